This design comes from an exercise in tuning for small area on the open sky130 flow, not from production work.
At most, simulation tests tie the RTL to the original design; equivalence was not proved.
The runs stand in the order in which they began. Some may have run side by side, so a run need not build on the results above it, and the first need not be the original design.
Some runs may be left out. An edit can pass the tests and still lose a function that they never use.
Function not checked in runs 2 to 4, 9, 14, 16 and 17: the RTL went through the layout flow alone.
No activity file was given, so power comes from the tool's default toggle rates.

==> design/flow/design.v <==
`timescale 1ns / 1ps
module DEC_v1(i_inst,o_aluOp,o_in1,o_in2, o_rw , o_msb, o_aluOp_1 , o_in_1, o_isJump , o_in_2 ,o_isLoad
					,o_isStore);
input [15:0] i_inst;
output [8:0] o_aluOp ;  
output[3:0] o_aluOp_1;  
output[7:0] o_in_1;		 
output[2:0] o_in_2;
output [2:0]o_in1,o_in2;
output o_rw;
output o_msb;
output reg o_isJump;
output reg o_isLoad;
output reg o_isStore;
assign o_aluOp = i_inst[14:6];
assign o_in1 = i_inst[5:3];
assign o_in2 = i_inst[2:0];
assign o_aluOp_1 = i_inst[14:11];
assign o_in_1 = i_inst[7:0];
assign o_in_2 = i_inst[10:8];
assign o_msb = i_inst[15];
assign o_rw = 	
					(o_aluOp_1 == 4'b0110)? 1 :		 
					(o_aluOp_1 == 4'b1001)? 1 :		 
					(o_aluOp_1 == 4'b0111)? 1 :		 
					(o_aluOp_1 == 4'b1000)? 0 :		 
					(o_aluOp == 9'b000000000)? 0 : 	 
					(o_aluOp == 9'b000000001)? 1 :	 
					(o_aluOp == 9'b000000010)? 1 :	 
					(o_aluOp == 9'b000000011)? 1 :	 
					(o_aluOp == 9'b000000100)? 1 :	 
					(o_aluOp == 9'b000000101)? 1 :	 
					(o_aluOp == 9'b000000110)? 1 :	 
					(o_aluOp == 9'b000001000)? 1 :	 
					(o_aluOp == 9'b000001001)? 1 :	 
					(o_aluOp == 9'b000001010)? 1 :	 
					(o_aluOp == 9'b000001011)? 1 :	 
					(o_aluOp == 9'b000001100)? 1 :	 
					(o_aluOp == 9'b000001101)? 1 :	 
					(o_aluOp == 9'b000001110)? 1 :	 
					(o_aluOp == 9'b000001111)? 1 :	 
					(o_aluOp == 9'b000010000)? 1 :	 
					(o_aluOp == 9'b000001010)? 1 :	 
					(o_aluOp == 9'b000010010)? 0 :	 
					(o_aluOp == 9'b000010011)? 0 :	 
					(o_aluOp == 9'b000010100)? 1 : 
					0	 
					;
always @(*)
begin 
	if((o_msb == 1) && (o_aluOp_1 < 6))
		begin
			o_isJump = 1;
			o_isLoad = 0;
			o_isStore = 0;
		end
	else if((o_msb == 1) && ((o_aluOp_1 == 6)||(o_aluOp_1 == 9) || (o_aluOp_1 == 7)))
		begin
			o_isJump = 0;
			o_isLoad = 1;
			o_isStore = 0;
		end
	else if ((o_msb == 1) && (o_aluOp_1 == 8))
		begin
			o_isJump = 0;
			o_isLoad = 0;
			o_isStore = 1;
		end	
	else
		begin 
			o_isJump = 0;
			o_isLoad = 0;
			o_isStore = 0;
		end
end
endmodule
`timescale 1ns / 1ps
module RF(i_aluOp,i_addr1,i_addr2,i_addrRw,i_rw,i_dataIn,i_clk,i_rst,o_data1,o_data2
,i_loadStoreReg , o_loadStoreReg 
,i_isLoad); 
input [2:0] i_addr1,i_addr2,i_addrRw;
input [8:0] i_aluOp;
input [7:0] i_dataIn;
input i_clk;
input i_rst;
input i_rw;
output reg [7:0] o_data1;
output reg [7:0] o_data2;
input [2:0]i_loadStoreReg;
output reg [7:0] o_loadStoreReg;
input i_isLoad;
reg [7:0]rf[7:0] ;
always@(*) 
begin
	o_data1 = rf[i_addr1];
	if((i_aluOp>8) && (i_aluOp<15)) 
		o_data2 = {5'b00000,i_addr2};
	else
		o_data2 = rf[i_addr2];	
	o_loadStoreReg = rf[i_loadStoreReg];
end
always @(posedge i_clk)
begin 
	if(i_rst)
	begin
		rf[0] <= 4;
		rf[1] <= 9;
		rf[2] <= 11;
		rf[3] <= 3;
		rf[4] <= 3;
		rf[5] <= 5;
		rf[6] <= 6;
		rf[7] <= 7;
	end
	else if(i_rw == 1)
	begin 	
		rf[i_addrRw] <= i_dataIn ;
	end
	else if(i_isLoad)
	begin 
		rf[i_addrRw] <= i_dataIn ;
	end
end	
endmodule
`timescale 1ns / 1ps
module EXE(i_data1,i_data2,i_aluOp,o_res,o_exe_v1_branchResult
,i_zeroFlag,zeroFlag,i_carryFlag,carryFlag,i_signFlag,signFlag,i_overflowFlag,overflowFlag);
	input[7:0] i_data1,i_data2;
	input[8:0] i_aluOp;
	output reg[7:0] o_res;
	output reg o_exe_v1_branchResult;
	input i_zeroFlag;
	input i_carryFlag;
	input i_signFlag;
	input i_overflowFlag;
	output reg zeroFlag;
	output reg carryFlag;
	output reg signFlag;
	output reg overflowFlag;
	reg[15:0] rotateTemp;
	reg [7:0] idataCopy;
	wire [3:0] aluOp_1;
	assign aluOp_1 = i_aluOp[8:5];	
	always @(*)
	begin 
		case(aluOp_1)
			0:														 
				begin
					if(i_zeroFlag == 1)
						o_exe_v1_branchResult = 1;
					else 
						o_exe_v1_branchResult = 0;					
				end
			1:														 
				begin 
					if(i_carryFlag == 1)
						o_exe_v1_branchResult = 1;
					else
						o_exe_v1_branchResult = 0;
				end
			2:														 
				begin 
					if(i_carryFlag == 0 && i_zeroFlag == 0)
						o_exe_v1_branchResult = 1;
					else
						o_exe_v1_branchResult = 0;
				end
			3:														 
				begin 
					if(i_signFlag != i_overflowFlag)
						o_exe_v1_branchResult = 1;
					else
						o_exe_v1_branchResult = 0;
				end
			4:														 
				begin 
					if( (i_signFlag == i_overflowFlag) && (i_zeroFlag == 0) )
						o_exe_v1_branchResult = 1;
					else
						o_exe_v1_branchResult = 0;
				end		
			5:														 
				begin 				
						o_exe_v1_branchResult = 1;				
				end
			default: 
				o_exe_v1_branchResult = 0;
		endcase				
	end 
	reg[7:0] temp;
	always@(*) 
	begin 
		zeroFlag = i_zeroFlag;
		carryFlag = i_carryFlag;
		signFlag = i_signFlag;
		overflowFlag = i_overflowFlag;
		rotateTemp = 16'b0;
		idataCopy = 8'b0;
		temp = 8'b0;
		case(i_aluOp)
			0:
				begin o_res = 0;							 
				end
			1: 												 
				begin 
					{carryFlag,o_res} = i_data1+i_data2;
					signFlag = o_res[7];
					if(o_res == 0)
						zeroFlag = 1;
					else
						zeroFlag = 0;
					overflowFlag = carryFlag;
				end			
			2:  												 
				begin 
					o_res = i_data1 & i_data2;
					signFlag = o_res[7];
					if(o_res == 0)
						zeroFlag = 1;
					else
						zeroFlag = 0;
					overflowFlag = 0;
					carryFlag = 0;
				end
			3:  												 
				begin 
					o_res = i_data1 - i_data2;
					signFlag = o_res[7];
					if(o_res == 0)
						zeroFlag = 1;
					else
						zeroFlag = 0;
					overflowFlag = carryFlag;
				end 
			4:  												 
			begin 
				o_res = i_data1 | i_data2;
				signFlag = o_res[7];
					if(o_res == 0)
						zeroFlag = 1;
					else
						zeroFlag = 0;
					overflowFlag = 0;
					carryFlag = 0;
			end 
			5:  												 
			begin
				o_res = i_data1 ^ i_data2;			
				signFlag = o_res[7];
					if(o_res == 0)
						zeroFlag = 1;
					else
						zeroFlag = 0;
					overflowFlag = 0;
					carryFlag = 0;
			end 
			6: o_res = i_data2;							 
			8: o_res = ~i_data1; 						 
			9: 												 
			begin 
				o_res = i_data1 >>> i_data2[2:0];
				if(o_res[7] == i_data1[7])
					overflowFlag = 0;
				else 
					overflowFlag = 1; 
				if(i_data2[2:0] == 0)
					carryFlag = 0;
				else
					carryFlag = i_data1[i_data2[2:0]-3'd1];
				signFlag = o_res[7];
				if(o_res == 0)
					zeroFlag = 1;
				else
					zeroFlag = 0;				
			end 
			10: 												 
			begin 
				o_res = i_data1 >> i_data2[2:0];
				if(o_res[7] == i_data1[7])
					overflowFlag = 0;
				else 
					overflowFlag = 1; 
				if(i_data2[2:0] == 0)
					carryFlag = 0;
				else
					carryFlag = i_data1[i_data2[2:0]-3'd1];
				signFlag = o_res[7];
				if(o_res == 0)
					zeroFlag = 1;
				else
					zeroFlag = 0;	
			end 
			11: 												 
			begin 
				o_res = i_data1<<<i_data2[2:0];
				if(o_res[7] == i_data1[7])
					overflowFlag = 0;
				else 
					overflowFlag = 1;  
				if(i_data2[2:0] == 0)
					carryFlag = 0;
				else
					carryFlag = i_data1[3'd0 - i_data2[2:0]];
				signFlag = o_res[7];
				if(o_res == 0)
					zeroFlag = 1;
				else
					zeroFlag = 0;	
			end 
			12: 												 
			begin 
				o_res = i_data1<<i_data2[2:0];
				if(o_res[7] == i_data1[7])
					overflowFlag = 0;
				else 
					overflowFlag = 1;  
				if(i_data2[2:0] == 0)
					carryFlag = 0;
				else
					carryFlag = i_data1[3'd0 - i_data2[2:0]];
				signFlag = o_res[7];
				if(o_res == 0)
					zeroFlag = 1;
				else
					zeroFlag = 0;	
			end 
			13: 												 
				begin
					rotateTemp = {i_data1,i_data1}<< i_data2[2:0];
					o_res = rotateTemp[15:8];
					if(idataCopy[7] == i_data1[7])
					begin 
						overflowFlag = 0;
					end
					else
						overflowFlag = 1;
					carryFlag = o_res[7];
					if(o_res == 0)
						zeroFlag = 1;
					else 
						zeroFlag = 0;
					signFlag = o_res[7];
				end
			14:												 
				begin 
					rotateTemp = {i_data1,i_data1}>> i_data2[2:0];
					o_res = rotateTemp[7:0];
					if(idataCopy[7] == i_data1[7])
					begin 
						overflowFlag = 0;
					end
					else
						overflowFlag = 1;
					carryFlag = o_res[7];
					if(o_res == 0)
						zeroFlag = 1;
					else 
						zeroFlag = 0;
					signFlag = o_res[7];
				end
			15:
				begin 
					{carryFlag, o_res} = i_data1 + 9'd1;			 
					signFlag = o_res[7];
					if(o_res == 0)
						zeroFlag = 1;
					else
						zeroFlag = 0;
					overflowFlag = carryFlag;
				end
			16:
				begin 
					{carryFlag,o_res} = {1'b0,i_data1} - 9'd1;			 
					signFlag = o_res[7];
					if(o_res == 0)
						zeroFlag = 1;
					else
						zeroFlag = 0;
					overflowFlag = carryFlag;
				end
			18: 
			begin 
				o_res = i_data1;									 
			end
			20:														 
			begin 
					temp = i_data1 - i_data2;
					o_res = i_data1;
					signFlag = temp[7];
					if(temp == 0)
						zeroFlag = 1;
					else
						zeroFlag = 0;
					overflowFlag = carryFlag;
				end 
			196: 
				o_res = i_data1;
			default: o_res = 8'b00000011;
		endcase		
	end
endmodule
`timescale 1ns / 1ps
module cpu8(
	input clk,
	input rst,                  
	output [7:0] imem_addr,     
	input [15:0] imem_data,     
	output [7:0] dmem_addr,
	output [7:0] dmem_wdata,
	output dmem_we,
	input [7:0] dmem_rdata,     
	input [7:0] dip,            
	output [7:0] result         
	);
wire [15:0] inst;
assign inst = imem_data;
wire [8:0] dec_v1_aluOp;
wire [2:0] dec_v1_in1;
wire [2:0] dec_v1_in2;
wire [7:0] rf_v1_data1;
wire [7:0] rf_v1_data2;
wire [7:0] exe_v1_result;
wire rw_wire;
wire isJump,msb,exe_v1_branchResult;
wire [3:0] dec_v1_aluOp_1;
wire [7:0] bracnPc;
reg zeroFlagReg, carryFlagReg, signFlagReg, overflowFlagReg;
wire zeroFlagNext, carryFlagNext, signFlagNext, overflowFlagNext;
wire [7:0]loadStoreData;
wire isStore;
wire [7:0]dataMemOutput;
assign dataMemOutput = dmem_rdata;
wire isLoad;
wire [2:0] loadStoreReg;
wire [2:0] rf_addrRW;
wire [7:0] rf_dataIn;
assign rf_addrRW = (isLoad)? loadStoreReg : dec_v1_in1;
assign rf_dataIn =
(isLoad && (dec_v1_aluOp_1 == 4'b0110))? bracnPc:
(isLoad && (dec_v1_aluOp_1 == 4'b1001))? dip:
(isLoad && (dec_v1_aluOp_1 == 4'b0111))? dataMemOutput:
exe_v1_result;
reg [7:0] pc;
assign imem_addr = pc;
assign dmem_addr = bracnPc;
assign dmem_wdata = loadStoreData;
assign dmem_we = isStore;
assign result = exe_v1_result;
DEC_v1 dec_v1(.i_inst(inst),.o_aluOp(dec_v1_aluOp),.o_in1(dec_v1_in1),.o_in2(dec_v1_in2),.o_rw(rw_wire)
, .o_msb(msb), .o_aluOp_1(dec_v1_aluOp_1) , .o_in_1(bracnPc), .o_isJump(isJump)
,.o_in_2(loadStoreReg) , .o_isLoad(isLoad) ,.o_isStore(isStore));
RF rf_v1(.i_aluOp(dec_v1_aluOp),.i_addr1(dec_v1_in1),.i_addr2(dec_v1_in2)
	,.i_addrRw(rf_addrRW)
	,.i_rw(rw_wire)
	,.i_dataIn(rf_dataIn),.i_clk(clk),.i_rst(rst)
	,.o_data1(rf_v1_data1),.o_data2(rf_v1_data2)
	,.i_loadStoreReg(loadStoreReg),.o_loadStoreReg(loadStoreData)
	,.i_isLoad(isLoad));
EXE exe_v1(.i_data1(rf_v1_data1),.i_data2(rf_v1_data2),.i_aluOp(dec_v1_aluOp)
	,.o_res(exe_v1_result),.o_exe_v1_branchResult(exe_v1_branchResult)
	,.i_zeroFlag(zeroFlagReg),.zeroFlag(zeroFlagNext)
	,.i_carryFlag(carryFlagReg),.carryFlag(carryFlagNext)
	,.i_signFlag(signFlagReg),.signFlag(signFlagNext),
	.i_overflowFlag(overflowFlagReg),.overflowFlag(overflowFlagNext));
always @(posedge clk)
begin
	if(rst)
		pc <= 0;
	else if(exe_v1_branchResult && isJump)
		pc <= bracnPc;
	else
		pc <= pc + 1;
end
always @(posedge clk)
begin
	if(rst)
	begin
		zeroFlagReg <= 0;
		carryFlagReg <= 0;
		signFlagReg <= 0;
		overflowFlagReg <= 0;
	end
	else
	begin
		zeroFlagReg <= zeroFlagNext;
		carryFlagReg <= carryFlagNext;
		signFlagReg <= signFlagNext;
		overflowFlagReg <= overflowFlagNext;
	end
end
endmodule
==> design/flow/run.sh <==
#!/bin/bash
# synth_recipe.tcl (not shown) runs the flow's synth.tcl, then flattens the netlist and writes it again
# the make line also repeats each setting of config.mk as NAME=value (left out here)
make -C /OpenROAD-flow-scripts/flow DESIGN_CONFIG=/design/flow/config.mk WORK_HOME=/design/flow/orfs CLKGATE_MAP_FILE= SYNTH_SCRIPT=/design/flow/synth_recipe.tcl finish
==> design/flow/config.mk <==
export PLATFORM = sky130hd
export DESIGN_NAME = cpu8
export DESIGN_NICKNAME = cpu8
export VERILOG_FILES = /design/flow/design.v
export SDC_FILE = /design/flow/constraint.sdc
export NUM_CORES = 4
export LEC_CHECK = 0
export CAP_MARGIN = 20
export CORE_MARGIN = 2
export CORE_UTILIZATION = 40
export SLEW_MARGIN = 20
==> design/flow/constraint.sdc <==
create_clock -name core_clock -period 7.0 [get_ports {clk}]
set_input_delay 1.4000 -clock core_clock [delete_from_list [all_inputs] [get_ports {clk}]]
set_output_delay 1.4000 -clock core_clock [all_outputs]
set_load 0.01 [all_outputs]
==> results.tsv, run 1 <==
metric	value	unit
placed inst area	10120	um2
DPL Wire Length	24.84	mm
vias in the first global route	8555	
Bufs and invs on worst path	3	
Final setup viols	0	
setup TNS	0	ns
overall routing resource usage	0.2933	
Peak supply drop	0.0001432	V
post-route core utilization	0.5024	
Synth Cell Area	8502	um2
Reg2Reg Capture Point	rf_v1.rf[4][5]	
Worst path depth	15	
WL per Instance	24.31	um
EDFF count, synth	64	
DRC	0	
run status	timing/DRC/antenna clean	
ANT nets after route	0	
fin crit period	6.817	ns
n_diodes	0	
# hold bufs at CTS	0	
top_reg_cell synth	edfxtp_1	
Max-slew headroom	0.4260	
count of cell types in the netlist	88	
Final Wtd Congestion	0.9709	
total wire length	32.43	mm
CP peak stage delay	0.55	ns
Hold Fails Final Rpt	0	
reg2reg path depth	17	
design area	10530	um2
Startpoint Class	input pin	
Port-buffer cells	66	
RSZ-0062 raised after global routing	no	
Placeable Area	20960	um2
Die ar.	22440	um2
first-pass GRT wire length	50.75	mm
Critical Path Slowest Stage Cell	or4b_4	
sequential fraction of the synthesis area	0.2543	
Power Dens Cells	166.6	nW/um2
CTS tree	yes	
area growth from synthesis to layout	23.83	%
slew at the pin closest to its max-slew limit	0.8537	ns
Worst Setup SP	imem_data[13]	
skew final	0.009425	ns
crit path kind	input pin to primary output	
CP arrival	5.42	ns
Core Rows	53	
Cells after Synth	930	
reg2reg start	rf_v1.rf[7][0]	
largest net degree at the start of global routing	37	
layout cells sized above 1	0.2427	
CP endpoint	result[2]	
Crit path max-delay family	compound AO/OA/AOI/OAI gates	
Detailed Route Iter0 Violations	841	
count of max-cap constraint violations	0	
Yosys reg bits	76	
Avg Cell Area, Syn	9.142	um2
initial antenna violation count	0	
Leak Pwr	0.003950	uW
Slew Limit Fails	0	
Die X	149.8	um
Initial Utilization	0.4057	
CTS sink cnt	76	
critical path capture point type	primary output	
Root Buffer	clkbuf_16	
Post-synth ARST share	0	
critical path peak fanout	5	
Mapped Nets	998	
CTS Buf Count	9	
Die H	149.8	um
Highest Clock Rate	0.1467	GHz
Ports	67	
Hold Crit Class	flip-flop to flip-flop	
crit share post-route	0.9738	
clock latency (worst-skew pair)	0.34	ns
Overflow after GRT	0	
critical-path cell list	clkdlybuf4s50_1 -> or4b_4 -> or3_4 -> o211a_1 -> a21o_4 -> fa_1 -> xnor2_2 -> o32a_1 -> o21ai_1 -> a221oi_2 -> buf_4 -> o31ai_1 -> a2111oi_1 -> nand3_1 -> dlygate4sd2_1	
Synth Warn #	4	
R2R Setup Slk	2.40	ns
Nets	1122	
clk buf depth	2	
via count	8650	
CTS clock-pin slew for the worst setup and hold paths	0.06	ns
Worst EP required	5.60	ns
htree depth	3	
Pre-Repair DR Iteration Count	5	
vias per inst	6.484	
[worst register-to-register path, delay by kind of cell (launching register included)]
family / cells / cell delay (ns)
AO/OA/AOI/OAI: 6 / 1.39
AND/OR/NAND/NOR: 2 / 0.69
XOR/XNOR: 1 / 0.09
adder cells (fa/ha/maj): 1 / 0.21
multiplexers: 2 / 0.79
buffers and inverters: 5 / 0.70
flip-flops: 1 / 0.44
[cell usage in the layout (no fill, tap or decap), types with 38 or more instances in the layout]
cell type / instances
a21oi_1: 57
buf_4: 122
clkdlybuf4s50_1: 57
edfxtp_1: 64
mux2i_1: 47
mux4_2: 52
nand2_1: 81
nand3_1: 38
nor2_1: 88
nor3_1: 42
[metrics by stage]
stage               hold slack (ns)  setup WS, ns  std cells  total power [uW]
CTS                          0.5372      0.004002       1334              1733
finish                       0.5443        0.1831       1334              1754
global placement             0.5275       -0.3259       1317              1270
floorplan                    0.4973        0.2919        930             971.2
global route                 0.6196      0.001888       1334              1826
detailed placement           0.5221       -0.2937       1317              1268
[registers in the layout, indices dropped and copies added, names as in the netlist]
| name | flops |
|---|---|
| carryFlagReg | 1 |
| zeroFlagReg | 1 |
| signFlagReg | 1 |
| pc | 8 |
| rf_v1.rf | 64 |
| overflowFlagReg | 1 |
[routing by layer]
| layer | share of wire | wire [um] | vias to the layer above | global-route usage |
|---|---|---|---|---|
| li1 | - | - | 3843 | - |
| met4 | 0.050 | 1622 | 0 | 0.1311 |
| met1 | 0.40 | 12880 | 4199 | 0.3786 |
| met2 | 0.48 | 15580 | 497 | 0.4929 |
| met5 | 0 | 0 | - | 0 |
| met3 | 0.072 | 2336 | 111 | 0.03720 |
[cells in the mapped netlist (all sizes together) (16+ instances only)]
| master | instances | area [um2] |
|---|---|---|
| nand3 | 40 | 205.2 |
| a211oi | 16 | 120.1 |
| mux2i | 48 | 484.2 |
| ha | 32 | 400.4 |
| edfxtp | 64 | 1922 |
| xnor2 | 18 | 157.7 |
| nor3 | 43 | 226.5 |
| mux4 | 52 | 1171 |
| mux2 | 19 | 214.0 |
| nand2 | 81 | 304.0 |
| inv | 21 | 83.83 |
| a21oi | 61 | 316.6 |
| nor2 | 89 | 341.6 |
| clkbuf | 40 | 151.4 |
| buf | 40 | 245.2 |
| o21ai | 38 | 197.7 |
[layout make-up]
cell class | instances | area (um2)
Fill cell | 2037 | 10430
Multi-Input combinational cell | 748 | 5962
Sequential cell | 76 | 2162
Timing Repair Buffer | 193 | 1667
Tap cell | 275 | 344.1
Clock buffer | 12 | 236.5
Inverter | 26 | 107.6
Clock inverter | 4 | 48.80
[what timing repair did]
action                     in CTS  in global routing
setup buffers                   1                  0
setup endpoints to repair       8                  7
resized for setup              16                 17
pin swaps                       4                  8
[cell families (layout without fill, tap and decap cells)]
logic type / after synthesis / in the layout / synth area share
compound gates: 228 / 228 / 0.1873
flops: 76 / 76 / 0.2543
fa+ha+maj: 34 / 34 / 0.05180
simple gates: 342 / 342 / 0.2016
xor+xnor: 25 / 25 / 0.02575
buf+inv: 106 / 235 / 0.05931
mux: 119 / 119 / 0.2199
[worst min path at each step]
| stage | start | to | slack, ns | depth (start not counted) |
|---|---|---|---|---|
| 6_report | overflowFlagReg | overflowFlagReg | 0.54 | 2 |
| 5_1_grt | overflowFlagReg | overflowFlagReg | 0.62 | 2 |
| 4_1_cts | overflowFlagReg | overflowFlagReg | 0.54 | 2 |
| 3_5_place_dp | overflowFlagReg | overflowFlagReg | 0.52 | 2 |
| 3_3_place_gp | overflowFlagReg | overflowFlagReg | 0.53 | 2 |
| 2_1_floorplan | overflowFlagReg | overflowFlagReg | 0.50 | 2 |
[where the power goes]
group	switching (uW)	internal, uW	leakage, uW
registers	15.0	508	0.000716
logic	426	344	0.00309
clock network	184	277	0.000141
==> run 2, diff against run 1 <==
==> design/flow/design.v (replaced) <==
`timescale 1ns / 1ps
module cpu8(
	input clk,
	input rst,                  
	output [7:0] imem_addr,     
	input [15:0] imem_data,     
	output [7:0] dmem_addr,
	output [7:0] dmem_wdata,
	output dmem_we,
	input [7:0] dmem_rdata,     
	input [7:0] dip,            
	output [7:0] result         
	);
wire [15:0] i = imem_data;
wire       msb = i[15];
wire [3:0] a1  = i[14:11];
wire [4:0] lo  = i[10:6];       
wire [2:0] in1 = i[5:3];
wire [2:0] in2 = i[2:0];
wire [2:0] ls  = i[10:8];
wire [7:0] imm = i[7:0];
wire a1_0 = (a1 == 4'd0);
wire a1_6 = (a1 == 4'd6);
wire a1_7 = (a1 == 4'd7);
wire a1_8 = (a1 == 4'd8);
wire a1_9 = (a1 == 4'd9);
wire ldsel = a1_6 | a1_7 | a1_9;
wire isLoad  = msb & ldsel;
wire isStore = msb & a1_8;
wire isJump  = msb & (a1 < 4'd6);
wire op_nop  = a1_0 & (lo == 5'd0);
wire op_add  = a1_0 & (lo == 5'd1);
wire op_and  = a1_0 & (lo == 5'd2);
wire op_sub  = a1_0 & (lo == 5'd3);
wire op_or   = a1_0 & (lo == 5'd4);
wire op_xor  = a1_0 & (lo == 5'd5);
wire op_mov  = a1_0 & (lo == 5'd6);
wire op_not  = a1_0 & (lo == 5'd8);
wire op_shr  = a1_0 & ((lo == 5'd9)  | (lo == 5'd10));
wire op_shl  = a1_0 & ((lo == 5'd11) | (lo == 5'd12));
wire op_rol  = a1_0 & (lo == 5'd13);
wire op_ror  = a1_0 & (lo == 5'd14);
wire op_inc  = a1_0 & (lo == 5'd15);
wire op_dec  = a1_0 & (lo == 5'd16);
wire op_cmp  = a1_0 & (lo == 5'd20);
wire op_d1   = (a1_0 & ((lo == 5'd18) | (lo == 5'd20))) | (a1_6 & (lo == 5'd4));
wire op_shift = op_shr | op_shl;
wire op_rot  = op_rol | op_ror;
wire op_arith = op_add | op_sub | op_inc | op_dec;
wire op_logic = op_and | op_or | op_xor;
wire op_three = ~(op_nop | op_arith | op_logic | op_mov | op_not | op_shift | op_rot | op_d1);
wire rw = ldsel | (~a1_8 & (op_arith | op_logic | op_mov | op_not | op_shift | op_rot | op_cmp));
reg [7:0] r [0:7];
wire [2:0] ra = isStore ? ls : in1;
wire [7:0] d1 = r[ra];
wire [7:0] rb = r[in2];
wire sub_like = op_sub | op_cmp;
wire [7:0] b = op_inc ? 8'd0 : op_dec ? 8'hff : sub_like ? ~rb : rb;
wire cin = sub_like | op_inc;
wire [8:0] sum = {1'b0, d1} + {1'b0, b} + {8'd0, cin};
wire [2:0] n = in2;
wire right = op_shr | op_ror;
wire [2:0] k = right ? (3'd0 - n) : n;
wire [7:0] s1 = k[0] ? {d1[6:0], d1[7]}   : d1;
wire [7:0] s2 = k[1] ? {s1[5:0], s1[7:6]} : s1;
wire [7:0] rot = k[2] ? {s2[3:0], s2[7:4]} : s2;
wire [7:0] mL = 8'hff << n;
wire [7:0] mR = 8'hff >> n;
wire [7:0] shres = rot & (op_shl ? mL : op_shr ? mR : 8'hff);
reg [7:0] res;
always @(*) begin
	res = 8'd0;
	if (op_arith)  res = sum[7:0];
	if (op_and)    res = d1 & rb;
	if (op_or)     res = d1 | rb;
	if (op_xor)    res = d1 ^ rb;
	if (op_mov)    res = rb;
	if (op_not)    res = ~d1;
	if (op_shift | op_rot) res = shres;
	if (op_d1)     res = d1;
	if (op_three)  res = 8'd3;
end
assign result = res;
reg fz, fc, fs, fo;
wire nz = (n != 3'd0);
wire setzs = op_arith | op_logic | op_shift | op_rot | op_cmp;
wire [7:0] zsrc = op_cmp ? sum[7:0] : res;
wire zn = (zsrc == 8'd0);
wire sn = zsrc[7];
reg cn, on;
always @(*) begin
	cn = fc; on = fo;
	if (op_add | op_inc) begin cn = sum[8];  on = sum[8]; end
	if (op_dec)          begin cn = ~sum[8]; on = ~sum[8]; end
	if (op_sub | op_cmp) begin on = fc; end
	if (op_logic)        begin cn = 1'b0; on = 1'b0; end
	if (op_shr)          begin cn = nz & rot[7]; on = res[7] ^ d1[7]; end
	if (op_shl)          begin cn = nz & rot[0]; on = res[7] ^ d1[7]; end
	if (op_rot)          begin cn = res[7]; on = d1[7]; end
end
always @(posedge clk) begin
	if (rst) begin
		fz <= 1'b0; fc <= 1'b0; fs <= 1'b0; fo <= 1'b0;
	end else begin
		if (setzs) begin fz <= zn; fs <= sn; end
		fc <= cn; fo <= on;
	end
end
wire [2:0] wa = isLoad ? ls : in1;
wire [7:0] wd = isLoad ? (a1_6 ? imm : a1_9 ? dip : dmem_rdata) : res;
always @(posedge clk) begin
	if (rst) begin
		r[0] <= 8'd4; r[1] <= 8'd9; r[2] <= 8'd11; r[3] <= 8'd3;
		r[4] <= 8'd3; r[5] <= 8'd5; r[6] <= 8'd6; r[7] <= 8'd7;
	end else if (rw) begin
		r[wa] <= wd;
	end
end
reg [7:0] pc;
reg take;
always @(*) begin
	case (a1[2:0])
	3'd0: take = fz;
	3'd1: take = fc;
	3'd2: take = ~fc & ~fz;
	3'd3: take = fs ^ fo;
	3'd4: take = ~(fs ^ fo) & ~fz;
	default: take = 1'b1;
	endcase
end
always @(posedge clk) begin
	if (rst)                 pc <= 8'd0;
	else if (isJump & take)  pc <= imm;
	else                     pc <= pc + 8'd1;
end
assign imem_addr = pc;
assign dmem_addr = imm;
assign dmem_wdata = d1;
assign dmem_we = isStore;
endmodule
==> run 2 against run 1 <==
Still clean. Critical path depth is 6 higher. Setup slack worse by 0.0024 ns. Global-route usage is 1.3 points lower. Register-to-register slack better by 0.05 ns. Worst hold slack worse by 0.0070 ns. Final area is 9.2% lower. Via count is 16% lower. Wire length is 20% lower. Largest power group unchanged.
==> results.tsv, run 2 <==
metric	value	unit	change
run status	timing/DRC/antenna clean		
post-route non-filler standard cell count	1246		-6.6%
Overflow after GRT	0		unchanged
most common cell after layout, fill and taps aside	buf_4		
skew final	0.008031	ns	-0.001394 ns
count of cell types in the netlist	84		-4.5%
slew at the pin closest to its max-slew limit	0.7259	ns	-0.1278 ns
Worst EP required	5.60	ns	about the same
Peak supply drop	0.0001776	V	+24%
Root Buffer	clkbuf_16		
Nets	1080		-3.7%
CP arrival	5.42	ns	about the same
R2R Setup Slk	2.45	ns	+0.05 ns
EDFF count, synth	64		unchanged
max reg flops	64		unchanged
sequential fraction of the synthesis area	0.3047		+0.05035
Yosys reg bits	76		unchanged
Avg Cell Area, Syn	8.644	um2	-5.4%
net switching component of the power	500.7	uW	-20%
Final setup viols	0		unchanged
crit path kind	input pin to primary output		
critical path capture point type	primary output		
Setup WS pre-CTS	-0.5971	ns	-0.3034 ns
Die ar.	18820	um2	-16%
design area	9563	um2	-9.2%
Sequential Power Share	0.339		+0.041
fin crit period	6.819	ns	+0.002391 ns
Gate power share	0.350		-0.089
overall routing resource usage	0.2802		-0.01307
Highest Clock Rate	0.1466	GHz	about the same
Leak Pwr	0.003876	uW	-1.9%
CTS tree	yes		
reg2reg start	r[7][0]		
setup TNS	0	ns	unchanged
worst setup margin	0.1807	ns	-0.002391 ns
Ports	67		unchanged
Die H	137.2	um	-8.4%
largest net degree at the start of global routing	25		-32%
hold path start	pc[0]		
clock latency (worst-skew pair)	0.34	ns	about the same
top_reg_cell synth	edfxtp_1		
Pre-Repair DR Iteration Count	5		unchanged
Hold Crit Class	flip-flop to flip-flop		
DRC	0		unchanged
# hold bufs at CTS	0		unchanged
count of max-cap constraint violations	0		unchanged
Slew Limit Fails	0		unchanged
placed inst area	8982	um2	-11%
largest cells by area after synthesis	edfxtp_1, nor2_1, mux4_2		
Cells after Synth	821		-12%
htree depth	3		unchanged
CTS Buf Count	9		unchanged
Synth Cell Area	7097	um2	-17%
CTS clock-pin slew for the worst setup and hold paths	0.06	ns	about the same
DPL Wire Length	20.55	mm	-17%
reg2reg path depth	21		+4
Initial Utilization	0.4103		+0.004581
count leader, synth	nor2_1		
Regs by FF count	r x64, pc x8		
initial antenna violation count	0		unchanged
Post-synth top cells	nor2_1, nand2_1, edfxtp_1		
highest-count cells in the layout ignoring fill and taps	buf_4, nor2_1, nand2_1		
Placed Instances	1211		-8.0%
WL per Instance	20.69	um	-15%
Synth top area share	0.2708		+0.04476
CTS sink cnt	76		unchanged
post-synth top area cell	edfxtp_1		
Startpoint Class	input pin		
Detailed Route Iter0 Violations	725		-14%
Hold Path Depth	1		-1
clk buf depth	2		unchanged
Port-buffer cells	66		unchanged
Core Rows	48		-9.4%
Final Wtd Congestion	0.9485		-2.3%
layout cells sized above 1	0.2674		+0.02470
Synth Warn #	1		-3
area growth from synthesis to layout	34.75	%	
Post-synth ARST share	0		unchanged
vias per inst	5.864		-9.6%
Pint	1054	uW	-6.6%
vias in the first global route	7110		-17%
ANT nets after route	0		unchanged
Clock Power Share	0.310		+0.047
via count	7306		-16%
first-pass GRT wire length	39.74	mm	-22%
Max-slew headroom	0.5161		+0.09004
Fill cells	1593		-22%
total wire length	25.78	mm	-20%
crit share post-route	0.9742		about the same
hold path endpoint	pc[0]		
Reg2Reg Capture Point	r[2][5]		
Hold Fails Final Rpt	0		unchanged
Switching Share	0.3220		-0.03466
n_diodes	0		unchanged
Die X	137.2	um	-8.4%
critical path peak fanout	5		unchanged
Placeable Area	17300	um2	-17%
Mapped Nets	885		-11%
Power Dens Cells	162.6	nW/um2	-2.4%
largest reg by FF count	r		
[run 2: changes by cell type in the layout (fill, tap and decap cells not counted), moves of 10 or more]
| cell | delta |
|---|---|
| inv_1 | +20 |
| mux2_2 | -15 |
| and2_1 | +10 |
| nor3_1 | -14 |
| buf_4 | +51 |
| mux2i_1 | -22 |
| nand4_1 | -14 |
| nand2_1 | -16 |
| nor2b_1 | +10 |
| mux4_2 | -36 |
[run 2: power groups by stage]
stage          combinational (uW)  sequential (uW)  clock, uW
2_1_floorplan                 269              530          0
3_3_place_gp                  492              536          0
3_5_place_dp                  496              536          0
4_1_cts                       524              527        486
5_1_grt                       588              529        502
6_report                      545              528        483
[run 2: cell type report]
| class | instances | area (um2) | area share |
|---|---|---|---|
| clock buffer | 9 | 225.2 | 0.02355 |
| clock inverter | 7 | 82.58 | 0.008635 |
| inverter | 41 | 153.9 | 0.01609 |
| timing repair buffer | 242 | 1978 | 0.2069 |
| sequential | 76 | 2162 | 0.2261 |
| tap | 225 | 281.5 | 0.02944 |
| multi-input combinational | 646 | 4679 | 0.4893 |
[run 2: worst max-delay path by stage]
stage	depth (start not counted)	to	slack [ns]	from
2_1_floorplan	19	result[7]	0.33	imem_data[11]
3_3_place_gp	22	result[6]	-0.45	imem_data[13]
3_5_place_dp	22	result[6]	-0.60	imem_data[13]
4_1_cts	22	result[6]	0.005	imem_data[13]
5_1_grt	24	result[7]	-0.0001	imem_data[14]
6_report	21	result[5]	0.18	imem_data[14]
[run 2: critical path, cell delays in order]
cell and delay, ns:
dlygate4sd2_1 0.24, buf_4 0.13, buf_4 0.14, or4_1 0.60, nor3_2 0.19, buf_4 0.17, xnor2_1 0.12, a21oi_1 0.10
fa_2 0.36, buf_4 0.14, buf_4 0.12, a21oi_2 0.13, nor2b_1 0.07, o21ai_1 0.16, a21boi_2 0.09, nor2_1 0.13
xnor2_1 0.10, a221oi_1 0.29, nand2_1 0.14, a211o_1 0.30, dlygate4sd2_1 0.30
[run 2: cells by family after synthesis]
family | count (synthesis) | share of synthesized area
and+or+nand+nor | 318 | 0.2243
AOI/OAI and AO/OA | 221 | 0.2200
buffers and inverters | 99 | 0.06012
DFF | 76 | 0.3047
muxes | 53 | 0.1063
adders and majority gates | 30 | 0.05501
xor gates and xnor gates | 24 | 0.02962
[run 2: metrics by stage]
stage	hold WS [ns]	total power [uW]	util
finish	0.5373	1555	0.5529
global route	0.5645	1618	0.5529
CTS	0.5410	1536	0.5480
detailed placement	0.5248	1032	0.5193
global placement	0.5150	1028	0.5193
floorplan	0.5027	799.4	-
[run 2: repair_timing]
action,CTS,global route
setup endpoints to repair,8,8
buffers inserted,16,4
gates resized for setup,34,23
pin swaps,21,17
[run 2: metal layers]
layer  track usage  wire length, um  vias to the layer above  share of wire
met5             0                0                        -              0
met1        0.3806            11170                     3462           0.43
met4       0.08820              629                        0          0.024
met3       0.03238             1747                       52          0.068
li1              -                -                     3461              -
met2        0.4677            12230                      331           0.47
==> run 3, diff against run 2 <==
--- a/design/flow/config.mk
+++ b/design/flow/config.mk
@@ -8,4 +8,5 @@
 export CAP_MARGIN = 20
 export CORE_MARGIN = 2
 export CORE_UTILIZATION = 40
+export GPL_TIMING_DRIVEN = 0
 export SLEW_MARGIN = 20
==> run 3 against run 2 <==
Non-clock buffer count fell by 62. Critical path depth grew 1. Clock-buffer cell count is the same. Critical endpoint is now result[6]. Largest cell class unchanged. Largest power group is now registers. Highest routed layer unchanged.
==> results.tsv, run 3 <==
metric	value	unit	change
run status	timing/DRC/antenna clean		
Initial Utilization	0.4103		unchanged
Yosys reg bits	76		unchanged
Avg Cell Area, Syn	8.644	um2	unchanged
EDFF count, synth	64		unchanged
CP peak stage delay	0.59	ns	about the same
Top Layer Used	met4		
Cells after Synth	821		unchanged
Crit path max-delay family	compound AO/OA/AOI/OAI gates		
slew at the pin closest to its max-slew limit	0.8403	ns	+0.1144 ns
clk buf depth	2		unchanged
vias per inst	6.138		+4.7%
mux share of post-synthesis cell area	0.1063		unchanged
worst setup margin	0.1106	ns	-0.07015 ns
most common cell after layout, fill and taps aside	nor2_1		
Die ar.	18820	um2	unchanged
area growth from synthesis to layout	28.79	%	
n_diodes	0		unchanged
count of cell types in the netlist	84		unchanged
crit share post-route	0.9842		+0.01002
skew final	0.01022	ns	+0.002184 ns
critical path peak fanout	4		-1
largest net degree at the start of global routing	15		-40%
Synth Warn #	1		unchanged
critical-path cell list	clkbuf_2 -> buf_6 -> or4b_4 -> o21ai_4 -> buf_12 -> nand3_1 -> a21oi_4 -> nor3_4 -> nor2_4 -> fa_2 -> inv_2 -> fa_2 -> nor2b_1 -> o21ai_0 -> nand2_1 -> a21o_1 -> a21oi_4 -> xnor2_2 -> a22oi_2 -> o221ai_2 -> a311o_1 -> clkdlybuf4s15_2		
Pre-Repair DR Iteration Count	6		+1
routed wl met3	1.995	mm	+14%
met2 WL	12.21	mm	-0.20%
main combinational cell family by area after synthesis	simple AND/OR/NAND/NOR gates		
simple-gate portion of the synthesized area	0.2243		unchanged
vias in the first global route	6976		-1.9%
Leak Pwr	0.003477	uW	-10%
reg2reg start	r[3][0]		
post-synthesis adder-cell area fraction	0.05501		unchanged
Setup WS pre-CTS	-1.716	ns	-1.119 ns
Hold Path Depth	1		unchanged
Worst EP required	5.60	ns	about the same
clock latency (worst-skew pair)	0.35	ns	about the same
Hold Fails Final Rpt	0		unchanged
htree depth	3		unchanged
Power Dens Cells	160.3	nW/um2	-1.4%
hold path start	pc[0]		
Post-synth ARST share	0		unchanged
total wire length	26.44	mm	+2.6%
largest cells by area after synthesis	edfxtp_1, nor2_1, mux4_2		
post-synth top area cell	edfxtp_1		
Port-buffer cells	61		-7.6%
overall routing resource usage	0.2866		+0.006425
placed inst area	7989	um2	-11%
Peak supply drop	0.0001662	V	-6.4%
fin crit period	6.889	ns	+0.07015 ns
reg2reg path depth	20		-4.8%
Nets	1018		-5.7%
Detailed Route Iter0 Violations	747		+3.0%
Placeable Area	17300	um2	unchanged
CTS clock-pin slew for the worst setup and hold paths	0.06	ns	about the same
Synth Area in Compound Gates	0.2200		unchanged
Ports	67		unchanged
Final setup viols	0		unchanged
Startpoint Class	input pin		
Core Rows	48		unchanged
Slew Limit Fails	0		unchanged
Synth top area share	0.2708		unchanged
Regs by FF count	r x64, pc x8		
Root Buffer	clkbuf_16		
RSZ-0062 raised after global routing	yes		
Die X	137.2	um	unchanged
Highest Clock Rate	0.1452	GHz	-1.0%
setup TNS	0	ns	unchanged
CTS sink cnt	76		unchanged
ANT nets after route	0		unchanged
Bufs and invs on worst path	5		-2
CP arrival	5.49	ns	+0.07 ns
post-route core utilization	0.5284		-0.02445
crit path kind	input pin to primary output		
design area	9140	um2	-4.4%
CTS Buf Count	9		unchanged
Overflow after GRT	0		unchanged
R2R Setup Slk	2.37	ns	-0.08 ns
Hold Crit Class	flip-flop to flip-flop		
Final Wtd Congestion	0.9584		+1.0%
highest-count cells in the layout ignoring fill and taps	nor2_1, buf_4, nand2_1, edfxtp_1, a21oi_1		
initial antenna violation count	0		unchanged
DPL Wire Length	19.84	mm	-3.5%
critical path capture point type	primary output		
XOR/XNOR share of the synthesized area	0.02962		unchanged
max reg flops	64		unchanged
largest reg by FF count	r		
DRC	0		unchanged
Reg2Reg Capture Point	r[1][6]		
count leader, synth	nor2_1		
count of max-cap constraint violations	0		unchanged
Synth Cell Area	7097	um2	unchanged
Critical Path Slowest Stage Cell	or4b_4		
first-pass GRT wire length	40.36	mm	+1.5%
Max-slew headroom	0.4398		-0.07630
Die H	137.2	um	unchanged
Mapped Nets	885		unchanged
hold path endpoint	pc[0]		
met1 WL	11.32	mm	+1.3%
WL per Instance	22.33	um	+7.9%
via count	7267		-0.53%
hold slack	0.5163	ns	-0.02093 ns
sequential fraction of the synthesis area	0.3047		unchanged
Post-synth top cells	nor2_1, nand2_1, edfxtp_1		
CTS tree	yes		
top_reg_cell synth	edfxtp_1		
layout cells sized above 1	0.2252		-0.04215
-- run 3: changes by cell type in the layout (fill, tap and decap cells not counted), moves of 4 or more --
| cell | delta |
|---|---|
| inv_1 | -4 |
| clkbuf_1 | +19 |
| mux2i_1 | -4 |
| buf_2 | +9 |
| clkdlybuf4s50_1 | -5 |
| buf_6 | +6 |
| clkbuf_2 | +7 |
| buf_4 | -103 |
-- run 3: per-layer routing --
| layer | vias to the layer above | GRT usage |
|---|---|---|
| met3 | 71 | 0.05372 |
| met2 | 353 | 0.4613 |
| met4 | 0 | 0.1123 |
| li1 | 3336 | - |
| met1 | 3507 | 0.3818 |
| met5 | - | 0 |
-- run 3: repair_timing --
action,in CTS,in global routing
hold buffers,0,0
setup buffers,43,21
endpoints found under the setup margin,16,8
endpoints found under the hold margin,0,0
gates resized for setup,100,41
pin swaps,26,21
-- run 3: final cells by class --
| type | count | area, um2 |
|---|---|---|
| timing repair buffer | 125 | 1089 |
| inverter | 41 | 158.9 |
| fill | 1613 | 8157 |
| clock inverter | 7 | 50.05 |
| multi-input combinational | 646 | 4851 |
| sequential | 76 | 2162 |
| clock buffer | 9 | 225.2 |
| tap | 225 | 281.5 |
| buffer | 55 | 322.8 |
-- run 3: metrics by stage --
step / instances / total power, uW
floorplan: 821 / 799.4
global placement: 1107 / 940.5
detailed placement: 1107 / 940.8
CTS: 1163 / 1431
global route: 1184 / 1525
finish: 1184 / 1465
-- run 3: cell families after synthesis --
| kind of cell | Yosys count |
|---|---|
| compound gates | 221 |
| flops | 76 |
| fa+ha+maj | 30 |
| mux | 53 |
| buf+inv | 99 |
| simple gates | 318 |
| xor+xnor | 24 |
-- run 3: how the worst max path moves through the flow --
stage               cells after the start           from        end  slack (ns)
finish                                 22  imem_data[13]  result[6]        0.11
global route                           22  imem_data[13]  result[6]       -0.07
CTS                                    22  imem_data[14]  result[7]       -0.06
detailed placement                     20  imem_data[14]  result[7]       -1.72
global placement                       20  imem_data[14]  result[7]       -1.73
floorplan                              19  imem_data[11]  result[7]        0.33
-- run 3: worst register-to-register path, stage by stage (launching register included) --
cell and delay [ns]:
edfxtp_1 0.45, mux4_2 0.52, mux2i_4 0.25, inv_1 0.13
xnor2_1 0.14, a21oi_1 0.18, fa_2 0.28, inv_2 0.05
fa_2 0.39, nor2b_1 0.11, o21ai_0 0.07, nand2_1 0.11
a21o_1 0.18, a21oi_4 0.09, xnor2_2 0.17, a22oi_2 0.15
o221ai_2 0.12, a311o_1 0.33, buf_4 0.17, a21oi_2 0.38
nor2_1 0.09
-- run 3: power breakdown --
group | internal, uW | switching, uW | leakage, uW
registers | 511 | 16.7 | 0.000743
logic | 214 | 282 | 0.00260
clock network | 241 | 199 | 0.000131
total | 966 | 498 | 0.00348
==> run 4, diff against run 3 <==
--- a/design/flow/config.mk
+++ b/design/flow/config.mk
@@ -5,6 +5,7 @@
 export SDC_FILE = /design/flow/constraint.sdc
 export NUM_CORES = 4
 export LEC_CHECK = 0
+export ABC_AREA = 1
 export CAP_MARGIN = 20
 export CORE_MARGIN = 2
 export CORE_UTILIZATION = 40
==> run 4 against run 3 <==
Non-clock buffer count down 57. Clock-buffer cell count rose by 2. Largest power group unchanged. Wire length fell by 3.9%. Still clean. Final cell count increased by 11%. Combinational power shrank 12%. Clock skew shrank 0.0010 ns. Fmax rose by 1.6%. Die area shrank 0.38%.
==> results.tsv, run 4 <==
metric	value	unit	change
CTS tree	yes		
Post-synth ARST share	0		unchanged
Synth Warn #	1		unchanged
total wire length	25.40	mm	-3.9%
layout cells sized above 1	0.1766		-0.04860
Hold Crit Class	flip-flop to flip-flop		
Port-buffer cells	66		+8.2%
fin crit period	6.783	ns	-0.1063 ns
first-pass GRT wire length	37.74	mm	-6.5%
Fill cells	1799		+12%
XOR/XNOR share of the synthesized area	0.01982		-0.009796
Multi-input gate area	4315	um2	-11%
clock latency (worst-skew pair)	0.36	ns	about the same
Detailed Route Iter0 Violations	696		-6.8%
critical path peak fanout	8		+4
clk buf depth	2		unchanged
CTS Buf Count	9		unchanged
Ports	67		unchanged
Initial Utilization	0.4087		-0.001591
Leak Pwr	0.003765	uW	+8.3%
sequential fraction of the synthesis area	0.3058		+0.001186
ANT nets after route	0		unchanged
Die H	136.9	um	-0.19%
DRC	0		unchanged
Yosys reg bits	76		unchanged
skew final	0.009176	ns	-0.001040 ns
Avg Cell Area, Syn	7.184	um2	-17%
EDFF count, synth	64		unchanged
initial antenna violation count	0		unchanged
CP peak stage delay	0.56	ns	-0.03 ns
Hold Path Depth	1		unchanged
Startpoint Class	input pin		
most common cell after layout, fill and taps aside	nand2_1		
Synth top area share	0.2719		+0.001054
reg2reg start	r[5][0]		
reg2reg path depth	21		+5.0%
Pre-Repair DR Iteration Count	6		unchanged
Overflow after GRT	0		unchanged
Max-slew headroom	0.3129		-0.1269
Synth Area in Compound Gates	0.1520		-0.06799
Regs by FF count	r x64, pc x8		
htree depth	3		unchanged
R2R Setup Slk	2.85	ns	+0.48 ns
largest cells by area after synthesis	edfxtp_1, nand2_1, nand3_1		
max reg flops	64		unchanged
Power Dens Cells	171.3	nW/um2	+6.9%
run status	timing/DRC/antenna clean		
top_reg_cell synth	edfxtp_1		
Core Rows	48		unchanged
count of cell types in the netlist	60		-29%
highest-count cells in the layout ignoring fill and taps	nand2_1, nand3_1, nor2_1		
post-synth top area cell	edfxtp_1		
Post-synth top cells	nand2_1, nand3_1, nor2_1		
WL per Instance	19.36	um	-13%
Final Wtd Congestion	0.9623		+0.41%
crit share post-route	0.9690		-0.01518
Cells after Synth	984		+20%
Die ar.	18750	um2	-0.38%
mux share of post-synthesis cell area	0		-0.1063
Final setup viols	0		unchanged
count of max-cap constraint violations	0		unchanged
Bufs and invs on worst path	7		+2
via count	7252		-0.21%
register area	2162	um2	unchanged
Slew Limit Fails	0		unchanged
vias in the first global route	6537		-6.3%
Critical Path Slowest Stage Cell	fa_2		
n_diodes	0		unchanged
# hold bufs at CTS	0		unchanged
Root Buffer	clkbuf_16		
area growth from synthesis to layout	22.09	%	
largest reg by FF count	r		
Highest Clock Rate	0.1474	GHz	+1.6%
CTS sink cnt	76		unchanged
CP arrival	5.38	ns	-0.11 ns
crit path kind	input pin to primary output		
CTS clock-pin slew for the worst setup and hold paths	0.06	ns	about the same
Reg2Reg Capture Point	r[6][6]		
slew at the pin closest to its max-slew limit	1.026	ns	+0.1858 ns
Mapped Nets	1048		+18%
hold path endpoint	pc[0]		
post-synthesis adder-cell area fraction	0.05522		+0.0002142
main combinational cell family by area after synthesis	simple AND/OR/NAND/NOR gates		
placed inst area	8011	um2	+0.28%
Worst EP required	5.60	ns	about the same
Placeable Area	17300	um2	unchanged
setup TNS	0	ns	unchanged
critical path capture point type	primary output		
largest net degree at the start of global routing	15		unchanged
Nets	1146		+13%
critical-path cell list	clkdlybuf4s50_1 -> inv_2 -> nor2_4 -> nand3_4 -> o21ai_4 -> buf_4 -> nand3_2 -> nand2_2 -> fa_1 -> inv_1 -> fa_2 -> inv_1 -> nand2_1 -> o2111ai_1 -> nor4_1 -> nand2_1 -> a21boi_2 -> inv_2 -> clkdlybuf4s50_1		
RSZ-0062 raised after global routing	no		
DPL Wire Length	19.79	mm	-0.27%
Peak supply drop	0.0001742	V	+4.8%
simple-gate portion of the synthesized area	0.3690		+0.1448
vias per inst	5.527		-9.9%
design area	8631	um2	-5.6%
count leader, synth	nand2_1		
Die X	136.9	um	-0.19%
overall routing resource usage	0.2719		-0.01468
Synth Cell Area	7069	um2	-0.39%
hold path start	pc[0]		
Hold Fails Final Rpt	0		unchanged
Crit path max-delay family	buffers and inverters		
-- run 4: cells by family after synthesis --
kind of cell	count (synthesis)
simple gates	556
compound gates	157
buf+inv	149
xor+xnor	16
fa+ha+maj	30
flops	76
-- run 4: worst max-delay path by stage --
stage,startpoint,end,slack [ns],cells past startpoint
after global routing,imem_data[14],result[1],0.007,22
final,imem_data[14],result[1],0.22,19
after global placement,imem_data[10],result[6],-0.79,24
after detailed placement,imem_data[10],result[6],-0.76,24
after floorplan,imem_data[8],result[6],1.13,24
after CTS,imem_data[12],result[7],0.0007,28
-- run 4: worst reg2reg max path, stage by stage (launching register included) --
cell and delay (ns):
edfxtp_1 0.38, nand2_1 0.08, a32o_1 0.30, o21ai_4 0.21
a21oi_1 0.09, o21ai_0 0.08, nand2_1 0.07, inv_1 0.07
fa_1 0.18, inv_1 0.07, fa_2 0.41, o21ai_2 0.16
a21oi_1 0.10, o21bai_1 0.23, xnor2_1 0.18, o21ai_0 0.11
a21oi_1 0.13, nand3_1 0.10, nand2_1 0.08, nand2_1 0.14
a22oi_2 0.60, nor2_1 0.10
-- run 4: routing by layer --
metal	up-vias	share of wire	global-route usage
met5	-	0	0
met4	0	0.032	0.1128
met3	46	0.063	0.04704
met2	281	0.46	0.4221
met1	3408	0.45	0.3731
li1	3517	-	-
-- run 4: where the power goes --
part / internal (uW) / switching [uW] / leakage, uW
sequential: 512 / 17.7 / 0.000751
combinational: 169 / 267 / 0.00285
clock: 311 / 202 / 0.000163
-- run 4: cell type report --
type	instances	area share
tap	225	0.03262
clock inverter	5	0.007393
inverter	112	0.04929
sequential	76	0.2505
timing repair buffer	86	0.09481
clock buffer	11	0.03059
buffer	37	0.03479
multi-input combinational	760	0.5000
-- run 4: stage by stage --
stage               cells  total power, uW  utilization  setup slack [ns]  hold slack (ns)
floorplan             984            790.5            -             1.132           0.4636
global placement     1275            936.0       0.4632           -0.7883           0.4838
detailed placement   1275            938.0       0.4632           -0.7589           0.4958
CTS                  1300             1462       0.4920         0.0006590           0.5106
global route         1312             1536       0.4990          0.007311           0.5412
finish               1312             1479       0.4990            0.2169           0.5021
-- run 4: what timing repair did --
action,in CTS,in global routing
setup endpoints to repair,8,7
resized for setup,45,16
cloned,1,0
endpoints found under the hold margin,0,0
setup buffers,8,12
pin swaps,5,16
==> run 5, diff against run 4 <==
==> design/flow/design.v (replaced) <==
`timescale 1ns / 1ps
module cpu8(
	input clk,
	input rst,                  
	output [7:0] imem_addr,     
	input [15:0] imem_data,     
	output [7:0] dmem_addr,
	output [7:0] dmem_wdata,
	output dmem_we,
	input [7:0] dmem_rdata,     
	input [7:0] dip,            
	output [7:0] result         
	);
wire [15:0] i = imem_data;
wire       msb = i[15];
wire [3:0] a1  = i[14:11];
wire [4:0] lo  = i[10:6];       
wire [2:0] in1 = i[5:3];
wire [2:0] in2 = i[2:0];
wire [2:0] ls  = i[10:8];
wire [7:0] imm = i[7:0];
wire a1_0 = (a1 == 4'd0);
wire a1_6 = (a1 == 4'd6);
wire a1_8 = (a1 == 4'd8);
wire a1_9 = (a1 == 4'd9);
wire ldsel = a1_6 | (a1 == 4'd7) | a1_9;
wire isLoad  = msb & ldsel;
wire isStore = msb & a1_8;
wire isJump  = msb & ~a1[3] & ~(a1[2] & a1[1]);
wire [31:0] lod = 32'd1 << lo;
wire [31:0] opd = a1_0 ? lod : 32'd0;
wire op_196  = a1_6 & lod[4];
wire sel_sum = opd[1] | opd[3] | opd[15] | opd[16];
wire sel_p   = opd[4] | opd[5] | opd[8] | opd[18];
wire sel_g   = opd[2] | opd[4];
wire sel_b   = opd[6];
wire sel_d1  = opd[20] | op_196;
wire sel_sh  = opd[9] | opd[10] | opd[11] | opd[12] | opd[13] | opd[14];
wire op_shr  = opd[9] | opd[10];
wire op_shl  = opd[11] | opd[12];
wire op_rot  = opd[13] | opd[14];
wire known   = opd[0] | sel_sum | sel_p | sel_g | sel_b | sel_d1 | sel_sh;
wire sel_3   = ~known;
wire rw = ldsel | (opd[1] | opd[2] | opd[3] | opd[4] | opd[5] | opd[6] | opd[8]
                   | sel_sh | opd[15] | opd[16] | opd[20]);
reg [7:0] r [0:7];
wire [2:0] rbad = a1[3] ? ls : in2;
wire [7:0] d1 = r[in1];
wire [7:0] rb = r[rbad];
wire use_b = ~lo[3] & (~lo[4] | lo[2]);
wire inv_b = (lo[4] & ~lo[1]) | (lo[0] & lo[1] & ~lo[2]) | (lo[3] & ~lo[0]);
wire cin   = lo[1] | lo[2];
wire [7:0] b = ({8{use_b}} & rb) ^ {8{inv_b}};
wire [7:0] p = d1 ^ b;
wire [7:0] g = d1 & b;
wire [8:0] sum = {1'b0, d1} + {1'b0, b} + {8'd0, cin};
wire [2:0] n = in2;
wire right = op_shr | opd[14];
wire [2:0] k = right ? (3'd0 - n) : n;
wire [7:0] s1 = k[0] ? {d1[6:0], d1[7]}   : d1;
wire [7:0] s2 = k[1] ? {s1[5:0], s1[7:6]} : s1;
wire [7:0] rot = k[2] ? {s2[3:0], s2[7:4]} : s2;
wire [7:0] th = 8'hff << n;                  
wire [7:0] thr = {th[0], th[1], th[2], th[3], th[4], th[5], th[6], th[7]};
wire [7:0] mask = ~({8{op_shl}} & ~th) & ~({8{op_shr}} & ~thr);
wire [7:0] shres = rot & mask;
wire [7:0] res = ({8{sel_sum}} & sum[7:0]) | ({8{sel_p}} & p) | ({8{sel_g}} & g)
               | ({8{sel_b}} & rb) | ({8{sel_d1}} & d1) | ({8{sel_sh}} & shres)
               | {6'd0, sel_3, sel_3};
assign result = res;
reg fz, fc, fs, fo;
wire nz = (n != 3'd0);
wire setzs = sel_sum | opd[2] | opd[4] | opd[5] | sel_sh | opd[20];
wire [7:0] zsrc = opd[20] ? sum[7:0] : res;
wire zn = (zsrc == 8'd0);
wire sn = zsrc[7];
reg cn, on;
always @(*) begin
	cn = fc; on = fo;
	if (opd[1] | opd[15]) begin cn = sum[8];  on = sum[8]; end
	if (opd[16])          begin cn = ~sum[8]; on = ~sum[8]; end
	if (opd[3] | opd[20]) begin on = fc; end
	if (opd[2] | opd[4] | opd[5]) begin cn = 1'b0; on = 1'b0; end
	if (op_shr)           begin cn = nz & rot[7]; on = res[7] ^ d1[7]; end
	if (op_shl)           begin cn = nz & rot[0]; on = res[7] ^ d1[7]; end
	if (op_rot)           begin cn = res[7]; on = d1[7]; end
end
always @(posedge clk) begin
	if (rst) begin
		fz <= 1'b0; fc <= 1'b0; fs <= 1'b0; fo <= 1'b0;
	end else begin
		if (setzs) begin fz <= zn; fs <= sn; end
		fc <= cn; fo <= on;
	end
end
wire [2:0] wa = isLoad ? ls : in1;
wire [7:0] wd = isLoad ? (a1_6 ? imm : a1_9 ? dip : dmem_rdata) : res;
always @(posedge clk) begin
	if (rst) begin
		r[0] <= 8'd4; r[1] <= 8'd9; r[2] <= 8'd11; r[3] <= 8'd3;
		r[4] <= 8'd3; r[5] <= 8'd5; r[6] <= 8'd6; r[7] <= 8'd7;
	end else if (rw) begin
		r[wa] <= wd;
	end
end
reg [7:0] pc;
reg take;
always @(*) begin
	case (a1[2:0])
	3'd0: take = fz;
	3'd1: take = fc;
	3'd2: take = ~fc & ~fz;
	3'd3: take = fs ^ fo;
	3'd4: take = ~(fs ^ fo) & ~fz;
	default: take = 1'b1;
	endcase
end
always @(posedge clk) begin
	if (rst)                 pc <= 8'd0;
	else if (isJump & take)  pc <= imm;
	else                     pc <= pc + 8'd1;
end
assign imem_addr = pc;
assign dmem_addr = imm;
assign dmem_wdata = rb;
assign dmem_we = isStore;
endmodule
==> run 5 against run 4 <==
Clock skew fell by 0.0056 ns. Global-route usage barely moved. Critical path type unchanged. Wire length fell by 5.6%. Power rose by 3.3%. Clock power rose by 5.3%. Synthesized cell count rose by 1.0%. Sequential power barely moved. Still clean on timing, DRC and antenna. Critical path depth rose by 5. Sequential share of layout area rose by 1.8 points.
==> results.tsv, run 5 <==
metric	value	unit	change
run status	timing/DRC/antenna clean		
Worst EP required	5.60	ns	about the same
Post-synth ARST share	0		unchanged
Regs by FF count	r x64, pc x8		
Hold Fails Final Rpt	0		unchanged
crit path kind	input pin to primary output		
initial antenna violation count	0		unchanged
skew final	0.003579	ns	-0.005596 ns
Port-buffer cells	63		-4.5%
top_reg_cell synth	edfxtp_1		
Highest Clock Rate	0.1465	GHz	-0.64%
fin crit period	6.827	ns	+0.04378 ns
Hold Crit Class	flip-flop to flip-flop		
Switching Share	0.3240		-0.005236
simple-gate portion of the synthesized area	0.4174		+0.04836
largest cells by area after synthesis	edfxtp_1, nand2_1, nand3_1		
Die X	133.1	um	-2.8%
Leak Pwr	0.003615	uW	-4.0%
worst setup margin	0.1731	ns	-0.04378 ns
CP arrival	5.43	ns	+0.05 ns
Clock Power Share	0.354		+0.007
CTS Buf Count	9		unchanged
critical path capture point type	primary output		
Die ar.	17710	um2	-5.6%
main combinational cell family by area after synthesis	simple AND/OR/NAND/NOR gates		
Die H	133.1	um	-2.8%
R2R Setup Slk	2.97	ns	+0.12 ns
highest-count cells in the layout ignoring fill and taps	nand2_1, nand3_1, nor2_1		
most common cell after layout, fill and taps aside	nand2_1		
Pre-Repair DR Iteration Count	5		-1
largest net degree at the start of global routing	14		-1
vias per inst	5.425		-1.9%
Ports	67		unchanged
Setup WS pre-CTS	-0.4096	ns	+0.3493 ns
crit share post-route	0.9753		+0.006254
Cells after Synth	994		+1.0%
net switching component of the power	495.1	uW	+1.7%
Max-slew headroom	0.1826		-0.1303
Slew Limit Fails	0		unchanged
Fill cells	1646		-8.5%
Synth Warn #	1		unchanged
vias in the first global route	6406		-2.0%
CTS sink cnt	76		unchanged
Nets	1129		-1.5%
post-synth top area cell	edfxtp_1		
Overflow after GRT	0		unchanged
WL per Instance	18.37	um	-5.1%
Synth Area in Compound Gates	0.09632		-0.05572
CTS clock-pin slew for the worst setup and hold paths	0.06	ns	about the same
n_diodes	0		unchanged
Power Dens Cells	190.0	nW/um2	+11%
Detailed Route Iter0 Violations	724		+4.0%
via count	7079		-2.4%
count leader, synth	nand2_1		
total wire length	23.98	mm	-5.6%
slew at the pin closest to its max-slew limit	1.218	ns	+0.1918 ns
mux share of post-synthesis cell area	0		unchanged
Initial Utilization	0.4062		-0.002548
layout cells sized above 1	0.1281		-0.04852
Synth Cell Area	6664	um2	-5.7%
htree depth	3		unchanged
Startpoint Class	input pin		
Peak supply drop	0.0001615	V	-7.3%
Sequential Power Share	0.347		-0.011
post-synthesis adder-cell area fraction	0.03042		-0.02480
clk buf depth	2		unchanged
DRC	0		unchanged
CTS tree	yes		
Final setup viols	0		unchanged
count of cell types in the netlist	48		-20%
EDFF count, synth	64		unchanged
Yosys reg bits	76		unchanged
Placeable Area	16410	um2	-5.1%
Pint	1033	uW	+4.1%
largest reg by FF count	r		
area growth from synthesis to layout	20.71	%	
Final Wtd Congestion	0.9606		-0.18%
first-pass GRT wire length	36.65	mm	-2.9%
Post-synth top cells	nand2_1, nand3_1, nor2_1		
overall routing resource usage	0.2724		+0.0004648
setup TNS	0	ns	unchanged
ANT nets after route	0		unchanged
max reg flops	64		unchanged
Synth top area share	0.2884		+0.01654
Root Buffer	clkbuf_16		
count of max-cap constraint violations	0		unchanged
XOR/XNOR share of the synthesized area	0.02629		+0.006463
clock latency (worst-skew pair)	0.34	ns	-0.02 ns
Mapped Nets	1043		-0.48%
Gate power share	0.300		+0.005
Core Rows	47		-2.1%
critical path peak fanout	10		+2
Power, Total	1528	uW	+3.3%
DPL Wire Length	18.32	mm	-7.4%
Avg Cell Area, Syn	6.704	um2	-6.7%
sequential fraction of the synthesis area	0.3244		+0.01861
-- run 5: cell types whose count changed after synthesis, moves of 8 or more --
cell	delta
a21oi_1	-23
a32o_1	-15
ha_1	-15
inv_1	+8
nand2_1	+21
nand3_1	+26
nand3_2	-14
nand4_1	+10
nor2_1	+24
nor3_1	-9
o21ai_1	+11
-- run 5: area by class of cell --
class / count / area, um2 / share of cell area
well taps: 220 / 275.3 / 0.03422
plain buffers: 37 / 239.0 / 0.02971
clock buffers: 10 / 229.0 / 0.02846
flip-flops and latches: 76 / 2162 / 0.2688
inverters: 125 / 483.0 / 0.06004
repair buffers: 75 / 716.9 / 0.08913
multi-input cells: 756 / 3829 / 0.4760
clock inverters: 6 / 110.1 / 0.01369
-- run 5: critical path, stage by stage --
cell             delay (ns)
clkdlybuf4s50_1        0.48
buf_4                  0.18
inv_2                  0.10
nand2_1                0.08
nand2_2                0.10
buf_4                  0.21
nand2_1                0.07
nand2_1                0.06
nand2_1                0.06
nand3_1                0.17
and2_1                 0.24
nand2_1                0.08
xor2_1                 0.24
inv_1                  0.08
ha_1                   0.32
nand4_1                0.11
o211ai_1               0.15
a21oi_1                0.26
or2_1                  0.15
nand2_1                0.05
nor2_1                 0.11
nor2_2                 0.06
nand2_2                0.10
clkdlybuf4s50_1        0.54
-- run 5: stage by stage --
| step | instances | area, um2 | hold slack (ns) | utilization |
|---|---|---|---|---|
| detailed placement | 1277 | 7570 | 0.4904 | 0.4614 |
| global route | 1305 | 8044 | 0.5232 | 0.4903 |
| floorplan | 994 | 6664 | 0.4625 | - |
| CTS | 1296 | 7945 | 0.5057 | 0.4843 |
| global placement | 1277 | 7570 | 0.4885 | 0.4614 |
| finish | 1305 | 8044 | 0.4997 | 0.4903 |
-- run 5: kinds of logic (layout without fill, tap and decap cells) --
logic type,Yosys count,after routing
XOR/XNOR,20,20
adder cells (fa/ha/maj),15,15
flip-flops,76,76
AND/OR/NAND/NOR,613,613
AO/OA/AOI/OAI,108,108
buffers and inverters,162,253
-- run 5: repair_timing --
action	in CTS	in global routing
setup buffers	3	8
gates cloned	0	0
hold buffers	0	0
gates resized for setup	11	14
endpoints found under the setup margin	6	7
endpoints found under the hold margin	0	0
pin swaps	1	4
-- run 5: path summary, 6_finish.rpt --
path	startpoint	endpoint	cells past startpoint
min reg2reg	fz	fz	2
min	fz	fz	2
max	imem_data[8]	result[7]	24
max reg2reg	r[1][0]	r[3][4]	20
-- run 5: power by group through the flow --
stage / clock network, uW / registers [uW] / logic [uW]
6_report: 540 / 530 / 458
5_1_grt: 557 / 532 / 500
4_1_cts: 544 / 530 / 436
3_5_place_dp: 0 / 539 / 430
3_3_place_gp: 0 / 539 / 429
2_1_floorplan: 0 / 535 / 281
-- run 5: routing by layer --
| layer | up-vias | share of wire | routed length [um] | GRT usage |
|---|---|---|---|---|
| met4 | 0 | 0.032 | 771 | 0.1093 |
| li1 | 3425 | - | - | - |
| met5 | - | 0 | 0 | 0 |
| met1 | 3334 | 0.44 | 10660 | 0.3794 |
| met2 | 281 | 0.45 | 10830 | 0.4286 |
| met3 | 39 | 0.071 | 1713 | 0.03602 |
==> run 6, diff against run 5 <==
==> design/flow/flow/run.sh (new file) <==
#!/bin/bash
# Standard ORFS layout with two changes: an area-oriented ABC mapping
# script (flow/abc.script) and minimum-size port buffers.
set -uo pipefail
rm -rf scripts_mod
cp -r "$FLOW_HOME/scripts" scripts_mod
cp flow/abc.script scripts_mod/abc_area.script
bash standard.sh SCRIPTS_DIR="$PWD/scripts_mod" ABC_AREA=1 \
  "BUFFER_PORTS_ARGS=-buffer_cell sky130_fd_sc_hd__buf_1" finish > standard.log 2>&1
==> design/flow/flow/abc.script (new file) <==
&get -n
&st
&dch
&nf -R 1000
&put
buffer -c
topo
stime -c
upsize -c
dnsize -c
==> design/flow/standard.sh (new file) <==
#!/bin/bash
# synth_recipe.tcl (not shown) runs the flow's synth.tcl, then flattens the netlist and writes it again
# the make line also repeats each setting of config.mk as NAME=value (left out here)
make -C /OpenROAD-flow-scripts/flow DESIGN_CONFIG=/design/flow/config.mk WORK_HOME=/design/flow/orfs CLKGATE_MAP_FILE= SYNTH_SCRIPT=/design/flow/synth_recipe.tcl "${@:-finish}"
removed: design/flow/run.sh
==> run 6 against run 5 <==
First-iteration DRC count up 7.0%. Sequential cell count unchanged. Synthesized cell count down 32%. Combinational power down 19%. Largest cell class unchanged. Highest routed layer unchanged.
==> results.tsv, run 6 <==
metric	value	unit	change
gr busiest metal	met2		
highest-count cells in the layout ignoring fill and taps	nor2_1, edfxtp_1, buf_1		
most common cell after layout, fill and taps aside	nor2_1		
Synth Area in Compound Gates	0.1818		+0.08552
run status	timing/DRC/antenna clean		
via count	5653		-20%
Setup WS pre-CTS	-0.9822	ns	-0.5726 ns
Die ar.	15550	um2	-12%
Core Rows	44		-6.4%
clk buf depth	2		unchanged
Peak supply drop	0.0001565	V	-3.1%
Synth top area share	0.3298		+0.04136
skew final	0.01009	ns	+0.006510 ns
layout cells sized above 1	0.1273		-0.0007896
crit share post-route	0.9717		-0.003574
DRC	0		unchanged
Die X	124.7	um	-6.3%
Max-slew headroom	0.2931		+0.1105
Root Buffer	clkbuf_16		
Pre-Repair DR Iteration Count	5		unchanged
Power Dens Cells	208.3	nW/um2	+9.7%
Cells after Synth	676		-32%
sequential fraction of the synthesis area	0.3710		+0.04653
vias per inst	6.027		+11%
total wire length	19.18	mm	-20%
Synth Cell Area	5828	um2	-13%
CTS sink cnt	76		unchanged
post-synth top area cell	edfxtp_1		
Leak Pwr	0.002498	uW	-31%
main combinational cell family by area after synthesis	simple AND/OR/NAND/NOR gates		
initial antenna violation count	0		unchanged
Post-synth ARST share	0		unchanged
critical path capture point type	primary output		
met3 Use GR	0.03393		-0.002081
Final setup viols	0		unchanged
vias in the first global route	5395		-16%
Avg Cell Area, Syn	8.621	um2	+29%
CP arrival	5.40	ns	-0.03 ns
Startpoint Class	input pin		
first-pass GRT wire length	29.47	mm	-20%
overall routing resource usage	0.2435		-0.02887
post-synthesis adder-cell area fraction	0.03478		+0.004362
Hold Fails Final Rpt	0		unchanged
Yosys reg bits	76		unchanged
Pint	967.3	uW	-6.4%
CTS clock-pin slew for the worst setup and hold paths	0.06	ns	about the same
n_diodes	0		unchanged
Clock Power Share	0.365		+0.011
Switching Share	0.3159		-0.008116
crit path kind	input pin to primary output		
largest net degree at the start of global routing	16		+2
XOR/XNOR share of the synthesized area	0.03456		+0.008278
Ports	67		unchanged
Post-synth top cells	nor2_1, edfxtp_1, o21ai_0		
Fill cells	1383		-16%
EDFF count, synth	64		unchanged
Initial Utilization	0.4056		-0.0005540
Highest Clock Rate	0.1470	GHz	+0.37%
top_reg_cell synth	edfxtp_1		
mux share of post-synthesis cell area	0.1168		+0.1168
met1 usage	0.3295		-0.04986
Mapped Nets	725		-30%
Nets	798		-29%
Sequential Power Share	0.371		+0.024
Slew Limit Fails	0		unchanged
WL per Instance	20.45	um	+11%
Final Wtd Congestion	0.9459		-1.5%
DPL Wire Length	14.52	mm	-21%
net switching component of the power	446.6	uW	-9.8%
post-route core utilization	0.4724		-0.01788
largest reg by FF count	r		
Placeable Area	14370	um2	-12%
Regs by FF count	r x64, pc x8		
Gate power share	0.264		-0.036
Die H	124.7	um	-6.3%
Overflow after GRT	0		unchanged
CTS Buf Count	9		unchanged
htree depth	3		unchanged
count of cell types in the netlist	52		+8.3%
Port-buffer cells	60		-4.8%
clock latency (worst-skew pair)	0.35	ns	about the same
largest cells by area after synthesis	edfxtp_1, nor2_1, mux4_2		
count of max-cap constraint violations	0		unchanged
Detailed Route Iter0 Violations	775		+7.0%
slew at the pin closest to its max-slew limit	1.051	ns	-0.1673 ns
Synth Warn #	1		unchanged
count leader, synth	nor2_1		
Hold Crit Class	flip-flop to flip-flop		
worst setup margin	0.1981	ns	+0.02501 ns
ANT nets after route	0		unchanged
setup TNS	0	ns	unchanged
grt met2 use	0.3941		-0.03453
# hold bufs at CTS	0		unchanged
fin crit period	6.802	ns	-0.02501 ns
CTS tree	yes		
Worst EP required	5.60	ns	about the same
simple-gate portion of the synthesized area	0.2112		-0.2061
max reg flops	64		unchanged
critical path peak fanout	10		unchanged
area growth from synthesis to layout	16.47	%	
run 6: changes by cell type after synthesis, sizes merged, moves of 11 or more:
cell,delta
buf,-18
inv,-99
xor2,+11
nand3,-129
o22ai,+13
nand2,-241
nand2b,+14
clkbuf,+22
a21oi,+22
nor2,+13
mux2i,+24
mux4,+16
o21ai,+11
run 6: power by group through the flow:
| stage | Combinational [uW] | Clock [uW] | Sequential, uW |
|---|---|---|---|
| after global routing | 410 | 544 | 527 |
| after global placement | 337 | 0 | 533 |
| after CTS | 354 | 524 | 524 |
| after detailed placement | 345 | 0 | 533 |
| after floorplan | 246 | 0 | 530 |
| final | 373 | 516 | 524 |
run 6: cell families (layout without fill, tap and decap cells):
group,Yosys count,count (layout)
compound gates,176,176
flops,76,76
mux,46,46
fa+ha+maj,15,15
buf+inv,66,144
simple gates,274,274
xor+xnor,23,23
run 6: metrics by stage:
stage,std cells,area (um2),hold slack [ns],total power (uW)
final,938,6788,0.4966,1414
after floorplan,676,5828,0.4570,775.7
after global placement,920,6284,0.4775,869.1
after global routing,938,6788,0.5535,1480
after CTS,936,6705,0.4962,1403
after detailed placement,920,6284,0.4815,878.1
run 6: per-layer routing:
layer / vias up / wire length (um)
met3: 47 / 1430
met1: 2727 / 8048
li1: 2600 / -
met4: 0 / 533
met5: - / 0
met2: 279 / 9170
run 6: final timing paths:
| kind | start | endpoint | slack (ns) | depth (start not counted) |
|---|---|---|---|---|
| max | imem_data[14] | result[4] | 0.20 | 20 |
| min | fc | fc | 0.50 | 2 |
| max reg2reg | r[4][0] | r[0][2] | 2.38 | 15 |
| min reg2reg | fc | fc | 0.50 | 2 |
run 6: cell type report:
cell class / instances / area (um2) / share of cell area
inverter: 25 / 96.34 / 0.01419
multi-input combinational: 534 / 3468 / 0.5110
timing repair buffer: 62 / 245.2 / 0.03613
clock buffer: 9 / 225.2 / 0.03318
tap: 184 / 230.2 / 0.03392
buffer: 41 / 255.2 / 0.03760
sequential: 76 / 2162 / 0.3185
clock inverter: 7 / 105.1 / 0.01548
run 6: what timing repair did:
action | 4_1_cts | 5_1_grt
setup buffers | 0 | 2
resized for setup | 36 | 33
setup endpoints to repair | 16 | 7
pin swaps | 0 | 3
run 6: critical path: stages:
cell	delay [ns]
buf_2	0.15
clkbuf_8	0.19
nor2_2	0.20
a21o_4	0.16
buf_4	0.19
o21ai_0	0.15
o22ai_2	0.23
o22ai_4	0.14
nor2_1	0.14
xor2_1	0.21
inv_1	0.09
fa_2	0.42
fa_1	0.48
o21ai_2	0.19
xor2_1	0.11
a222oi_1	0.19
o21ai_0	0.13
a21oi_1	0.27
o21ai_2	0.17
buf_1	0.16
==> run 7, diff against run 6 <==
==> design/flow/flow/abc.script (replaced) <==
strash
dch
amap
topo
stime -c
upsize -c
dnsize -c
==> run 7 against run 6 <==
Clock-buffer cell count is the same. Via count grew 6.1%. Final cell count shrank 0.21%. Sequential share of layout area grew 0.80 points. Largest power group unchanged. First-iteration DRC count grew 2.2%. Worst hold slack gained 0.024 ns. Largest cell class unchanged. Final area shrank 2.5%. Register-to-register slack lost 0.40 ns. Critical endpoint unchanged. Synthesized cell count shrank 1.6%. Power shrank 1.7%. Sequential power grew 0.8%.
==> results.tsv, run 7 <==
metric	value	unit	change
Synth top area share	0.3469		+0.01713
count of max-cap constraint violations	0		unchanged
reg2reg start	r[2][0]		
Avg Cell Area, Syn	8.331	um2	-3.4%
Post-synth ARST share	0		unchanged
sequential fraction of the synthesis area	0.3902		+0.01927
Startpoint Class	input pin		
WL per Instance	21.95	um	+7.3%
Fill cells	1362		-1.5%
placed inst area	6046	um2	-3.8%
CTS tree	yes		
Die X	121.7	um	-2.4%
Hold Fails Final Rpt	0		unchanged
critical path peak fanout	16		+6
CP peak stage delay	0.54	ns	+0.06 ns
overall routing resource usage	0.2794		+0.03584
first-pass GRT wire length	31.05	mm	+5.4%
top_reg_cell synth	edfxtp_1		
most common cell after layout, fill and taps aside	nor2_1		
post-route non-filler standard cell count	936		-0.21%
Placed Instances	913		-0.76%
crit share post-route	0.9728		+0.001132
EDFF count, synth	64		unchanged
Final setup viols	0		unchanged
Nets	800		+0.25%
CP arrival	5.41	ns	about the same
Detailed Route Iter0 Violations	792		+2.2%
CTS sink cnt	76		unchanged
Max-slew headroom	0.1255		-0.1676
vias in the first global route	5505		+2.0%
vias per inst	6.408		+6.3%
Synth Warn #	1		unchanged
clock latency (worst-skew pair)	0.34	ns	about the same
hold path start	fs		
Worst EP required	5.60	ns	about the same
Peak supply drop	0.0001305	V	-17%
Power Dens Cells	210.0	nW/um2	+0.81%
reg2reg path depth	17		+2
Initial Utilization	0.4038		-0.001777
n_diodes	0		unchanged
total wire length	20.54	mm	+7.1%
Worst Setup SP	imem_data[8]		
skew final	0.008008	ns	-0.002081 ns
area growth from synthesis to layout	19.51	%	
Setup WS pre-CTS	-1.717	ns	-0.7345 ns
htree depth	3		unchanged
count of cell types in the netlist	51		-1.9%
worst setup margin	0.1902	ns	-0.007922 ns
Pre-Repair DR Iteration Count	6		+1
CTS Buf Count	9		unchanged
Multi-input gate area	3133	um2	-9.7%
Port-buffer cells	66		+10%
largest net degree at the start of global routing	36		+20
Highest Clock Rate	0.1468	GHz	-0.12%
DPL Wire Length	14.66	mm	+0.97%
Final Wtd Congestion	0.9569		+1.2%
Regs by FF count	r x64, pc x8		
initial antenna violation count	0		unchanged
Overflow after GRT	0		unchanged
largest cells by area after synthesis	edfxtp_1, o22ai_1, nor2_1		
Leak Pwr	0.002132	uW	-15%
CTS clock-pin slew for the worst setup and hold paths	0.06	ns	about the same
Cells after Synth	665		-1.6%
R2R Setup Slk	1.98	ns	-0.40 ns
design area	6621	um2	-2.5%
hold path endpoint	fs		
Die H	121.7	um	-2.4%
post-synth top area cell	edfxtp_1		
ANT nets after route	0		unchanged
Core Rows	43		-2.3%
count leader, synth	nor2_1		
highest-count cells in the layout ignoring fill and taps	nor2_1, nand2_1, clkinv_1		
Ports	67		unchanged
critical-path cell list	buf_4 -> inv_4 -> o22ai_4 -> buf_12 -> buf_12 -> a22oi_2 -> o22ai_1 -> o22ai_2 -> nor2_2 -> nand2_1 -> o21ai_2 -> inv_2 -> fa_2 -> fa_1 -> o21ai_0 -> a21oi_1 -> nor2_1 -> a21oi_1 -> a2111oi_1 -> o211ai_1 -> buf_1		
DRC	0		unchanged
crit path kind	input pin to primary output		
max reg flops	64		unchanged
clk buf depth	2		unchanged
post-route core utilization	0.4826		+0.01023
register area	2162	um2	unchanged
Mapped Nets	714		-1.5%
largest reg by FF count	r		
Critical Path Slowest Stage Cell	a2111oi_1		
Hold Crit Class	flip-flop to flip-flop		
layout cells sized above 1	0.1019		-0.02547
Slew Limit Fails	0		unchanged
Die ar.	14810	um2	-4.8%
Placeable Area	13720	um2	-4.5%
Reg2Reg Capture Point	r[2][4]		
via count	5998		+6.1%
# hold bufs at CTS	0		unchanged
Root Buffer	clkbuf_16		
setup TNS	0	ns	unchanged
fin crit period	6.810	ns	+0.007922 ns
Synth Cell Area	5540	um2	-4.9%
Hold Path Depth	1		-1
critical path capture point type	primary output		
Yosys reg bits	76		unchanged
Post-synth top cells	nor2_1, nand2_1, clkinv_1, o22ai_1, edfxtp_1		
slew at the pin closest to its max-slew limit	1.300	ns	+0.2491 ns
run status	timing/DRC/antenna clean		
-- run 7: cell types whose count changed in the layout (fill, tap and decap cells not counted), moves of 23 or more --
cell,delta
a21oi_1,-35
a22oi_1,+30
clkinv_1,+71
inv_1,-23
nand2_1,+33
nand3_1,-23
nor2_1,-45
o21ai_0,-24
o22ai_1,+57
-- run 7: worst max path at each step --
stage	end	slack, ns	cells after the start
after detailed placement	result[7]	-1.72	25
after floorplan	result[7]	0.21	23
after CTS	result[7]	0.002	26
after global placement	result[7]	-1.96	25
after global routing	result[7]	-0.05	27
final	result[4]	0.19	21
-- run 7: timing repair --
action | in CTS | in global routing
setup buffers | 4 | 2
pin swaps | 3 | 5
cloned | 1 | 0
endpoints found under the setup margin | 68 | 4
resized for setup | 36 | 22
-- run 7: layout make-up --
| class | count | share of cell area |
|---|---|---|
| Clock buffer | 9 | 0.03401 |
| Multi-Input combinational cell | 501 | 0.4732 |
| Sequential cell | 76 | 0.3265 |
| Inverter | 81 | 0.05423 |
| Clock inverter | 7 | 0.01379 |
| Timing Repair Buffer | 74 | 0.05518 |
| Tap cell | 180 | 0.03401 |
| Buffer | 8 | 0.009070 |
-- run 7: logic make-up (layout without fill, tap and decap cells) --
logic type / count (synthesis) / after routing / synth area share
adder cells (fa/ha/maj): 15 / 15 / 0.03659
flip-flops: 76 / 76 / 0.3902
XOR/XNOR: 1 / 1 / 0.001581
AND/OR/NAND/NOR: 231 / 231 / 0.1757
AO/OA/AOI/OAI: 253 / 254 / 0.3250
buffers and inverters: 89 / 179 / 0.07091
-- run 7: routing by layer --
layer,global-route usage,vias up,share of wire
met1,0.3633,2863,0.40
met2,0.4389,326,0.46
met4,0.1408,0,0.044
met5,0,-,0
met3,0.06180,53,0.087
li1,-,2756,-
-- run 7: critical path: cells and delay by family --
family          cells  cell delay (ns)
fa+ha+maj           2             0.88
simple gates        3             0.37
compound gates     10             1.91
buf+inv             6             0.85
-- run 7: power breakdown --
group          switching [uW]  internal, uW  leakage [uW]
sequential               14.9           513      0.000745
clock                     185           310      0.000145
combinational             244           124       0.00124
-- run 7: stage by stage --
| stage | total power, uW | hold slack (ns) |
|---|---|---|
| after floorplan | 745.9 | 0.4877 |
| after global placement | 851.6 | 0.5036 |
| after detailed placement | 860.4 | 0.5054 |
| after CTS | 1373 | 0.5187 |
| after global routing | 1446 | 0.5584 |
| final | 1390 | 0.5204 |
==> run 8, diff against run 7 <==
==> design/flow/flow/abc.script (replaced) <==
&get -n
&st
&dch
&nf -R 1000
&put
buffer -c
topo
stime -c
upsize -c
dnsize -c
--- a/design/flow/config.mk
+++ b/design/flow/config.mk
@@ -9,5 +9,6 @@
 export CAP_MARGIN = 20
 export CORE_MARGIN = 2
 export CORE_UTILIZATION = 40
+export CTS_BUF_LIST = sky130_fd_sc_hd__clkbuf_8
 export GPL_TIMING_DRIVEN = 0
 export SLEW_MARGIN = 20
==> run 8 against run 7 <==
Still clean. First-iteration DRC count up 4.9%. Synthesized area increased by 5.2%. Clock power decreased by 21%. Worst hold slack got worse by 0.018 ns. Sequential cell count is the same. Die area rose by 5.0%.
==> results.tsv, run 8 <==
metric	value	unit	change
Post-synth top cells	nor2_1, edfxtp_1, o21ai_0		
n_diodes	0		unchanged
max reg flops	64		unchanged
CTS clock-pin slew for the worst setup and hold paths	0.08	ns	+0.02 ns
clk buf depth	2		unchanged
# hold bufs at CTS	0		unchanged
hold slack	0.5020	ns	-0.01835 ns
Port-buffer cells	60		-9.1%
htree depth	3		unchanged
WL per Instance	20.36	um	-7.2%
Root Buffer	clkbuf_8		
met1 usage	0.3297		-0.03364
grt met2 use	0.3918		-0.04707
Startpoint Class	input pin		
overall routing resource usage	0.2406		-0.03873
worst setup margin	0.1852	ns	-0.004928 ns
gr busiest metal	met2		
largest cells by area after synthesis	edfxtp_1, nor2_1, mux4_2		
Gate power share	0.290		+0.025
Cells after Synth	676		+1.7%
vias per inst	6.019		-6.1%
EDFF count, synth	64		unchanged
largest net degree at the start of global routing	16		-56%
Power Dens Cells	192.9	nW/um2	-8.1%
Hold Crit Class	flip-flop to flip-flop		
crit share post-route	0.9735		about the same
Pre-Repair DR Iteration Count	8		+2
net switching component of the power	434.6	uW	-1.9%
Leak Pwr	0.002452	uW	+15%
Placeable Area	14370	um2	+4.7%
via count	5646		-5.9%
Avg Cell Area, Syn	8.621	um2	+3.5%
largest reg by FF count	r		
Post-synth ARST share	0		unchanged
Core Rows	44		+2.3%
Synth top area share	0.3298		-0.01713
post-synth top area cell	edfxtp_1		
total wire length	19.09	mm	-7.0%
Clock Power Share	0.304		-0.052
vias in the first global route	5393		-2.0%
clock latency (worst-skew pair)	0.37	ns	+0.03 ns
Detailed Route Iter0 Violations	831		+4.9%
Highest Clock Rate	0.1467	GHz	about the same
critical path capture point type	primary output		
Overflow after GRT	0		unchanged
first-pass GRT wire length	29.33	mm	-5.5%
Switching Share	0.3369		+0.01821
Max-slew headroom	0.2486		+0.1231
Die X	124.7	um	+2.5%
CP arrival	5.41	ns	about the same
Initial Utilization	0.4056		+0.001777
area growth from synthesis to layout	14.73	%	
Worst EP required	5.60	ns	about the same
Slew Limit Fails	0		unchanged
Fill cells	1401		+2.9%
most common cell after layout, fill and taps aside	nor2_1		
crit path kind	input pin to primary output		
Regs by FF count	r x64, pc x8		
CTS sink cnt	76		unchanged
CTS tree	yes		
Synth Cell Area	5828	um2	+5.2%
top_reg_cell synth	edfxtp_1		
Sequential Power Share	0.406		+0.026
layout cells sized above 1	0.1273		+0.02547
Yosys reg bits	76		unchanged
highest-count cells in the layout ignoring fill and taps	nor2_1, edfxtp_1, buf_1		
Die ar.	15550	um2	+5.0%
Pint	855.3	uW	-9.7%
Die H	124.7	um	+2.5%
initial antenna violation count	0		unchanged
Hold Fails Final Rpt	0		unchanged
DRC	0		unchanged
Final Wtd Congestion	0.9459		-1.1%
Nets	798		-0.25%
skew final	0.01516	ns	+0.007151 ns
count leader, synth	nor2_1		
CTS Buf Count	9		unchanged
DPL Wire Length	14.52	mm	-0.96%
Ports	67		unchanged
ANT nets after route	0		unchanged
fin crit period	6.815	ns	+0.004928 ns
Power, Total	1290	uW	-7.2%
count of cell types in the netlist	52		+2.0%
run status	timing/DRC/antenna clean		
Final setup viols	0		unchanged
Peak supply drop	0.0001375	V	+5.4%
Mapped Nets	725		+1.5%
sequential fraction of the synthesis area	0.3710		-0.01927
critical path peak fanout	10		-6
count of max-cap constraint violations	0		unchanged
Synth Warn #	1		unchanged
met3 Use GR	0.03136		-0.03044
R2R Setup Slk	2.50	ns	+0.52 ns
Setup WS pre-CTS	-0.9822	ns	+0.7345 ns
slew at the pin closest to its max-slew limit	1.117	ns	-0.1830 ns
setup TNS	0	ns	unchanged
-- run 8: final cells by class --
class                           instances  area, um2  share of cell area
Timing Repair Buffer                   62      245.2             0.03668
Clock inverter                          7      105.1             0.01572
Clock buffer                            9      123.9             0.01853
Inverter                               25      96.34             0.01441
Sequential cell                        76       2162              0.3234
Multi-Input combinational cell        534       3468              0.5187
Buffer                                 41      255.2             0.03817
Tap cell                              184      230.2             0.03443
-- run 8: path summary, 6_finish.rpt --
| kind | depth (start not counted) | to | from |
|---|---|---|---|
| setup / recovery | 20 | result[7] | imem_data[14] |
| hold / removal | 2 | fc | fc |
| setup reg to reg | 15 | r[0][2] | r[4][0] |
| hold reg to reg | 2 | fc | fc |
-- run 8: timing repair --
item,in CTS,in global routing
resized for setup,36,33
endpoints found under the setup margin,16,7
buffers inserted,0,2
pin swaps,0,3
-- run 8: power groups by stage --
stage          Clock, uW  Sequential, uW  Combinational [uW]
6_report             392             524                 375
5_1_grt              416             526                 409
3_5_place_dp           0             533                 345
4_1_cts              394             523                 354
2_1_floorplan          0             530                 246
3_3_place_gp           0             533                 337
-- run 8: layer usage --
layer | routed length (um) | part of all wire | vias up
met5 | 0 | 0 | -
met4 | 443 | 0.023 | 0
met1 | 8202 | 0.43 | 2728
li1 | - | - | 2602
met3 | 1252 | 0.066 | 36
met2 | 9196 | 0.48 | 280
-- run 8: cells by family after synthesis --
| logic type | synth area share |
|---|---|
| xor gates and xnor gates | 0.03456 |
| adders and majority gates | 0.03478 |
| AOI/OAI and AO/OA | 0.1818 |
| DFF | 0.3710 |
| buffers and inverters | 0.04981 |
| and+or+nand+nor | 0.2113 |
| muxes | 0.1168 |
-- run 8: per-stage QoR --
stage / cells / util / instance area, um2
floorplan: 676 / - / 5828
global placement: 920 / 0.4373 / 6284
detailed placement: 920 / 0.4373 / 6284
CTS: 936 / 0.4596 / 6604
global route: 938 / 0.4653 / 6686
finish: 938 / 0.4653 / 6686
-- run 8: critical path: stages --
cell and delay, ns:
buf_2 0.18, clkbuf_8 0.22, mux2i_4 0.36, clkbuf_4 0.31, o21ai_0 0.14, o22ai_2 0.31, nor2_1 0.10, xor2_1 0.17
ha_1 0.39, a21oi_1 0.16, o21ai_1 0.11, a21o_1 0.21, a21o_1 0.21, a21oi_1 0.17, nor2_1 0.06, nor2_1 0.12
xnor2_1 0.14, a211oi_4 0.35, inv_1 0.14, buf_1 0.15
==> run 9, diff against run 8 <==
--- a/design/flow/design.v
+++ b/design/flow/design.v
@@ -44,9 +44,17 @@
 wire rw = ldsel | (opd[1] | opd[2] | opd[3] | opd[4] | opd[5] | opd[6] | opd[8]
                    | sel_sh | opd[15] | opd[16] | opd[20]);
 reg [7:0] r [0:7];
-wire [2:0] rbad = a1[3] ? ls : in2;
-wire [7:0] d1 = r[in1];
-wire [7:0] rb = r[rbad];
+wire [7:0] sa = 8'd1 << in1;
+wire [7:0] sb = a1[3] ? (8'd1 << ls) : (8'd1 << in2);
+reg [7:0] d1, rb;
+integer j;
+always @(*) begin
+	d1 = 8'd0; rb = 8'd0;
+	for (j = 0; j < 8; j = j + 1) begin
+		d1 = d1 | ({8{sa[j]}} & r[j]);
+		rb = rb | ({8{sb[j]}} & r[j]);
+	end
+end
 wire use_b = ~lo[3] & (~lo[4] | lo[2]);
 wire inv_b = (lo[4] & ~lo[1]) | (lo[0] & lo[1] & ~lo[2]) | (lo[3] & ~lo[0]);
 wire cin   = lo[1] | lo[2];
@@ -71,9 +79,8 @@
 reg fz, fc, fs, fo;
 wire nz = (n != 3'd0);
 wire setzs = sel_sum | opd[2] | opd[4] | opd[5] | sel_sh | opd[20];
-wire [7:0] zsrc = opd[20] ? sum[7:0] : res;
-wire zn = (zsrc == 8'd0);
-wire sn = zsrc[7];
+wire zn = opd[20] ? (&p) : (res == 8'd0);
+wire sn = opd[20] ? sum[7] : res[7];
 reg cn, on;
 always @(*) begin
 	cn = fc; on = fo;
==> design/flow/flow/abc.script (replaced) <==
strash
dch
amap
topo
stime -c
upsize -c
dnsize -c
--- a/design/flow/config.mk
+++ b/design/flow/config.mk
@@ -9,6 +9,5 @@
 export CAP_MARGIN = 20
 export CORE_MARGIN = 2
 export CORE_UTILIZATION = 40
-export CTS_BUF_LIST = sky130_fd_sc_hd__clkbuf_8
 export GPL_TIMING_DRIVEN = 0
 export SLEW_MARGIN = 20
==> run 9 against run 8 <==
Critical path type unchanged. Critical path depth fell by 1. Via count rose by 6.3%. Sequential share of layout area down 0.53 points. Setup slack better by 0.052 ns. Still clean.
==> results.tsv, run 9 <==
metric	value	unit	change
Detailed Route Iter0 Violations	627		-25%
crit share post-route	0.9661		-0.007415
Post-synth top cells	clkinv_1, nor2_1, o22ai_1		
CP peak stage delay	0.47	ns	+0.08 ns
Nets	858		+7.5%
count of cell types in the netlist	57		+9.6%
n_diodes	0		unchanged
CP arrival	5.36	ns	-0.05 ns
ANT nets after route	0		unchanged
clock latency (worst-skew pair)	0.35	ns	-0.02 ns
total wire length	22.10	mm	+16%
Fill cells	1405		+0.29%
Hold Fails Final Rpt	0		unchanged
Core Rows	43		-2.3%
EDFF count, synth	64		unchanged
max reg flops	64		unchanged
overall routing resource usage	0.2937		+0.05310
htree depth	3		unchanged
Die H	123.4	um	-1.1%
design area	6798	um2	+1.7%
CTS clock-pin slew for the worst setup and hold paths	0.06	ns	-0.02 ns
WL per Instance	22.24	um	+9.2%
DPL Wire Length	17.06	mm	+17%
first-pass GRT wire length	32.52	mm	+11%
largest cells by area after synthesis	edfxtp_1, o22ai_1, clkinv_1		
fin crit period	6.763	ns	-0.05191 ns
largest net degree at the start of global routing	17		+1
area growth from synthesis to layout	19.28	%	
Mapped Nets	770		+6.2%
Final setup viols	0		unchanged
post-synth top area cell	edfxtp_1		
CTS tree	yes		
hold slack	0.4978	ns	-0.004267 ns
Crit path max-delay family	compound AO/OA/AOI/OAI gates		
Port-buffer cells	66		+10%
highest-count cells in the layout ignoring fill and taps	clkinv_1, nor2_1, nand2_1		
Ports	67		unchanged
slew at the pin closest to its max-slew limit	1.145	ns	+0.02779 ns
Highest Clock Rate	0.1479	GHz	+0.77%
Hold Crit Class	flip-flop to flip-flop		
run status	timing/DRC/antenna clean		
Worst EP required	5.60	ns	about the same
initial antenna violation count	0		unchanged
top_reg_cell synth	edfxtp_1		
CTS sink cnt	76		unchanged
critical path capture point type	primary output		
setup TNS	0	ns	unchanged
Leak Pwr	0.002226	uW	-9.2%
vias per inst	6.038		+0.32%
Bufs and invs on worst path	6		+1
vias in the first global route	5620		+4.2%
layout cells sized above 1	0.1499		+0.02256
Startpoint Class	input pin		
skew final	0.006888	ns	-0.008272 ns
Max-slew headroom	0.2299		-0.01870
Slew Limit Fails	0		unchanged
DRC	0		unchanged
CTS Buf Count	9		unchanged
Die X	123.4	um	-1.1%
Power Dens Cells	197.9	nW/um2	+2.6%
Pre-Repair DR Iteration Count	5		-3
Yosys reg bits	76		unchanged
crit path kind	input pin to primary output		
placed inst area	6217	um2	-1.1%
critical-path cell list	buf_2 -> inv_2 -> o22ai_4 -> buf_4 -> or3_4 -> o22ai_2 -> nor4b_4 -> nor2_1 -> o21ai_2 -> fa_1 -> clkinv_1 -> fa_1 -> o21ai_1 -> a21oi_2 -> o31ai_2 -> clkinv_1 -> o221ai_2 -> o2111ai_2 -> buf_1		
Root Buffer	clkbuf_16		
Critical Path Slowest Stage Cell	fa_1		
Synth Warn #	1		unchanged
sequential fraction of the synthesis area	0.3794		+0.008389
count of max-cap constraint violations	0		unchanged
via count	6002		+6.3%
largest reg by FF count	r		
RSZ-0062 raised after global routing	no		
critical path peak fanout	12		+2
Peak supply drop	0.0001401	V	+1.9%
count leader, synth	clkinv_1		
most common cell after layout, fill and taps aside	clkinv_1		
Cells after Synth	721		+6.7%
clk buf depth	2		unchanged
Initial Utilization	0.4106		+0.004974
Post-synth ARST share	0		unchanged
Avg Cell Area, Syn	7.905	um2	-8.3%
Synth top area share	0.3372		+0.007457
post-route core utilization	0.4897		+0.02438
Overflow after GRT	0		unchanged
Placeable Area	13880	um2	-3.4%
Die ar.	15220	um2	-2.1%
Synth Cell Area	5699	um2	-2.2%
Regs by FF count	r x64, pc x8		
Final Wtd Congestion	0.9711		+2.7%
-- run 9: cell types whose count changed after synthesis, sizes merged, moves of 12 or more --
cell,delta
o21ai,-26
nand3,-12
clkinv,+123
nor3,+13
clkbuf,-28
mux4,-16
nor2,-40
xor2,-18
o22ai,+77
nand2b,-13
nand2,+36
a21oi,-34
mux2i,-24
-- run 9: final timing paths --
| kind | start | endpoint | slack, ns | cells after the start |
|---|---|---|---|---|
| hold reg to reg | fz | fz | 0.50 | 2 |
| hold / removal | fz | fz | 0.50 | 2 |
| setup / recovery | imem_data[0] | result[6] | 0.24 | 19 |
| setup reg to reg | r[2][0] | r[7][4] | 2.50 | 16 |
-- run 9: layout make-up --
type                    count  area, um2  share of cell area
plain buffers               8      60.06            0.008835
repair buffers             77      341.6             0.05025
clock inverters             7      75.07             0.01104
multi-input cells         494       3164              0.4655
inverters                 143      544.3             0.08007
clock buffers               9      225.2             0.03313
well taps                 180      225.2             0.03313
flip-flops and latches     76       2162              0.3181
-- run 9: metrics by stage --
step | power [uW] | worst slack, ns | std cells
after detailed placement | 845.2 | -0.9925 | 968
after floorplan | 732.4 | 0.7508 | 721
after global placement | 838.0 | -1.014 | 967
after global routing | 1393 | 0.02633 | 994
final | 1346 | 0.2371 | 994
after CTS | 1324 | 0.008507 | 987
-- run 9: what timing repair did --
action | in CTS | in global routing
resized for setup | 26 | 21
setup endpoints to repair | 11 | 7
buffers inserted | 3 | 7
pin swaps | 4 | 4
hold buffers | 0 | 0
-- run 9: kinds of logic (layout without fill, tap and decap cells) --
| logic type | after synthesis | in the layout | share of synthesized area |
|---|---|---|---|
| xor gates and xnor gates | 1 | 1 | 0.001537 |
| and+or+nand+nor | 269 | 269 | 0.2252 |
| adders and majority gates | 15 | 15 | 0.03557 |
| buffers and inverters | 151 | 244 | 0.1052 |
| DFF | 76 | 76 | 0.3794 |
| AOI/OAI and AO/OA | 209 | 209 | 0.2531 |
-- run 9: where the power goes --
group / internal, uW / total (uW) / switching [uW]
logic: 112 / 348 / 237
registers: 511 / 522 / 11.1
clock network: 278 / 475 / 197
total: 900 / 1350 / 445
-- run 9: per-layer routing --
| metal | global-route usage | wire, um |
|---|---|---|
| met5 | 0 | 0 |
| met2 | 0.4832 | 10680 |
| met4 | 0.1520 | 1004 |
| met3 | 0.05489 | 1456 |
| met1 | 0.3664 | 8968 |
-- run 9: worst register-to-register path, cell delays in order (launching register included) --
cell       delay [ns]
edfxtp_1         0.39
clkinv_1         0.09
o22ai_1          0.09
nor4_2           0.64
clkinv_1         0.29
fa_1             0.47
clkinv_1         0.10
fa_1             0.22
o21ai_1          0.08
a21oi_2          0.24
a211oi_1         0.15
a2111oi_4        0.35
o311ai_4         0.21
buf_4            0.19
o22ai_1          0.42
buf_4            0.27
nor2_1           0.06
==> run 10, diff against run 9 <==
--- a/design/flow/design.v
+++ b/design/flow/design.v
@@ -44,17 +44,9 @@
 wire rw = ldsel | (opd[1] | opd[2] | opd[3] | opd[4] | opd[5] | opd[6] | opd[8]
                    | sel_sh | opd[15] | opd[16] | opd[20]);
 reg [7:0] r [0:7];
-wire [7:0] sa = 8'd1 << in1;
-wire [7:0] sb = a1[3] ? (8'd1 << ls) : (8'd1 << in2);
-reg [7:0] d1, rb;
-integer j;
-always @(*) begin
-	d1 = 8'd0; rb = 8'd0;
-	for (j = 0; j < 8; j = j + 1) begin
-		d1 = d1 | ({8{sa[j]}} & r[j]);
-		rb = rb | ({8{sb[j]}} & r[j]);
-	end
-end
+wire [2:0] rbad = a1[3] ? ls : in2;
+wire [7:0] d1 = r[in1];
+wire [7:0] rb = r[rbad];
 wire use_b = ~lo[3] & (~lo[4] | lo[2]);
 wire inv_b = (lo[4] & ~lo[1]) | (lo[0] & lo[1] & ~lo[2]) | (lo[3] & ~lo[0]);
 wire cin   = lo[1] | lo[2];
@@ -79,8 +71,9 @@
 reg fz, fc, fs, fo;
 wire nz = (n != 3'd0);
 wire setzs = sel_sum | opd[2] | opd[4] | opd[5] | sel_sh | opd[20];
-wire zn = opd[20] ? (&p) : (res == 8'd0);
-wire sn = opd[20] ? sum[7] : res[7];
+wire [7:0] zsrc = opd[20] ? sum[7:0] : res;
+wire zn = (zsrc == 8'd0);
+wire sn = zsrc[7];
 reg cn, on;
 always @(*) begin
 	cn = fc; on = fo;
--- a/design/flow/flow/run.sh
+++ b/design/flow/flow/run.sh
@@ -6,4 +6,4 @@
 cp -r "$FLOW_HOME/scripts" scripts_mod
 cp flow/abc.script scripts_mod/abc_area.script
 bash standard.sh SCRIPTS_DIR="$PWD/scripts_mod" ABC_AREA=1 \
-  "BUFFER_PORTS_ARGS=-buffer_cell sky130_fd_sc_hd__buf_1" finish > standard.log 2>&1
+  "BUFFER_PORTS_ARGS=-buffer_cell sky130_fd_sc_hd__buf_1" "CTS_ARGS=-sink_clustering_enable -repair_clock_nets -sink_clustering_size 8 -sink_clustering_max_diameter 40 -buf_list sky130_fd_sc_hd__clkbuf_4 -root_buf sky130_fd_sc_hd__clkbuf_8 -dont_use_dummy_load" finish > standard.log 2>&1
==> run 10 against run 9 <==
Still clean. Synthesized area shrank 2.8%. Clock-buffer cell count unchanged. Die area fell by 2.7%. Via count grew 0.23%. Sequential power up 1%. Clock power decreased by 45%. Clock skew increased by 0.024 ns. Final area decreased by 5.2%. First-iteration DRC count up 36%. Sequential share of layout area grew 1.7 points. Largest power group unchanged.
==> results.tsv, run 10 <==
metric	value	unit	change
n_diodes	0		unchanged
Avg Cell Area, Syn	8.331	um2	+5.4%
DPL Wire Length	14.66	mm	-14%
Post-synth top cells	nor2_1, nand2_1, clkinv_1, o22ai_1, edfxtp_1		
WL per Instance	22.06	um	-0.78%
Synth Warn #	1		unchanged
Yosys reg bits	76		unchanged
sequential fraction of the synthesis area	0.3902		+0.01088
fin crit period	6.793	ns	+0.03031 ns
Startpoint Class	input pin		
Post-synth ARST share	0		unchanged
CTS tree	yes		
Max-slew headroom	0.1191		-0.1108
layout cells sized above 1	0.09733		-0.05254
critical path peak fanout	32		+20
Power, Total	1157	uW	-14%
Leak Pwr	0.002061	uW	-7.4%
Hold Crit Class	flip-flop to flip-flop		
Root Buffer	clkbuf_8		
Core Rows	43		unchanged
top_reg_cell synth	edfxtp_1		
htree depth	3		unchanged
crit path kind	input pin to primary output		
Cells after Synth	665		-7.8%
Final Wtd Congestion	0.9569		-1.5%
CP endpoint	result[4]		
Overflow after GRT	0		unchanged
first-pass GRT wire length	30.77	mm	-5.4%
largest net degree at the start of global routing	36		+19
Worst EP required	5.60	ns	about the same
CP arrival	5.39	ns	+0.03 ns
Regs by FF count	r x64, pc x8		
reg2reg start	r[2][0]		
Initial Utilization	0.4038		-0.006752
clk buf depth	2		unchanged
Nets	801		-6.6%
most common cell after layout, fill and taps aside	nor2_1		
Port-buffer cells	66		unchanged
via count	6016		+0.23%
EDFF count, synth	64		unchanged
run status	timing/DRC/antenna clean		
Power Dens Cells	179.5	nW/um2	-9.3%
ANT nets after route	0		unchanged
R2R Setup Slk	1.99	ns	-0.51 ns
Die X	121.7	um	-1.4%
overall routing resource usage	0.2759		-0.01785
clock latency (worst-skew pair)	0.36	ns	about the same
highest-count cells in the layout ignoring fill and taps	nor2_1, nand2_1, clkinv_1		
Setup WS pre-CTS	-1.717	ns	-0.7241 ns
Die ar.	14810	um2	-2.7%
Pre-Repair DR Iteration Count	6		+1
max reg flops	64		unchanged
Hold Fails Final Rpt	0		unchanged
count of cell types in the netlist	51		-11%
CTS Buf Count	9		unchanged
largest cells by area after synthesis	edfxtp_1, o22ai_1, nor2_1		
Peak supply drop	0.0001290	V	-7.9%
area growth from synthesis to layout	16.35	%	
slew at the pin closest to its max-slew limit	1.309	ns	+0.1647 ns
Slew Limit Fails	0		unchanged
Reg2Reg Capture Point	r[3][4]		
count leader, synth	nor2_1		
Highest Clock Rate	0.1472	GHz	-0.45%
initial antenna violation count	0		unchanged
Die H	121.7	um	-1.4%
count of max-cap constraint violations	0		unchanged
Worst Setup SP	imem_data[8]		
reg2reg path depth	17		+1
Ports	67		unchanged
largest reg by FF count	r		
Detailed Route Iter0 Violations	852		+36%
total wire length	20.52	mm	-7.2%
Placeable Area	13720	um2	-1.2%
CTS clock-pin slew for the worst setup and hold paths	0.08	ns	+0.02 ns
Synth Cell Area	5540	um2	-2.8%
vias in the first global route	5468		-2.7%
vias per inst	6.469		+7.1%
Synth top area share	0.3469		+0.009672
critical path capture point type	primary output		
crit share post-route	0.9705		+0.004330
worst setup margin	0.2068	ns	-0.03031 ns
Final setup viols	0		unchanged
post-synth top area cell	edfxtp_1		
CTS sink cnt	76		unchanged
Mapped Nets	714		-7.3%
skew final	0.03050	ns	+0.02362 ns
DRC	0		unchanged
Fill cells	1381		-1.7%
-- run 10: cell type report --
| cell class | count | area [um2] | share of cell area |
|---|---|---|---|
| clock buffers | 9 | 123.9 | 0.01922 |
| plain buffers | 8 | 60.06 | 0.009317 |
| repair buffers | 75 | 372.9 | 0.05784 |
| flip-flops and latches | 76 | 2162 | 0.3354 |
| inverters | 81 | 361.6 | 0.05609 |
| well taps | 180 | 225.2 | 0.03494 |
| multi-input cells | 501 | 3141 | 0.4872 |
-- run 10: worst min-delay path by stage --
stage / from / endpoint / slack [ns] / depth (start not counted)
CTS: fs / fs / 0.52 / 1
detailed placement: fs / fs / 0.51 / 1
floorplan: fs / fs / 0.49 / 1
global route: fs / fs / 0.56 / 1
global placement: fs / fs / 0.50 / 1
finish: fs / fs / 0.53 / 1
-- run 10: timing repair --
item | in CTS | in global routing
resized for setup | 32 | 29
endpoints found under the setup margin | 63 | 4
setup buffers | 4 | 3
gates cloned | 1 | 0
pin swaps | 2 | 6
hold buffers | 0 | 0
-- run 10: logic make-up after synthesis --
kind of cell             Yosys count  share of synthesized area
buffers and inverters             89                    0.07091
XOR/XNOR                           1                   0.001581
AND/OR/NAND/NOR                  231                     0.1757
AO/OA/AOI/OAI                    253                     0.3250
flip-flops                        76                     0.3902
adder cells (fa/ha/maj)           15                    0.03659
-- run 10: per-layer routing --
| layer | GRT usage | share of wire |
|---|---|---|
| met2 | 0.4431 | 0.47 |
| met1 | 0.3629 | 0.40 |
| met3 | 0.05243 | 0.089 |
| met4 | 0.1228 | 0.036 |
| met5 | 0 | 0 |
-- run 10: power breakdown --
part | internal (uW) | switching [uW] | total [uW]
logic | 126 | 244 | 370
clock network | 115 | 145 | 259
registers | 513 | 14.7 | 527
total | 753 | 404 | 1160
-- run 10: worst max-delay path, stage by stage --
cell and delay, ns:
buf_4 0.18, inv_4 0.10, o22ai_4 0.18, buf_12 0.16, inv_12 0.07, a22oi_2 0.21
o22ai_2 0.12, o22ai_2 0.27, nor2_2 0.07, o21ai_2 0.17, inv_2 0.06, fa_2 0.41
fa_1 0.47, o21ai_0 0.20, a21oi_1 0.10, nor2_1 0.12, a21oi_1 0.08, a2111oi_1 0.55
o211ai_1 0.26, buf_1 0.19
-- run 10: stage by stage --
stage	setup TNS, ns	std cells	util	hold WS (ns)	cell area, um2
floorplan	0	665	-	0.4877	5540
global placement	-72.66	911	0.4383	0.5036	6013
detailed placement	-58.08	913	0.4407	0.5054	6046
CTS	-0.04104	927	0.4602	0.5232	6314
global route	-0.01501	930	0.4699	0.5635	6446
finish	0	930	0.4699	0.5257	6446
==> run 11, diff against run 10 <==
==> design/flow/flow/run.sh (replaced) <==
#!/bin/bash
# Standard ORFS layout with two changes: an area-oriented ABC mapping
# script (flow/abc.script) and minimum-size port buffers.
set -uo pipefail
rm -rf scripts_mod
cp -r "$FLOW_HOME/scripts" scripts_mod
cp flow/abc.script scripts_mod/abc_area.script
bash standard.sh SCRIPTS_DIR="$PWD/scripts_mod" ABC_AREA=1 \
  "BUFFER_PORTS_ARGS=-buffer_cell sky130_fd_sc_hd__buf_1" "CTS_ARGS=-sink_clustering_enable -repair_clock_nets -buf_list sky130_fd_sc_hd__clkbuf_8 -dont_use_dummy_load" finish > standard.log 2>&1
==> run 11 against run 10 <==
Clock power barely moved. Critical path type unchanged. Synthesized cell count did not move. Global-route usage did not move. Largest power group unchanged. Critical endpoint unchanged.
==> results.tsv, run 11 <==
metric	value	unit	change
run status	timing/DRC/antenna clean		
DRC	0		unchanged
total wire length	20.52	mm	unchanged
DPL Wire Length	14.66	mm	unchanged
count of max-cap constraint violations	0		unchanged
Synth Cell Area	5540	um2	unchanged
vias in the first global route	5468		unchanged
highest-count cells in the layout ignoring fill and taps	nor2_1, nand2_1, clkinv_1		
CP endpoint	result[4]		
CTS sink cnt	76		unchanged
sequential fraction of the synthesis area	0.3902		unchanged
design area	6446	um2	unchanged
Post-synth ARST share	0		unchanged
clk buf depth	2		unchanged
critical path peak fanout	32		unchanged
most common cell after layout, fill and taps aside	nor2_1		
routed wl met3	1.832	mm	unchanged
Core Rows	43		unchanged
CP peak stage delay	0.55	ns	about the same
htree depth	3		unchanged
Mapped Nets	714		unchanged
layout cells sized above 1	0.09733		unchanged
Fill cells	1381		unchanged
Port-buffer cells	66		unchanged
CTS Buf Count	9		unchanged
post-synth top area cell	edfxtp_1		
Peak supply drop	0.0001290	V	unchanged
EDFF count, synth	64		unchanged
WL per Instance	22.06	um	unchanged
Top Layer Used	met4		
reg2reg start	r[2][0]		
Reg2Reg Capture Point	r[3][4]		
Overflow after GRT	0		unchanged
Root Buffer	clkbuf_8		
clock latency (worst-skew pair)	0.36	ns	about the same
Leak Pwr	0.002061	uW	unchanged
largest cells by area after synthesis	edfxtp_1, o22ai_1, nor2_1		
Critical Path Slowest Stage Cell	a2111oi_1		
CP arrival	5.39	ns	about the same
R2R Setup Slk	1.99	ns	about the same
Synth top area share	0.3469		unchanged
Ports	67		unchanged
n_diodes	0		unchanged
Avg Cell Area, Syn	8.331	um2	unchanged
Die X	121.7	um	unchanged
area growth from synthesis to layout	16.35	%	unchanged
vias per inst	6.469		unchanged
Power Dens Cells	179.5	nW/um2	unchanged
Final Wtd Congestion	0.9569		unchanged
CTS tree	yes		
largest net degree at the start of global routing	36		unchanged
Post-synth top cells	nor2_1, nand2_1, clkinv_1, o22ai_1, edfxtp_1		
Worst path depth	20		unchanged
crit path kind	input pin to primary output		
critical path capture point type	primary output		
crit share post-route	0.9705		unchanged
overall routing resource usage	0.2759		unchanged
count of cell types in the netlist	51		unchanged
Yosys reg bits	76		unchanged
Startpoint Class	input pin		
ANT nets after route	0		unchanged
skew final	0.03050	ns	unchanged
Final setup viols	0		unchanged
initial antenna violation count	0		unchanged
Bufs and invs on worst path	6		unchanged
Synth Warn #	1		unchanged
Die ar.	14810	um2	unchanged
Worst Setup SP	imem_data[8]		
critical-path cell list	buf_4 -> inv_4 -> o22ai_4 -> buf_12 -> inv_12 -> a22oi_2 -> o22ai_2 -> o22ai_2 -> nor2_2 -> o21ai_2 -> inv_2 -> fa_2 -> fa_1 -> o21ai_0 -> a21oi_1 -> nor2_1 -> a21oi_1 -> a2111oi_1 -> o211ai_1 -> buf_1		
fin crit period	6.793	ns	unchanged
count leader, synth	nor2_1		
met1 WL	8.268	mm	unchanged
Hold Fails Final Rpt	0		unchanged
reg2reg path depth	17		unchanged
via count	6016		unchanged
largest reg by FF count	r		
Crit path max-delay family	compound AO/OA/AOI/OAI gates		
CTS clock-pin slew for the worst setup and hold paths	0.08	ns	about the same
Highest Clock Rate	0.1472	GHz	unchanged
Nets	801		unchanged
Power, Total	1157	uW	unchanged
Die H	121.7	um	unchanged
Detailed Route Iter0 Violations	852		unchanged
top_reg_cell synth	edfxtp_1		
max reg flops	64		unchanged
Cells after Synth	665		unchanged
Max-slew headroom	0.1191		unchanged
placed inst area	6046	um2	unchanged
met2 WL	9.688	mm	unchanged
Pre-Repair DR Iteration Count	6		unchanged
Worst EP required	5.60	ns	about the same
# hold bufs at CTS	0		unchanged
Hold Crit Class	flip-flop to flip-flop		
Regs by FF count	r x64, pc x8		
first-pass GRT wire length	30.77	mm	unchanged
slew at the pin closest to its max-slew limit	1.309	ns	unchanged
Placeable Area	13720	um2	unchanged
Slew Limit Fails	0		unchanged
Initial Utilization	0.4038		unchanged
[run 11: per-stage QoR]
step / hold WS [ns] / worst slack [ns] / util / instances / setup TNS [ns]
global placement: 0.5036 / -1.964 / 0.4383 / 911 / -72.66
finish: 0.5257 / 0.2068 / 0.4699 / 930 / 0
CTS: 0.5232 / -0.04046 / 0.4602 / 927 / -0.04104
global route: 0.5635 / -0.01501 / 0.4699 / 930 / -0.01501
floorplan: 0.4877 / 0.2120 / - / 665 / 0
detailed placement: 0.5054 / -1.717 / 0.4407 / 913 / -58.08
[run 11: layer usage]
layer,vias up,track usage
met3,41,0.05243
met5,-,0
met2,336,0.4431
li1,2750,-
met4,0,0.1228
met1,2889,0.3629
[run 11: timing repair]
action                                  4_1_cts  5_1_grt
resized for setup                            32       29
buffers inserted                              4        3
cloned                                        1        0
hold endpoints to repair                      0        0
endpoints found under the setup margin       63        4
pin swaps                                     2        6
[run 11: area by class of cell]
class / count / area [um2] / share of cell area
repair buffers: 75 / 372.9 / 0.05784
plain buffers: 8 / 60.06 / 0.009317
well taps: 180 / 225.2 / 0.03494
flip-flops and latches: 76 / 2162 / 0.3354
inverters: 81 / 361.6 / 0.05609
multi-input cells: 501 / 3141 / 0.4872
clock buffers: 9 / 123.9 / 0.01922
[run 11: kinds of logic after synthesis]
| family | share of synthesized area |
|---|---|
| DFF | 0.3902 |
| AOI/OAI and AO/OA | 0.3250 |
| buffers and inverters | 0.07091 |
| xor gates and xnor gates | 0.001581 |
| and+or+nand+nor | 0.1757 |
| adders and majority gates | 0.03659 |
[run 11: power by group]
part	switching [uW]	leakage [uW]	internal, uW
clock	145	0.0000647	115
combinational	244	0.00125	126
sequential	14.7	0.000745	513
total	404	0.00206	753
[run 11: how the worst min path moves through the flow]
stage / depth (start not counted) / slack (ns) / end / start
2_1_floorplan: 1 / 0.49 / fs / fs
3_3_place_gp: 1 / 0.50 / fs / fs
3_5_place_dp: 1 / 0.51 / fs / fs
4_1_cts: 1 / 0.52 / fs / fs
5_1_grt: 1 / 0.56 / fs / fs
6_report: 1 / 0.53 / fs / fs
[run 11: worst register-to-register path, delay by kind of cell, from the launching register on]
kind	cells	cell delay, ns
AOI/OAI and AO/OA	10	2.87
adders and majority gates	2	0.88
DFF	1	0.42
buffers and inverters	2	0.28
and+or+nand+nor	3	0.27
==> run 12, diff against run 11 <==
--- a/design/flow/flow/run.sh
+++ b/design/flow/flow/run.sh
@@ -5,5 +5,5 @@
 rm -rf scripts_mod
 cp -r "$FLOW_HOME/scripts" scripts_mod
 cp flow/abc.script scripts_mod/abc_area.script
-bash standard.sh SCRIPTS_DIR="$PWD/scripts_mod" ABC_AREA=1 \
+bash standard.sh SCRIPTS_DIR="$PWD/scripts_mod" ABC_AREA=1 ADDER_MAP_FILE= \
   "BUFFER_PORTS_ARGS=-buffer_cell sky130_fd_sc_hd__buf_1" "CTS_ARGS=-sink_clustering_enable -repair_clock_nets -buf_list sky130_fd_sc_hd__clkbuf_8 -dont_use_dummy_load" finish > standard.log 2>&1
==> design/flow/flow/abc.script (replaced) <==
strash
dch
amap
==> run 12 against run 11 <==
Sequential power about the same. Via count about the same. First-iteration DRC count down 29%. Setup slack better by 0.061 ns. Sequential cell count unchanged. Die area down 3.6%. Synthesized cell count down 0.90%. Final area down 2.5%. Clock power up 2%. Synthesized area down 3.7%. Global-route usage up 0.58 points. Register-to-register slack better by 0.55 ns.
==> results.tsv, run 12 <==
metric	value	unit	change
main combinational cell family by area after synthesis	compound AO/OA/AOI/OAI gates		
Power Dens Cells	181.8	nW/um2	+1.3%
area growth from synthesis to layout	17.86	%	
vias in the first global route	5644		+3.2%
Placeable Area	13140	um2	-4.2%
post-route non-filler standard cell count	924		-0.65%
Mapped Nets	693		-2.9%
Initial Utilization	0.4059		+0.002074
EDFF count, synth	64		unchanged
crit share post-route	0.9618		-0.008678
max reg flops	64		unchanged
count leader, synth	nor2_1		
Synth Area in Compound Gates	0.3522		+0.02720
Leak Pwr	0.002014	uW	-2.3%
count of max-cap constraint violations	0		unchanged
CTS clock-pin slew for the worst setup and hold paths	0.06	ns	-0.02 ns
largest net degree at the start of global routing	36		unchanged
slew at the pin closest to its max-slew limit	1.158	ns	-0.1518 ns
first-pass GRT wire length	30.72	mm	-0.18%
crit path kind	input pin to primary output		
WL per Instance	22.09	um	+0.12%
Peak supply drop	0.0001364	V	+5.7%
top_reg_cell synth	edfxtp_1		
htree depth	3		unchanged
Post-synth top cells	nor2_1, o22ai_1, clkinv_1		
Avg Cell Area, Syn	8.092	um2	-2.9%
Port-buffer cells	66		unchanged
total wire length	20.41	mm	-0.53%
CTS Buf Count	9		unchanged
skew final	0.02003	ns	-0.01048 ns
# hold bufs at CTS	0		unchanged
post-synth top area cell	edfxtp_1		
Max-slew headroom	0.2283		+0.1093
count of cell types in the netlist	42		-18%
Pre-Repair DR Iteration Count	5		-1
Hold Crit Class	flip-flop to flip-flop		
Final Wtd Congestion	0.9417		-1.6%
Synth Warn #	1		unchanged
Worst EP required	5.60	ns	about the same
post-synthesis adder-cell area fraction	0		-0.03659
fin crit period	6.732	ns	-0.06074 ns
Regs by FF count	r x64, pc x8		
clk buf depth	2		unchanged
Die X	119.5	um	-1.8%
Synth Cell Area	5333	um2	-3.7%
highest-count cells in the layout ignoring fill and taps	nor2_1, o22ai_1, edfxtp_1		
via count	6022		+0.10%
RSZ-0062 raised after global routing	yes		
sequential fraction of the synthesis area	0.4054		+0.01520
clock latency (worst-skew pair)	0.37	ns	about the same
overall routing resource usage	0.2817		+0.005812
Yosys reg bits	76		unchanged
Detailed Route Iter0 Violations	601		-29%
largest reg by FF count	r		
ANT nets after route	0		unchanged
Highest Clock Rate	0.1485	GHz	+0.90%
Startpoint Class	input pin		
critical path peak fanout	16		-50%
CTS tree	yes		
n_diodes	0		unchanged
Core Rows	42		-2.3%
Final setup viols	0		unchanged
initial antenna violation count	0		unchanged
Slew Limit Fails	0		unchanged
DRC	0		unchanged
largest cells by area after synthesis	edfxtp_1, nor2_1, o22ai_1		
Placed Instances	902		-1.2%
Hold Fails Final Rpt	0		unchanged
vias per inst	6.517		+0.75%
Synth top area share	0.3604		+0.01351
Nets	784		-2.1%
critical path capture point type	primary output		
most common cell after layout, fill and taps aside	nor2_1		
Die H	119.5	um	-1.8%
mux share of post-synthesis cell area	0		unchanged
Power, Total	1142	uW	-1.3%
CTS sink cnt	76		unchanged
Root Buffer	clkbuf_8		
Cells after Synth	659		-0.90%
simple-gate portion of the synthesized area	0.1847		+0.008955
Die ar.	14270	um2	-3.6%
XOR/XNOR share of the synthesized area	0		-0.001581
run status	timing/DRC/antenna clean		
Overflow after GRT	0		unchanged
Post-synth ARST share	0		unchanged
CP arrival	5.33	ns	-0.06 ns
Fill cells	1340		-3.0%
Ports	67		unchanged
layout cells sized above 1	0.09091		-0.006424
DPL Wire Length	14.37	mm	-2.0%
[run 12: cell count changes after synthesis, sizes merged, moves of 7 or more]
| cell | before | now |
|---|---|---|
| a21oi | 20 | 33 |
| ha | 13 | 0 |
| nand2 | 75 | 61 |
| nor2 | 112 | 140 |
| clkinv | 73 | 66 |
| o21ai | 36 | 24 |
| inv | 7 | 0 |
[run 12: kinds of logic after synthesis]
logic type | Yosys count
AND/OR/NAND/NOR | 242
buffers and inverters | 74
AO/OA/AOI/OAI | 267
flip-flops | 76
[run 12: what timing repair did]
| item | in CTS | in global routing |
|---|---|---|
| resized for setup | 39 | 16 |
| endpoints found under the setup margin | 69 | 8 |
| cloned | 1 | 1 |
| buffers inserted | 2 | 8 |
| pin swaps | 2 | 2 |
[run 12: final cells by class]
class                   count  area [um2]  area share
well taps                 176       220.2     0.03504
flip-flops and latches     76        2162      0.3440
repair buffers             78       360.3     0.05734
repair inverters            1       8.758    0.001394
inverters                  66       285.3     0.04539
clock buffers               9       123.9     0.01971
plain buffers               8       60.06    0.009556
multi-input cells         510        3064      0.4876
[run 12: per-layer routing]
metal  vias to the layer above  GRT usage  share of wire
met4                         0     0.1184          0.030
met2                       348     0.4582           0.48
met3                        58    0.06992          0.089
met5                         -          0              0
li1                       2750          -              -
met1                      2866     0.3568           0.40
[run 12: worst paths after layout]
kind / endpoint / cells past startpoint / slack [ns] / startpoint
worst max-delay path: result[7] / 18 / 0.27 / imem_data[14]
worst min-delay path: fs / 2 / 0.48 / fs
worst max register to register: r[2][6] / 18 / 2.54 / r[4][0]
worst min register to register: fs / 2 / 0.48 / fs
[run 12: report_power, final]
group | switching [uW] | leakage (uW) | internal, uW
Clock | 151 | 0.0000647 | 115
Sequential | 14.4 | 0.000745 | 512
Combinational | 240 | 0.00120 | 110
Total | 405 | 0.00201 | 737
[run 12: stage by stage]
step / setup TNS (ns) / hold WS (ns) / utilization / setup slack [ns] / cell area (um2)
after floorplan: 0 / 0.4453 / - / 0.1139 / 5348
after global placement: -100.40 / 0.4839 / 0.4427 / -2.496 / 5816
after detailed placement: -83.93 / 0.4743 / 0.4441 / -2.260 / 5834
after CTS: 0 / 0.4829 / 0.4681 / 0.06331 / 6150
after global routing: -0.01085 / 0.5236 / 0.4784 / -0.01085 / 6285
final: 0 / 0.4846 / 0.4784 / 0.2676 / 6285
[run 12: critical path: stages]
cell      delay [ns]
buf_4           0.22
clkinv_4        0.16
o22ai_2         0.77
a22oi_1         0.16
o22ai_1         0.21
o22ai_1         0.19
nor2_1          0.20
nor2_1          0.06
a21oi_1         0.26
nor2_1          0.12
a21oi_1         0.28
clkinv_1        0.18
o31ai_2         0.34
nor2_1          0.07
a21oi_1         0.19
clkinv_1        0.16
o221ai_4        0.19
buf_1           0.18
==> run 13, diff against run 12 <==
==> design/flow/flow/abc.script (replaced) <==
&get -n
&deepsyn -T 20
&put
dch
amap
--- a/design/flow/config.mk
+++ b/design/flow/config.mk
@@ -10,4 +10,5 @@
 export CORE_MARGIN = 2
 export CORE_UTILIZATION = 40
 export GPL_TIMING_DRIVEN = 0
+export SETUP_SLACK_MARGIN = 0.1
 export SLEW_MARGIN = 20
==> run 13 against run 12 <==
Largest power group unchanged. Final cell count up 0.32%. Setup slack worse by 0.052 ns. First-iteration DRC count up 18%. Register-to-register slack worse by 0.58 ns. Worst hold slack better by 0.013 ns. Still clean. Critical endpoint is now result[5]. Utilization up 3.1 points. Synthesized area down 4.0%. Non-clock buffer count up 24.
==> results.tsv, run 13 <==
metric	value	unit	change
run status	timing/DRC/antenna clean		
skew final	0.02577	ns	+0.005744 ns
Final setup viols	0		unchanged
post-synth top area cell	edfxtp_1		
Die ar.	13720	um2	-3.9%
DRC	0		unchanged
Final Wtd Congestion	0.9194		-2.4%
RSZ-0062 raised after global routing	no		
Fill cells	1244		-7.2%
htree depth	3		unchanged
largest cells by area after synthesis	edfxtp_1, nor2_1, o22ai_1		
largest net degree at the start of global routing	19		-47%
count of max-cap constraint violations	0		unchanged
Placeable Area	12570	um2	-4.3%
post-route non-filler standard cell count	927		+0.32%
Highest Clock Rate	0.1474	GHz	-0.76%
initial antenna violation count	0		unchanged
Post-synth top cells	nor2_1, clkinv_1, nand2_1		
vias per inst	6.127		-6.0%
Synth top area share	0.3755		+0.01506
Slew Limit Fails	0		unchanged
WL per Instance	20.89	um	-5.5%
Pre-Repair DR Iteration Count	6		+1
design area	6402	um2	+1.9%
fin crit period	6.784	ns	+0.05168 ns
most common cell after layout, fill and taps aside	nor2_1		
Avg Cell Area, Syn	7.948	um2	-1.8%
Synth Cell Area	5119	um2	-4.0%
Post-synth ARST share	0		unchanged
Placed Instances	886		-1.8%
Peak supply drop	0.0001659	V	+22%
highest-count cells in the layout ignoring fill and taps	nor2_1, edfxtp_1, clkinv_1		
total wire length	19.36	mm	-5.1%
via count	5680		-5.7%
count of cell types in the netlist	43		+2.4%
critical path peak fanout	9		-7
Core Rows	41		-2.4%
crit share post-route	0.9692		+0.007383
n_diodes	0		unchanged
DPL Wire Length	13.98	mm	-2.7%
top_reg_cell synth	edfxtp_1		
Nets	791		+0.89%
Mapped Nets	678		-2.2%
Root Buffer	clkbuf_8		
Die H	117.1	um	-2.0%
hold slack	0.4977	ns	+0.01308 ns
Worst EP required	5.60	ns	about the same
clock latency (worst-skew pair)	0.38	ns	about the same
area growth from synthesis to layout	25.08	%	
Cells after Synth	644		-2.3%
Ports	67		unchanged
Power Dens Cells	184.6	nW/um2	+1.5%
ANT nets after route	0		unchanged
Synth Warn #	1		unchanged
slew at the pin closest to its max-slew limit	1.010	ns	-0.1478 ns
vias in the first global route	5217		-7.6%
Hold Crit Class	flip-flop to flip-flop		
Leak Pwr	0.002167	uW	+7.6%
CP arrival	5.38	ns	+0.05 ns
CTS tree	yes		
clk buf depth	2		unchanged
first-pass GRT wire length	28.75	mm	-6.4%
count leader, synth	nor2_1		
EDFF count, synth	64		unchanged
Initial Utilization	0.4073		+0.001363
Startpoint Class	input pin		
Hold Fails Final Rpt	0		unchanged
Regs by FF count	r x64, pc x8		
largest reg by FF count	r		
Port-buffer cells	66		unchanged
CTS Buf Count	9		unchanged
critical path capture point type	primary output		
Die X	117.1	um	-2.0%
CTS clock-pin slew for the worst setup and hold paths	0.07	ns	about the same
# hold bufs at CTS	0		unchanged
placed inst area	5648	um2	-3.2%
layout cells sized above 1	0.1656		+0.07465
CTS sink cnt	76		unchanged
sequential fraction of the synthesis area	0.4224		+0.01695
overall routing resource usage	0.2823		+0.0006171
Max-slew headroom	0.3180		+0.08970
max reg flops	64		unchanged
Yosys reg bits	76		unchanged
Overflow after GRT	0		unchanged
Detailed Route Iter0 Violations	708		+18%
crit path kind	input pin to primary output		
run 13: changes by cell type in the layout (fill, tap and decap cells not counted), moves of 5 or more:
cell,previous run,this run
a221oi_1,11,1
buf_4,19,41
clkinv_1,56,63
o221ai_1,8,16
or2_0,4,17
a22oi_1,40,1
buf_1,61,56
a31oi_1,4,13
o22ai_1,71,42
a21oi_1,31,20
o21ai_1,0,11
run 13: area by class of cell:
type                       instances  area (um2)  area share
timing repair buffer             102       559.3     0.08736
tap                              172       215.2     0.03361
buffer                             8       60.06    0.009380
multi-input combinational        483        2954      0.4614
clock buffer                       9       123.9     0.01935
sequential                        76        2162      0.3377
inverter                          77       327.8     0.05120
run 13: cell families (layout without fill, tap and decap cells):
kind of cell           Yosys count  count (layout)  synth area share
buffers and inverters           85             196           0.06820
flip-flops                      76              76            0.4224
AND/OR/NAND/NOR                275             275            0.2261
XOR/XNOR                         1               1          0.001711
AO/OA/AOI/OAI                  207             207            0.2816
run 13: power breakdown:
| group | internal, uW | switching [uW] |
|---|---|---|
| Clock | 115 | 148 |
| Combinational | 138 | 256 |
| Sequential | 511 | 14.3 |
| Total | 764 | 418 |
run 13: per-layer routing:
layer,vias to the layer above,share of wire,track usage
li1,2628,-,-
met1,2693,0.41,0.3632
met2,309,0.48,0.4721
met3,50,0.074,0.05304
met4,0,0.038,0.1106
met5,-,0,0
run 13: final timing paths:
| check | slack [ns] | cells after the start | end | startpoint |
|---|---|---|---|---|
| worst max register to register | 1.96 | 30 | r[0][6] | r[3][1] |
| worst min-delay path | 0.50 | 1 | pc[0] | pc[0] |
| worst max-delay path | 0.22 | 22 | result[5] | imem_data[9] |
| worst min register to register | 0.50 | 1 | pc[0] | pc[0] |
run 13: metrics by stage:
stage | TNS [ns] | setup WS (ns) | utilization | power [uW]
final | 0 | 0.2159 | 0.5094 | 1182
after global placement | -87.08 | -2.479 | 0.4446 | 829.0
after CTS | 0 | 0.09351 | 0.4901 | 1146
after floorplan | 0 | 0.1869 | - | 727.5
after global routing | 0 | 0.02425 | 0.5094 | 1232
after detailed placement | -69.36 | -2.372 | 0.4494 | 838.9
run 13: critical path, stage by stage:
cell       delay [ns]
buf_6            0.14
inv_8            0.06
o32ai_4          0.36
clkinv_4         0.13
nand2_8          0.10
clkinv_2         0.11
a22o_1           0.23
a2111oi_0        0.30
a31oi_1          0.23
o21ai_2          0.25
nor2_1           0.09
a21oi_2          0.21
clkinv_1         0.12
nor2_1           0.18
nor2_1           0.08
nand2_1          0.09
o21ai_1          0.10
nor2_1           0.19
a211oi_1         0.08
a2111oi_2        0.47
clkinv_1         0.26
buf_1            0.18
run 13: timing repair:
item                                    4_1_cts  5_1_grt
buffers inserted                             23        8
pin swaps                                     7       10
endpoints found under the setup margin       76       15
gates resized for setup                      54       51
gates cloned                                  0        0
==> run 14, diff against run 13 <==
--- a/design/flow/design.v
+++ b/design/flow/design.v
@@ -43,10 +43,10 @@
 wire sel_3   = ~known;
 wire rw = ldsel | (opd[1] | opd[2] | opd[3] | opd[4] | opd[5] | opd[6] | opd[8]
                    | sel_sh | opd[15] | opd[16] | opd[20]);
-reg [7:0] r [0:7];
+reg [63:0] rf;                  
 wire [2:0] rbad = a1[3] ? ls : in2;
-wire [7:0] d1 = r[in1];
-wire [7:0] rb = r[rbad];
+wire [7:0] d1 = rf[8*in1 +: 8];
+wire [7:0] rb = rf[8*rbad +: 8];
 wire use_b = ~lo[3] & (~lo[4] | lo[2]);
 wire inv_b = (lo[4] & ~lo[1]) | (lo[0] & lo[1] & ~lo[2]) | (lo[3] & ~lo[0]);
 wire cin   = lo[1] | lo[2];
@@ -74,17 +74,14 @@
 wire [7:0] zsrc = opd[20] ? sum[7:0] : res;
 wire zn = (zsrc == 8'd0);
 wire sn = zsrc[7];
-reg cn, on;
-always @(*) begin
-	cn = fc; on = fo;
-	if (opd[1] | opd[15]) begin cn = sum[8];  on = sum[8]; end
-	if (opd[16])          begin cn = ~sum[8]; on = ~sum[8]; end
-	if (opd[3] | opd[20]) begin on = fc; end
-	if (opd[2] | opd[4] | opd[5]) begin cn = 1'b0; on = 1'b0; end
-	if (op_shr)           begin cn = nz & rot[7]; on = res[7] ^ d1[7]; end
-	if (op_shl)           begin cn = nz & rot[0]; on = res[7] ^ d1[7]; end
-	if (op_rot)           begin cn = res[7]; on = d1[7]; end
-end
+wire c_add = opd[1] | opd[15];       
+wire c_dec = opd[16];                
+wire c_keep = ~(c_add | c_dec | opd[2] | opd[4] | opd[5] | op_shr | op_shl | op_rot);
+wire cn = (c_add & sum[8]) | (c_dec & ~sum[8]) | (c_keep & fc)
+        | (op_shr & nz & rot[7]) | (op_shl & nz & rot[0]) | (op_rot & res[7]);
+wire o_keep = ~(c_add | c_dec | opd[3] | opd[20] | opd[2] | opd[4] | opd[5] | op_shr | op_shl | op_rot);
+wire on = (c_add & sum[8]) | (c_dec & ~sum[8]) | ((opd[3] | opd[20]) & fc) | (o_keep & fo)
+        | ((op_shr | op_shl) & (res[7] ^ d1[7])) | (op_rot & d1[7]);
 always @(posedge clk) begin
 	if (rst) begin
 		fz <= 1'b0; fc <= 1'b0; fs <= 1'b0; fo <= 1'b0;
@@ -95,14 +92,17 @@
 end
 wire [2:0] wa = isLoad ? ls : in1;
 wire [7:0] wd = isLoad ? (a1_6 ? imm : a1_9 ? dip : dmem_rdata) : res;
-always @(posedge clk) begin
-	if (rst) begin
-		r[0] <= 8'd4; r[1] <= 8'd9; r[2] <= 8'd11; r[3] <= 8'd3;
-		r[4] <= 8'd3; r[5] <= 8'd5; r[6] <= 8'd6; r[7] <= 8'd7;
-	end else if (rw) begin
-		r[wa] <= wd;
+wire [63:0] init = {8'd7, 8'd6, 8'd5, 8'd3, 8'd3, 8'd11, 8'd9, 8'd4};
+wire [7:0] wd0 = wd & ~{8{rst}};
+wire [7:0] wd1 = wd | {8{rst}};
+wire [7:0] wsel = 8'd1 << wa;
+genvar wk, bb;
+generate for (wk = 0; wk < 8; wk = wk + 1) begin : wr
+	wire en = rst | (rw & wsel[wk]);
+	for (bb = 0; bb < 8; bb = bb + 1) begin : bt
+		always @(posedge clk) if (en) rf[8*wk+bb] <= init[8*wk+bb] ? wd1[bb] : wd0[bb];
 	end
-end
+end endgenerate
 reg [7:0] pc;
 reg take;
 always @(*) begin
==> design/flow/flow/abc.script (replaced) <==
strash
dch
amap
--- a/design/flow/config.mk
+++ b/design/flow/config.mk
@@ -10,5 +10,4 @@
 export CORE_MARGIN = 2
 export CORE_UTILIZATION = 40
 export GPL_TIMING_DRIVEN = 0
-export SETUP_SLACK_MARGIN = 0.1
 export SLEW_MARGIN = 20
==> run 14 against run 13 <==
Critical path depth is 6 lower. Clock skew is 0.0099 ns lower. Worst hold slack better by 0.0096 ns. Final area is 4.7% lower. Highest routed layer unchanged. Clock-buffer cell count stayed put.
==> results.tsv, run 14 <==
metric	value	unit	change
Die ar.	13630	um2	-0.66%
post-route core utilization	0.4876		-0.02180
placed inst area	5693	um2	+0.80%
via count	5593		-1.5%
slew at the pin closest to its max-slew limit	1.140	ns	+0.1306 ns
Worst path depth	16		-27%
critical path capture point type	primary output		
Die X	116.7	um	-0.33%
design area	6103	um2	-4.7%
largest net degree at the start of global routing	36		+17
EDFF count, synth	64		unchanged
Top cell by count, worst path	nor2_1		
count of max-cap constraint violations	0		unchanged
post-synth top area cell	edfxtp_1		
Cells after Synth	596		-7.5%
Critical Path Slowest Stage Cell	clkinv_1		
first-pass GRT wire length	27.48	mm	-4.4%
Detailed Route Iter0 Violations	713		+0.71%
Synth Cell Area	5084	um2	-0.68%
reg2reg path depth	19		-37%
Core Rows	41		unchanged
Slew Limit Fails	0		unchanged
RSZ-0062 raised after global routing	yes		
Root Buffer	clkbuf_8		
post-route non-filler standard cell count	863		-6.9%
run status	timing/DRC/antenna clean		
Hold Crit Class	flip-flop to flip-flop		
ANT nets after route	0		unchanged
CTS tree	yes		
n_diodes	0		unchanged
WL per Instance	21.46	um	+2.8%
CP arrival	5.41	ns	+0.03 ns
Final Wtd Congestion	0.9459		+2.9%
Final setup viols	0		unchanged
hold slack	0.5072	ns	+0.009557 ns
overall routing resource usage	0.2712		-0.01115
layout cells sized above 1	0.1100		-0.05558
DRC	0		unchanged
CTS Buf Count	9		unchanged
Yosys reg bits	76		unchanged
largest reg by FF count	rf		
initial antenna violation count	0		unchanged
vias per inst	6.481		+5.8%
Ports	67		unchanged
Die H	116.7	um	-0.33%
Initial Utilization	0.4061		-0.001130
Placeable Area	12520	um2	-0.41%
sequential fraction of the synthesis area	0.4253		+0.002911
largest cells by area after synthesis	edfxtp_1, o22ai_1, nor2_1		
CTS clock-pin slew for the worst setup and hold paths	0.07	ns	about the same
skew final	0.01585	ns	-0.009917 ns
Peak supply drop	0.0001074	V	-35%
clock latency (worst-skew pair)	0.36	ns	-0.02 ns
critical-path cell list	buf_1 -> clkinv_1 -> a21oi_1 -> a21oi_1 -> nor2_1 -> clkinv_1 -> nand2_1 -> nor2_1 -> nor2_1 -> nor2_1 -> nor2_1 -> clkinv_1 -> a41oi_2 -> a21oi_1 -> a2111o_1 -> buf_1		
Port-buffer cells	66		unchanged
Avg Cell Area, Syn	8.530	um2	+7.3%
fin crit period	6.808	ns	+0.02362 ns
max reg flops	64		unchanged
most common cell after layout, fill and taps aside	nor2_1		
Pre-Repair DR Iteration Count	6		unchanged
Worst EP required	5.60	ns	about the same
htree depth	3		unchanged
Overflow after GRT	0		unchanged
Hold Fails Final Rpt	0		unchanged
total wire length	18.52	mm	-4.3%
Power Dens Cells	193.9	nW/um2	+5.0%
crit share post-route	0.9725		+0.003374
area growth from synthesis to layout	20.06	%	
CTS sink cnt	76		unchanged
Placed Instances	846		-4.5%
crit path kind	input pin to primary output		
Leak Pwr	0.001997	uW	-7.9%
Crit path max-delay family	buffers and inverters		
Post-synth top cells	nor2_1, o22ai_1, edfxtp_1		
clk buf depth	2		unchanged
Nets	727		-8.1%
Hold Path Depth	2		+1
vias in the first global route	5094		-2.4%
Post-synth ARST share	0		unchanged
critical path peak fanout	11		+2
Highest Clock Rate	0.1469	GHz	-0.35%
top_reg_cell synth	edfxtp_1		
Mapped Nets	630		-7.1%
count leader, synth	nor2_1		
Startpoint Class	input pin		
DPL Wire Length	13.41	mm	-4.1%
Synth top area share	0.3780		+0.002587
highest-count cells in the layout ignoring fill and taps	nor2_1, o22ai_1, edfxtp_1		
CP peak stage delay	0.67	ns	+0.20 ns
count of cell types in the netlist	40		-7.0%
Synth Warn #	1		unchanged
Regs by FF count	rf x64, pc x8		
Max-slew headroom	0.2339		-0.08414
Bufs and invs on worst path	5		-2
-- run 14: cell count changes in the layout (fill, tap and decap cells not counted), sizes merged, moves of 9 or more --
cell,change
nor2,-48
o22ai,+30
a221oi,+24
nand2,-23
a21oi,+16
buf,-14
o21ai,-13
a31oi,-10
o221a,-10
or2,-10
clkinv,-9
-- run 14: layer usage --
metal  track usage  wire [um]  vias up  share of wire
li1              -          -     2579              -
met1        0.3750       7784     2635           0.42
met2        0.4189       8540      330           0.46
met3       0.04567       1665       49          0.090
met4        0.1208        532        0          0.029
met5             0          0        -              0
-- run 14: cells by family (layout without fill, tap and decap cells) --
kind of cell	after synthesis	after routing	share of synthesized area
AO/OA/AOI/OAI	260	260	0.3584
AND/OR/NAND/NOR	189	189	0.1580
flip-flops	76	76	0.4253
buffers and inverters	71	166	0.05833
-- run 14: worst register-to-register path, stage by stage, from the launching register on --
cell	delay, ns
edfxtp_1	0.35
o22ai_1	0.09
a22o_1	0.25
o32ai_2	0.19
clkinv_1	0.15
nor2_1	0.14
a21oi_1	0.10
nor2_1	0.15
clkinv_1	0.10
nand2_1	0.10
nor2_1	0.07
nor2_1	0.25
nor2_1	0.12
nor2_1	0.15
clkinv_1	0.14
a41oi_2	0.28
a21oi_1	0.12
a2111o_1	0.49
a22oi_1	0.25
nor2_1	0.18
-- run 14: timing repair --
item / in CTS / in global routing
pin swaps: 1 / 4
setup buffers: 1 / 7
setup endpoints to repair: 17 / 7
hold buffers: 0 / 0
gates resized for setup: 26 / 22
gates cloned: 0 / 0
-- run 14: final cells by class --
cell class	instances	area [um2]
Fill cell	1234	6414
Multi-Input combinational cell	449	2823
Sequential cell	76	2162
Timing Repair Buffer	86	449.2
Inverter	63	270.3
Tap cell	172	215.2
Clock buffer	9	123.9
Buffer	8	60.06
-- run 14: through the flow --
stage	setup slack [ns]	total power, uW	setup TNS [ns]
floorplan	0.02284	772.2	0
global placement	-2.558	878.7	-86.58
detailed placement	-1.509	893.9	-18.37
CTS	0.03700	1156	0
global route	-0.04376	1242	-0.04376
finish	0.1923	1183	0
-- run 14: report_power, final --
part           switching, uW  internal, uW
Combinational            252           130
Clock                    142           115
Sequential              19.1           526
Total                    412           771
-- run 14: worst paths after layout --
path               end         start  slack, ns
min                 fz            fz       0.51
max reg2reg      rf[6]        rf[16]       2.98
min reg2reg         fz            fz       0.51
max          result[6]  imem_data[5]       0.19
==> run 15, diff against run 14 <==
--- a/design/flow/design.v
+++ b/design/flow/design.v
@@ -74,14 +74,17 @@
 wire [7:0] zsrc = opd[20] ? sum[7:0] : res;
 wire zn = (zsrc == 8'd0);
 wire sn = zsrc[7];
-wire c_add = opd[1] | opd[15];       
-wire c_dec = opd[16];                
-wire c_keep = ~(c_add | c_dec | opd[2] | opd[4] | opd[5] | op_shr | op_shl | op_rot);
-wire cn = (c_add & sum[8]) | (c_dec & ~sum[8]) | (c_keep & fc)
-        | (op_shr & nz & rot[7]) | (op_shl & nz & rot[0]) | (op_rot & res[7]);
-wire o_keep = ~(c_add | c_dec | opd[3] | opd[20] | opd[2] | opd[4] | opd[5] | op_shr | op_shl | op_rot);
-wire on = (c_add & sum[8]) | (c_dec & ~sum[8]) | ((opd[3] | opd[20]) & fc) | (o_keep & fo)
-        | ((op_shr | op_shl) & (res[7] ^ d1[7])) | (op_rot & d1[7]);
+reg cn, on;
+always @(*) begin
+	cn = fc; on = fo;
+	if (opd[1] | opd[15]) begin cn = sum[8];  on = sum[8]; end
+	if (opd[16])          begin cn = ~sum[8]; on = ~sum[8]; end
+	if (opd[3] | opd[20]) begin on = fc; end
+	if (opd[2] | opd[4] | opd[5]) begin cn = 1'b0; on = 1'b0; end
+	if (op_shr)           begin cn = nz & rot[7]; on = res[7] ^ d1[7]; end
+	if (op_shl)           begin cn = nz & rot[0]; on = res[7] ^ d1[7]; end
+	if (op_rot)           begin cn = res[7]; on = d1[7]; end
+end
 always @(posedge clk) begin
 	if (rst) begin
 		fz <= 1'b0; fc <= 1'b0; fs <= 1'b0; fo <= 1'b0;
==> run 15 against run 14 <==
Setup slack got worse by 0.043 ns. Final area rose by 0.66%. Combinational power is 4% lower. Non-clock buffer count increased by 4. Worst hold slack lost 0.022 ns. Sequential share of layout area down 0.23 points. Sequential power shrank 0.9%. Critical path type unchanged. Critical endpoint is now result[7]. Largest power group unchanged.
==> results.tsv, run 15 <==
metric	value	unit	change
Power Dens Cells	188.5	nW/um2	-2.8%
grt met2 use	0.4408		+0.02197
most common cell after layout, fill and taps aside	nor2_1		
CTS clock-pin slew for the worst setup and hold paths	0.06	ns	about the same
Detailed Route Iter0 Violations	730		+2.4%
critical path peak fanout	11		unchanged
area growth from synthesis to layout	20.67	%	
worst setup margin	0.1497	ns	-0.04254 ns
Ports	67		unchanged
Synth Warn #	1		unchanged
skew final	0.007741	ns	-0.008111 ns
DPL Wire Length	13.35	mm	-0.43%
Regs by FF count	rf x64, pc x8		
# hold bufs at CTS	0		unchanged
CTS tree	yes		
Power, Total	1158	uW	-2.1%
Setup WS pre-CTS	-2.249	ns	-0.7398 ns
max reg flops	64		unchanged
run status	timing/DRC/antenna clean		
Mapped Nets	626		-0.63%
overall routing resource usage	0.2839		+0.01275
layout cells sized above 1	0.1198		+0.009784
largest net degree at the start of global routing	36		unchanged
Nets	729		+0.28%
met1 usage	0.3997		+0.02463
clock latency (worst-skew pair)	0.36	ns	about the same
htree depth	3		unchanged
slew at the pin closest to its max-slew limit	1.123	ns	-0.01732 ns
Startpoint Class	input pin		
Hold Fails Final Rpt	0		unchanged
hold slack	0.4851	ns	-0.02214 ns
fin crit period	6.850	ns	+0.04254 ns
Die X	116.8	um	about the same
EDFF count, synth	64		unchanged
reg2reg path depth	22		+3
Hold Path Depth	2		unchanged
total wire length	19.23	mm	+3.8%
Fill cells	1259		+2.0%
Synth top area share	0.3775		-0.0005575
gr busiest metal	met2		
ANT nets after route	0		unchanged
first-pass GRT wire length	28.54	mm	+3.9%
largest reg by FF count	rf		
top_reg_cell synth	edfxtp_1		
sequential fraction of the synthesis area	0.4247		-0.0006271
Highest Clock Rate	0.1460	GHz	-0.62%
Core Rows	41		unchanged
met3 Use GR	0.06385		+0.01818
count of cell types in the netlist	38		-5.0%
critical path capture point type	primary output		
Port-buffer cells	66		unchanged
Final setup viols	0		unchanged
highest-count cells in the layout ignoring fill and taps	nor2_1, o22ai_1, edfxtp_1		
Peak supply drop	0.0001200	V	+12%
Yosys reg bits	76		unchanged
Cells after Synth	592		-0.67%
vias in the first global route	5028		-1.3%
Post-synth top cells	nor2_1, o22ai_1, edfxtp_1		
Overflow after GRT	0		unchanged
Final Wtd Congestion	0.9372		-0.92%
Slew Limit Fails	0		unchanged
Pre-Repair DR Iteration Count	6		unchanged
Initial Utilization	0.4067		+0.0005997
via count	5611		+0.32%
Placeable Area	12520	um2	unchanged
Hold Crit Class	flip-flop to flip-flop		
vias per inst	6.487		about the same
WL per Instance	22.23	um	+3.6%
post-synth top area cell	edfxtp_1		
count of max-cap constraint violations	0		unchanged
CP arrival	5.45	ns	+0.04 ns
initial antenna violation count	0		unchanged
CTS Buf Count	9		unchanged
largest cells by area after synthesis	edfxtp_1, o22ai_1, nor2_1		
Leak Pwr	0.001986	uW	-0.53%
CTS sink cnt	76		unchanged
count leader, synth	nor2_1		
clk buf depth	2		unchanged
Die H	116.8	um	about the same
Synth Cell Area	5091	um2	+0.15%
crit share post-route	0.9786		+0.006077
n_diodes	0		unchanged
Avg Cell Area, Syn	8.600	um2	+0.82%
Post-synth ARST share	0		unchanged
Worst EP required	5.60	ns	about the same
Max-slew headroom	0.2513		+0.01740
DRC	0		unchanged
crit path kind	input pin to primary output		
Root Buffer	clkbuf_8		
Die ar.	13650	um2	+0.14%
-- run 15: routing by layer --
| layer | wire [um] | part of all wire |
|---|---|---|
| met4 | 467 | 0.024 |
| met3 | 2023 | 0.11 |
| met1 | 8064 | 0.42 |
| met5 | 0 | 0 |
| met2 | 8674 | 0.45 |
-- run 15: final cells by class --
cell class,count,area [um2],share of cell area
Buffer,8,60.06,0.009776
Clock buffer,9,123.9,0.02016
Inverter,58,262.8,0.04277
Multi-Input combinational cell,451,2839,0.4621
Sequential cell,76,2162,0.3519
Tap cell,172,215.2,0.03503
Timing Repair Buffer,90,471.7,0.07678
Timing Repair inverter,1,8.758,0.001426
-- run 15: stage by stage --
stage | utilization | area [um2] | setup TNS (ns) | cells
3_3_place_gp | 0.4454 | 5575 | -68.03 | 830
6_report | 0.4908 | 6143 | 0 | 865
2_1_floorplan | - | 5112 | 0 | 592
3_5_place_dp | 0.4526 | 5665 | -69.85 | 839
4_1_cts | 0.4790 | 5996 | 0 | 855
5_1_grt | 0.4908 | 6143 | -0.02296 | 865
-- run 15: kinds of logic after synthesis --
| kind of cell | after synthesis | synth area share |
|---|---|---|
| simple gates | 184 | 0.1575 |
| flops | 76 | 0.4247 |
| compound gates | 266 | 0.3632 |
| buf+inv | 66 | 0.05456 |
-- run 15: timing repair --
item | in CTS | in global routing
endpoints found under the hold margin | 0 | 0
pin swaps | 3 | 5
cloned | 2 | 0
gates resized for setup | 31 | 26
endpoints found under the setup margin | 60 | 9
buffers inserted | 5 | 10
-- run 15: where the power goes --
| part | internal (uW) | switching [uW] | total, uW | leakage (uW) |
|---|---|---|---|---|
| Sequential | 523 | 16.5 | 540 | 0.000749 |
| Clock | 115 | 139 | 254 | 0.0000647 |
| Combinational | 123 | 242 | 365 | 0.00117 |
-- run 15: critical path: stages --
cell	delay, ns
buf_1	0.60
clkinv_1	0.68
a21oi_1	0.34
a21oi_2	0.15
nor2_1	0.21
a21o_1	0.14
nor2_1	0.06
nor2_1	0.15
nor2_1	0.08
nor2_1	0.16
nor2_2	0.07
nor2_1	0.17
nor3_1	0.08
a211oi_2	0.32
o31ai_2	0.16
nor2_1	0.16
a21oi_2	0.07
o21ai_2	0.26
clkbuf_2	0.18
-- run 15: final timing paths --
kind | from | end | slack [ns]
max | imem_data[5] | result[7] | 0.15
min | fs | fs | 0.49
max reg2reg | rf[32] | rf[31] | 2.45
min reg2reg | fs | fs | 0.49
==> run 16, diff against run 15 <==
--- a/design/flow/design.v
+++ b/design/flow/design.v
@@ -74,17 +74,14 @@
 wire [7:0] zsrc = opd[20] ? sum[7:0] : res;
 wire zn = (zsrc == 8'd0);
 wire sn = zsrc[7];
-reg cn, on;
-always @(*) begin
-	cn = fc; on = fo;
-	if (opd[1] | opd[15]) begin cn = sum[8];  on = sum[8]; end
-	if (opd[16])          begin cn = ~sum[8]; on = ~sum[8]; end
-	if (opd[3] | opd[20]) begin on = fc; end
-	if (opd[2] | opd[4] | opd[5]) begin cn = 1'b0; on = 1'b0; end
-	if (op_shr)           begin cn = nz & rot[7]; on = res[7] ^ d1[7]; end
-	if (op_shl)           begin cn = nz & rot[0]; on = res[7] ^ d1[7]; end
-	if (op_rot)           begin cn = res[7]; on = d1[7]; end
-end
+wire c_add = opd[1] | opd[15];       
+wire c_dec = opd[16];                
+wire c_keep = ~(c_add | c_dec | opd[2] | opd[4] | opd[5] | op_shr | op_shl | op_rot);
+wire cn = (c_add & sum[8]) | (c_dec & ~sum[8]) | (c_keep & fc)
+        | (op_shr & nz & rot[7]) | (op_shl & nz & rot[0]) | (op_rot & res[7]);
+wire o_keep = ~(c_add | c_dec | opd[3] | opd[20] | opd[2] | opd[4] | opd[5] | op_shr | op_shl | op_rot);
+wire on = (c_add & sum[8]) | (c_dec & ~sum[8]) | ((opd[3] | opd[20]) & fc) | (o_keep & fo)
+        | ((op_shr | op_shl) & (res[7] ^ d1[7])) | (op_rot & d1[7]);
 always @(posedge clk) begin
 	if (rst) begin
 		fz <= 1'b0; fc <= 1'b0; fs <= 1'b0; fo <= 1'b0;
==> design/flow/flow/abc.script (replaced) <==
strash
dch
amap
topo
stime -c
upsize -D 3000
dnsize -D 3000
==> run 16 against run 15 <==
Sequential share of layout area is 0.072 points higher. Die area increased by 2.1%. Still clean on timing, DRC and antenna. Combinational power grew 6.6%. Global-route usage fell by 1.1 points. Final cell count up 0.35%. Synthesized area is 2.2% higher. Non-clock buffer count unchanged. Critical endpoint is now result[6]. Register-to-register slack gained 0.57 ns. Final area is 0.20% lower. Highest routed layer unchanged.
==> results.tsv, run 16 <==
metric	value	unit	change
Detailed Route Iter0 Violations	644		-12%
setup TNS	0	ns	unchanged
layout cells sized above 1	0.1351		+0.01529
n_diodes	0		unchanged
EDFF count, synth	64		unchanged
slew at the pin closest to its max-slew limit	0.9521	ns	-0.1710 ns
count of cell types in the netlist	54		+42%
clock latency (worst-skew pair)	0.36	ns	about the same
hold path start	fz		
Mapped Nets	630		+0.64%
sequential fraction of the synthesis area	0.4156		-0.009090
Post-synth top cells	nor2_1, o22ai_1, edfxtp_1		
crit path kind	input pin to primary output		
CTS clock-pin slew for the worst setup and hold paths	0.06	ns	about the same
Critical Path Slowest Stage Cell	a2111o_1		
largest net degree at the start of global routing	36		unchanged
Worst Setup SP	imem_data[14]		
Die ar.	13930	um2	+2.1%
clk buf depth	2		unchanged
Yosys reg bits	76		unchanged
Regs by FF count	rf x64, pc x8		
critical-path cell list	clkbuf_4 -> inv_4 -> o22ai_4 -> buf_12 -> buf_4 -> buf_4 -> o22ai_1 -> a22o_1 -> o32ai_2 -> inv_2 -> nor2_1 -> nor2_1 -> a21oi_1 -> nor2_1 -> a21oi_1 -> clkinv_1 -> nor2_1 -> a221o_1 -> a41oi_2 -> nor2_1 -> a21oi_2 -> a2111o_1 -> buf_1		
run status	timing/DRC/antenna clean		
Root Buffer	clkbuf_8		
CP arrival	5.33	ns	-0.12 ns
worst setup margin	0.2741	ns	+0.1244 ns
Post-synth ARST share	0		unchanged
largest reg by FF count	rf		
htree depth	3		unchanged
first-pass GRT wire length	29.27	mm	+2.6%
Final Wtd Congestion	0.9451		+0.84%
fin crit period	6.726	ns	-0.1244 ns
Hold Crit Class	flip-flop to flip-flop		
Startpoint Class	input pin		
CTS sink cnt	76		unchanged
most common cell after layout, fill and taps aside	nor2_1		
count leader, synth	nor2_1		
Final setup viols	0		unchanged
Worst EP required	5.60	ns	about the same
WL per Instance	22.16	um	-0.34%
Setup WS pre-CTS	-0.8830	ns	+1.366 ns
highest-count cells in the layout ignoring fill and taps	nor2_1, o22ai_1, edfxtp_1		
Max-slew headroom	0.3653		+0.1140
Highest Clock Rate	0.1487	GHz	+1.8%
Slew Limit Fails	0		unchanged
total wire length	19.23	mm	about the same
post-synth top area cell	edfxtp_1		
via count	5741		+2.3%
critical path capture point type	primary output		
CTS tree	yes		
Placed Instances	844		+0.60%
critical path peak fanout	12		+1
Leak Pwr	0.002043	uW	+2.8%
Synth Warn #	1		unchanged
RSZ-0062 raised after global routing	no		
largest cells by area after synthesis	edfxtp_1, o22ai_1, nor2_1		
Nets	732		+0.41%
design area	6131	um2	-0.20%
Die X	118.0	um	+1.1%
Power Dens Cells	194.5	nW/um2	+3.2%
count of max-cap constraint violations	0		unchanged
# hold bufs at CTS	0		unchanged
CTS Buf Count	9		unchanged
ANT nets after route	0		unchanged
Port-buffer cells	66		unchanged
skew final	0.01838	ns	+0.01064 ns
Top cell by count, worst path	nor2_1		
max reg flops	64		unchanged
Die H	118.0	um	+1.1%
Initial Utilization	0.4106		+0.003848
vias per inst	6.614		+2.0%
Overflow after GRT	0		unchanged
reg2reg start	rf[48]		
post-route non-filler standard cell count	868		+0.35%
Synth top area share	0.3694		-0.008080
Core Rows	41		unchanged
Pre-Repair DR Iteration Count	6		unchanged
DPL Wire Length	13.55	mm	+1.5%
Avg Cell Area, Syn	8.729	um2	+1.5%
initial antenna violation count	0		unchanged
CP peak stage delay	0.50	ns	-0.18 ns
Placeable Area	12670	um2	+1.2%
overall routing resource usage	0.2733		-0.01067
post-route core utilization	0.4839		-0.006949
Peak supply drop	0.0001080	V	-10%
Ports	67		unchanged
top_reg_cell synth	edfxtp_1		
placed inst area	5749	um2	+1.5%
DRC	0		unchanged
Cells after Synth	596		+0.68%
Hold Fails Final Rpt	0		unchanged
vias in the first global route	5240		+4.2%
crit share post-route	0.9608		-0.01777
area growth from synthesis to layout	17.85	%	
Synth Cell Area	5202	um2	+2.2%
==> run 16: changes by cell type after synthesis, moves of 6 or more <==
cell / before / now
a211oi_1: 10 / 3
a221o_1: 1 / 8
a221oi_1: 15 / 29
a22oi_1: 37 / 9
clkinv_1: 58 / 46
inv_2: 0 / 12
o221a_1: 10 / 4
==> run 16: final timing paths <==
path / to / slack, ns / cells past startpoint
max: result[6] / 0.27 / 23
min: fz / 0.51 / 2
max reg2reg: rf[12] / 3.02 / 20
min reg2reg: fz / 0.51 / 2
==> run 16: logic make-up after synthesis <==
| group | share of synthesized area |
|---|---|
| AOI/OAI and AO/OA | 0.3665 |
| DFF | 0.4156 |
| buffers and inverters | 0.05892 |
| and+or+nand+nor | 0.1590 |
==> run 16: layout make-up <==
cell class | count | area, um2
fill | 1244 | 6540
multi-input combinational | 450 | 2875
sequential | 76 | 2162
timing repair buffer | 90 | 444.2
inverter | 63 | 250.2
tap | 172 | 215.2
clock buffer | 9 | 123.9
buffer | 8 | 60.06
==> run 16: metrics by stage <==
stage | hold slack [ns] | total power [uW]
final | 0.5065 | 1192
after global routing | 0.5477 | 1247
after CTS | 0.5085 | 1175
after detailed placement | 0.4937 | 904.3
after global placement | 0.4830 | 893.2
after floorplan | 0.4599 | 786.8
==> run 16: critical path: cells and delay by family <==
family	cells	cell delay (ns)
AO/OA/AOI/OAI	10	1.94
buffers and inverters	8	1.26
AND/OR/NAND/NOR	5	0.71
==> run 16: layer usage <==
layer	routed length [um]	global-route usage	part of all wire
met1	8153	0.3747	0.42
met2	8444	0.4070	0.44
met3	1733	0.06444	0.090
met4	900	0.1280	0.047
met5	0	0	0
==> run 16: power by group <==
part	leakage (uW)	internal, uW	total (uW)	switching (uW)
clock	0.0000647	115	260	145
combinational	0.00123	132	389	256
sequential	0.000748	526	544	17.9
total	0.00204	773	1190	419
==> run 16: timing repair <==
item	CTS	global route
endpoints found under the setup margin	7	6
setup buffers	6	7
cloned	1	0
resized for setup	11	13
pin swaps	2	3
==> run 17, diff against run 16 <==
==> design/flow/flow/abc.script (replaced) <==
strash
dch
amap
topo
stime -c
upsize -D 2500
dnsize -D 2500
==> run 17 against run 16 <==
Critical path depth unchanged. Via count unchanged. Synthesized cell count is the same. Non-clock buffer count is the same. Fmax did not move. Synthesized area is the same. Worst hold slack is the same. Largest cell class unchanged.
==> results.tsv, run 17 <==
metric	value	unit	change
Regs by FF count	rf x64, pc x8		
Mapped Nets	630		unchanged
Detailed Route Iter0 Violations	644		unchanged
skew final	0.01838	ns	unchanged
vias in the first global route	5240		unchanged
Final setup viols	0		unchanged
Port-buffer cells	66		unchanged
Switching Share	0.3517		unchanged
post-route non-filler standard cell count	868		unchanged
Leak Pwr	0.002043	uW	unchanged
Hold Crit Class	flip-flop to flip-flop		
CTS tree	yes		
most common cell after layout, fill and taps aside	nor2_1		
critical path capture point type	primary output		
Power, Total	1192	uW	unchanged
run status	timing/DRC/antenna clean		
Avg Cell Area, Syn	8.729	um2	unchanged
largest net degree at the start of global routing	36		unchanged
DRC	0		unchanged
EDFF count, synth	64		unchanged
Root Buffer	clkbuf_8		
count leader, synth	nor2_1		
area growth from synthesis to layout	17.85	%	unchanged
Core Rows	41		unchanged
Gate power share	0.326		about the same
Die H	118.0	um	unchanged
Sequential Power Share	0.456		about the same
initial antenna violation count	0		unchanged
largest cells by area after synthesis	edfxtp_1, o22ai_1, nor2_1		
Die X	118.0	um	unchanged
Initial Utilization	0.4106		unchanged
total wire length	19.23	mm	unchanged
Startpoint Class	input pin		
via count	5741		unchanged
Clock Power Share	0.218		about the same
crit share post-route	0.9608		unchanged
Synth Warn #	1		unchanged
max reg flops	64		unchanged
WL per Instance	22.16	um	unchanged
layout cells sized above 1	0.1351		unchanged
count of max-cap constraint violations	0		unchanged
Cells after Synth	596		unchanged
fin crit period	6.726	ns	unchanged
Post-synth top cells	nor2_1, o22ai_1, edfxtp_1		
Die ar.	13930	um2	unchanged
setup TNS	0	ns	unchanged
first-pass GRT wire length	29.27	mm	unchanged
top_reg_cell synth	edfxtp_1		
DPL Wire Length	13.55	mm	unchanged
net switching component of the power	419.4	uW	unchanged
CTS sink cnt	76		unchanged
CTS Buf Count	9		unchanged
sequential fraction of the synthesis area	0.4156		unchanged
highest-count cells in the layout ignoring fill and taps	nor2_1, o22ai_1, edfxtp_1		
ANT nets after route	0		unchanged
htree depth	3		unchanged
Worst EP required	5.60	ns	about the same
Hold Fails Final Rpt	0		unchanged
Slew Limit Fails	0		unchanged
Yosys reg bits	76		unchanged
slew at the pin closest to its max-slew limit	0.9521	ns	unchanged
Pint	773.1	uW	unchanged
Nets	732		unchanged
Placed Instances	844		unchanged
overall routing resource usage	0.2733		unchanged
vias per inst	6.614		unchanged
Post-synth ARST share	0		unchanged
Overflow after GRT	0		unchanged
Highest Clock Rate	0.1487	GHz	unchanged
hold slack	0.5065	ns	unchanged
Pre-Repair DR Iteration Count	6		unchanged
critical path peak fanout	12		unchanged
CTS clock-pin slew for the worst setup and hold paths	0.06	ns	about the same
Peak supply drop	0.0001080	V	unchanged
Final Wtd Congestion	0.9451		unchanged
Power Dens Cells	194.5	nW/um2	unchanged
Max-slew headroom	0.3653		unchanged
clock latency (worst-skew pair)	0.36	ns	about the same
CP arrival	5.33	ns	about the same
RSZ-0062 raised after global routing	no		
n_diodes	0		unchanged
Synth Cell Area	5202	um2	unchanged
crit path kind	input pin to primary output		
Ports	67		unchanged
count of cell types in the netlist	54		unchanged
worst setup margin	0.2741	ns	unchanged
clk buf depth	2		unchanged
Placeable Area	12670	um2	unchanged
Setup WS pre-CTS	-0.8830	ns	unchanged
largest reg by FF count	rf		
Synth top area share	0.3694		unchanged
post-synth top area cell	edfxtp_1		
# hold bufs at CTS	0		unchanged
[run 17: area by class of cell]
cell class	instances	area [um2]
buffer	8	60.06
clock buffer	9	123.9
fill	1244	6540
inverter	63	250.2
multi-input combinational	450	2875
sequential	76	2162
tap	172	215.2
timing repair buffer	90	444.2
[run 17: per-stage QoR]
step	utilization	cell area, um2
after floorplan	-	5202
after global placement	0.4471	5665
after detailed placement	0.4537	5749
after CTS	0.4745	6012
after global routing	0.4839	6131
final	0.4839	6131
[run 17: kinds of logic after synthesis]
kind of cell / synth area share
flip-flops: 0.4156
AO/OA/AOI/OAI: 0.3665
AND/OR/NAND/NOR: 0.1590
buffers and inverters: 0.05892
[run 17: power groups by stage]
stage | Combinational [uW] | Sequential (uW) | Clock [uW]
after floorplan | 236 | 551 | 0
after global placement | 341 | 552 | 0
after detailed placement | 351 | 553 | 0
after CTS | 368 | 543 | 264
after global routing | 421 | 547 | 279
final | 389 | 544 | 260
[run 17: path summary, 6_finish.rpt]
| kind | from | end | slack [ns] | cells past startpoint |
|---|---|---|---|---|
| setup / recovery | imem_data[14] | result[6] | 0.27 | 23 |
| hold / removal | fz | fz | 0.51 | 2 |
| hold reg to reg | fz | fz | 0.51 | 2 |
| setup reg to reg | rf[48] | rf[12] | 3.02 | 20 |
[run 17: layer usage]
layer	global-route usage	share of wire
met5	0	0
met4	0.1280	0.047
met3	0.06444	0.090
met2	0.4070	0.44
met1	0.3747	0.42
[run 17: critical path, stage by stage]
cell      delay [ns]
clkbuf_4        0.24
inv_4           0.14
o22ai_4         0.22
buf_12          0.17
buf_4           0.15
buf_4           0.11
o22ai_1         0.07
a22o_1          0.25
o32ai_2         0.21
inv_2           0.08
nor2_1          0.13
nor2_1          0.06
a21oi_1         0.15
nor2_1          0.11
a21oi_1         0.22
clkinv_1        0.21
nor2_1          0.24
a221o_1         0.21
a41oi_2         0.06
nor2_1          0.17
a21oi_2         0.05
a2111o_1        0.50
buf_1           0.16
[run 17: timing repair]
action                     4_1_cts  5_1_grt
cloned                           1        0
gates resized for setup         11       13
buffers inserted                 6        7
setup endpoints to repair        7        6
pin swaps                        2        3
==> run 18, diff against run 17 <==
--- a/design/flow/design.v
+++ b/design/flow/design.v
@@ -44,9 +44,9 @@
 wire rw = ldsel | (opd[1] | opd[2] | opd[3] | opd[4] | opd[5] | opd[6] | opd[8]
                    | sel_sh | opd[15] | opd[16] | opd[20]);
 reg [63:0] rf;                  
-wire [2:0] rbad = a1[3] ? ls : in2;
-wire [7:0] d1 = rf[8*in1 +: 8];
-wire [7:0] rb = rf[8*rbad +: 8];
+wire [2:0] raad = a1[3] ? ls : in1;
+wire [7:0] d1 = rf[8*raad +: 8];
+wire [7:0] rb = rf[8*in2 +: 8];
 wire use_b = ~lo[3] & (~lo[4] | lo[2]);
 wire inv_b = (lo[4] & ~lo[1]) | (lo[0] & lo[1] & ~lo[2]) | (lo[3] & ~lo[0]);
 wire cin   = lo[1] | lo[2];
@@ -122,6 +122,6 @@
 end
 assign imem_addr = pc;
 assign dmem_addr = imm;
-assign dmem_wdata = rb;
+assign dmem_wdata = d1;
 assign dmem_we = isStore;
 endmodule
==> design/flow/flow/abc.script (replaced) <==
strash
dch
amap
topo
stime -c
upsize -D 3000
dnsize -D 3000
==> run 18 against run 17 <==
Sequential cell count unchanged. Via count decreased by 0.78%. Combinational power decreased by 2%. First-iteration DRC count decreased by 3.4%. Highest routed layer unchanged. Die area decreased by 0.49%. Non-clock buffer count decreased by 8. Clock-buffer cell count unchanged. Critical endpoint is now result[0]. Final area decreased by 1.4%. Synthesized cell count decreased by 1.7%.
==> results.tsv, run 18 <==
metric	value	unit	change
Max-slew headroom	0.3362		-0.02911
CTS Buf Count	9		unchanged
setup TNS	0	ns	unchanged
Initial Utilization	0.4102		-0.0004131
DRC	0		unchanged
Setup WS pre-CTS	-0.8983	ns	-0.01528 ns
largest net degree at the start of global routing	44		+22%
crit share post-route	0.9663		+0.005512
count of max-cap constraint violations	0		unchanged
CTS clock-pin slew for the worst setup and hold paths	0.07	ns	about the same
Mapped Nets	620		-1.6%
Final Wtd Congestion	0.9903		+4.8%
CTS sink cnt	76		unchanged
Synth Area in Compound Gates	0.3747		+0.008145
clk buf depth	2		unchanged
placed inst area	5720	um2	-0.50%
WL per Instance	22.77	um	+2.8%
Die X	117.8	um	-0.25%
via count	5696		-0.78%
area growth from synthesis to layout	16.78	%	
Cells after Synth	586		-1.7%
Synth Warn #	1		unchanged
met2 WL	8.473	mm	+0.34%
Startpoint Class	input pin		
Worst EP required	5.60	ns	about the same
Synth top area share	0.3713		+0.001875
post-synth top area cell	edfxtp_1		
ANT nets after route	0		unchanged
Root Buffer	clkbuf_8		
Synth Cell Area	5176	um2	-0.51%
sequential fraction of the synthesis area	0.4177		+0.002110
layout cells sized above 1	0.1195		-0.01559
Port-buffer cells	66		unchanged
Regs by FF count	rf x64, pc x8		
Core Rows	41		unchanged
clock latency (worst-skew pair)	0.35	ns	about the same
hold path start	fz		
Post-synth ARST share	0		unchanged
CP arrival	5.36	ns	+0.03 ns
met1 WL	8.333	mm	+2.2%
count leader, synth	nor2_1		
vias in the first global route	5234		-0.11%
n_diodes	0		unchanged
EDFF count, synth	64		unchanged
Ports	67		unchanged
Yosys reg bits	76		unchanged
top_reg_cell synth	edfxtp_1		
worst setup margin	0.2356	ns	-0.03858 ns
slew at the pin closest to its max-slew limit	0.9881	ns	+0.03607 ns
fin crit period	6.764	ns	+0.03858 ns
critical path capture point type	primary output		
Highest Clock Rate	0.1478	GHz	-0.57%
count of cell types in the netlist	56		+3.7%
mux share of post-synthesis cell area	0		unchanged
critical path peak fanout	32		+20
design area	6045	um2	-1.4%
post-synthesis adder-cell area fraction	0		unchanged
initial antenna violation count	0		unchanged
reg2reg start	rf[35]		
first-pass GRT wire length	28.67	mm	-2.0%
main combinational cell family by area after synthesis	compound AO/OA/AOI/OAI gates		
DPL Wire Length	13.35	mm	-1.5%
Avg Cell Area, Syn	8.833	um2	+1.2%
Hold Crit Class	flip-flop to flip-flop		
Slew Limit Fails	0		unchanged
Worst Setup SP	imem_data[8]		
simple-gate portion of the synthesized area	0.1528		-0.006203
Die H	117.8	um	-0.25%
Top Layer Used	met4		
Hold Fails Final Rpt	0		unchanged
Fill cells	1240		-0.32%
Nets	714		-2.5%
max reg flops	64		unchanged
skew final	0.01870	ns	+0.0003215 ns
Multi-input gate area	2846	um2	-1.0%
htree depth	3		unchanged
most common cell after layout, fill and taps aside	nor2_1		
Post-synth top cells	nor2_1, o22ai_1, edfxtp_1		
Peak supply drop	0.00009351	V	-13%
XOR/XNOR share of the synthesized area	0		unchanged
Power Dens Cells	194.0	nW/um2	-0.26%
hold slack	0.5130	ns	+0.006529 ns
crit path kind	input pin to primary output		
routed wl met3	1.738	mm	+0.29%
Final setup viols	0		unchanged
run status	timing/DRC/antenna clean		
Overflow after GRT	0		unchanged
register area	2162	um2	unchanged
Placeable Area	12620	um2	-0.40%
Pre-Repair DR Iteration Count	8		+2
CTS tree	yes		
vias per inst	6.701		+1.3%
largest reg by FF count	rf		
overall routing resource usage	0.2649		-0.008405
Leak Pwr	0.001969	uW	-3.6%
largest cells by area after synthesis	edfxtp_1, o22ai_1, a22oi_1		
Detailed Route Iter0 Violations	622		-3.4%
highest-count cells in the layout ignoring fill and taps	nor2_1, o22ai_1, edfxtp_1		
Power, Total	1173	uW	-1.7%
total wire length	19.36	mm	+0.66%
Die ar.	13870	um2	-0.49%
run 18: changes by cell type in the layout (fill, tap and decap cells not counted), sizes merged, moves of 5 or more:
cell | before | now
a22oi | 9 | 46
buf | 94 | 88
o32ai | 12 | 6
nand3 | 0 | 8
a221oi | 29 | 11
o221ai | 10 | 16
nand2 | 42 | 37
a22o | 9 | 3
a221o | 8 | 1
clkinv | 45 | 38
a21oi | 41 | 32
nor3 | 20 | 13
nor2 | 101 | 95
inv | 18 | 12
run 18: worst max-delay path: stages:
cell,delay [ns]
buf_1,0.23
inv_2,0.30
o22ai_4,0.13
buf_12,0.16
inv_4,0.28
a221oi_1,0.15
o32ai_1,0.84
clkinv_1,0.46
o22ai_1,0.27
o22a_1,0.19
o22ai_1,0.11
o31ai_1,0.60
buf_1,0.21
run 18: power breakdown:
part	internal (uW)	switching (uW)
registers	523	17.0
clock network	115	138
logic	124	256
total	761	411
run 18: final cells by class:
type,instances,share of cell area
Tap cell,172,0.03560
Inverter,52,0.03850
Multi-Input combinational cell,451,0.4709
Sequential cell,76,0.3577
Timing Repair Buffer,82,0.06686
Buffer,8,0.009936
Clock buffer,9,0.02049
run 18: worst paths after layout:
kind | endpoint | slack [ns] | cells past startpoint
max | result[0] | 0.24 | 13
min | fz | 0.51 | 2
max reg2reg | rf[22] | 2.91 | 16
min reg2reg | fz | 0.51 | 2
run 18: routing by layer:
metal | up-vias | global-route usage
met5 | - | 0
met4 | 0 | 0.1205
met3 | 50 | 0.05281
met2 | 351 | 0.4048
met1 | 2711 | 0.3624
li1 | 2584 | -
run 18: cell families (layout without fill, tap and decap cells):
| family | Yosys count | in the layout |
|---|---|---|
| compound gates | 270 | 271 |
| buf+inv | 60 | 151 |
| simple gates | 180 | 180 |
| flops | 76 | 76 |
run 18: metrics by stage:
stage / instances / utilization
3_5_place_dp: 832 / 0.4533
5_1_grt: 850 / 0.4790
2_1_floorplan: 586 / -
3_3_place_gp: 824 / 0.4469
4_1_cts: 847 / 0.4718
6_report: 850 / 0.4790
run 18: what timing repair did:
action	4_1_cts	5_1_grt
hold buffers	0	0
endpoints found under the setup margin	8	8
pin swaps	2	0
resized for setup	11	13
buffers inserted	5	3
gates cloned	1	0
==> run 19, diff against run 18 <==
==> design/flow/flow/abc.script (replaced) <==
strash
dch
amap
==> run 19 against run 18 <==
Still clean on timing, DRC and antenna. Utilization down 0.077 points. Clock skew down 0.0051 ns. Worst hold slack better by 0.027 ns. Power down 0.49%. Wire length down 2.0%. Sequential cell count unchanged. Global-route usage up 1.7 points. Synthesized cell count unchanged. Critical path type unchanged. Largest cell class unchanged.
==> results.tsv, run 19 <==
metric	value	unit	change
Regs by FF count	rf x64, pc x8		
clock latency (worst-skew pair)	0.37	ns	+0.02 ns
largest cells by area after synthesis	edfxtp_1, o22ai_1, nor2_1		
Placeable Area	12520	um2	-0.81%
CTS sink cnt	76		unchanged
critical-path cell list	clkdlybuf4s15_2 -> inv_4 -> o22a_1 -> a32o_1 -> nor2_1 -> nor2_1 -> a21oi_1 -> a21o_1 -> nor2_1 -> nor2_1 -> nor2_1 -> nor2_1 -> clkinv_1 -> a41oi_1 -> a21oi_1 -> a2111o_1 -> buf_1		
met3 Use GR	0.04774		-0.005067
Ports	67		unchanged
Power Dens Cells	195.0	nW/um2	+0.49%
Max-slew headroom	0.3370		+0.0007700
Startpoint Class	input pin		
CP arrival	5.37	ns	about the same
met1 usage	0.3902		+0.02773
clk buf depth	2		unchanged
critical path peak fanout	23		-28%
crit path kind	input pin to primary output		
Detailed Route Iter0 Violations	682		+9.6%
Post-synth top cells	nor2_1, o22ai_1, edfxtp_1		
max reg flops	64		unchanged
Synth Warn #	1		unchanged
Root Buffer	clkbuf_8		
Yosys reg bits	76		unchanged
Port-buffer cells	66		unchanged
most common cell after layout, fill and taps aside	nor2_1		
Critical Path Slowest Stage Cell	clkdlybuf4s15_2		
hold path endpoint	fs		
Reg2Reg Capture Point	fz		
via count	5675		-0.37%
crit share post-route	0.9672		about the same
largest net degree at the start of global routing	44		unchanged
Pre-Repair DR Iteration Count	6		-2
ANT nets after route	0		unchanged
count of max-cap constraint violations	0		unchanged
Avg Cell Area, Syn	8.654	um2	-2.0%
gr busiest metal	met2		
Final setup viols	0		unchanged
EDFF count, synth	64		unchanged
reg2reg start	rf[48]		
Synth top area share	0.3790		+0.007695
Final Wtd Congestion	0.9596		-3.1%
CTS tree	yes		
total wire length	18.97	mm	-2.0%
Cells after Synth	586		unchanged
critical path capture point type	primary output		
count leader, synth	nor2_1		
Hold Fails Final Rpt	0		unchanged
Highest Clock Rate	0.1477	GHz	about the same
Worst EP required	5.60	ns	about the same
Top cell by count, worst path	nor2_1		
Die ar.	13590	um2	-2.0%
Post-synth ARST share	0		unchanged
vias per inst	6.684		-0.25%
Slew Limit Fails	0		unchanged
vias in the first global route	5166		-1.3%
overall routing resource usage	0.2820		+0.01717
layout cells sized above 1	0.09010		-0.02937
post-route non-filler standard cell count	849		-0.12%
CTS clock-pin slew for the worst setup and hold paths	0.06	ns	about the same
post-synth top area cell	edfxtp_1		
CP peak stage delay	0.57	ns	-0.27 ns
htree depth	3		unchanged
Nets	713		-0.14%
Core Rows	41		unchanged
reg2reg path depth	23		+7
Mapped Nets	620		unchanged
Worst path depth	17		+4
Hold Path Depth	2		unchanged
top_reg_cell synth	edfxtp_1		
DPL Wire Length	13.56	mm	+1.6%
largest reg by FF count	rf		
R2R Setup Slk	2.82	ns	-0.09 ns
Synth Cell Area	5071	um2	-2.0%
Leak Pwr	0.001943	uW	-1.3%
CTS Buf Count	9		unchanged
grt met2 use	0.4337		+0.02892
initial antenna violation count	0		unchanged
fin crit period	6.770	ns	+0.005933 ns
Overflow after GRT	0		unchanged
Bufs and invs on worst path	4		-2
sequential fraction of the synthesis area	0.4264		+0.008657
slew at the pin closest to its max-slew limit	0.9915	ns	+0.003375 ns
Peak supply drop	0.00009168	V	-2.0%
DRC	0		unchanged
Initial Utilization	0.4051		-0.005035
highest-count cells in the layout ignoring fill and taps	nor2_1, o22ai_1, edfxtp_1		
design area	5986	um2	-0.97%
WL per Instance	22.34	um	-1.9%
Die X	116.6	um	-0.99%
Placed Instances	835		+0.36%
Die H	116.6	um	-0.99%
skew final	0.01365	ns	-0.005053 ns
placed inst area	5684	um2	-0.63%
Hold Crit Class	flip-flop to flip-flop		
first-pass GRT wire length	28.59	mm	-0.29%
n_diodes	0		unchanged
Crit path max-delay family	compound AO/OA/AOI/OAI gates		
hold path start	fs		
run status	timing/DRC/antenna clean		
RSZ-0062 raised after global routing	no		
area growth from synthesis to layout	18.04	%	
count of cell types in the netlist	41		-27%
## run 19: cell count changes after synthesis, sizes merged
cell    previous run  this run
clkinv            41        52
inv               10         0
bufinv             1         0
## run 19: logic make-up after synthesis
family	count (synthesis)	synth area share
flops	76	0.4264
buf+inv	60	0.05033
simple gates	180	0.1520
compound gates	270	0.3713
## run 19: cell type report
| cell class | count | area [um2] |
|---|---|---|
| Fill cell | 1262 | 6531 |
| Multi-Input combinational cell | 450 | 2783 |
| Sequential cell | 76 | 2162 |
| Timing Repair Buffer | 82 | 424.2 |
| Inverter | 52 | 217.7 |
| Tap cell | 172 | 215.2 |
| Clock buffer | 9 | 123.9 |
| Buffer | 8 | 60.06 |
## run 19: where the power goes
part	total, uW	switching, uW	internal (uW)
registers	539	16.2	523
logic	369	248	122
clock network	259	144	115
total	1170	408	759
## run 19: layer usage
metal  part of all wire  vias up
li1                   -     2563
met1               0.43     2734
met2               0.45      327
met3              0.085       51
met4              0.039        0
met5                  0        -
## run 19: metrics by stage
stage                 util  hold slack [ns]  TNS [ns]  worst slack, ns  total power [uW]
floorplan                -           0.4624         0           0.2949             760.4
global placement    0.4427           0.4916    -98.04           -2.404             868.3
detailed placement  0.4541           0.5223    -11.91           -1.020             885.3
CTS                 0.4728           0.5430         0         0.006472              1152
global route        0.4782           0.5749         0          0.01238              1219
finish              0.4782           0.5398         0           0.2296              1167
## run 19: repair_timing
| item | in CTS | in global routing |
|---|---|---|
| buffers inserted | 0 | 5 |
| resized for setup | 26 | 8 |
| pin swaps | 0 | 2 |
| endpoints found under the setup margin | 18 | 7 |
| hold buffers | 0 | 0 |
## run 19: how the worst max path moves through the flow
| stage | startpoint | to | slack (ns) |
|---|---|---|---|
| 4_1_cts | imem_data[8] | result[6] | 0.006 |
| 3_3_place_gp | imem_data[0] | result[7] | -2.40 |
| 2_1_floorplan | imem_data[14] | result[7] | 0.29 |
| 6_report | imem_data[1] | result[6] | 0.23 |
| 5_1_grt | imem_data[8] | result[5] | 0.01 |
| 3_5_place_dp | imem_data[1] | result[7] | -1.02 |
## run 19: worst reg2reg max path, stage by stage (launching register included)
cell      delay (ns)
edfxtp_1        0.39
a22oi_1         0.18
o22a_1          0.17
a32o_1          0.23
nor2_1          0.09
nor2_1          0.12
a21oi_1         0.08
nor2_1          0.18
a21o_1          0.14
nor2_1          0.06
nor2_1          0.23
nor3_1          0.09
a211oi_2        0.28
clkinv_1        0.14
a41oi_1         0.30
a21oi_1         0.06
a31oi_1         0.23
o21ai_1         0.16
clkinv_1        0.14
o22ai_1         0.09
or4_1           0.42
nor2_1          0.13
a21oi_1         0.06
nor2_1          0.11
==> run 20, diff against run 19 <==
--- a/design/flow/config.mk
+++ b/design/flow/config.mk
@@ -8,6 +8,6 @@
 export ABC_AREA = 1
 export CAP_MARGIN = 20
 export CORE_MARGIN = 2
-export CORE_UTILIZATION = 40
+export CORE_UTILIZATION = 50
 export GPL_TIMING_DRIVEN = 0
 export SLEW_MARGIN = 20
==> run 20 against run 19 <==
Still clean on timing, DRC and antenna. First-iteration DRC count is 3.7% lower. Sequential cell count unchanged. Utilization rose by 12 points. Die area down 19%. Via count fell by 0.99%. Setup slack got worse by 0.061 ns. Critical path type unchanged. Largest cell class unchanged.
==> results.tsv, run 20 <==
metric	value	unit	change
Placeable Area	9819	um2	-22%
vias in the first global route	5047		-2.3%
Ports	67		unchanged
Die H	104.7	um	-10%
area growth from synthesis to layout	16.23	%	
Leak Pwr	0.001918	uW	-1.3%
design area	5894	um2	-1.5%
Synth Cell Area	5071	um2	unchanged
Yosys reg bits	76		unchanged
Cells after Synth	586		unchanged
layout cells sized above 1	0.08767		-0.002436
ANT nets after route	0		unchanged
placed inst area	5600	um2	-1.5%
EDFF count, synth	64		unchanged
Power, Total	1154	uW	-1.1%
Pre-Repair DR Iteration Count	5		-1
CTS Buf Count	9		unchanged
Post-synth ARST share	0		unchanged
count leader, synth	nor2_1		
clk buf depth	2		unchanged
initial antenna violation count	0		unchanged
Sequential Power Share	0.467		+0.005
largest net degree at the start of global routing	44		unchanged
Slew Limit Fails	0		unchanged
max reg flops	64		unchanged
critical path capture point type	primary output		
Gate power share	0.311		-0.005
Initial Utilization	0.5164		+0.1113
first-pass GRT wire length	27.68	mm	-3.2%
Crit path max-delay family	compound AO/OA/AOI/OAI gates		
CTS tree	yes		
Die X	104.7	um	-10%
critical path peak fanout	16		-30%
Max-slew headroom	0.2977		-0.03924
Hold Fails Final Rpt	0		unchanged
WL per Instance	22.65	um	+1.4%
crit path kind	input pin to primary output		
Power Dens Cells	195.7	nW/um2	+0.40%
CTS sink cnt	76		unchanged
highest-count cells in the layout ignoring fill and taps	nor2_1, o22ai_1, edfxtp_1		
DRC	0		unchanged
hold path start	fz		
Port-buffer cells	66		unchanged
top_reg_cell synth	edfxtp_1		
Bufs and invs on worst path	4		unchanged
Fill cells	935		-26%
sequential fraction of the synthesis area	0.4264		unchanged
Nets	709		-0.56%
largest reg by FF count	rf		
Synth top area share	0.3790		unchanged
skew final	0.01865	ns	+0.005005 ns
Critical Path Slowest Stage Cell	o32ai_1		
Synth Warn #	1		unchanged
Top cell by count, worst path	o22ai_1		
CP arrival	5.43	ns	+0.06 ns
Switching Share	0.3479		-0.001667
Detailed Route Iter0 Violations	657		-3.7%
Clock Power Share	0.222		about the same
reg2reg start	rf[32]		
Final Wtd Congestion	0.9219		-3.9%
critical-path cell list	buf_2 -> inv_4 -> o22ai_2 -> a221oi_1 -> o32ai_1 -> clkinv_1 -> o22ai_1 -> o22a_1 -> o22ai_1 -> o31ai_1 -> buf_1		
most common cell after layout, fill and taps aside	nor2_1		
CTS clock-pin slew for the worst setup and hold paths	0.06	ns	about the same
slew at the pin closest to its max-slew limit	1.045	ns	+0.05388 ns
net switching component of the power	401.3	uW	-1.6%
Regs by FF count	rf x64, pc x8		
largest cells by area after synthesis	edfxtp_1, o22ai_1, nor2_1		
DPL Wire Length	12.72	mm	-6.2%
Worst Setup SP	imem_data[14]		
overall routing resource usage	0.3280		+0.04598
Avg Cell Area, Syn	8.654	um2	unchanged
fin crit period	6.832	ns	+0.06122 ns
CP peak stage delay	0.84	ns	+0.27 ns
via count	5619		-0.99%
Peak supply drop	0.0001407	V	+53%
vias per inst	6.971		+4.3%
RSZ-0062 raised after global routing	yes		
Pint	752.3	uW	-0.88%
Post-synth top cells	nor2_1, o22ai_1, edfxtp_1		
Root Buffer	clkbuf_8		
Final setup viols	0		unchanged
count of max-cap constraint violations	0		unchanged
run status	timing/DRC/antenna clean		
Hold Crit Class	flip-flop to flip-flop		
Die ar.	10960	um2	-19%
Startpoint Class	input pin		
Worst EP required	5.60	ns	about the same
worst setup margin	0.1684	ns	-0.06122 ns
post-synth top area cell	edfxtp_1		
Core Rows	36		-12%
clock latency (worst-skew pair)	0.35	ns	-0.02 ns
total wire length	18.26	mm	-3.7%
Mapped Nets	620		unchanged
htree depth	3		unchanged
Overflow after GRT	0		unchanged
n_diodes	0		unchanged
Setup WS pre-CTS	-1.319	ns	-0.2990 ns
crit share post-route	0.9759		+0.008746
Highest Clock Rate	0.1464	GHz	-0.90%
count of cell types in the netlist	41		unchanged
==> run 20: cell types whose count changed in the layout (fill, tap and decap cells not counted), sizes merged <==
cell / previous run / this run
clkbuf: 11 / 12
clkinv: 49 / 47
buf: 87 / 81
o22ai: 73 / 74
inv: 3 / 4
clkinvlp: 0 / 1
==> run 20: cell families after synthesis <==
logic type	after synthesis	synth area share
AOI/OAI and AO/OA	270	0.3713
buffers and inverters	60	0.05033
DFF	76	0.4264
and+or+nand+nor	180	0.1520
==> run 20: power by group through the flow <==
stage,combinational [uW],sequential (uW),clock [uW]
4_1_cts,343,538,259
2_1_floorplan,215,546,0
3_5_place_dp,330,548,0
3_3_place_gp,318,547,0
6_report,358,539,256
5_1_grt,385,541,281
==> run 20: layout make-up <==
| class | instances | area (um2) | area share |
|---|---|---|---|
| Multi-Input combinational cell | 451 | 2790 | 0.4734 |
| Sequential cell | 76 | 2162 | 0.3668 |
| Timing Repair Buffer | 77 | 369.1 | 0.06262 |
| Inverter | 52 | 222.7 | 0.03778 |
| Tap cell | 133 | 166.4 | 0.02823 |
| Clock buffer | 9 | 123.9 | 0.02101 |
| Buffer | 8 | 60.06 | 0.01019 |
==> run 20: routing by layer <==
| metal | vias to the layer above | part of all wire | global-route usage |
|---|---|---|---|
| li1 | 2558 | - | - |
| met1 | 2652 | 0.40 | 0.4456 |
| met2 | 357 | 0.45 | 0.4995 |
| met3 | 52 | 0.11 | 0.07174 |
| met4 | 0 | 0.040 | 0.1552 |
| met5 | - | 0 | 0 |
==> run 20: per-stage QoR <==
step | instances | utilization | setup TNS (ns) | hold slack (ns)
2_1_floorplan | 586 | - | 0 | 0.4624
3_3_place_gp | 785 | 0.5594 | -96.81 | 0.4975
3_5_place_dp | 794 | 0.5703 | -26.67 | 0.4922
4_1_cts | 806 | 0.5951 | 0 | 0.5213
5_1_grt | 806 | 0.6003 | -0.04907 | 0.5592
6_report | 806 | 0.6003 | 0 | 0.5264
==> run 20: path summary, 6_finish.rpt <==
| path | to | slack (ns) | cells past startpoint |
|---|---|---|---|
| worst max register to register | fo | 2.64 | 20 |
| worst max-delay path | result[0] | 0.17 | 11 |
| worst min-delay path | fz | 0.53 | 2 |
| worst min register to register | fz | 0.53 | 2 |
==> run 20: what timing repair did <==
action,in CTS,in global routing
endpoints found under the setup margin,28,8
gates cloned,1,0
pin swaps,1,0
hold buffers,0,0
gates resized for setup,22,17
setup buffers,2,0
==> run 20: tightest hold or removal path, delay by kind of cell, from the launching register on <==
kind             cells  cell delay (ns)
flip-flops           1             0.32
AO/OA/AOI/OAI        1             0.12
AND/OR/NAND/NOR      1             0.05
==> run 21, diff against run 20 <==
--- a/design/flow/config.mk
+++ b/design/flow/config.mk
@@ -8,6 +8,6 @@
 export ABC_AREA = 1
 export CAP_MARGIN = 20
 export CORE_MARGIN = 2
-export CORE_UTILIZATION = 50
+export CORE_UTILIZATION = 55
 export GPL_TIMING_DRIVEN = 0
 export SLEW_MARGIN = 20
==> run 21 against run 20 <==
Sequential power about the same. Clock-buffer cell count unchanged. First-iteration DRC count down 4.7%. Clock power up 2%. Worst hold slack worse by 0.011 ns. Die area down 8.8%. Clock skew up 0.0063 ns. Fmax down 0.18%. Sequential cell count unchanged. Synthesized area unchanged. Critical path type unchanged. Highest routed layer unchanged.
==> results.tsv, run 21 <==
metric	value	unit	change
DRC	0		unchanged
RSZ-0062 raised after global routing	no		
Ports	67		unchanged
Clock Power Share	0.226		+0.004
overall routing resource usage	0.3551		+0.02708
run status	timing/DRC/antenna clean		
DPL Wire Length	12.29	mm	-3.3%
Die X	100.0	um	-4.5%
Placeable Area	9109	um2	-7.2%
Max-slew headroom	0.3064		+0.008667
Synth Cell Area	5071	um2	unchanged
vias per inst	7.204		+3.3%
first-pass GRT wire length	27.11	mm	-2.1%
Hold Fails Final Rpt	0		unchanged
largest cells by area after synthesis	edfxtp_1, o22ai_1, nor2_1		
count of max-cap constraint violations	0		unchanged
Post-synth ARST share	0		unchanged
Initial Utilization	0.5567		+0.04029
Regs by FF count	rf x64, pc x8		
Slew Limit Fails	0		unchanged
Pint	751.4	uW	-0.12%
Core Rows	35		-2.8%
n_diodes	0		unchanged
Overflow after GRT	0		unchanged
max reg flops	64		unchanged
Power Dens Cells	196.6	nW/um2	+0.43%
count of cell types in the netlist	41		unchanged
CTS Buf Count	9		unchanged
net switching component of the power	398.4	uW	-0.74%
Detailed Route Iter0 Violations	626		-4.7%
Port-buffer cells	66		unchanged
crit path kind	input pin to primary output		
Leak Pwr	0.001903	uW	-0.79%
Bufs and invs on worst path	4		unchanged
layout cells sized above 1	0.08209		-0.005578
largest reg by FF count	rf		
Synth Warn #	1		unchanged
top_reg_cell synth	edfxtp_1		
Root Buffer	clkbuf_8		
Die ar.	10000	um2	-8.8%
total wire length	17.65	mm	-3.3%
clk buf depth	2		unchanged
skew final	0.02492	ns	+0.006266 ns
most common cell after layout, fill and taps aside	nor2_1		
post-synth top area cell	edfxtp_1		
Final Wtd Congestion	0.9620		+4.3%
count leader, synth	nor2_1		
Switching Share	0.3465		-0.001413
Nets	706		-0.42%
Avg Cell Area, Syn	8.654	um2	unchanged
post-route non-filler standard cell count	781		-3.1%
crit share post-route	0.9777		+0.001735
largest net degree at the start of global routing	44		unchanged
critical path peak fanout	16		unchanged
CTS sink cnt	76		unchanged
critical path capture point type	primary output		
hold slack	0.5158	ns	-0.01058 ns
via count	5626		+0.12%
EDFF count, synth	64		unchanged
sequential fraction of the synthesis area	0.4264		unchanged
slew at the pin closest to its max-slew limit	1.032	ns	-0.01290 ns
Post-synth top cells	nor2_1, o22ai_1, edfxtp_1		
Die H	100.0	um	-4.5%
Critical Path Slowest Stage Cell	o32ai_1		
clock latency (worst-skew pair)	0.35	ns	about the same
Hold Crit Class	flip-flop to flip-flop		
initial antenna violation count	0		unchanged
htree depth	3		unchanged
critical-path cell list	buf_2 -> inv_4 -> o22ai_2 -> a221oi_1 -> o32ai_1 -> clkinv_1 -> o22ai_1 -> o22a_1 -> o22ai_1 -> o31ai_1 -> buf_1		
Peak supply drop	0.0001458	V	+3.6%
Highest Clock Rate	0.1461	GHz	-0.18%
Synth top area share	0.3790		unchanged
WL per Instance	22.60	um	-0.24%
Crit path max-delay family	compound AO/OA/AOI/OAI gates		
vias in the first global route	5131		+1.7%
CTS clock-pin slew for the worst setup and hold paths	0.07	ns	about the same
fin crit period	6.844	ns	+0.01214 ns
Mapped Nets	620		unchanged
Startpoint Class	input pin		
CP peak stage delay	0.83	ns	about the same
Cells after Synth	586		unchanged
Placed Instances	770		-3.0%
CP arrival	5.44	ns	about the same
Worst EP required	5.60	ns	about the same
Sequential Power Share	0.469		+0.002
area growth from synthesis to layout	15.35	%	
Final setup viols	0		unchanged
ANT nets after route	0		unchanged
CTS tree	yes		
Gate power share	0.306		-0.005
Top cell by count, worst path	o22ai_1		
Yosys reg bits	76		unchanged
Pre-Repair DR Iteration Count	6		+1
highest-count cells in the layout ignoring fill and taps	nor2_1, o22ai_1, edfxtp_1		
==> run 21: worst paths after layout <==
check / startpoint / endpoint / slack [ns] / cells past startpoint
setup reg to reg: rf[32] / fo / 2.70 / 20
setup / recovery: imem_data[14] / result[0] / 0.16 / 11
hold reg to reg: fz / fz / 0.52 / 2
hold / removal: fz / fz / 0.52 / 2
==> run 21: final cells by class <==
type | count | area, um2
inverters | 52 | 220.2
plain buffers | 8 | 60.06
multi-input cells | 451 | 2799
clock buffers | 9 | 123.9
repair buffers | 74 | 345.3
well taps | 111 | 138.9
flip-flops and latches | 76 | 2162
fillers | 807 | 3259
==> run 21: power by group through the flow <==
stage               Sequential [uW]  Combinational (uW)  Clock [uW]
finish                          539                 351         260
global route                    542                 380         277
CTS                             538                 334         259
detailed placement              548                 322           0
global placement                546                 311           0
floorplan                       546                 215           0
==> run 21: worst min-delay path, delay by kind of cell, from the launching register on <==
family | cells | cell delay, ns
simple gates | 1 | 0.08
compound gates | 1 | 0.07
flops | 1 | 0.34
==> run 21: cell families after synthesis <==
logic type,synth area share
DFF,0.4264
buffers and inverters,0.05033
AOI/OAI and AO/OA,0.3713
and+or+nand+nor,0.1520
==> run 21: layer usage <==
layer	track usage	wire, um	part of all wire
met5	0	0	0
met2	0.5577	7878	0.45
met3	0.06128	1947	0.11
met4	0.1517	674	0.038
met1	0.4882	7148	0.41
==> run 21: what timing repair did <==
item	CTS	global route
cloned	1	0
pin swaps	1	1
resized for setup	21	17
setup buffers	1	0
endpoints found under the setup margin	20	8
hold buffers	0	0
==> run 21: stage by stage <==
stage,utilization,setup TNS [ns],worst slack (ns),total power (uW),instance area (um2)
after floorplan,-,0,0.2949,760.4,5079
after global placement,0.6000,-84.66,-2.340,857.5,5465
after detailed placement,0.6102,-20.63,-1.286,870.4,5558
after CTS,0.6363,0,0.007827,1131,5796
after global routing,0.6422,0,0.01610,1200,5849
final,0.6422,0,0.1563,1150,5849
==> run 22, diff against run 21 <==
--- a/design/flow/config.mk
+++ b/design/flow/config.mk
@@ -8,6 +8,6 @@
 export ABC_AREA = 1
 export CAP_MARGIN = 20
 export CORE_MARGIN = 2
-export CORE_UTILIZATION = 55
-export GPL_TIMING_DRIVEN = 0
+export CORE_UTILIZATION = 60
+export GPL_TIMING_DRIVEN = 1
 export SLEW_MARGIN = 20
==> run 22 against run 21 <==
Sequential power about the same. Utilization increased by 7.3 points. Combinational power increased by 4%. Clock power decreased by 2%. Final area increased by 0.45%. Global-route usage increased by 4.9 points.
==> results.tsv, run 22 <==
metric	value	unit	change
Ports	67		unchanged
initial antenna violation count	0		unchanged
EDFF count, synth	64		unchanged
sequential fraction of the synthesis area	0.4264		unchanged
postcts setup bufs	0		-1
slew at the pin closest to its max-slew limit	0.8341	ns	-0.1984 ns
Bufs and invs on worst path	5		+1
Die H	95.94	um	-4.1%
count of max-cap constraint violations	0		unchanged
Crit path max-delay family	compound AO/OA/AOI/OAI gates		
Gate power share	0.314		+0.008
vias in the first global route	5189		+1.1%
Initial Utilization	0.6172		+0.06045
largest cells by area after synthesis	edfxtp_1, o22ai_1, nor2_1		
crit share post-route	0.9624		-0.01526
Startpoint Class	input pin		
ANT nets after route	0		unchanged
met1 usage	0.5425		+0.05422
Peak supply drop	0.0001322	V	-9.3%
Nets	732		+3.7%
WL per Instance	22.85	um	+1.1%
Yosys reg bits	76		unchanged
n_diodes	0		unchanged
critical path capture point type	primary output		
hold path endpoint	fz		
Final setup viols	0		unchanged
vias per inst	7.306		+1.4%
critical-path cell list	clkbuf_2 -> clkinv_1 -> buf_12 -> a22oi_1 -> o22ai_1 -> o22ai_1 -> nor2_1 -> nor2_1 -> a21oi_1 -> nor2_1 -> a21oi_1 -> clkinv_1 -> o22ai_1 -> a221o_1 -> a41oi_1 -> a21oi_1 -> a2111o_1 -> buf_1		
CTS Buf Count	9		unchanged
post-synth top area cell	edfxtp_1		
Synth top area share	0.3790		unchanged
CP peak stage delay	0.54	ns	-0.29 ns
reg2reg path depth	22		+10%
Pre-Repair DR Iteration Count	12		+6
DPL Wire Length	13.13	mm	+6.8%
Die X	95.94	um	-4.1%
first-pass GRT wire length	27.68	mm	+2.1%
Pint	762.2	uW	+1.4%
Sequential Power Share	0.466		-0.003
DRC	0		unchanged
Multi-input gate area	2676	um2	-4.4%
Clock Power Share	0.220		-0.006
Port-buffer cells	66		unchanged
count leader, synth	nor2_1		
register area	2162	um2	unchanged
layout cells sized above 1	0.08333		+0.001244
Power Dens Cells	197.9	nW/um2	+0.65%
most common cell after layout, fill and taps aside	nor2_1		
Highest Clock Rate	0.1484	GHz	+1.6%
Avg Cell Area, Syn	8.654	um2	unchanged
CTS sink cnt	76		unchanged
crit path kind	input pin to primary output		
Hold Fails Final Rpt	0		unchanged
Root Buffer	clkbuf_8		
CTS tree	yes		
reg2reg start	rf[48]		
Detailed Route Iter0 Violations	919		+47%
CTS clock-pin slew for the worst setup and hold paths	0.06	ns	about the same
Post-synth top cells	nor2_1, o22ai_1, edfxtp_1		
CP arrival	5.34	ns	-0.10 ns
Cells after Synth	586		unchanged
Regs by FF count	rf x64, pc x8		
skew final	0.02678	ns	+0.001858 ns
Placeable Area	8217	um2	-9.8%
critical path peak fanout	35		+19
Core Rows	33		-5.7%
Mapped Nets	620		unchanged
Critical Path Slowest Stage Cell	a2111o_1		
RSZ-0062 raised after global routing	no		
PostCTS Resize Cnt	0		-100%
clk buf depth	2		unchanged
Die ar.	9204	um2	-8.0%
setup TNS	0	ns	unchanged
met3 Use GR	0.09397		+0.03269
Hold Crit Class	flip-flop to flip-flop		
Hold Path Depth	2		unchanged
Worst Setup SP	imem_data[0]		
gr busiest metal	met2		
fin crit period	6.737	ns	-0.1068 ns
Worst EP required	5.60	ns	about the same
hold path start	fz		
Overflow after GRT	0		unchanged
count of cell types in the netlist	41		unchanged
total wire length	18.30	mm	+3.7%
largest reg by FF count	rf		
top_reg_cell synth	edfxtp_1		
overall routing resource usage	0.4037		+0.04857
htree depth	3		unchanged
Post-synth ARST share	0		unchanged
# hold bufs at CTS	0		unchanged
area growth from synthesis to layout	15.86	%	
Synth Cell Area	5071	um2	unchanged
via count	5852		+4.0%
post-route core utilization	0.7151		+0.07292
Fill cells	634		-21%
highest-count cells in the layout ignoring fill and taps	nor2_1, o22ai_1, buf_1		
net switching component of the power	400.3	uW	+0.48%
Switching Share	0.3443		-0.002160
Leak Pwr	0.001975	uW	+3.8%
Slew Limit Fails	0		unchanged
max reg flops	64		unchanged
run status	timing/DRC/antenna clean		
Synth Warn #	1		unchanged
Max-slew headroom	0.4388		+0.1324
R2R Setup Slk	2.87	ns	+0.17 ns
Final Wtd Congestion	1.044		+8.5%
largest net degree at the start of global routing	36		-18%
grt met2 use	0.6253		+0.06760
Reg2Reg Capture Point	fz		
clock latency (worst-skew pair)	0.36	ns	about the same
## run 22: area by class of cell
class,count,area share
multi-input combinational,450,0.4555
sequential,76,0.3680
timing repair buffer,109,0.09945
inverter,52,0.03365
tap,105,0.02236
clock buffer,9,0.02108
## run 22: worst max-delay path by stage
stage,depth (start not counted),slack (ns),end
final,18,0.26,result[6]
after detailed placement,18,0.34,result[6]
after floorplan,16,0.29,result[7]
after CTS,18,0.30,result[6]
after global placement,18,0.42,result[6]
after global routing,18,0.07,result[6]
## run 22: cell families after synthesis
family | synth area share
AOI/OAI and AO/OA | 0.3713
and+or+nand+nor | 0.1520
DFF | 0.4264
buffers and inverters | 0.05033
## run 22: per-layer routing
| metal | share of wire | up-vias |
|---|---|---|
| met5 | 0 | - |
| met4 | 0.045 | 0 |
| li1 | - | 2603 |
| met3 | 0.14 | 83 |
| met2 | 0.44 | 517 |
| met1 | 0.37 | 2649 |
## run 22: power groups by stage
stage	Clock, uW	Combinational [uW]	Sequential (uW)
floorplan	0	215	546
global placement	0	337	548
detailed placement	0	346	550
CTS	256	348	540
global route	272	389	544
finish	256	365	542
## run 22: stage by stage
| step | setup slack [ns] | total power [uW] | hold WS, ns | cell area, um2 | cells |
|---|---|---|---|---|---|
| after floorplan | 0.2949 | 760.4 | 0.4624 | 5079 | 586 |
| after global placement | 0.4237 | 885.4 | 0.4806 | 5734 | 792 |
| after detailed placement | 0.3374 | 896.0 | 0.5115 | 5734 | 792 |
| after CTS | 0.3012 | 1144 | 0.5278 | 5858 | 801 |
| after global routing | 0.06997 | 1205 | 0.5574 | 5876 | 801 |
| final | 0.2631 | 1163 | 0.5202 | 5876 | 801 |
## run 22: tightest hold or removal path, cell delays in order (launching register included)
cell and delay [ns]:
dfxtp_1 0.33, a21oi_1 0.07, nor2_1 0.08
==> run 23, diff against run 22 <==
--- a/design/flow/config.mk
+++ b/design/flow/config.mk
@@ -8,6 +8,6 @@
 export ABC_AREA = 1
 export CAP_MARGIN = 20
 export CORE_MARGIN = 2
-export CORE_UTILIZATION = 60
+export CORE_UTILIZATION = 55
 export GPL_TIMING_DRIVEN = 1
 export SLEW_MARGIN = 20
==> run 23 against run 22 <==
First-iteration DRC count fell by 27%. Worst hold slack got worse by 0.013 ns. Register-to-register slack worse by 0.13 ns. Setup slack better by 0.11 ns. Largest cell class unchanged. Sequential power about the same. Die area increased by 8.7%. Critical path depth is the same. Sequential cell count stayed put. Fmax is 1.7% higher. Highest routed layer unchanged. Critical path type unchanged. Final area down 0.43%. Clock power is 4% higher. Via count shrank 2.1%.
==> results.tsv, run 23 <==
metric	value	unit	change
run status	timing/DRC/antenna clean		
htree depth	3		unchanged
DRC	0		unchanged
first-pass GRT wire length	27.97	mm	+1.1%
ANT nets after route	0		unchanged
worst setup margin	0.3735	ns	+0.1105 ns
initial antenna violation count	0		unchanged
Leak Pwr	0.001958	uW	-0.87%
WL per Instance	22.33	um	-2.2%
most common cell after layout, fill and taps aside	nor2_1		
hold slack	0.5068	ns	-0.01337 ns
largest cells by area after synthesis	edfxtp_1, o22ai_1, nor2_1		
sequential fraction of the synthesis area	0.4264		unchanged
Post-synth top cells	nor2_1, o22ai_1, edfxtp_1		
DPL Wire Length	13.27	mm	+1.0%
n_diodes	0		unchanged
count of cell types in the netlist	41		unchanged
CP arrival	5.23	ns	-0.11 ns
CTS tree	yes		
Die ar.	10000	um2	+8.7%
Post-synth ARST share	0		unchanged
Synth Cell Area	5071	um2	unchanged
Core Rows	35		+6.1%
area growth from synthesis to layout	15.37	%	
Hold Fails Final Rpt	0		unchanged
Power Dens Cells	198.5	nW/um2	+0.33%
Highest Clock Rate	0.1509	GHz	+1.7%
Initial Utilization	0.5567		-0.06045
clk buf depth	2		unchanged
Yosys reg bits	76		unchanged
Port-buffer cells	66		unchanged
vias in the first global route	5196		+0.13%
largest reg by FF count	rf		
Synth top area share	0.3790		unchanged
fin crit period	6.626	ns	-0.1105 ns
post-synth top area cell	edfxtp_1		
Pre-Repair DR Iteration Count	9		-3
via count	5727		-2.1%
Regs by FF count	rf x64, pc x8		
Synth Warn #	1		unchanged
Avg Cell Area, Syn	8.654	um2	unchanged
highest-count cells in the layout ignoring fill and taps	nor2_1, o22ai_1, buf_1		
Setup WS pre-CTS	0.2688	ns	-0.06855 ns
slew at the pin closest to its max-slew limit	1.241	ns	+0.4069 ns
CTS clock-pin slew for the worst setup and hold paths	0.07	ns	about the same
total wire length	18.00	mm	-1.6%
crit path kind	input pin to primary output		
count of max-cap constraint violations	0		unchanged
Slew Limit Fails	0		unchanged
Placeable Area	9109	um2	+11%
RSZ-0062 raised after global routing	no		
Hold Crit Class	flip-flop to flip-flop		
Root Buffer	clkbuf_8		
EDFF count, synth	64		unchanged
top_reg_cell synth	edfxtp_1		
max reg flops	64		unchanged
Power, Total	1161	uW	about the same
overall routing resource usage	0.3623		-0.04140
Startpoint Class	input pin		
Worst EP required	5.60	ns	about the same
Fill cells	820		+29%
vias per inst	7.105		-2.7%
layout cells sized above 1	0.07770		-0.005635
CTS Buf Count	9		unchanged
largest net degree at the start of global routing	44		+22%
skew final	0.02386	ns	-0.002913 ns
critical path peak fanout	32		-8.6%
Die H	100.0	um	+4.3%
Final Wtd Congestion	0.9861		-5.5%
# hold bufs at CTS	0		unchanged
Cells after Synth	586		unchanged
Mapped Nets	620		unchanged
Die X	100.0	um	+4.3%
Nets	731		-0.14%
clock latency (worst-skew pair)	0.34	ns	-0.02 ns
postcts setup bufs	0		unchanged
Overflow after GRT	0		unchanged
critical path capture point type	primary output		
Ports	67		unchanged
Placed Instances	797		+0.63%
crit share post-route	0.9466		-0.01578
setup TNS	0	ns	unchanged
Detailed Route Iter0 Violations	674		-27%
Peak supply drop	0.0001228	V	-7.1%
Max-slew headroom	0.1671		-0.2717
post-route non-filler standard cell count	806		+0.62%
Final setup viols	0		unchanged
CTS sink cnt	76		unchanged
count leader, synth	nor2_1		
==> run 23: cell families (layout without fill, tap and decap cells) <==
group	after synthesis	in the layout	share of synthesized area
buffers and inverters	60	169	0.05033
AND/OR/NAND/NOR	180	180	0.1520
flip-flops	76	76	0.4264
AO/OA/AOI/OAI	270	270	0.3713
==> run 23: routing by layer <==
layer | global-route usage | share of wire
met1 | 0.5084 | 0.39
met2 | 0.5489 | 0.44
met3 | 0.07939 | 0.14
met4 | 0.1454 | 0.034
met5 | 0 | 0
==> run 23: final timing paths <==
check	startpoint	end	cells after the start	slack (ns)
setup reg to reg	rf[58]	rf[39]	18	2.74
hold / removal	fz	fz	2	0.51
setup / recovery	imem_data[14]	result[6]	18	0.37
hold reg to reg	fz	fz	2	0.51
==> run 23: critical path: stages <==
cell and delay, ns:
buf_1 0.20, clkinv_1 0.29, o22ai_2 0.33, buf_6 0.30, o22ai_1 0.12, a22o_1 0.24
o32ai_1 0.17, buf_4 0.21, clkinv_1 0.09, nor2_1 0.20, a21oi_1 0.09, clkinv_1 0.08
o22ai_1 0.08, a221o_1 0.33, a41oi_1 0.27, a21oi_1 0.14, a2111o_1 0.52, buf_1 0.16
==> run 23: cell type report <==
cell class / count / area, um2 / area share
inverters: 52 / 197.7 / 0.03379
multi-input cells: 450 / 2660 / 0.4547
repair buffers: 108 / 568.0 / 0.09709
well taps: 111 / 138.9 / 0.02374
clock buffers: 9 / 123.9 / 0.02117
flip-flops and latches: 76 / 2162 / 0.3695
==> run 23: power by group <==
group,internal [uW],switching [uW],total [uW],leakage (uW)
Combinational,122,234,356,0.00114
Sequential,523,18.0,541,0.000749
Clock,115,149,265,0.0000647
==> run 23: timing repair <==
action	4_1_cts	5_1_grt
hold endpoints to repair	0	0
setup endpoints to repair	0	3
resized for setup	0	3
==> run 23: stage by stage <==
step / utilization / area (um2)
3_5_place_dp: 0.6282 / 5722
6_report: 0.6423 / 5851
4_1_cts: 0.6418 / 5846
2_1_floorplan: - / 5079
5_1_grt: 0.6423 / 5851
3_3_place_gp: 0.6282 / 5722
==> run 24, diff against run 23 <==
==> design/flow/flow/run.sh (replaced) <==
#!/bin/bash
# Standard ORFS layout with two changes: an area-oriented ABC mapping
# script (flow/abc.script) and minimum-size port buffers.
set -uo pipefail
rm -rf scripts_mod
cp -r "$FLOW_HOME/scripts" scripts_mod
cp flow/abc.script scripts_mod/abc_area.script
bash standard.sh SCRIPTS_DIR="$PWD/scripts_mod" ABC_AREA=1 ADDER_MAP_FILE= RECOVER_POWER=100 \
  "BUFFER_PORTS_ARGS=-buffer_cell sky130_fd_sc_hd__buf_1" "CTS_ARGS=-sink_clustering_enable -repair_clock_nets -buf_list sky130_fd_sc_hd__clkbuf_8 -dont_use_dummy_load" finish > standard.log 2>&1
--- a/design/flow/config.mk
+++ b/design/flow/config.mk
@@ -8,6 +8,6 @@
 export ABC_AREA = 1
 export CAP_MARGIN = 20
 export CORE_MARGIN = 2
-export CORE_UTILIZATION = 55
+export CORE_UTILIZATION = 50
 export GPL_TIMING_DRIVEN = 1
 export SLEW_MARGIN = 20
==> run 24 against run 23 <==
Now fails the layout checks on capacitance limit, slew limit. Setup slack improved by 0.067 ns. Global-route usage fell by 3.2 points. Power fell by 0.77%. Critical path type unchanged. Critical endpoint unchanged. Highest routed layer unchanged.
==> results.tsv, run 24 <==
metric	value	unit	change
Setup WS pre-CTS	0.2025	ns	-0.06629 ns
Crit path max-delay family	compound AO/OA/AOI/OAI gates		
Synth Area in Compound Gates	0.3713		unchanged
postcts setup bufs	0		unchanged
initial antenna violation count	0		unchanged
PostCTS Resize Cnt	0		unchanged
count of cell types in the netlist	41		unchanged
post-synth top area cell	edfxtp_1		
register area	2162	um2	unchanged
simple-gate portion of the synthesized area	0.1520		unchanged
CP arrival	5.16	ns	-0.07 ns
largest cells by area after synthesis	edfxtp_1, o22ai_1, nor2_1		
Detailed Route Iter0 Violations	753		+12%
placed inst area	5727	um2	about the same
Final setup viols	0		unchanged
Multi-input gate area	2660	um2	unchanged
top_reg_cell synth	edfxtp_1		
Root Buffer	clkbuf_8		
Clock Power Share	0.226		-0.002
Placed Instances	816		+2.4%
Pre-Repair DR Iteration Count	9		unchanged
# hold bufs at CTS	0		unchanged
XOR/XNOR share of the synthesized area	0		unchanged
Core Rows	36		+2.9%
Switching Share	0.3465		+0.0004792
worst setup margin	0.4409	ns	+0.06741 ns
CP peak stage delay	0.49	ns	-0.03 ns
routed wl met3	1.968	mm	-19%
Pint	753.1	uW	-0.84%
highest-count cells in the layout ignoring fill and taps	nor2_1, o22ai_1, buf_1, edfxtp_1, clkinv_1		
Top cell by count, worst path	nor2_1		
critical-path cell list	clkbuf_1 -> clkinvlp_4 -> buf_4 -> a22oi_1 -> o22ai_1 -> o22ai_1 -> nor2_1 -> a21oi_1 -> nor2_1 -> a21oi_1 -> clkinv_1 -> nor2_1 -> a221o_1 -> a41oi_1 -> nor2_1 -> a21oi_1 -> a2111o_1 -> buf_1		
Worst EP required	5.60	ns	about the same
post-route core utilization	0.5916		-0.05069
main combinational cell family by area after synthesis	compound AO/OA/AOI/OAI gates		
Worst Setup SP	imem_data[0]		
mux share of post-synthesis cell area	0		unchanged
Overflow after GRT	0		unchanged
Slew Limit Fails	9		+9
slew at the pin closest to its max-slew limit	1.922	ns	+0.6805 ns
Startpoint Class	input pin		
Fill cells	951		+16%
n_diodes	0		unchanged
Top Layer Used	met4		
Synth top area share	0.3790		unchanged
Hold Fails Final Rpt	0		unchanged
Post-synth top cells	nor2_1, o22ai_1, edfxtp_1		
net switching component of the power	399.4	uW	-0.63%
max reg flops	64		unchanged
met2 WL	8.042	mm	+1.1%
most common cell after layout, fill and taps aside	nor2_1		
Hold Crit Class	flip-flop to flip-flop		
Cells after Synth	586		unchanged
critical path peak fanout	18		-44%
Avg Cell Area, Syn	8.654	um2	unchanged
Bufs and invs on worst path	5		-2
Synth Warn #	1		unchanged
reg2reg start	rf[48]		
CTS clock-pin slew for the worst setup and hold paths	0.08	ns	about the same
setup TNS	0	ns	unchanged
post-synthesis adder-cell area fraction	0		unchanged
vias per inst	6.879		-3.2%
Gate power share	0.306		about the same
critical path capture point type	primary output		
Regs by FF count	rf x64, pc x8		
count leader, synth	nor2_1		
sequential fraction of the synthesis area	0.4264		unchanged
ANT nets after route	0		unchanged
clock latency (worst-skew pair)	0.35	ns	about the same
WL per Instance	22.37	um	+0.17%
CTS tree	yes		
Max-slew headroom	-0.2946		-0.4617
overall routing resource usage	0.3307		-0.03159
Peak supply drop	0.0001275	V	+3.9%
fin crit period	6.559	ns	-0.06741 ns
design area	5809	um2	-0.71%
Sequential Power Share	0.469		+0.003
Die ar.	10960	um2	+9.6%
Post-synth ARST share	0		unchanged
Yosys reg bits	76		unchanged
Mapped Nets	620		unchanged
DPL Wire Length	13.35	mm	+0.63%
run status	failed layout checks		
skew final	0.02597	ns	+0.002111 ns
via count	5675		-0.91%
RSZ-0062 raised after global routing	no		
Final Wtd Congestion	0.9489		-3.8%
vias in the first global route	5150		-0.89%
Die X	104.7	um	+4.7%
Port-buffer cells	66		unchanged
layout cells sized above 1	0.05780		-0.01989
hold path start	fz		
EDFF count, synth	64		unchanged
Power Dens Cells	198.4	nW/um2	about the same
Synth Cell Area	5071	um2	unchanged
Ports	67		unchanged
met1 WL	7.558	mm	+8.1%
post-route non-filler standard cell count	825		+2.4%
Highest Clock Rate	0.1525	GHz	+1.0%
largest net degree at the start of global routing	44		unchanged
CTS sink cnt	76		unchanged
Leak Pwr	0.001897	uW	-3.1%
CTS Buf Count	9		unchanged
area growth from synthesis to layout	14.56	%	
first-pass GRT wire length	27.99	mm	about the same
largest reg by FF count	rf		
Die H	104.7	um	+4.7%
crit path kind	input pin to primary output		
htree depth	3		unchanged
clk buf depth	2		unchanged
DRC	0		unchanged
Initial Utilization	0.5164		-0.04029
Critical Path Slowest Stage Cell	a2111o_1		
total wire length	18.46	mm	+2.5%
Nets	728		-0.41%
Placeable Area	9819	um2	+7.8%
SO Viols	capacitance limit, slew limit		
crit share post-route	0.9370		-0.009629
count of max-cap constraint violations	1		+1
[run 24: logic make-up after synthesis]
family / count (synthesis)
buffers and inverters: 60
and+or+nand+nor: 180
AOI/OAI and AO/OA: 270
DFF: 76
[run 24: power groups by stage]
stage | Sequential [uW] | Combinational [uW] | Clock [uW]
floorplan | 546 | 215 | 0
global placement | 549 | 338 | 0
detailed placement | 549 | 344 | 0
CTS | 539 | 345 | 263
global route | 543 | 379 | 278
finish | 540 | 352 | 260
[run 24: path summary, 6_finish.rpt]
kind               endpoint  slack (ns)  depth (start not counted)
setup / recovery  result[6]        0.44                         18
hold / removal           fz        0.52                          2
setup reg to reg     rf[31]        2.76                         17
hold reg to reg          fz        0.52                          2
[run 24: stage by stage]
stage / hold WS (ns) / power (uW)
2_1_floorplan: 0.4624 / 760.4
3_3_place_gp: 0.4865 / 887.3
3_5_place_dp: 0.4950 / 892.8
4_1_cts: 0.5131 / 1147
5_1_grt: 0.5734 / 1200
6_report: 0.5152 / 1152
[run 24: layout make-up]
type                            instances  share of cell area
Tap cell                              133             0.02865
Sequential cell                        76              0.3722
Clock buffer                            9             0.02132
Inverter                               52             0.03468
Timing Repair Buffer                  105             0.08529
Multi-Input combinational cell        450              0.4579
[run 24: worst register-to-register path: cells and delay by family (launching register included)]
family / cells / cell delay (ns)
and+or+nand+nor: 5 / 0.51
AOI/OAI and AO/OA: 10 / 2.67
buffers and inverters: 2 / 0.38
DFF: 1 / 0.37
[run 24: per-layer routing]
layer  up-vias  track usage
li1       2588            -
met1      2595       0.4594
met2       422       0.4837
met3        70      0.07923
met4         0       0.1619
met5         -            0
==> run 25, diff against run 24 <==
==> design/flow/flow/run.sh (replaced) <==
#!/bin/bash
# Standard ORFS layout with two changes: an area-oriented ABC mapping
# script (flow/abc.script) and minimum-size port buffers.
set -uo pipefail
rm -rf scripts_mod
cp -r "$FLOW_HOME/scripts" scripts_mod
cp flow/abc.script scripts_mod/abc_area.script
bash standard.sh SCRIPTS_DIR="$PWD/scripts_mod" ABC_AREA=1 ADDER_MAP_FILE= \
  "BUFFER_PORTS_ARGS=-buffer_cell sky130_fd_sc_hd__buf_1" "CTS_ARGS=-sink_clustering_enable -repair_clock_nets -buf_list sky130_fd_sc_hd__clkbuf_8 -dont_use_dummy_load" finish > standard.log 2>&1
==> run 25 against run 24 <==
The run now finishes clean. Sequential share of layout area decreased by 0.32 points. Highest routed layer unchanged. Sequential power about the same. Global-route usage unchanged.
==> results.tsv, run 25 <==
metric	value	unit	change
largest net degree at the start of global routing	44		unchanged
CTS tree	yes		
fin crit period	6.609	ns	+0.05032 ns
htree depth	3		unchanged
EDFF count, synth	64		unchanged
DRC	0		unchanged
Worst Setup SP	imem_data[14]		
vias in the first global route	5150		unchanged
critical path peak fanout	21		+3
Post-synth ARST share	0		unchanged
Gate power share	0.309		+0.003
count of cell types in the netlist	41		unchanged
Synth top area share	0.3790		unchanged
sequential fraction of the synthesis area	0.4264		unchanged
CTS clock-pin slew for the worst setup and hold paths	0.07	ns	about the same
Clock Power Share	0.225		about the same
Power Dens Cells	197.5	nW/um2	-0.46%
reg2reg path depth	14		-3
Leak Pwr	0.001945	uW	+2.5%
top_reg_cell synth	edfxtp_1		
DPL Wire Length	13.35	mm	unchanged
Final setup viols	0		unchanged
count of max-cap constraint violations	0		-1
count leader, synth	nor2_1		
Final Wtd Congestion	0.9489		unchanged
Die H	104.7	um	unchanged
Yosys reg bits	76		unchanged
Nets	728		unchanged
WL per Instance	22.44	um	+0.32%
Overflow after GRT	0		unchanged
crit share post-route	0.9442		+0.007188
Ports	67		unchanged
PostCTS Resize Cnt	0		unchanged
layout cells sized above 1	0.07803		+0.02023
CP arrival	5.21	ns	+0.05 ns
Setup WS pre-CTS	0.2025	ns	unchanged
first-pass GRT wire length	27.99	mm	unchanged
Port-buffer cells	66		unchanged
Slew Limit Fails	0		-9
# hold bufs at CTS	0		unchanged
Cells after Synth	586		unchanged
CTS Buf Count	9		unchanged
initial antenna violation count	0		unchanged
Root Buffer	clkbuf_8		
highest-count cells in the layout ignoring fill and taps	nor2_1, o22ai_1, buf_1		
via count	5703		+0.49%
overall routing resource usage	0.3307		unchanged
R2R Setup Slk	2.72	ns	-0.04 ns
hold path start	fz		
Die X	104.7	um	unchanged
Peak supply drop	0.0001282	V	+0.53%
CTS sink cnt	76		unchanged
vias per inst	6.913		+0.49%
Pint	757.0	uW	+0.53%
Startpoint Class	input pin		
clock latency (worst-skew pair)	0.36	ns	about the same
crit path kind	input pin to primary output		
clk buf depth	2		unchanged
Switching Share	0.3457		-0.0008503
Pre-Repair DR Iteration Count	8		-1
area growth from synthesis to layout	15.54	%	
total wire length	18.52	mm	+0.32%
Initial Utilization	0.5164		unchanged
RSZ-0062 raised after global routing	no		
Max-slew headroom	0.4086		+0.7032
skew final	0.02486	ns	-0.001111 ns
Sequential Power Share	0.467		-0.002
Reg2Reg Capture Point	rf[31]		
Fill cells	936		-1.6%
Core Rows	36		unchanged
max reg flops	64		unchanged
Synth Warn #	1		unchanged
net switching component of the power	399.9	uW	+0.15%
slew at the pin closest to its max-slew limit	0.8804	ns	-1.041 ns
worst setup margin	0.3906	ns	-0.05032 ns
most common cell after layout, fill and taps aside	nor2_1		
post-synth top area cell	edfxtp_1		
Mapped Nets	620		unchanged
Hold Path Depth	2		unchanged
setup TNS	0	ns	unchanged
hold path endpoint	fz		
Detailed Route Iter0 Violations	757		+0.53%
Highest Clock Rate	0.1513	GHz	-0.76%
ANT nets after route	0		unchanged
Hold Crit Class	flip-flop to flip-flop		
Hold Fails Final Rpt	0		unchanged
Worst EP required	5.60	ns	about the same
Die ar.	10960	um2	unchanged
reg2reg start	rf[38]		
run status	timing/DRC/antenna clean		
n_diodes	0		unchanged
largest reg by FF count	rf		
Avg Cell Area, Syn	8.654	um2	unchanged
critical path capture point type	primary output		
Post-synth top cells	nor2_1, o22ai_1, edfxtp_1		
postcts setup bufs	0		unchanged
Regs by FF count	rf x64, pc x8		
Synth Cell Area	5071	um2	unchanged
Placeable Area	9819	um2	unchanged
largest cells by area after synthesis	edfxtp_1, o22ai_1, nor2_1		
## run 25: cell counts after synthesis
No cell type changed its count.
## run 25: layout make-up
| cell class | instances | area (um2) | share of cell area |
|---|---|---|---|
| Sequential cell | 76 | 2162 | 0.3690 |
| Tap cell | 133 | 166.4 | 0.02840 |
| Inverter | 52 | 201.4 | 0.03438 |
| Multi-Input combinational cell | 450 | 2664 | 0.4546 |
| Clock buffer | 9 | 123.9 | 0.02114 |
| Timing Repair Buffer | 105 | 541.8 | 0.09246 |
## run 25: cells by family after synthesis
group / Yosys count / share of synthesized area
AOI/OAI and AO/OA: 270 / 0.3713
DFF: 76 / 0.4264
buffers and inverters: 60 / 0.05033
and+or+nand+nor: 180 / 0.1520
## run 25: layer usage
layer | GRT usage | wire [um]
met5 | 0 | 0
met1 | 0.4594 | 7468
met4 | 0.1619 | 811
met2 | 0.4837 | 7954
met3 | 0.07923 | 2282
## run 25: through the flow
stage	total power (uW)	std cells	hold slack [ns]	cell area (um2)	utilization
finish	1157	825	0.5123	5859	0.5967
global route	1205	825	0.5734	5859	0.5967
CTS	1147	825	0.5131	5851	0.5958
detailed placement	892.8	816	0.4950	5727	0.5832
global placement	887.3	816	0.4865	5727	0.5832
floorplan	760.4	586	0.4624	5079	-
## run 25: worst max-delay path by stage
stage | cells past startpoint | to | slack [ns]
floorplan | 16 | result[7] | 0.29
global placement | 18 | result[7] | 0.38
detailed placement | 17 | result[7] | 0.20
CTS | 17 | result[7] | 0.16
global route | 17 | result[7] | 0.11
finish | 17 | result[7] | 0.39
## run 25: power groups by stage
| stage | Combinational (uW) | Sequential, uW | Clock (uW) |
|---|---|---|---|
| after global placement | 338 | 549 | 0 |
| after floorplan | 215 | 546 | 0 |
| after global routing | 384 | 543 | 278 |
| after CTS | 345 | 539 | 263 |
| after detailed placement | 344 | 549 | 0 |
| final | 357 | 540 | 260 |
## run 25: critical path, cell delays in order
cell and delay (ns):
buf_1 0.20, inv_2 0.13, o22ai_2 0.28, buf_4 0.32, o22ai_1 0.12, a22o_1 0.24
o32ai_1 0.19, clkinv_1 0.24, nor2_1 0.27, a21o_1 0.17, nor3_1 0.07, a211oi_1 0.35
clkinv_1 0.17, a41oi_1 0.40, a31oi_1 0.17, o21ai_1 0.28, buf_1 0.19
==> run 26, diff against run 25 <==
==> design/flow/flow/run.sh (replaced) <==
#!/bin/bash
# ORFS layout (standard.sh) with these changes:
#  - synthesis maps with an area-only ABC script (flow/abc.script) and
#    leaves adders as plain gates (no full-adder cell extraction);
#  - ports get minimum-size buffers (buf_1);
#  - CTS uses clkbuf_8 and no dummy loads;
#  - after global routing, gates with positive slack are downsized
#    (RECOVER_POWER), then repair_design fixes any slew/cap limit.
set -uo pipefail
rm -rf scripts_mod
cp -r "$FLOW_HOME/scripts" scripts_mod
cp flow/abc.script scripts_mod/abc_area.script
python3 - <<'PY'
p = 'scripts_mod/util.tcl'
s = open(p).read()
old = """  log_cmd repair_timing {*}$additional_args
  report_tns
  report_wns
  report_power
}"""
new = """  log_cmd repair_timing {*}$additional_args
  repair_design_helper
  log_cmd detailed_placement
  report_tns
  report_wns
  report_power
}"""
assert s.count(old) == 1
open(p, 'w').write(s.replace(old, new))
PY
bash standard.sh SCRIPTS_DIR="$PWD/scripts_mod" ABC_AREA=1 ADDER_MAP_FILE= RECOVER_POWER=100 \
  "BUFFER_PORTS_ARGS=-buffer_cell sky130_fd_sc_hd__buf_1" \
  "CTS_ARGS=-sink_clustering_enable -repair_clock_nets -buf_list sky130_fd_sc_hd__clkbuf_8 -dont_use_dummy_load" \
  finish > standard.log 2>&1
==> run 26 against run 25 <==
Synthesized cell count did not move. Sequential share of layout area rose by 0.29 points. Setup slack barely moved. Critical endpoint unchanged. Non-clock buffer count did not move. Synthesized area did not move. Final cell count did not move. Still clean. Global-route usage did not move. Sequential cell count did not move. Fmax barely moved.
==> results.tsv, run 26 <==
metric	value	unit	change
ANT nets after route	0		unchanged
design area	5813	um2	-0.79%
top_reg_cell synth	edfxtp_1		
CTS tree	yes		
count of max-cap constraint violations	0		unchanged
initial antenna violation count	0		unchanged
Startpoint Class	input pin		
fin crit period	6.610	ns	+0.0002860 ns
mux share of post-synthesis cell area	0		unchanged
count of cell types in the netlist	41		unchanged
Regs by FF count	rf x64, pc x8		
Leak Pwr	0.001898	uW	-2.4%
CTS Buf Count	9		unchanged
most common cell after layout, fill and taps aside	nor2_1		
XOR/XNOR share of the synthesized area	0		unchanged
Setup WS pre-CTS	0.2025	ns	unchanged
overall routing resource usage	0.3307		unchanged
Ports	67		unchanged
WL per Instance	22.31	um	-0.59%
Synth Warn #	1		unchanged
Multi-input gate area	2664	um2	unchanged
postcts setup bufs	0		unchanged
RSZ-0062 raised after global routing	no		
Die H	104.7	um	unchanged
Slew Limit Fails	0		unchanged
clk buf depth	2		unchanged
post-synth top area cell	edfxtp_1		
Final setup viols	0		unchanged
largest reg by FF count	rf		
Hold Fails Final Rpt	0		unchanged
Root Buffer	clkbuf_8		
Yosys reg bits	76		unchanged
Overflow after GRT	0		unchanged
Post-synth ARST share	0		unchanged
Die X	104.7	um	unchanged
Placeable Area	9819	um2	unchanged
Synth top area share	0.3790		unchanged
# hold bufs at CTS	0		unchanged
layout cells sized above 1	0.05925		-0.01879
vias in the first global route	5150		unchanged
clock latency (worst-skew pair)	0.35	ns	about the same
crit path kind	input pin to primary output		
simple-gate portion of the synthesized area	0.1520		unchanged
Final Wtd Congestion	0.9489		unchanged
Die ar.	10960	um2	unchanged
count leader, synth	nor2_1		
Worst EP required	5.60	ns	about the same
sequential fraction of the synthesis area	0.4264		unchanged
post-route core utilization	0.5920		-0.004715
CP arrival	5.21	ns	about the same
Max-slew headroom	0.3897		-0.01886
DRC	0		unchanged
Avg Cell Area, Syn	8.654	um2	unchanged
run status	timing/DRC/antenna clean		
Core Rows	36		unchanged
skew final	0.02377	ns	-0.001092 ns
Nets	728		unchanged
Post-synth top cells	nor2_1, o22ai_1, edfxtp_1		
CTS clock-pin slew for the worst setup and hold paths	0.08	ns	about the same
DPL Wire Length	13.35	mm	unchanged
Highest Clock Rate	0.1513	GHz	about the same
first-pass GRT wire length	27.99	mm	unchanged
crit share post-route	0.9442		about the same
Detailed Route Iter0 Violations	759		+0.26%
largest cells by area after synthesis	edfxtp_1, o22ai_1, nor2_1		
Port-buffer cells	66		unchanged
Synth Cell Area	5071	um2	unchanged
Synth Area in Compound Gates	0.3713		unchanged
highest-count cells in the layout ignoring fill and taps	nor2_1, o22ai_1, buf_1, edfxtp_1, clkinv_1		
area growth from synthesis to layout	14.63	%	
vias per inst	6.875		-0.54%
Fill cells	951		+1.6%
critical path capture point type	primary output		
main combinational cell family by area after synthesis	compound AO/OA/AOI/OAI gates		
Hold Crit Class	flip-flop to flip-flop		
Peak supply drop	0.0001278	V	-0.35%
largest net degree at the start of global routing	44		unchanged
critical path peak fanout	21		unchanged
Cells after Synth	586		unchanged
worst setup margin	0.3903	ns	-0.0002860 ns
placed inst area	5727	um2	unchanged
CTS sink cnt	76		unchanged
Power Dens Cells	198.4	nW/um2	+0.47%
htree depth	3		unchanged
max reg flops	64		unchanged
total wire length	18.41	mm	-0.59%
register area	2162	um2	unchanged
via count	5672		-0.54%
Pre-Repair DR Iteration Count	6		-2
EDFF count, synth	64		unchanged
n_diodes	0		unchanged
slew at the pin closest to its max-slew limit	0.9154	ns	+0.03506 ns
setup TNS	0	ns	unchanged
Mapped Nets	620		unchanged
Initial Utilization	0.5164		unchanged
PostCTS Resize Cnt	0		unchanged
post-synthesis adder-cell area fraction	0		unchanged
run 26: cell families (layout without fill, tap and decap cells):
logic type,after synthesis,count (layout)
DFF,76,76
buffers and inverters,60,166
and+or+nand+nor,180,180
AOI/OAI and AO/OA,270,270
run 26: layer usage:
| layer | GRT usage | vias up | routed length [um] |
|---|---|---|---|
| met2 | 0.4837 | 419 | 7998 |
| li1 | - | 2589 | - |
| met4 | 0.1619 | 0 | 816 |
| met3 | 0.07923 | 54 | 2076 |
| met1 | 0.4594 | 2610 | 7516 |
| met5 | 0 | - | 0 |
run 26: path summary, 6_finish.rpt:
| kind | startpoint | endpoint | slack [ns] | cells after the start |
|---|---|---|---|---|
| setup / recovery | imem_data[14] | result[7] | 0.39 | 17 |
| hold / removal | fz | fz | 0.52 | 2 |
| setup reg to reg | rf[48] | rf[31] | 2.72 | 17 |
| hold reg to reg | fz | fz | 0.52 | 2 |
run 26: cell type report:
cell class / instances / share of cell area
multi-input cells: 450 / 0.4582
inverters: 52 / 0.03465
well taps: 133 / 0.02863
clock buffers: 9 / 0.02131
repair buffers: 105 / 0.08523
flip-flops and latches: 76 / 0.3719
run 26: critical path, stage by stage:
cell	delay, ns
buf_1	0.20
inv_2	0.13
o22ai_2	0.28
buf_4	0.32
o22ai_1	0.12
a22o_1	0.24
o32ai_1	0.18
clkinv_1	0.24
nor2_1	0.27
a21o_1	0.17
nor3_1	0.07
a211oi_1	0.35
clkinv_1	0.17
a41oi_1	0.39
a31oi_1	0.17
o21ai_1	0.28
buf_1	0.19
run 26: stage by stage:
| step | cells | hold WS [ns] | total power [uW] |
|---|---|---|---|
| 2_1_floorplan | 586 | 0.4624 | 760.4 |
| 3_3_place_gp | 816 | 0.4865 | 887.3 |
| 3_5_place_dp | 816 | 0.4950 | 892.8 |
| 5_1_grt | 825 | 0.5734 | 1201 |
| 6_report | 825 | 0.5152 | 1153 |
| 4_1_cts | 825 | 0.5131 | 1147 |
run 26: power by group:
group	leakage [uW]	switching, uW	internal, uW
Sequential	0.000749	17.2	523
Combinational	0.00108	237	115
Clock	0.0000647	146	115
Total	0.00190	400	753
==> run 27, diff against run 26 <==
--- a/design/flow/flow/run.sh
+++ b/design/flow/flow/run.sh
@@ -28,7 +28,7 @@
 assert s.count(old) == 1
 open(p, 'w').write(s.replace(old, new))
 PY
-bash standard.sh SCRIPTS_DIR="$PWD/scripts_mod" ABC_AREA=1 ADDER_MAP_FILE= RECOVER_POWER=100 \
+bash standard.sh SCRIPTS_DIR="$PWD/scripts_mod" ABC_AREA=1 ADDER_MAP_FILE= RECOVER_POWER=100 GPL_KEEP_OVERFLOW=0 \
   "BUFFER_PORTS_ARGS=-buffer_cell sky130_fd_sc_hd__buf_1" \
   "CTS_ARGS=-sink_clustering_enable -repair_clock_nets -buf_list sky130_fd_sc_hd__clkbuf_8 -dont_use_dummy_load" \
   finish > standard.log 2>&1
==> run 27 against run 26 <==
Worst hold slack better by 0.0071 ns. Clock skew is 0.0015 ns higher. Non-clock buffer count is 24 lower. Synthesized area stayed put. Sequential power hardly changed. Register-to-register slack worse by 0.02 ns. Clock-buffer cell count stayed put. Wire length is 1.7% higher. Die area stayed put. First-iteration DRC count is 13% higher. Fmax is 2.0% lower. Utilization is 0.38 points higher. Highest routed layer unchanged.
==> results.tsv, run 27 <==
metric	value	unit	change
max reg flops	64		unchanged
overall routing resource usage	0.3356		+0.004929
post-synth top area cell	edfxtp_1		
top_reg_cell synth	edfxtp_1		
R2R Setup Slk	2.70	ns	-0.02 ns
largest cells by area after synthesis	edfxtp_1, o22ai_1, nor2_1		
CTS Buf Count	9		unchanged
skew final	0.02530	ns	+0.001531 ns
Worst Setup SP	imem_data[8]		
Avg Cell Area, Syn	8.654	um2	unchanged
ANT nets after route	0		unchanged
DPL Wire Length	13.03	mm	-2.4%
Synth top area share	0.3790		unchanged
Gate power share	0.309		+0.004
most common cell after layout, fill and taps aside	nor2_1		
Worst EP required	5.60	ns	about the same
Final Wtd Congestion	0.9755		+2.8%
Placed Instances	785		-3.8%
Reg2Reg Capture Point	rf[23]		
fin crit period	6.745	ns	+0.1357 ns
count of max-cap constraint violations	0		unchanged
Power Dens Cells	197.6	nW/um2	-0.41%
Peak supply drop	0.0001764	V	+38%
Post-synth ARST share	0		unchanged
met1 usage	0.4574		-0.001999
reg2reg path depth	17		unchanged
Ports	67		unchanged
critical-path cell list	clkbuf_2 -> clkinv_2 -> o22ai_4 -> clkinv_4 -> a22oi_1 -> o22ai_1 -> o22ai_1 -> a21o_1 -> nor2_1 -> nor2_1 -> nor3_1 -> a211oi_1 -> clkinv_1 -> a41oi_1 -> a31oi_1 -> o21ai_1 -> buf_1		
design area	5851	um2	+0.65%
Switching Share	0.3502		+0.003236
count leader, synth	nor2_1		
Sequential Power Share	0.468		about the same
Hold Fails Final Rpt	0		unchanged
crit path kind	input pin to primary output		
Synth Cell Area	5071	um2	unchanged
placed inst area	5513	um2	-3.7%
Highest Clock Rate	0.1483	GHz	-2.0%
initial antenna violation count	0		unchanged
Final setup viols	0		unchanged
Setup WS pre-CTS	-1.213	ns	-1.415 ns
crit share post-route	0.9636		+0.01938
worst setup margin	0.2547	ns	-0.1357 ns
first-pass GRT wire length	28.43	mm	+1.6%
Clock Power Share	0.224		-0.002
CTS clock-pin slew for the worst setup and hold paths	0.07	ns	about the same
gr busiest metal	met2		
Max-slew headroom	0.3262		-0.06351
Yosys reg bits	76		unchanged
Startpoint Class	input pin		
EDFF count, synth	64		unchanged
Die ar.	10960	um2	unchanged
Crit path max-delay family	compound AO/OA/AOI/OAI gates		
largest net degree at the start of global routing	45		+2.3%
Core Rows	36		unchanged
layout cells sized above 1	0.07623		+0.01698
slew at the pin closest to its max-slew limit	1.003	ns	+0.08755 ns
Port-buffer cells	66		unchanged
vias per inst	7.055		+2.6%
Power, Total	1156	uW	+0.24%
RSZ-0062 raised after global routing	no		
vias in the first global route	5100		-0.97%
Worst path depth	17		unchanged
Detailed Route Iter0 Violations	857		+13%
Critical Path Slowest Stage Cell	o22ai_1		
WL per Instance	23.35	um	+4.7%
Root Buffer	clkbuf_8		
largest reg by FF count	rf		
CP arrival	5.35	ns	+0.14 ns
Hold Crit Class	flip-flop to flip-flop		
Nets	705		-3.2%
Slew Limit Fails	0		unchanged
CP endpoint	result[7]		
clock latency (worst-skew pair)	0.36	ns	about the same
Mapped Nets	620		unchanged
CP peak stage delay	0.41	ns	+0.02 ns
Cells after Synth	586		unchanged
area growth from synthesis to layout	15.37	%	
critical path peak fanout	32		+52%
clk buf depth	2		unchanged
Placeable Area	9819	um2	unchanged
via count	5658		-0.25%
highest-count cells in the layout ignoring fill and taps	nor2_1, o22ai_1, edfxtp_1		
Pint	751.1	uW	-0.26%
Overflow after GRT	0		unchanged
CTS tree	yes		
reg2reg start	rf[48]		
critical path capture point type	primary output		
Pre-Repair DR Iteration Count	8		+2
Synth Warn #	1		unchanged
Die X	104.7	um	unchanged
run status	timing/DRC/antenna clean		
Fill cells	891		-6.3%
Regs by FF count	rf x64, pc x8		
total wire length	18.73	mm	+1.7%
count of cell types in the netlist	41		unchanged
Bufs and invs on worst path	5		-1
Die H	104.7	um	unchanged
n_diodes	0		unchanged
sequential fraction of the synthesis area	0.4264		unchanged
DRC	0		unchanged
met3 Use GR	0.06613		-0.01310
CTS sink cnt	76		unchanged
Initial Utilization	0.5164		unchanged
htree depth	3		unchanged
net switching component of the power	404.8	uW	+1.2%
Leak Pwr	0.001882	uW	-0.86%
Post-synth top cells	nor2_1, o22ai_1, edfxtp_1		
post-route non-filler standard cell count	802		-2.8%
grt met2 use	0.5294		+0.04575
-- run 27: cell counts after synthesis --
No cell type changed its count.
-- run 27: how the worst min path moves through the flow --
| stage | from | depth (start not counted) | slack (ns) | to |
|---|---|---|---|---|
| 6_report | fz | 2 | 0.52 | fz |
| 5_1_grt | fz | 2 | 0.57 | fz |
| 4_1_cts | fz | 2 | 0.52 | fz |
| 3_5_place_dp | fz | 2 | 0.50 | fz |
| 3_3_place_gp | fz | 2 | 0.49 | fz |
| 2_1_floorplan | fz | 2 | 0.46 | fz |
-- run 27: kinds of logic (layout without fill, tap and decap cells) --
kind of cell,count (synthesis),in the layout,share of synthesized area
flops,76,76,0.4264
compound gates,270,271,0.3713
buf+inv,60,142,0.05033
simple gates,180,180,0.1520
-- run 27: power by group through the flow --
| stage | Clock (uW) | Combinational, uW | Sequential (uW) |
|---|---|---|---|
| after floorplan | 0 | 215 | 546 |
| after global placement | 0 | 312 | 549 |
| after detailed placement | 0 | 322 | 549 |
| after CTS | 259 | 336 | 539 |
| after global routing | 278 | 384 | 543 |
| final | 259 | 357 | 541 |
-- run 27: metrics by stage --
stage | TNS (ns) | hold WS, ns | util
6_report | 0 | 0.5223 | 0.5958
5_1_grt | 0 | 0.5704 | 0.5958
4_1_cts | 0 | 0.5198 | 0.5878
3_5_place_dp | -19.79 | 0.4954 | 0.5614
3_3_place_gp | -81.64 | 0.4920 | 0.5533
2_1_floorplan | 0 | 0.4624 | -
-- run 27: worst register-to-register path, stage by stage, from the launching register on --
cell and delay (ns):
edfxtp_1 0.38, a22oi_1 0.10, o22a_1 0.22, a32o_1 0.25, nor2_1 0.13, nor2_1 0.06, a21oi_1 0.23, a21o_1 0.19
nor2_1 0.06, nor2_1 0.20, nor3_1 0.08, a211oi_1 0.38, clkinv_1 0.17, a41oi_1 0.35, a31oi_1 0.16, o21ai_1 0.29
clkinv_1 0.25, a21oi_1 0.54
-- run 27: area by class of cell --
type / count / area (um2) / share of cell area
tap: 133 / 166.4 / 0.02844
clock buffer: 9 / 123.9 / 0.02117
sequential: 76 / 2162 / 0.3695
multi-input combinational: 451 / 2794 / 0.4775
timing repair buffer: 81 / 384.1 / 0.06565
inverter: 52 / 220.2 / 0.03764
-- run 27: routing by layer --
metal | part of all wire | routed length (um)
met2 | 0.46 | 8554
met4 | 0.035 | 649
met3 | 0.11 | 2131
met1 | 0.39 | 7392
met5 | 0 | 0
-- run 27: repair_timing --
| item | in CTS | in global routing |
|---|---|---|
| setup buffers | 4 | 3 |
| endpoints found under the setup margin | 27 | 7 |
| resized for setup | 19 | 20 |
| hold buffers | 0 | 0 |
| pin swaps | 2 | 2 |
| cloned | 1 | 0 |
==> run 28, diff against run 27 <==
--- a/design/flow/flow/run.sh
+++ b/design/flow/flow/run.sh
@@ -28,7 +28,7 @@
 assert s.count(old) == 1
 open(p, 'w').write(s.replace(old, new))
 PY
-bash standard.sh SCRIPTS_DIR="$PWD/scripts_mod" ABC_AREA=1 ADDER_MAP_FILE= RECOVER_POWER=100 GPL_KEEP_OVERFLOW=0 \
+bash standard.sh SCRIPTS_DIR="$PWD/scripts_mod" ABC_AREA=1 ADDER_MAP_FILE= RECOVER_POWER=100 \
   "BUFFER_PORTS_ARGS=-buffer_cell sky130_fd_sc_hd__buf_1" \
   "CTS_ARGS=-sink_clustering_enable -repair_clock_nets -buf_list sky130_fd_sc_hd__clkbuf_8 -dont_use_dummy_load" \
   finish > standard.log 2>&1
--- a/design/flow/config.mk
+++ b/design/flow/config.mk
@@ -6,8 +6,8 @@
 export NUM_CORES = 4
 export LEC_CHECK = 0
 export ABC_AREA = 1
-export CAP_MARGIN = 20
+export CAP_MARGIN = 0
 export CORE_MARGIN = 2
 export CORE_UTILIZATION = 50
 export GPL_TIMING_DRIVEN = 1
-export SLEW_MARGIN = 20
+export SLEW_MARGIN = 0
==> run 28 against run 27 <==
Still clean on timing, DRC and antenna. Clock skew shrank 0.0015 ns. Wire length shrank 1.2%. Die area is the same. Sequential share of layout area grew 0.21 points. Clock power is essentially flat. Clock-buffer cell count is the same. Power shrank 0.24%. Setup slack gained 0.15 ns. Critical path depth is the same. Via count grew 1.6%. Non-clock buffer count grew 25. Largest cell class unchanged. Largest power group unchanged. Highest routed layer unchanged.
==> results.tsv, run 28 <==
metric	value	unit	change
sequential fraction of the synthesis area	0.4264		unchanged
reg2reg start	rf[48]		
Regs by FF count	rf x64, pc x8		
area growth from synthesis to layout	14.71	%	
Overflow after GRT	0		unchanged
Port-buffer cells	66		unchanged
setup TNS	0	ns	unchanged
WL per Instance	22.40	um	-4.1%
Initial Utilization	0.5164		unchanged
Peak supply drop	0.0001258	V	-29%
Worst Setup SP	imem_data[14]		
Worst EP required	5.60	ns	about the same
crit share post-route	0.9419		-0.02176
layout cells sized above 1	0.05916		-0.01707
vias per inst	6.958		-1.4%
skew final	0.02376	ns	-0.001536 ns
Ports	67		unchanged
Mapped Nets	620		unchanged
CTS clock-pin slew for the worst setup and hold paths	0.07	ns	about the same
count of max-cap constraint violations	0		unchanged
Fill cells	949		+6.5%
hold slack	0.5147	ns	-0.007665 ns
Startpoint Class	input pin		
Nets	729		+3.4%
CP arrival	5.19	ns	-0.16 ns
DRC	0		unchanged
clk buf depth	2		unchanged
top_reg_cell synth	edfxtp_1		
ANT nets after route	0		unchanged
crit path kind	input pin to primary output		
Synth top area share	0.3790		unchanged
CTS Buf Count	9		unchanged
Synth Cell Area	5071	um2	unchanged
count of cell types in the netlist	41		unchanged
critical path peak fanout	21		-34%
largest cells by area after synthesis	edfxtp_1, o22ai_1, nor2_1		
n_diodes	0		unchanged
Die H	104.7	um	unchanged
Die ar.	10960	um2	unchanged
clock latency (worst-skew pair)	0.35	ns	about the same
Die X	104.7	um	unchanged
Hold Fails Final Rpt	0		unchanged
Final Wtd Congestion	0.9489		-2.7%
via count	5747		+1.6%
Yosys reg bits	76		unchanged
initial antenna violation count	0		unchanged
Post-synth top cells	nor2_1, o22ai_1, edfxtp_1		
Post-synth ARST share	0		unchanged
Placeable Area	9819	um2	unchanged
most common cell after layout, fill and taps aside	nor2_1		
count leader, synth	nor2_1		
Root Buffer	clkbuf_8		
critical path capture point type	primary output		
Max-slew headroom	0.4015		+0.07525
Final setup viols	0		unchanged
largest reg by FF count	rf		
DPL Wire Length	13.35	mm	+2.5%
slew at the pin closest to its max-slew limit	0.8910	ns	-0.1120 ns
Leak Pwr	0.001902	uW	+1.1%
largest net degree at the start of global routing	44		-2.2%
Synth Warn #	1		unchanged
post-synth top area cell	edfxtp_1		
Pre-Repair DR Iteration Count	5		-3
CTS sink cnt	76		unchanged
run status	timing/DRC/antenna clean		
Highest Clock Rate	0.1517	GHz	+2.3%
Cells after Synth	586		unchanged
fin crit period	6.593	ns	-0.1523 ns
htree depth	3		unchanged
EDFF count, synth	64		unchanged
Slew Limit Fails	0		unchanged
Power Dens Cells	198.2	nW/um2	+0.34%
Detailed Route Iter0 Violations	797		-7.0%
hold path start	fz		
Hold Crit Class	flip-flop to flip-flop		
CTS tree	yes		
Avg Cell Area, Syn	8.654	um2	unchanged
total wire length	18.50	mm	-1.2%
RSZ-0062 raised after global routing	no		
overall routing resource usage	0.3307		-0.004929
first-pass GRT wire length	27.99	mm	-1.6%
max reg flops	64		unchanged
vias in the first global route	5150		+0.98%
highest-count cells in the layout ignoring fill and taps	nor2_1, o22ai_1, buf_1, edfxtp_1, clkinv_1		
Core Rows	36		unchanged
[run 28: worst paths after layout]
check	to	slack, ns	cells past startpoint
hold reg to reg	fz	0.51	2
hold / removal	fz	0.51	2
setup reg to reg	rf[31]	2.72	17
setup / recovery	result[7]	0.41	17
[run 28: power by group]
part	switching [uW]	total (uW)	internal (uW)
logic	238	353	116
clock network	145	259	115
registers	17.2	540	523
[run 28: area by class of cell]
type / count / area, um2 / share of cell area
Multi-Input combinational cell: 450 / 2660 / 0.4573
Sequential cell: 76 / 2162 / 0.3717
Timing Repair Buffer: 106 / 503.0 / 0.08647
Inverter: 52 / 201.4 / 0.03463
Tap cell: 133 / 166.4 / 0.02861
Clock buffer: 9 / 123.9 / 0.02129
[run 28: layer usage]
metal,vias up,wire [um],share of wire,global-route usage
met3,68,2159,0.12,0.07923
li1,2593,-,-,-
met2,423,7912,0.43,0.4837
met4,0,851,0.046,0.1619
met1,2663,7576,0.41,0.4594
met5,-,0,0,0
[run 28: repair_timing]
item / CTS / global route
resized for setup: 0 / 4
endpoints found under the setup margin: 0 / 3
hold buffers: 0 / 0
buffers inserted: 0 / 0
[run 28: critical path, cell delays in order]
cell,delay [ns]
buf_1,0.20
inv_2,0.13
o22ai_2,0.28
buf_4,0.32
o22ai_1,0.12
a22o_1,0.24
o32ai_1,0.18
clkinv_1,0.25
nor2_1,0.27
a21o_1,0.17
nor3_1,0.07
a211oi_1,0.35
clkinv_1,0.17
a41oi_1,0.39
a31oi_1,0.17
o21ai_1,0.27
buf_1,0.19
[run 28: kinds of logic (layout without fill, tap and decap cells)]
group / after synthesis / count (layout) / synth area share
AOI/OAI and AO/OA: 270 / 270 / 0.3713
buffers and inverters: 60 / 167 / 0.05033
DFF: 76 / 76 / 0.4264
and+or+nand+nor: 180 / 180 / 0.1520
[run 28: metrics by stage]
step | std cells | utilization | power, uW | cell area (um2) | worst slack [ns]
after floorplan | 586 | - | 760.4 | 5079 | 0.2949
after global placement | 816 | 0.5832 | 887.3 | 5727 | 0.3787
after detailed placement | 816 | 0.5832 | 892.8 | 5727 | 0.2025
after CTS | 825 | 0.5958 | 1147 | 5851 | 0.1583
after global routing | 826 | 0.5924 | 1201 | 5817 | 0.09268
final | 826 | 0.5924 | 1153 | 5817 | 0.4070
==> run 29, diff against run 28 <==
--- a/design/flow/config.mk
+++ b/design/flow/config.mk
@@ -6,8 +6,8 @@
 export NUM_CORES = 4
 export LEC_CHECK = 0
 export ABC_AREA = 1
-export CAP_MARGIN = 0
+export CAP_MARGIN = 20
 export CORE_MARGIN = 2
 export CORE_UTILIZATION = 50
-export GPL_TIMING_DRIVEN = 1
-export SLEW_MARGIN = 0
+export GPL_TIMING_DRIVEN = 0
+export SLEW_MARGIN = 20
==> run 29 against run 28 <==
Register-to-register slack got worse by 0.07 ns. Power increased by 0.15%. First-iteration DRC count decreased by 18%. Clock power about the same. Critical endpoint is now result[0].
==> results.tsv, run 29 <==
metric	value	unit	change
run status	timing/DRC/antenna clean		
Nets	709		-2.7%
Final setup viols	0		unchanged
largest cells by area after synthesis	edfxtp_1, o22ai_1, nor2_1		
Avg Cell Area, Syn	8.654	um2	unchanged
hold path endpoint	fz		
CTS sink cnt	76		unchanged
hold path start	fz		
Detailed Route Iter0 Violations	657		-18%
Startpoint Class	input pin		
clock latency (worst-skew pair)	0.35	ns	about the same
n_diodes	0		unchanged
CTS Buf Count	9		unchanged
Multi-input gate area	2790	um2	+4.9%
DRC	0		unchanged
Cells after Synth	586		unchanged
count of max-cap constraint violations	0		unchanged
Fill cells	935		-1.5%
CTS tree	yes		
Overflow after GRT	0		unchanged
post-route core utilization	0.6003		+0.007900
Reg2Reg Capture Point	fo		
total wire length	18.29	mm	-1.1%
Power Dens Cells	195.9	nW/um2	-1.2%
via count	5653		-1.6%
htree depth	3		unchanged
layout cells sized above 1	0.08767		+0.02850
# hold bufs at CTS	0		unchanged
Root Buffer	clkbuf_8		
design area	5894	um2	+1.3%
vias in the first global route	5047		-2.0%
Regs by FF count	rf x64, pc x8		
crit share post-route	0.9767		+0.03483
post-synth top area cell	edfxtp_1		
vias per inst	7.014		+0.81%
Final Wtd Congestion	0.9219		-2.8%
Yosys reg bits	76		unchanged
Die H	104.7	um	unchanged
most common cell after layout, fill and taps aside	nor2_1		
Placeable Area	9819	um2	unchanged
initial antenna violation count	0		unchanged
crit path kind	input pin to primary output		
fin crit period	6.837	ns	+0.2438 ns
Worst Setup SP	imem_data[14]		
Hold Fails Final Rpt	0		unchanged
reg2reg start	rf[32]		
largest net degree at the start of global routing	44		unchanged
critical path capture point type	primary output		
Post-synth top cells	nor2_1, o22ai_1, edfxtp_1		
Synth Cell Area	5071	um2	unchanged
Port-buffer cells	66		unchanged
Max-slew headroom	0.2973		-0.1042
Pre-Repair DR Iteration Count	5		unchanged
top_reg_cell synth	edfxtp_1		
count leader, synth	nor2_1		
Synth Warn #	1		unchanged
Mapped Nets	620		unchanged
clk buf depth	2		unchanged
sequential fraction of the synthesis area	0.4264		unchanged
Ports	67		unchanged
critical path peak fanout	16		-24%
Slew Limit Fails	0		unchanged
Peak supply drop	0.0001407	V	+12%
skew final	0.01972	ns	-0.004049 ns
Leak Pwr	0.001918	uW	+0.84%
max reg flops	64		unchanged
placed inst area	5600	um2	-2.2%
Post-synth ARST share	0		unchanged
Core Rows	36		unchanged
CTS clock-pin slew for the worst setup and hold paths	0.06	ns	about the same
overall routing resource usage	0.3280		-0.002667
EDFF count, synth	64		unchanged
setup TNS	0	ns	unchanged
area growth from synthesis to layout	16.23	%	
R2R Setup Slk	2.65	ns	-0.07 ns
DPL Wire Length	12.72	mm	-4.7%
ANT nets after route	0		unchanged
Highest Clock Rate	0.1463	GHz	-3.6%
Synth top area share	0.3790		unchanged
Worst EP required	5.60	ns	about the same
first-pass GRT wire length	27.68	mm	-1.1%
Die ar.	10960	um2	unchanged
highest-count cells in the layout ignoring fill and taps	nor2_1, o22ai_1, edfxtp_1		
RSZ-0062 raised after global routing	yes		
slew at the pin closest to its max-slew limit	1.046	ns	+0.1551 ns
largest reg by FF count	rf		
WL per Instance	22.69	um	+1.3%
reg2reg path depth	20		+3
Hold Crit Class	flip-flop to flip-flop		
register area	2162	um2	unchanged
Initial Utilization	0.5164		unchanged
Hold Path Depth	2		unchanged
count of cell types in the netlist	41		unchanged
Die X	104.7	um	unchanged
CP arrival	5.44	ns	+0.25 ns
## run 29: stage by stage
stage                     hold WS (ns)  total power, uW  instances  setup WS [ns]
after floorplan                 0.4624            760.4        586         0.2949
after global placement          0.4975            864.2        785         -2.386
after detailed placement        0.4922            877.4        794         -1.319
after CTS                       0.5213             1139        806       0.008900
after global routing            0.5592             1207        806       -0.03202
final                           0.5245             1155        806         0.1632
## run 29: repair_timing
item	CTS	global route
cloned	1	0
gates resized for setup	22	17
endpoints found under the setup margin	28	8
pin swaps	1	0
hold endpoints to repair	0	0
setup buffers	2	0
## run 29: how the worst max path moves through the flow
stage | endpoint | slack, ns
finish | result[0] | 0.16
global route | result[1] | -0.03
CTS | result[6] | 0.009
detailed placement | result[7] | -1.32
global placement | result[7] | -2.39
floorplan | result[7] | 0.29
## run 29: logic make-up (layout without fill, tap and decap cells)
kind of cell,count (synthesis),count (layout),share of synthesized area
AND/OR/NAND/NOR,180,180,0.1520
buffers and inverters,60,146,0.05033
AO/OA/AOI/OAI,270,271,0.3713
flip-flops,76,76,0.4264
## run 29: metal layers
| layer | vias up | track usage | wire length (um) |
|---|---|---|---|
| met5 | - | 0 | 0 |
| met4 | 0 | 0.1552 | 721 |
| met3 | 51 | 0.07174 | 1998 |
| met2 | 366 | 0.4995 | 8172 |
| met1 | 2679 | 0.4456 | 7398 |
| li1 | 2557 | - | - |
## run 29: critical path: stages
cell and delay (ns):
buf_2 0.28, inv_4 0.16, o22ai_2 0.64, a221oi_1 0.19, o32ai_1 0.84, clkinv_1 0.43
o22ai_1 0.29, o22a_1 0.19, o22ai_1 0.11, o31ai_1 0.68, buf_1 0.21
## run 29: area by class of cell
type | instances | area share
inverter | 52 | 0.03778
buffer | 8 | 0.01019
multi-input combinational | 451 | 0.4734
timing repair buffer | 77 | 0.06262
tap | 133 | 0.02823
sequential | 76 | 0.3668
clock buffer | 9 | 0.02101
## run 29: report_power, final
group | internal, uW | switching [uW] | total, uW | leakage, uW
registers | 523 | 16.1 | 539 | 0.000749
clock network | 115 | 143 | 258 | 0.0000647
logic | 115 | 244 | 358 | 0.00110
total | 752 | 403 | 1150 | 0.00192
==> run 30, diff against run 29 <==
--- a/design/flow/flow/run.sh
+++ b/design/flow/flow/run.sh
@@ -28,7 +28,10 @@
 assert s.count(old) == 1
 open(p, 'w').write(s.replace(old, new))
 PY
-bash standard.sh SCRIPTS_DIR="$PWD/scripts_mod" ABC_AREA=1 ADDER_MAP_FILE= RECOVER_POWER=100 \
+DU=$(make -s -C "$FLOW_HOME" DESIGN_CONFIG="$PWD/config.mk" WORK_HOME="$PWD/du" print-DONT_USE_CELLS 2>/dev/null | sed -n 's/^DONT_USE_CELLS: //p')
+DU="$DU sky130_fd_sc_hd__buf_4 sky130_fd_sc_hd__buf_6 sky130_fd_sc_hd__buf_8 sky130_fd_sc_hd__buf_12 sky130_fd_sc_hd__buf_16"
+echo "$DU" > dont_use.txt
+bash standard.sh "DONT_USE_CELLS=$DU" SCRIPTS_DIR="$PWD/scripts_mod" ABC_AREA=1 ADDER_MAP_FILE= RECOVER_POWER=100 \
   "BUFFER_PORTS_ARGS=-buffer_cell sky130_fd_sc_hd__buf_1" \
   "CTS_ARGS=-sink_clustering_enable -repair_clock_nets -buf_list sky130_fd_sc_hd__clkbuf_8 -dont_use_dummy_load" \
   finish > standard.log 2>&1
--- a/design/flow/config.mk
+++ b/design/flow/config.mk
@@ -9,5 +9,5 @@
 export CAP_MARGIN = 20
 export CORE_MARGIN = 2
 export CORE_UTILIZATION = 50
-export GPL_TIMING_DRIVEN = 0
+export GPL_TIMING_DRIVEN = 1
 export SLEW_MARGIN = 20
==> run 30 against run 29 <==
The run now fails in synthesis.
==> results.tsv, run 30 <==
metric	value	unit	change
Synth Warn #	1		unchanged
run status	stopped before the end		
Stopped at	synthesis		
Error	ERROR: TCL interpreter returned an error: The step that buffers pass-through wires placed cells that are on DONT_USE_CELLS: 8 sky130_fd_sc_hd__buf_4 (a module's cells ...		
==> run 31, diff against run 30 <==
--- a/design/flow/flow/run.sh
+++ b/design/flow/flow/run.sh
@@ -28,10 +28,7 @@
 assert s.count(old) == 1
 open(p, 'w').write(s.replace(old, new))
 PY
-DU=$(make -s -C "$FLOW_HOME" DESIGN_CONFIG="$PWD/config.mk" WORK_HOME="$PWD/du" print-DONT_USE_CELLS 2>/dev/null | sed -n 's/^DONT_USE_CELLS: //p')
-DU="$DU sky130_fd_sc_hd__buf_4 sky130_fd_sc_hd__buf_6 sky130_fd_sc_hd__buf_8 sky130_fd_sc_hd__buf_12 sky130_fd_sc_hd__buf_16"
-echo "$DU" > dont_use.txt
-bash standard.sh "DONT_USE_CELLS=$DU" SCRIPTS_DIR="$PWD/scripts_mod" ABC_AREA=1 ADDER_MAP_FILE= RECOVER_POWER=100 \
+bash standard.sh "MIN_BUF_CELL_AND_PORTS=sky130_fd_sc_hd__buf_1 A X" SCRIPTS_DIR="$PWD/scripts_mod" ABC_AREA=1 ADDER_MAP_FILE= RECOVER_POWER=100 \
   "BUFFER_PORTS_ARGS=-buffer_cell sky130_fd_sc_hd__buf_1" \
   "CTS_ARGS=-sink_clustering_enable -repair_clock_nets -buf_list sky130_fd_sc_hd__clkbuf_8 -dont_use_dummy_load" \
   finish > standard.log 2>&1
==> run 31 against run 30 <==
Now clean on timing, DRC and antenna.
==> results.tsv, run 31 <==
metric	value	unit	change
fin crit period	6.759	ns	
count of max-cap constraint violations	0		
Synth Cell Area	5041	um2	
run status	timing/DRC/antenna clean		
Port-buffer cells	66		
CP arrival	5.36	ns	
most common cell after layout, fill and taps aside	nor2_1		
total wire length	18.47	mm	
CTS clock-pin slew for the worst setup and hold paths	0.07	ns	
Power Dens Cells	196.8	nW/um2	
DRC	0		
clock latency (worst-skew pair)	0.35	ns	
initial antenna violation count	0		
critical-path cell list	buf_1 -> clkinv_1 -> o22ai_2 -> clkinv_2 -> a22oi_1 -> o22ai_1 -> o22ai_1 -> a21o_1 -> nor2_1 -> nor2_1 -> nor3_1 -> a211oi_1 -> clkinv_1 -> a41oi_1 -> a31oi_1 -> o21ai_0 -> buf_1		
sequential fraction of the synthesis area	0.4289		
Power, Total	1145	uW	
Regs by FF count	rf x64, pc x8		
largest reg by FF count	rf		
grt met2 use	0.5257		
Sequential Power Share	0.473		
Gate power share	0.308		
Final setup viols	0		
Pint	751.0	uW	
Post-synth top cells	nor2_1, o22ai_1, edfxtp_1		
ANT nets after route	0		
met1 usage	0.4610		
Overflow after GRT	0		
first-pass GRT wire length	28.55	mm	
Synth top area share	0.3812		
gr busiest metal	met2		
WL per Instance	22.23	um	
Hold Fails Final Rpt	0		
CTS Buf Count	9		
placed inst area	5764	um2	
top_reg_cell synth	edfxtp_1		
via count	5715		
DPL Wire Length	14.00	mm	
Startpoint Class	input pin		
postcts setup bufs	0		
Detailed Route Iter0 Violations	685		
Mapped Nets	620		
Ports	67		
highest-count cells in the layout ignoring fill and taps	nor2_1, o22ai_1, buf_1, edfxtp_1, clkinv_1		
design area	5819	um2	
Hold Crit Class	flip-flop to flip-flop		
CTS sink cnt	76		
vias per inst	6.877		
Nets	734		
Max-slew headroom	0.3254		
Switching Share	0.3441		
slew at the pin closest to its max-slew limit	1.001	ns	
layout cells sized above 1	0.05158		
CP peak stage delay	0.43	ns	
Die ar.	10900	um2	
post-synth top area cell	edfxtp_1		
Peak supply drop	0.0001332	V	
Root Buffer	clkbuf_8		
overall routing resource usage	0.3351		
htree depth	3		
Initial Utilization	0.5157		
count of cell types in the netlist	41		
clk buf depth	2		
Final Wtd Congestion	0.9732		
area growth from synthesis to layout	15.44	%	
critical path peak fanout	17		
Worst EP required	5.60	ns	
Pre-Repair DR Iteration Count	5		
Post-synth ARST share	0		
Highest Clock Rate	0.1480	GHz	
Die H	104.4	um	
max reg flops	64		
PostCTS Resize Cnt	0		
Placeable Area	9774	um2	
Yosys reg bits	76		
crit path kind	input pin to primary output		
Avg Cell Area, Syn	8.603	um2	
net switching component of the power	394.0	uW	
vias in the first global route	5188		
Leak Pwr	0.001893	uW	
Slew Limit Fails	0		
crit share post-route	0.9655		
EDFF count, synth	64		
n_diodes	0		
critical path capture point type	primary output		
Clock Power Share	0.219		
Critical Path Slowest Stage Cell	o22ai_1		
met3 Use GR	0.06203		
RSZ-0062 raised after global routing	no		
skew final	0.03165	ns	
Core Rows	36		
CTS tree	yes		
# hold bufs at CTS	0		
Cells after Synth	586		
largest cells by area after synthesis	edfxtp_1, o22ai_1, nor2_1		
Synth Warn #	1		unchanged
count leader, synth	nor2_1		
setup TNS	0	ns	
Die X	104.4	um	
largest net degree at the start of global routing	44		
==> run 31: final timing paths <==
check	from	endpoint	slack, ns	cells past startpoint
setup / recovery	imem_data[14]	result[7]	0.24	17
hold / removal	pc[0]	pc[0]	0.56	1
setup reg to reg	rf[32]	rf[63]	2.44	16
hold reg to reg	pc[0]	pc[0]	0.56	1
==> run 31: power groups by stage <==
stage	registers [uW]	logic (uW)	clock network (uW)
floorplan	546	213	0
global placement	550	344	0
detailed placement	550	348	0
CTS	540	350	254
global route	544	380	271
finish	541	353	251
==> run 31: final cells by class <==
type                    instances  area, um2
clock buffers                   9      123.9
fillers                       907       3955
inverters                      52      196.4
multi-input cells             450       2660
flip-flops and latches         76       2162
well taps                     133      166.4
repair buffers                111      510.5
==> run 31: kinds of logic (layout without fill, tap and decap cells) <==
logic type,Yosys count,after routing,synth area share
simple gates,180,180,0.1529
buf+inv,60,172,0.04468
compound gates,270,270,0.3735
flops,76,76,0.4289
==> run 31: worst max-delay path, delay by kind of cell <==
family	cells	cell delay, ns
AO/OA/AOI/OAI	9	2.62
buffers and inverters	5	1.00
AND/OR/NAND/NOR	3	0.32
==> run 31: metrics by stage <==
step	hold slack [ns]	instances	setup slack, ns	utilization
after detailed placement	0.5316	821	0.4432	0.5897
after CTS	0.5485	830	0.4253	0.6024
after floorplan	0.4624	586	0.2949	-
after global placement	0.4890	821	0.5560	0.5897
final	0.5556	831	0.2412	0.5954
after global routing	0.5812	831	0.001646	0.5954
==> run 31: routing by layer <==
metal,up-vias,wire (um)
met2,398,8143
met5,-,0
met1,2660,7514
met3,53,2198
li1,2604,-
met4,0,615
==> run 32, diff against run 31 <==
--- a/design/flow/flow/run.sh
+++ b/design/flow/flow/run.sh
@@ -28,7 +28,10 @@
 assert s.count(old) == 1
 open(p, 'w').write(s.replace(old, new))
 PY
-bash standard.sh "MIN_BUF_CELL_AND_PORTS=sky130_fd_sc_hd__buf_1 A X" SCRIPTS_DIR="$PWD/scripts_mod" ABC_AREA=1 ADDER_MAP_FILE= RECOVER_POWER=100 \
+DU=$(make -s -C "$FLOW_HOME" DESIGN_CONFIG="$PWD/config.mk" WORK_HOME="$PWD/du" print-DONT_USE_CELLS 2>/dev/null | sed -n 's/^DONT_USE_CELLS: //p')
+DU="$DU sky130_fd_sc_hd__buf_4 sky130_fd_sc_hd__buf_6 sky130_fd_sc_hd__buf_8 sky130_fd_sc_hd__buf_12 sky130_fd_sc_hd__buf_16"
+echo "$DU" > dont_use.txt
+bash standard.sh "DONT_USE_CELLS=$DU" "MIN_BUF_CELL_AND_PORTS=sky130_fd_sc_hd__buf_1 A X" SCRIPTS_DIR="$PWD/scripts_mod" ABC_AREA=1 ADDER_MAP_FILE= RECOVER_POWER=100 \
   "BUFFER_PORTS_ARGS=-buffer_cell sky130_fd_sc_hd__buf_1" \
   "CTS_ARGS=-sink_clustering_enable -repair_clock_nets -buf_list sky130_fd_sc_hd__clkbuf_8 -dont_use_dummy_load" \
   finish > standard.log 2>&1
==> run 32 against run 31 <==
Still clean on timing, DRC and antenna. Sequential power is essentially flat. Via count grew 1.1%. First-iteration DRC count shrank 14%. Combinational power grew 3%. Register-to-register slack gained 0.06 ns. Global-route usage shrank 0.071 points. Final area grew 3.7%. Non-clock buffer count grew 5. Fmax grew 3.0%. Largest cell class unchanged.
==> results.tsv, run 32 <==
metric	value	unit	change
n_diodes	0		unchanged
reg2reg path depth	19		+3
XOR/XNOR share of the synthesized area	0		unchanged
initial antenna violation count	0		unchanged
post-synthesis adder-cell area fraction	0		unchanged
Hold Fails Final Rpt	0		unchanged
CTS Buf Count	9		unchanged
Initial Utilization	0.5157		unchanged
overall routing resource usage	0.3344		-0.0007114
Synth Warn #	1		unchanged
Die X	104.4	um	unchanged
Startpoint Class	input pin		
max reg flops	64		unchanged
mux share of post-synthesis cell area	0		unchanged
ANT nets after route	0		unchanged
DPL Wire Length	13.25	mm	-5.4%
post-synth top area cell	edfxtp_1		
Setup WS pre-CTS	0.2293	ns	-0.2139 ns
# hold bufs at CTS	0		unchanged
EDFF count, synth	64		unchanged
critical path peak fanout	12		-5
Regs by FF count	rf x64, pc x8		
hold path start	fz		
Peak supply drop	0.0001696	V	+27%
hold path endpoint	fz		
clk buf depth	2		unchanged
Pint	759.7	uW	+1.2%
hold slack	0.5326	ns	-0.02296 ns
R2R Setup Slk	2.50	ns	+0.06 ns
highest-count cells in the layout ignoring fill and taps	nor2_1, o22ai_1, buf_1, edfxtp_1, clkinv_1		
Mapped Nets	620		unchanged
Synth Area in Compound Gates	0.3735		unchanged
worst setup margin	0.4391	ns	+0.1978 ns
Post-synth ARST share	0		unchanged
Hold Path Depth	2		+1
Synth top area share	0.3812		unchanged
Final Wtd Congestion	0.9426		-3.1%
grt met2 use	0.5243		-0.001401
Pre-Repair DR Iteration Count	5		unchanged
Die H	104.4	um	unchanged
area growth from synthesis to layout	19.68	%	
main combinational cell family by area after synthesis	compound AO/OA/AOI/OAI gates		
Nets	739		+0.68%
largest reg by FF count	rf		
run status	timing/DRC/antenna clean		
vias in the first global route	5194		+0.12%
net switching component of the power	399.0	uW	+1.3%
count leader, synth	nor2_1		
vias per inst	6.911		+0.50%
Reg2Reg Capture Point	rf[15]		
reg2reg start	rf[50]		
sequential fraction of the synthesis area	0.4289		unchanged
Clock Power Share	0.221		+0.002
simple-gate portion of the synthesized area	0.1529		unchanged
placed inst area	5823	um2	+1.0%
via count	5778		+1.1%
Hold Crit Class	flip-flop to flip-flop		
top_reg_cell synth	edfxtp_1		
Power, Total	1159	uW	+1.2%
Overflow after GRT	0		unchanged
met3 Use GR	0.04762		-0.01441
DRC	0		unchanged
Gate power share	0.313		+0.005
CTS tree	yes		
met1 usage	0.4737		+0.01271
Ports	67		unchanged
CTS sink cnt	76		unchanged
Final setup viols	0		unchanged
htree depth	3		unchanged
Placeable Area	9774	um2	unchanged
crit share post-route	0.9373		-0.02826
setup TNS	0	ns	unchanged
Root Buffer	clkbuf_8		
Yosys reg bits	76		unchanged
clock latency (worst-skew pair)	0.35	ns	about the same
Port-buffer cells	66		unchanged
crit path kind	input pin to primary output		
CTS clock-pin slew for the worst setup and hold paths	0.06	ns	about the same
gr busiest metal	met2		
Worst EP required	5.60	ns	about the same
layout cells sized above 1	0.03983		-0.01175
Highest Clock Rate	0.1524	GHz	+3.0%
Die ar.	10900	um2	unchanged
design area	6033	um2	+3.7%
Power Dens Cells	192.1	nW/um2	-2.4%
Sequential Power Share	0.466		-0.007
CP arrival	5.16	ns	-0.20 ns
Avg Cell Area, Syn	8.603	um2	unchanged
count of max-cap constraint violations	0		unchanged
RSZ-0062 raised after global routing	no		
Slew Limit Fails	0		unchanged
most common cell after layout, fill and taps aside	nor2_1		
skew final	0.02390	ns	-0.007744 ns
slew at the pin closest to its max-slew limit	0.8649	ns	-0.1364 ns
count of cell types in the netlist	41		unchanged
largest cells by area after synthesis	edfxtp_1, o22ai_1, nor2_1		
first-pass GRT wire length	28.26	mm	-0.99%
Synth Cell Area	5041	um2	unchanged
Post-synth top cells	nor2_1, o22ai_1, edfxtp_1		
Cells after Synth	586		unchanged
Switching Share	0.3444		about the same
fin crit period	6.561	ns	-0.1978 ns
Leak Pwr	0.002043	uW	+7.9%
critical path capture point type	primary output		
largest net degree at the start of global routing	44		unchanged
Max-slew headroom	0.4181		+0.09268
Detailed Route Iter0 Violations	591		-14%
WL per Instance	22.22	um	about the same
total wire length	18.58	mm	+0.57%
Core Rows	36		unchanged
[run 32: cell counts after synthesis]
No cell type changed its count.
[run 32: logic make-up (layout without fill, tap and decap cells)]
family                 count (synthesis)  after routing
AO/OA/AOI/OAI                        270            270
flip-flops                            76             76
AND/OR/NAND/NOR                      180            180
buffers and inverters                 60            177
[run 32: routing by layer]
layer  vias up  wire [um]
li1       2617          -
met1      2685       7490
met2       426       8389
met3        50       2162
met4         0        533
met5         -          0
[run 32: worst max-delay path by stage]
stage | startpoint | to | slack (ns) | cells past startpoint
after floorplan | imem_data[14] | result[7] | 0.29 | 16
after global placement | imem_data[14] | result[5] | 0.44 | 17
after detailed placement | imem_data[14] | result[7] | 0.23 | 18
after CTS | imem_data[14] | result[7] | 0.21 | 18
after global routing | imem_data[14] | result[1] | 0.04 | 16
final | imem_data[14] | result[6] | 0.44 | 16
[run 32: worst max-delay path, cell delays in order]
cell           delay (ns)
clkbuf_1             0.22
clkinv_1             0.19
o22ai_1              0.29
clkinvlp_4           0.34
dlygate4sd2_1        0.39
o22ai_1              0.13
o22ai_1              0.22
nor2_1               0.34
a21oi_2              0.12
clkinv_1             0.11
nor2_1               0.06
a221o_1              0.31
a41oi_1              0.28
a21oi_1              0.14
a2111o_1             0.47
buf_1                0.15
[run 32: area by class of cell]
type | count | area (um2)
well taps | 133 | 166.4
flip-flops and latches | 76 | 2162
multi-input cells | 450 | 2673
clock buffers | 9 | 123.9
repair buffers | 116 | 703.2
fillers | 903 | 3741
inverters | 52 | 205.2
[run 32: what timing repair did]
action	in CTS	in global routing
setup buffers	0	5
setup endpoints to repair	0	3
gates resized for setup	0	6
[run 32: through the flow]
step                      utilization  cells
after global routing           0.6173    836
after CTS                      0.6084    826
after detailed placement       0.5958    817
after global placement         0.5954    817
final                          0.6173    836
after floorplan                     -    586
[run 32: power groups by stage]
stage               Clock [uW]  Sequential [uW]  Combinational [uW]
floorplan                    0              546                 213
global placement             0              548                 336
detailed placement           0              549                 343
CTS                        260              539                 344
global route               277              543                 391
finish                     256              540                 363

-- static timing again, ports no longer ideal --
Ports are ideal in the flow. The routed layouts listed here were re-timed in OpenROAD.
Step 1 (the two cells are an assumption about what drives the block):
set clk [get_ports {clk}]
set_driving_cell -lib_cell sky130_fd_sc_hd__clkbuf_16 $clk
set_driving_cell -lib_cell sky130_fd_sc_hd__buf_2 [delete_from_list [all_inputs] $clk]
Step 2 also shifts input and output timing later by t, the mid clock arrival at the registers, as if the neighbouring blocks saw the same clock.
a / b / c = no drivers / after step 1 / after step 2; a / b = the first two.
run | shift t [ns] | setup WS [ns] | worst hold slack (ns) | clock arrival spread, ns
run 1 | 0.376 | 0.183 / 0.158 / 0.158 | 0.544 / 0.544 / 0.544 | 0.011 / 0.010
run 2 | 0.374 | 0.181 / 0.156 / 0.156 | 0.537 / 0.537 / 0.537 | 0.008 / 0.008
run 3 | 0.389 | 0.111 / 0.075 / 0.075 | 0.516 / 0.516 / 0.516 | 0.010 / 0.010
run 4 | 0.393 | 0.217 / 0.173 / 0.173 | 0.502 / 0.502 / 0.502 | 0.009 / 0.009
run 5 | 0.386 | 0.173 / 0.132 / 0.132 | 0.500 / 0.500 / 0.500 | 0.004 / 0.004
run 6 | 0.386 | 0.198 / 0.178 / 0.178 | 0.497 / 0.497 / 0.497 | 0.010 / 0.010
run 7 | 0.372 | 0.190 / 0.159 / 0.159 | 0.520 / 0.520 / 0.520 | 0.009 / 0.008
run 8 | 0.391 | 0.185 / 0.163 / 0.163 | 0.502 / 0.502 / 0.502 | 0.015 / 0.015
run 9 | 0.389 | 0.237 / 0.217 / 0.217 | 0.498 / 0.498 / 0.498 | 0.007 / 0.007
run 10 | 0.378 | 0.207 / 0.179 / 0.179 | 0.526 / 0.526 / 0.526 | 0.030 / 0.030
run 11 | 0.378 | 0.207 / 0.179 / 0.179 | 0.526 / 0.526 / 0.526 | 0.030 / 0.030
run 12 | 0.394 | 0.268 / 0.244 / 0.244 | 0.485 / 0.485 / 0.485 | 0.020 / 0.020
run 13 | 0.399 | 0.216 / 0.178 / 0.105 | 0.498 / 0.498 / 0.498 | 0.026 / 0.026
run 14 | 0.385 | 0.192 / 0.167 / 0.167 | 0.507 / 0.507 / 0.507 | 0.016 / 0.016
run 15 | 0.385 | 0.150 / 0.124 / 0.124 | 0.485 / 0.485 / 0.485 | 0.007 / 0.007
run 16 | 0.388 | 0.274 / 0.252 / 0.252 | 0.506 / 0.506 / 0.506 | 0.019 / 0.018
run 17 | 0.388 | 0.274 / 0.252 / 0.252 | 0.506 / 0.506 / 0.506 | 0.019 / 0.018
run 18 | 0.368 | 0.236 / 0.214 / 0.214 | 0.513 / 0.513 / 0.513 | 0.019 / 0.019
run 19 | 0.393 | 0.230 / 0.207 / 0.207 | 0.540 / 0.540 / 0.540 | 0.013 / 0.014
run 20 | 0.372 | 0.168 / 0.135 / 0.135 | 0.526 / 0.526 / 0.526 | 0.019 / 0.018
run 21 | 0.373 | 0.156 / 0.124 / 0.124 | 0.516 / 0.516 / 0.516 | 0.025 / 0.025
run 22 | 0.374 | 0.263 / 0.238 / 0.238 | 0.520 / 0.520 / 0.520 | 0.026 / 0.027
run 23 | 0.369 | 0.374 / 0.339 / 0.339 | 0.507 / 0.507 / 0.507 | 0.024 / 0.023
run 24 | 0.373 | 0.441 / 0.417 / 0.417 | 0.515 / 0.515 / 0.515 | 0.026 / 0.026
run 25 | 0.376 | 0.391 / 0.361 / 0.361 | 0.512 / 0.512 / 0.512 | 0.025 / 0.025
run 26 | 0.374 | 0.390 / 0.360 / 0.360 | 0.515 / 0.515 / 0.515 | 0.024 / 0.024
run 27 | 0.384 | 0.255 / 0.230 / 0.230 | 0.522 / 0.522 / 0.522 | 0.025 / 0.026
run 28 | 0.372 | 0.407 / 0.377 / 0.377 | 0.515 / 0.515 / 0.515 | 0.024 / 0.024
run 29 | 0.373 | 0.163 / 0.134 / 0.134 | 0.524 / 0.524 / 0.524 | 0.020 / 0.020
run 31 | 0.366 | 0.241 / 0.209 / 0.209 | 0.556 / 0.556 / 0.556 | 0.032 / 0.032
run 32 | 0.371 | 0.439 / 0.415 / 0.415 | 0.533 / 0.533 / 0.533 | 0.024 / 0.024
For run 13, which loses most, drivers alone change the setup slack by -0.038 ns; drivers and shift together by -0.111 ns.
